Source: an optimization exercise on an open RTL-to-GDS flow (aim: small area). Production flows keep margins and buffers that such runs may drop.
Only simulation tests tie the RTL to the original design; equivalence was not proved.
Runs are listed by start time; runs that overlapped did not see each other's results, and the first one shown may already differ from the original design.
Some runs may be left out. An edit can pass the tests and still lose a function that they never use.
Power is estimated from default activity; no workload was simulated.

--- flow/run.sh ---
#!/bin/bash
# synth_recipe.tcl (not shown) runs the flow's synth.tcl, then flattens the netlist and writes it again
# the make line also repeats each setting of config.mk as NAME=value (left out here)
make -C /OpenROAD-flow-scripts/flow DESIGN_CONFIG=/design/flow/config.mk WORK_HOME=/design/flow/orfs CLKGATE_MAP_FILE= SYNTH_SCRIPT=/design/flow/synth_recipe.tcl finish
--- flow/config.mk ---
export PLATFORM = sky130hd
export DESIGN_NAME = blinkled
export DESIGN_NICKNAME = blinkled
export VERILOG_FILES = /design/flow/design.v
export SDC_FILE = /design/flow/constraint.sdc
export NUM_CORES = 4
export LEC_CHECK = 0
export CAP_MARGIN = 20
export CORE_MARGIN = 2
export CORE_UTILIZATION = 40
export SLEW_MARGIN = 20
--- flow/constraint.sdc ---
create_clock -name core_clock -period 10.0 [get_ports {CLK}]
set_input_delay 2.0000 -clock core_clock [delete_from_list [all_inputs] [get_ports {CLK}]]
set_output_delay 2.0000 -clock core_clock [all_outputs]
set_load 0.01 [all_outputs]
--- flow/design.v ---
module blinkled
(
  input CLK,
  input RST,
  output [32-1:0] maxi_awaddr,
  output [8-1:0] maxi_awlen,
  output [3-1:0] maxi_awsize,
  output [2-1:0] maxi_awburst,
  output [1-1:0] maxi_awlock,
  output [4-1:0] maxi_awcache,
  output [3-1:0] maxi_awprot,
  output [4-1:0] maxi_awqos,
  output [2-1:0] maxi_awuser,
  output maxi_awvalid,
  input maxi_awready,
  output [32-1:0] maxi_wdata,
  output [4-1:0] maxi_wstrb,
  output maxi_wlast,
  output maxi_wvalid,
  input maxi_wready,
  input [2-1:0] maxi_bresp,
  input maxi_bvalid,
  output maxi_bready,
  output [32-1:0] maxi_araddr,
  output [8-1:0] maxi_arlen,
  output [3-1:0] maxi_arsize,
  output [2-1:0] maxi_arburst,
  output [1-1:0] maxi_arlock,
  output [4-1:0] maxi_arcache,
  output [3-1:0] maxi_arprot,
  output [4-1:0] maxi_arqos,
  output [2-1:0] maxi_aruser,
  output maxi_arvalid,
  input maxi_arready,
  input [32-1:0] maxi_rdata,
  input [2-1:0] maxi_rresp,
  input maxi_rlast,
  input maxi_rvalid,
  output maxi_rready,
  input [32-1:0] saxi_awaddr,
  input [4-1:0] saxi_awcache,
  input [3-1:0] saxi_awprot,
  input saxi_awvalid,
  output saxi_awready,
  input [32-1:0] saxi_wdata,
  input [4-1:0] saxi_wstrb,
  input saxi_wvalid,
  output saxi_wready,
  output [2-1:0] saxi_bresp,
  output saxi_bvalid,
  input saxi_bready,
  input [32-1:0] saxi_araddr,
  input [4-1:0] saxi_arcache,
  input [3-1:0] saxi_arprot,
  input saxi_arvalid,
  output saxi_arready,
  output [32-1:0] saxi_rdata,
  output [2-1:0] saxi_rresp,
  output saxi_rvalid,
  input saxi_rready
);
  assign maxi_awlen   = 8'd0;
  assign maxi_awsize  = 3'd2;
  assign maxi_awburst = 2'd1;
  assign maxi_awlock  = 1'd0;
  assign maxi_awcache = 4'd3;
  assign maxi_awprot  = 3'd0;
  assign maxi_awqos   = 4'd0;
  assign maxi_awuser  = 2'd0;
  assign maxi_wstrb   = 4'hf;
  assign maxi_wlast   = 1'b1;
  assign maxi_bready  = 1'b1;
  assign maxi_arlen   = 8'd0;
  assign maxi_arsize  = 3'd2;
  assign maxi_arburst = 2'd1;
  assign maxi_arlock  = 1'd0;
  assign maxi_arcache = 4'd3;
  assign maxi_arprot  = 3'd0;
  assign maxi_arqos   = 4'd0;
  assign maxi_aruser  = 2'd0;
  assign saxi_bresp   = 2'd0;
  assign saxi_rresp   = 2'd0;
  reg [31:0] r_n, r_a, r_b, r_c, r_s6, r_s7;
  reg        busy;
  reg        bvalid_r, rvalid_r;
  reg [2:0]  raddr;
  wire wr = saxi_awvalid & saxi_wvalid & ~bvalid_r;
  wire rd = saxi_arvalid & ~rvalid_r;
  assign saxi_awready = wr;
  assign saxi_wready  = wr;
  assign saxi_arready = ~rvalid_r;
  assign saxi_bvalid  = bvalid_r;
  assign saxi_rvalid  = rvalid_r;
  reg [31:0] rdata_mux;
  always @* begin
    case (raddr)
      3'd2: rdata_mux = r_n;
      3'd3: rdata_mux = r_a;
      3'd4: rdata_mux = r_b;
      3'd5: rdata_mux = r_c;
      3'd6: rdata_mux = r_s6;
      3'd7: rdata_mux = r_s7;
      default: rdata_mux = {31'd0, busy};
    endcase
  end
  assign saxi_rdata = rdata_mux;
  wire start = wr & (saxi_awaddr[4:2] == 3'd0) & (saxi_wdata == 32'd1);
  always @(posedge CLK) begin
    if (RST) begin
      bvalid_r <= 1'b0;
      rvalid_r <= 1'b0;
    end else begin
      if (wr) bvalid_r <= 1'b1;
      else if (saxi_bready) bvalid_r <= 1'b0;
      if (rd) rvalid_r <= 1'b1;
      else if (saxi_rready) rvalid_r <= 1'b0;
    end
    if (rd) raddr <= saxi_araddr[4:2];
    if (wr) begin
      case (saxi_awaddr[4:2])
        3'd2: r_n  <= saxi_wdata;
        3'd3: r_a  <= saxi_wdata;
        3'd4: r_b  <= saxi_wdata;
        3'd5: r_c  <= saxi_wdata;
        3'd6: r_s6 <= saxi_wdata;
        3'd7: r_s7 <= saxi_wdata;
        default: ;
      endcase
    end
  end
  wire [4:0] n5  = r_n[4:0];
  wire [3:0] nm1 = n5 - 5'd1;
  wire [8:0] nn  = n5 * n5;
  wire [7:0] nnm1 = nn - 9'd1;
  reg       ar_run, ar_sel;
  reg [3:0] ak, aj, ai;
  reg [7:0] arow, boff;
  wire [7:0]  aoff  = arow + {4'd0, ak};
  wire [7:0]  roff  = ar_sel ? boff : aoff;
  wire [31:0] rbase = ar_sel ? r_b : r_a;
  assign maxi_araddr  = rbase + {22'd0, roff, 2'b00};
  assign maxi_arvalid = ar_run;
  wire ar_hs = ar_run & maxi_arready;
  wire ak_last = (ak == nm1);
  wire aj_last = (aj == nm1);
  always @(posedge CLK) begin
    if (RST) ar_run <= 1'b0;
    else if (start) ar_run <= 1'b1;
    else if (ar_hs & ar_sel & ak_last & aj_last & (ai == nm1)) ar_run <= 1'b0;
    if (start) begin
      ar_sel <= 1'b0;
      ak <= 4'd0; aj <= 4'd0; ai <= 4'd0;
      arow <= 8'd0; boff <= 8'd0;
    end else if (ar_hs) begin
      ar_sel <= ~ar_sel;
      if (ar_sel) begin
        boff <= (ak_last & aj_last) ? 8'd0 : boff + 8'd1;
        ak <= ak_last ? 4'd0 : ak + 4'd1;
        if (ak_last) begin
          aj <= aj_last ? 4'd0 : aj + 4'd1;
          if (aj_last) begin
            arow <= arow + {3'd0, n5};
            ai <= ai + 4'd1;
          end
        end
      end
    end
  end
  localparam C_IDLE = 3'd0, C_A = 3'd1, C_B = 3'd2, C_L = 3'd3, C_W = 3'd4;
  reg [2:0]  cst;
  reg [1:0]  s;
  reg        pend3;
  reg [31:0] X, acc;
  reg [3:0]  ck;
  reg [7:0]  cidx;
  reg        aw_ok, b_pend;
  wire slice3 = ((cst == C_A) & pend3) | (cst == C_L);
  reg [7:0] ysel;
  always @* begin
    case (s)
      2'd0: ysel = maxi_rdata[7:0];
      2'd1: ysel = maxi_rdata[15:8];
      default: ysel = maxi_rdata[23:16];
    endcase
  end
  wire [7:0]  y   = slice3 ? X[7:0] : ysel;
  wire [31:0] xm  = slice3 ? {X[31:8], 8'd0} : X;
  wire [31:0] accn = acc + xm * y;
  assign maxi_rready  = (cst == C_A) | ((cst == C_B) & (s == 2'd2));
  assign maxi_wdata   = acc;
  assign maxi_wvalid  = (cst == C_W) & aw_ok;
  assign maxi_awvalid = (cst != C_IDLE) & ~aw_ok & ~b_pend;
  assign maxi_awaddr  = r_c + {22'd0, cidx, 2'b00};
  wire w_hs = maxi_wvalid & maxi_wready;
  always @(posedge CLK) begin
    if (RST) begin
      cst <= C_IDLE;
      pend3 <= 1'b0;
      aw_ok <= 1'b0;
      b_pend <= 1'b0;
      busy <= 1'b0;
    end else begin
      if (start) busy <= 1'b1;
      else if (busy & (cst == C_IDLE) & ~b_pend & ~rvalid_r) busy <= 1'b0;
      if (maxi_awvalid & maxi_awready) aw_ok <= 1'b1;
      else if (w_hs) aw_ok <= 1'b0;
      if (w_hs) b_pend <= 1'b1;
      else if (maxi_bvalid) b_pend <= 1'b0;
      case (cst)
        C_IDLE: if (start) cst <= C_A;
        C_A: begin
          pend3 <= 1'b0;
          if (maxi_rvalid) cst <= C_B;
        end
        C_B: if (maxi_rvalid & (s == 2'd2)) begin
          if (ck == nm1) cst <= C_L;
          else begin cst <= C_A; pend3 <= 1'b1; end
        end
        C_L: cst <= C_W;
        C_W: if (w_hs) cst <= (cidx == nnm1) ? C_IDLE : C_A;
        default: cst <= C_IDLE;
      endcase
    end
    if (start) begin
      acc <= 32'd0;
      ck <= 4'd0;
      cidx <= 8'd0;
      s <= 2'd0;
    end
    if (slice3 | ((cst == C_B) & maxi_rvalid)) acc <= accn;
    case (cst)
      C_A: if (maxi_rvalid) begin X <= maxi_rdata; s <= 2'd0; end
      C_B: if (maxi_rvalid) begin
        s <= s + 2'd1;
        if (s == 2'd2) begin
          X <= {X[23:0], maxi_rdata[31:24]};
          ck <= ck + 4'd1;
        end else begin
          X <= {X[23:0], 8'd0};
        end
      end
      C_W: if (w_hs) begin
        acc <= 32'd0;
        ck <= 4'd0;
        cidx <= cidx + 8'd1;
      end
      default: ;
    endcase
  end
endmodule
==> results of run 1 <==
-- sequential cells by signal (all words and copies together), names as in the netlist, 8 cells and up --
register and flops:
r_b 32, r_s7 32, r_s6 32, cidx 8, r_a 32, r_c 32
boff 8, X 32, acc 32, r_n 32, arow 8
-- report_power, final --
part	total, uW	switching, uW	internal, uW
Sequential	1500	52.9	1440
Combinational	5800	3380	2410
Clock	1530	601	934
Total	8830	4040	4790
-- per-stage QoR --
stage / utilization, % / hold WS (ns) / total power [uW] / cell area [um^2]
detailed placement: 45.10 / 0.4570 / 7266 / 25920
global route: 47.55 / 0.4864 / 9657 / 27330
global placement: 45.10 / 0.4563 / 7145 / 25920
CTS: 47.52 / 0.4684 / 8845 / 27310
finish: 47.55 / 0.4661 / 8827 / 27330
floorplan: - / 0.4370 / 5924 / 23360
-- logic make-up after synthesis --
logic type               Yosys count  share of synthesized area (%)
other                              2                        0.03247
AO/OA/AOI/OAI                    372                          10.66
AND/OR/NAND/NOR                  719                          14.72
adder cells (fa/ha/maj)          282                          21.55
multiplexers                      43                          2.061
XOR/XNOR                         144                          5.577
buffers and inverters            452                          8.563
flip-flops                       312                          36.83
-- synth_stat cells (68+ instances only) --
| library cell | n |
|---|---|
| inv_1 | 300 |
| nand3_1 | 70 |
| fa_1 | 194 |
| clkbuf_1 | 69 |
| nor2_1 | 125 |
| and2_1 | 128 |
| a21oi_1 | 68 |
| o21ai_0 | 78 |
| a22oi_1 | 95 |
| nand2_1 | 265 |
| ha_1 | 88 |
| xnor2_1 | 76 |
| edfxtp_1 | 227 |
| dfxtp_1 | 85 |
| buf_4 | 69 |
-- worst paths after layout --
kind         slack (ns)       to  depth (start not counted)          start
max                1.62  acc[28]                         21  maxi_rdata[5]
min                0.47     busy                          2           busy
max reg2reg        2.48  acc[28]                         20         cst[0]
min reg2reg        0.47     busy                          2           busy
-- worst reg2reg max path, stage by stage (launching register included) --
cell,delay [ns]
dfxtp_1,0.52
inv_2,0.13
or3_2,0.77
mux2i_2,0.95
and2_1,0.27
fa_1,0.41
fa_1,0.47
fa_1,0.54
inv_1,0.05
fa_1,0.52
inv_1,0.04
ha_1,0.37
a21o_1,0.20
a21o_1,0.20
a311oi_1,0.58
nor2_1,0.09
nor2_1,0.25
a31oi_1,0.21
o21a_1,0.24
or3_1,0.31
a32o_1,0.26
-- cell type report --
| class | instances | area (um^2) |
|---|---|---|
| antenna | 2 | 5.005 |
| multi-input combinational | 1624 | 12980 |
| sequential | 312 | 8519 |
| clock inverter | 23 | 387.9 |
| inverter | 301 | 1130 |
| fill | 5360 | 30140 |
| clock buffer | 46 | 1001 |
| tap | 765 | 957.2 |
| timing repair buffer | 241 | 2355 |
-- per-layer routing --
metal  wire [um]  vias to the layer above  share of wire [%]  global-route usage, %
met3        4402                      118                6.7                  4.006
met5          38                        -              0.058                      0
met4        2136                        6                3.3                  7.389
met1       27630                     8770                 42                  28.67
met2       31430                      597                 48                  36.29
li1            -                     8056                  -                      -
==> summary.txt, run 1 <==
Placement
  • Estimated wirelength of the detail-placed design: between 40000 and 50000 um
  • I/O Buffers: roughly 220
  • Worst slack at placement: 1.086 ns
  • Placed cells: 3243
  • Routability cong.: between 0.8 and 0.9

GRT
  • Vias in the first global route: roughly 18000
  • Largest net degree at the start of global routing: 47
  • Initial antenna violation count: 5
  • Tot GR Track Use: between 20% and 30%
  • First-pass GRT wire length: a little over 100000 um
  • Global route overflow: 0

Final layout
  • Area Growth Syn to Fin: 18.17%
  • Layout Nets: just under 3000
  • Layout cells sized above 1: 5.300%
  • Leading cell type in the layout, fill and taps excluded: inv_1
  • Non-Filler Instances: 3314
  • Commonest cells after routing, fill and taps aside: 300 x inv_1, 265 x nand2_1, 227 x edfxtp_1

Critical path
  • Critical Path RT: 10.45 ns
  • Critical Path Max Stage Delay: slightly below 0.6 ns
  • Most frequent CP cell: fa_1
  • Critical path class: in2reg
  • Worst EP arrival: between 8 and 9 ns
  • Worst Path Buf+Inv: 3
  • Critical path's slowest cell: a311oi_1
  • CP delay by family, top: compound AO/OA/AOI/OAI gates
  • Worst Path Max Fanout: 19
  • Cells along the critical path: clkdlybuf4s50_1, a22o_1, a21oi_1, a21oi_2, and2_1, fa_1, fa_1, fa_1, inv_1, fa_1, inv_1, ha_1, a21o_1, a21o_1, a311oi_1, nor2_1, nor2_1, a31oi_1, o21a_1, or3_1, a32o_1
  • Crit end category: flop
  • Crit path launch type: input port

Run
  • Max Cap Violations: 0

Floorplanning
  • Die extent in x: approximately 240 um
  • Placeable Area: about 0.057 mm^2
  • IO Count: about 360
  • Initial Util: a little over 40%
  • Die footprint: 0.05976 mm^2
  • Number of core rows: 88
  • Die Y: between 200 and 250 um

Synthesis
  • Yosys top cell area share: just under 30%
  • EDFF count, synth: 227
  • Netlist cell types: 73
  • Cell taking the most area after synthesis: edfxtp_1
  • Syn Inst Count: ~2300
  • Syn avg cell area: 9.944 um^2
  • Asr flop ratio synth: 0%
  • Ys flop type: edfxtp_1
  • Post-Syn Area: around 0.023 mm^2
  • Synth Warn #: 1
  • Largest cells by area after synthesis: edfxtp_1 29%, fa_1 17%, dfxtp_1 7.4%, inv_1 4.9%, ha_1 4.8%
  • Sequential share of the synthesized area: a little under two fifths
  • Yosys reg bits: between 300 and 400

Drt
  • DRT iter0 DRCs: ~1100
  • Routed via count: roughly 18000
  • Routed WL per cell: 19.81 um
  • Pre-antenna DRT Iters: 5
  • Detail Route Antenna Nets: 0
  • DRC: 0
  • Routed wire length: about 66000 um
  • Via/cell ratio: approximately 5.3

CTS
  • CTS resizes: 0
  • Max clock buf depth: 3
  • Clock sink count: about 310
  • CTS Hold Bufs: 0
  • H-tree depth: 2
  • Clk Latency, worst-skew pair: slightly below 0.6 ns
  • Root Driver: clkbuf_16
  • Post-CTS Repair Setup Buffers: 0
  • TritonCTS buffer count: 38
  • CTS tree: done
  • CTS clk-pin slew, worst paths: around 0.06 ns

Timing
  • TNS Setup: 0 ns
  • Setup-failing EPs final: 0
  • Worst slew pin tran: 1.072 ns
  • Clock Skew: about 0.045 ns
  • Fin crit period: 8.382 ns
  • Final WS setup: 1.618 ns
  • Fin crit share: between 80% and 90%
  • Unrepaired setup endpoints after global routing: no
  • Max Slew Vio Count: 0
  • Max-Slew Margin vs Limit: a little over a quarter
  • Final Hold Viols: 0
  • F_max: ~120 MHz

Power and ir drop
  • Pleak: 0.01125 uW
  • Peak supply drop: 0.0003768 V
  • P per Cell Area: between 300 and 400 mW/mm^2

Min path
  • HP Class: reg2reg

Outcome
  • Status: timing/DRC/antenna clean
==> inputs of run 2 (changes only) <==
--- a/flow/design.v
+++ b/flow/design.v
@@ -83,5 +83,5 @@
   reg [31:0] r_n, r_a, r_b, r_c, r_s6, r_s7;
-  reg        busy;
-  reg        bvalid_r, rvalid_r;
+  reg        bvalid_r, rvalid_r, rbusy;
   reg [2:0]  raddr;
+  wire       busy;
   wire wr = saxi_awvalid & saxi_wvalid & ~bvalid_r;
@@ -102,3 +102,3 @@
       3'd7: rdata_mux = r_s7;
-      default: rdata_mux = {31'd0, busy};
+      default: rdata_mux = {31'd0, rbusy};
     endcase
@@ -117,3 +117,6 @@
     end
-    if (rd) raddr <= saxi_araddr[4:2];
+    if (rd) begin
+      raddr <= saxi_araddr[4:2];
+      rbusy <= busy;
+    end
     if (wr) begin
@@ -132,4 +135,21 @@
   wire [3:0] nm1 = n5 - 5'd1;
-  wire [8:0] nn  = n5 * n5;
-  wire [7:0] nnm1 = nn - 9'd1;
+  function [29:0] addr_add;
+    input [29:0] base;
+    input [7:0]  off;
+    reg c;
+    reg p;
+    integer i;
+    begin
+      c = 1'b0;
+      for (i = 0; i < 8; i = i + 1) begin
+        addr_add[i] = base[i] ^ off[i] ^ c;
+        c = (base[i] & off[i]) | (c & (base[i] ^ off[i]));
+      end
+      p = 1'b1;
+      for (i = 8; i < 30; i = i + 1) begin
+        addr_add[i] = base[i] ^ (c & p);
+        p = p & base[i];
+      end
+    end
+  endfunction
   reg       ar_run, ar_sel;
@@ -137,14 +157,30 @@
   reg [7:0] arow, boff;
-  wire [7:0]  aoff  = arow + {4'd0, ak};
-  wire [7:0]  roff  = ar_sel ? boff : aoff;
-  wire [31:0] rbase = ar_sel ? r_b : r_a;
-  assign maxi_araddr  = rbase + {22'd0, roff, 2'b00};
-  assign maxi_arvalid = ar_run;
-  wire ar_hs = ar_run & maxi_arready;
+  reg       aw_v;
+  reg [1:0] wcnt;
   wire ak_last = (ak == nm1);
   wire aj_last = (aj == nm1);
+  wire ai_last = (ai == nm1);
+  wire elem_end = ar_sel & ak_last;
+  wire [7:0]  aoff  = arow + {4'd0, ak};
+  wire [7:0]  roff  = ar_sel ? boff : aoff;
+  wire [29:0] rbase = ar_sel ? r_b[31:2] : r_a[31:2];
+  assign maxi_araddr  = {addr_add(rbase, roff), 2'b00};
+  assign maxi_arvalid = ar_run & ~(elem_end & (aw_v | (wcnt == 2'd3)));
+  assign maxi_awvalid = aw_v;
+  assign maxi_awaddr  = {addr_add(r_c[31:2], arow + {4'd0, aj}), 2'b00};
+  assign busy = ar_run | (wcnt != 2'd0);
+  wire ar_hs = maxi_arvalid & maxi_arready;
+  wire job_end = elem_end & aj_last & ai_last;
   always @(posedge CLK) begin
-    if (RST) ar_run <= 1'b0;
-    else if (start) ar_run <= 1'b1;
-    else if (ar_hs & ar_sel & ak_last & aj_last & (ai == nm1)) ar_run <= 1'b0;
+    if (RST) begin
+      ar_run <= 1'b0;
+      aw_v <= 1'b0;
+      wcnt <= 2'd0;
+    end else begin
+      if (start) ar_run <= 1'b1;
+      else if (ar_hs & job_end) ar_run <= 1'b0;
+      if (start | (ar_hs & elem_end & ~job_end)) aw_v <= 1'b1;
+      else if (maxi_awready) aw_v <= 1'b0;
+      wcnt <= wcnt + {1'b0, start | (ar_hs & elem_end & ~job_end)} - {1'b0, maxi_bvalid};
+    end
     if (start) begin
@@ -168,3 +204,3 @@
   end
-  localparam C_IDLE = 3'd0, C_A = 3'd1, C_B = 3'd2, C_L = 3'd3, C_W = 3'd4;
+  localparam C_A = 3'd0, C_B = 3'd1, C_L = 3'd2, C_F = 3'd3, C_W = 3'd4;
   reg [2:0]  cst;
@@ -173,39 +209,32 @@
   reg [31:0] X, acc;
+  reg [2:0]  cr;
   reg [3:0]  ck;
-  reg [7:0]  cidx;
-  reg        aw_ok, b_pend;
   wire slice3 = ((cst == C_A) & pend3) | (cst == C_L);
-  reg [7:0] ysel;
+  wire bslice = (cst == C_B);
+  reg [8:0] ybus;
   always @* begin
     case (s)
-      2'd0: ysel = maxi_rdata[7:0];
-      2'd1: ysel = maxi_rdata[15:8];
-      default: ysel = maxi_rdata[23:16];
+      2'd0: ybus = {maxi_rdata[7:0], 1'b0};
+      2'd1: ybus = maxi_rdata[15:7];
+      default: ybus = maxi_rdata[23:15];
     endcase
   end
-  wire [7:0]  y   = slice3 ? X[7:0] : ysel;
-  wire [31:0] xm  = slice3 ? {X[31:8], 8'd0} : X;
-  wire [31:0] accn = acc + xm * y;
-  assign maxi_rready  = (cst == C_A) | ((cst == C_B) & (s == 2'd2));
-  assign maxi_wdata   = acc;
-  assign maxi_wvalid  = (cst == C_W) & aw_ok;
-  assign maxi_awvalid = (cst != C_IDLE) & ~aw_ok & ~b_pend;
-  assign maxi_awaddr  = r_c + {22'd0, cidx, 2'b00};
-  wire w_hs = maxi_wvalid & maxi_wready;
+  wire [8:0]  y  = ({9{slice3}} & X[8:0]) | ({9{bslice}} & ybus);
+  wire [31:0] xm = slice3 ? {X[31:9], 9'd0} : X;
+  wire [31:0] sum;
+  wire [2:0]  co;
+  mac_core u_mac (.x(xm), .y(y), .acc(acc), .ci(cr), .sum(sum), .co(co));
+  assign maxi_rready = (cst == C_A) | (bslice & (s == 2'd2));
+  assign maxi_wdata  = acc;
+  assign maxi_wvalid = (cst == C_W);
+  wire w_hs = (cst == C_W) & maxi_wready;
   always @(posedge CLK) begin
     if (RST) begin
-      cst <= C_IDLE;
+      cst <= C_A;
+      pend3 <= 1'b0;
+    end else if (start) begin
+      cst <= C_A;
       pend3 <= 1'b0;
-      aw_ok <= 1'b0;
-      b_pend <= 1'b0;
-      busy <= 1'b0;
     end else begin
-      if (start) busy <= 1'b1;
-      else if (busy & (cst == C_IDLE) & ~b_pend & ~rvalid_r) busy <= 1'b0;
-      if (maxi_awvalid & maxi_awready) aw_ok <= 1'b1;
-      else if (w_hs) aw_ok <= 1'b0;
-      if (w_hs) b_pend <= 1'b1;
-      else if (maxi_bvalid) b_pend <= 1'b0;
       case (cst)
-        C_IDLE: if (start) cst <= C_A;
         C_A: begin
@@ -218,14 +247,16 @@
         end
-        C_L: cst <= C_W;
-        C_W: if (w_hs) cst <= (cidx == nnm1) ? C_IDLE : C_A;
-        default: cst <= C_IDLE;
+        C_L: cst <= (co == 3'd0) ? C_W : C_F;
+        C_F: if (co == 3'd0) cst <= C_W;
+        C_W: if (maxi_wready) cst <= C_A;
+        default: cst <= C_A;
       endcase
     end
-    if (start) begin
+    if (start | w_hs) begin
       acc <= 32'd0;
+      cr <= 3'd0;
       ck <= 4'd0;
-      cidx <= 8'd0;
-      s <= 2'd0;
+    end else if (slice3 | (bslice & maxi_rvalid) | (cst == C_F)) begin
+      acc <= sum;
+      cr <= co;
     end
-    if (slice3 | ((cst == C_B) & maxi_rvalid)) acc <= accn;
     case (cst)
@@ -235,3 +266,3 @@
         if (s == 2'd2) begin
-          X <= {X[23:0], maxi_rdata[31:24]};
+          X <= {X[23:1], maxi_rdata[31:23]};
           ck <= ck + 4'd1;
@@ -241,7 +272,2 @@
       end
-      C_W: if (w_hs) begin
-        acc <= 32'd0;
-        ck <= 4'd0;
-        cidx <= cidx + 8'd1;
-      end
       default: ;
@@ -250 +276,551 @@
 endmodule
+module mac_core (
+  input  [31:0] x,
+  input  [8:0]  y,
+  input  [31:0] acc,
+  input  [2:0]  ci,
+  output [31:0] sum,
+  output [2:0]  co
+);
+  wire one1 = y[1] ^ y[0];
+  wire two2 = (y[2] & ~y[1] & ~y[0]) | (~y[2] & y[1] & y[0]);
+  wire neg3 = y[2] & ~(y[1] & y[0]);
+  wire pp4 = ((one1 & x[0]) ^ neg3);
+  wire pp5 = (((one1 & x[1]) | (two2 & x[0])) ^ neg3);
+  wire pp6 = (((one1 & x[2]) | (two2 & x[1])) ^ neg3);
+  wire pp7 = (((one1 & x[3]) | (two2 & x[2])) ^ neg3);
+  wire pp8 = (((one1 & x[4]) | (two2 & x[3])) ^ neg3);
+  wire pp9 = (((one1 & x[5]) | (two2 & x[4])) ^ neg3);
+  wire pp10 = (((one1 & x[6]) | (two2 & x[5])) ^ neg3);
+  wire pp11 = (((one1 & x[7]) | (two2 & x[6])) ^ neg3);
+  wire pp12 = (((one1 & x[8]) | (two2 & x[7])) ^ neg3);
+  wire pp13 = (((one1 & x[9]) | (two2 & x[8])) ^ neg3);
+  wire pp14 = (((one1 & x[10]) | (two2 & x[9])) ^ neg3);
+  wire pp15 = (((one1 & x[11]) | (two2 & x[10])) ^ neg3);
+  wire pp16 = (((one1 & x[12]) | (two2 & x[11])) ^ neg3);
+  wire pp17 = (((one1 & x[13]) | (two2 & x[12])) ^ neg3);
+  wire pp18 = (((one1 & x[14]) | (two2 & x[13])) ^ neg3);
+  wire pp19 = (((one1 & x[15]) | (two2 & x[14])) ^ neg3);
+  wire pp20 = (((one1 & x[16]) | (two2 & x[15])) ^ neg3);
+  wire pp21 = (((one1 & x[17]) | (two2 & x[16])) ^ neg3);
+  wire pp22 = (((one1 & x[18]) | (two2 & x[17])) ^ neg3);
+  wire pp23 = (((one1 & x[19]) | (two2 & x[18])) ^ neg3);
+  wire pp24 = (((one1 & x[20]) | (two2 & x[19])) ^ neg3);
+  wire pp25 = (((one1 & x[21]) | (two2 & x[20])) ^ neg3);
+  wire pp26 = (((one1 & x[22]) | (two2 & x[21])) ^ neg3);
+  wire pp27 = (((one1 & x[23]) | (two2 & x[22])) ^ neg3);
+  wire pp28 = (((one1 & x[24]) | (two2 & x[23])) ^ neg3);
+  wire pp29 = (((one1 & x[25]) | (two2 & x[24])) ^ neg3);
+  wire pp30 = (((one1 & x[26]) | (two2 & x[25])) ^ neg3);
+  wire pp31 = (((one1 & x[27]) | (two2 & x[26])) ^ neg3);
+  wire pp32 = (((one1 & x[28]) | (two2 & x[27])) ^ neg3);
+  wire pp33 = (((one1 & x[29]) | (two2 & x[28])) ^ neg3);
+  wire pp34 = (((one1 & x[30]) | (two2 & x[29])) ^ neg3);
+  wire pp35 = (((one1 & x[31]) | (two2 & x[30])) ^ neg3);
+  wire one36 = y[3] ^ y[2];
+  wire two37 = (y[4] & ~y[3] & ~y[2]) | (~y[4] & y[3] & y[2]);
+  wire neg38 = y[4] & ~(y[3] & y[2]);
+  wire pp39 = ((one36 & x[0]) ^ neg38);
+  wire pp40 = (((one36 & x[1]) | (two37 & x[0])) ^ neg38);
+  wire pp41 = (((one36 & x[2]) | (two37 & x[1])) ^ neg38);
+  wire pp42 = (((one36 & x[3]) | (two37 & x[2])) ^ neg38);
+  wire pp43 = (((one36 & x[4]) | (two37 & x[3])) ^ neg38);
+  wire pp44 = (((one36 & x[5]) | (two37 & x[4])) ^ neg38);
+  wire pp45 = (((one36 & x[6]) | (two37 & x[5])) ^ neg38);
+  wire pp46 = (((one36 & x[7]) | (two37 & x[6])) ^ neg38);
+  wire pp47 = (((one36 & x[8]) | (two37 & x[7])) ^ neg38);
+  wire pp48 = (((one36 & x[9]) | (two37 & x[8])) ^ neg38);
+  wire pp49 = (((one36 & x[10]) | (two37 & x[9])) ^ neg38);
+  wire pp50 = (((one36 & x[11]) | (two37 & x[10])) ^ neg38);
+  wire pp51 = (((one36 & x[12]) | (two37 & x[11])) ^ neg38);
+  wire pp52 = (((one36 & x[13]) | (two37 & x[12])) ^ neg38);
+  wire pp53 = (((one36 & x[14]) | (two37 & x[13])) ^ neg38);
+  wire pp54 = (((one36 & x[15]) | (two37 & x[14])) ^ neg38);
+  wire pp55 = (((one36 & x[16]) | (two37 & x[15])) ^ neg38);
+  wire pp56 = (((one36 & x[17]) | (two37 & x[16])) ^ neg38);
+  wire pp57 = (((one36 & x[18]) | (two37 & x[17])) ^ neg38);
+  wire pp58 = (((one36 & x[19]) | (two37 & x[18])) ^ neg38);
+  wire pp59 = (((one36 & x[20]) | (two37 & x[19])) ^ neg38);
+  wire pp60 = (((one36 & x[21]) | (two37 & x[20])) ^ neg38);
+  wire pp61 = (((one36 & x[22]) | (two37 & x[21])) ^ neg38);
+  wire pp62 = (((one36 & x[23]) | (two37 & x[22])) ^ neg38);
+  wire pp63 = (((one36 & x[24]) | (two37 & x[23])) ^ neg38);
+  wire pp64 = (((one36 & x[25]) | (two37 & x[24])) ^ neg38);
+  wire pp65 = (((one36 & x[26]) | (two37 & x[25])) ^ neg38);
+  wire pp66 = (((one36 & x[27]) | (two37 & x[26])) ^ neg38);
+  wire pp67 = (((one36 & x[28]) | (two37 & x[27])) ^ neg38);
+  wire pp68 = (((one36 & x[29]) | (two37 & x[28])) ^ neg38);
+  wire one69 = y[5] ^ y[4];
+  wire two70 = (y[6] & ~y[5] & ~y[4]) | (~y[6] & y[5] & y[4]);
+  wire neg71 = y[6] & ~(y[5] & y[4]);
+  wire pp72 = ((one69 & x[0]) ^ neg71);
+  wire pp73 = (((one69 & x[1]) | (two70 & x[0])) ^ neg71);
+  wire pp74 = (((one69 & x[2]) | (two70 & x[1])) ^ neg71);
+  wire pp75 = (((one69 & x[3]) | (two70 & x[2])) ^ neg71);
+  wire pp76 = (((one69 & x[4]) | (two70 & x[3])) ^ neg71);
+  wire pp77 = (((one69 & x[5]) | (two70 & x[4])) ^ neg71);
+  wire pp78 = (((one69 & x[6]) | (two70 & x[5])) ^ neg71);
+  wire pp79 = (((one69 & x[7]) | (two70 & x[6])) ^ neg71);
+  wire pp80 = (((one69 & x[8]) | (two70 & x[7])) ^ neg71);
+  wire pp81 = (((one69 & x[9]) | (two70 & x[8])) ^ neg71);
+  wire pp82 = (((one69 & x[10]) | (two70 & x[9])) ^ neg71);
+  wire pp83 = (((one69 & x[11]) | (two70 & x[10])) ^ neg71);
+  wire pp84 = (((one69 & x[12]) | (two70 & x[11])) ^ neg71);
+  wire pp85 = (((one69 & x[13]) | (two70 & x[12])) ^ neg71);
+  wire pp86 = (((one69 & x[14]) | (two70 & x[13])) ^ neg71);
+  wire pp87 = (((one69 & x[15]) | (two70 & x[14])) ^ neg71);
+  wire pp88 = (((one69 & x[16]) | (two70 & x[15])) ^ neg71);
+  wire pp89 = (((one69 & x[17]) | (two70 & x[16])) ^ neg71);
+  wire pp90 = (((one69 & x[18]) | (two70 & x[17])) ^ neg71);
+  wire pp91 = (((one69 & x[19]) | (two70 & x[18])) ^ neg71);
+  wire pp92 = (((one69 & x[20]) | (two70 & x[19])) ^ neg71);
+  wire pp93 = (((one69 & x[21]) | (two70 & x[20])) ^ neg71);
+  wire pp94 = (((one69 & x[22]) | (two70 & x[21])) ^ neg71);
+  wire pp95 = (((one69 & x[23]) | (two70 & x[22])) ^ neg71);
+  wire pp96 = (((one69 & x[24]) | (two70 & x[23])) ^ neg71);
+  wire pp97 = (((one69 & x[25]) | (two70 & x[24])) ^ neg71);
+  wire pp98 = (((one69 & x[26]) | (two70 & x[25])) ^ neg71);
+  wire pp99 = (((one69 & x[27]) | (two70 & x[26])) ^ neg71);
+  wire one100 = y[7] ^ y[6];
+  wire two101 = (y[8] & ~y[7] & ~y[6]) | (~y[8] & y[7] & y[6]);
+  wire neg102 = y[8] & ~(y[7] & y[6]);
+  wire pp103 = ((one100 & x[0]) ^ neg102);
+  wire pp104 = (((one100 & x[1]) | (two101 & x[0])) ^ neg102);
+  wire pp105 = (((one100 & x[2]) | (two101 & x[1])) ^ neg102);
+  wire pp106 = (((one100 & x[3]) | (two101 & x[2])) ^ neg102);
+  wire pp107 = (((one100 & x[4]) | (two101 & x[3])) ^ neg102);
+  wire pp108 = (((one100 & x[5]) | (two101 & x[4])) ^ neg102);
+  wire pp109 = (((one100 & x[6]) | (two101 & x[5])) ^ neg102);
+  wire pp110 = (((one100 & x[7]) | (two101 & x[6])) ^ neg102);
+  wire pp111 = (((one100 & x[8]) | (two101 & x[7])) ^ neg102);
+  wire pp112 = (((one100 & x[9]) | (two101 & x[8])) ^ neg102);
+  wire pp113 = (((one100 & x[10]) | (two101 & x[9])) ^ neg102);
+  wire pp114 = (((one100 & x[11]) | (two101 & x[10])) ^ neg102);
+  wire pp115 = (((one100 & x[12]) | (two101 & x[11])) ^ neg102);
+  wire pp116 = (((one100 & x[13]) | (two101 & x[12])) ^ neg102);
+  wire pp117 = (((one100 & x[14]) | (two101 & x[13])) ^ neg102);
+  wire pp118 = (((one100 & x[15]) | (two101 & x[14])) ^ neg102);
+  wire pp119 = (((one100 & x[16]) | (two101 & x[15])) ^ neg102);
+  wire pp120 = (((one100 & x[17]) | (two101 & x[16])) ^ neg102);
+  wire pp121 = (((one100 & x[18]) | (two101 & x[17])) ^ neg102);
+  wire pp122 = (((one100 & x[19]) | (two101 & x[18])) ^ neg102);
+  wire pp123 = (((one100 & x[20]) | (two101 & x[19])) ^ neg102);
+  wire pp124 = (((one100 & x[21]) | (two101 & x[20])) ^ neg102);
+  wire pp125 = (((one100 & x[22]) | (two101 & x[21])) ^ neg102);
+  wire pp126 = (((one100 & x[23]) | (two101 & x[22])) ^ neg102);
+  wire pp127 = (((one100 & x[24]) | (two101 & x[23])) ^ neg102);
+  wire pp128 = (((one100 & x[25]) | (two101 & x[24])) ^ neg102);
+  wire s129 = pp8 ^ pp41;
+  wire c130 = pp8 & pp41;
+  wire s131 = pp9 ^ pp42;
+  wire c132 = pp9 & pp42;
+  wire p133 = pp10 ^ pp43;
+  wire s134 = p133 ^ pp74;
+  wire c135 = (pp10 & pp43) | (p133 & pp74);
+  wire s136 = pp103 ^ neg102;
+  wire c137 = pp103 & neg102;
+  wire p138 = pp11 ^ pp44;
+  wire s139 = p138 ^ pp75;
+  wire c140 = (pp11 & pp44) | (p138 & pp75);
+  wire s141 = pp104 ^ acc[7];
+  wire c142 = pp104 & acc[7];
+  wire p143 = pp12 ^ pp45;
+  wire s144 = p143 ^ pp76;
+  wire c145 = (pp12 & pp45) | (p143 & pp76);
+  wire s146 = pp105 ^ acc[8];
+  wire c147 = pp105 & acc[8];
+  wire p148 = pp13 ^ pp46;
+  wire s149 = p148 ^ pp77;
+  wire c150 = (pp13 & pp46) | (p148 & pp77);
+  wire s151 = pp106 ^ acc[9];
+  wire c152 = pp106 & acc[9];
+  wire p153 = pp14 ^ pp47;
+  wire s154 = p153 ^ pp78;
+  wire c155 = (pp14 & pp47) | (p153 & pp78);
+  wire s156 = pp107 ^ acc[10];
+  wire c157 = pp107 & acc[10];
+  wire p158 = pp15 ^ pp48;
+  wire s159 = p158 ^ pp79;
+  wire c160 = (pp15 & pp48) | (p158 & pp79);
+  wire s161 = pp108 ^ acc[11];
+  wire c162 = pp108 & acc[11];
+  wire p163 = pp16 ^ pp49;
+  wire s164 = p163 ^ pp80;
+  wire c165 = (pp16 & pp49) | (p163 & pp80);
+  wire s166 = pp109 ^ acc[12];
+  wire c167 = pp109 & acc[12];
+  wire p168 = pp17 ^ pp50;
+  wire s169 = p168 ^ pp81;
+  wire c170 = (pp17 & pp50) | (p168 & pp81);
+  wire s171 = pp110 ^ acc[13];
+  wire c172 = pp110 & acc[13];
+  wire p173 = pp18 ^ pp51;
+  wire s174 = p173 ^ pp82;
+  wire c175 = (pp18 & pp51) | (p173 & pp82);
+  wire s176 = pp111 ^ acc[14];
+  wire c177 = pp111 & acc[14];
+  wire p178 = pp19 ^ pp52;
+  wire s179 = p178 ^ pp83;
+  wire c180 = (pp19 & pp52) | (p178 & pp83);
+  wire s181 = pp112 ^ acc[15];
+  wire c182 = pp112 & acc[15];
+  wire p183 = pp20 ^ pp53;
+  wire s184 = p183 ^ pp84;
+  wire c185 = (pp20 & pp53) | (p183 & pp84);
+  wire s186 = pp113 ^ acc[16];
+  wire c187 = pp113 & acc[16];
+  wire p188 = pp21 ^ pp54;
+  wire s189 = p188 ^ pp85;
+  wire c190 = (pp21 & pp54) | (p188 & pp85);
+  wire s191 = pp114 ^ acc[17];
+  wire c192 = pp114 & acc[17];
+  wire p193 = pp22 ^ pp55;
+  wire s194 = p193 ^ pp86;
+  wire c195 = (pp22 & pp55) | (p193 & pp86);
+  wire s196 = pp115 ^ acc[18];
+  wire c197 = pp115 & acc[18];
+  wire p198 = pp23 ^ pp56;
+  wire s199 = p198 ^ pp87;
+  wire c200 = (pp23 & pp56) | (p198 & pp87);
+  wire s201 = pp116 ^ acc[19];
+  wire c202 = pp116 & acc[19];
+  wire p203 = pp24 ^ pp57;
+  wire s204 = p203 ^ pp88;
+  wire c205 = (pp24 & pp57) | (p203 & pp88);
+  wire s206 = pp117 ^ acc[20];
+  wire c207 = pp117 & acc[20];
+  wire p208 = pp25 ^ pp58;
+  wire s209 = p208 ^ pp89;
+  wire c210 = (pp25 & pp58) | (p208 & pp89);
+  wire s211 = pp118 ^ acc[21];
+  wire c212 = pp118 & acc[21];
+  wire p213 = pp26 ^ pp59;
+  wire s214 = p213 ^ pp90;
+  wire c215 = (pp26 & pp59) | (p213 & pp90);
+  wire s216 = pp119 ^ acc[22];
+  wire c217 = pp119 & acc[22];
+  wire p218 = pp27 ^ pp60;
+  wire s219 = p218 ^ pp91;
+  wire c220 = (pp27 & pp60) | (p218 & pp91);
+  wire s221 = pp120 ^ acc[23];
+  wire c222 = pp120 & acc[23];
+  wire p223 = pp28 ^ pp61;
+  wire s224 = p223 ^ pp92;
+  wire c225 = (pp28 & pp61) | (p223 & pp92);
+  wire s226 = pp121 ^ acc[24];
+  wire c227 = pp121 & acc[24];
+  wire p228 = pp29 ^ pp62;
+  wire s229 = p228 ^ pp93;
+  wire c230 = (pp29 & pp62) | (p228 & pp93);
+  wire s231 = pp122 ^ acc[25];
+  wire c232 = pp122 & acc[25];
+  wire p233 = pp30 ^ pp63;
+  wire s234 = p233 ^ pp94;
+  wire c235 = (pp30 & pp63) | (p233 & pp94);
+  wire s236 = pp123 ^ acc[26];
+  wire c237 = pp123 & acc[26];
+  wire p238 = pp31 ^ pp64;
+  wire s239 = p238 ^ pp95;
+  wire c240 = (pp31 & pp64) | (p238 & pp95);
+  wire s241 = pp124 ^ acc[27];
+  wire c242 = pp124 & acc[27];
+  wire p243 = pp32 ^ pp65;
+  wire s244 = p243 ^ pp96;
+  wire c245 = (pp32 & pp65) | (p243 & pp96);
+  wire s246 = pp125 ^ acc[28];
+  wire c247 = pp125 & acc[28];
+  wire p248 = pp33 ^ pp66;
+  wire s249 = p248 ^ pp97;
+  wire c250 = (pp33 & pp66) | (p248 & pp97);
+  wire s251 = pp126 ^ acc[29];
+  wire c252 = pp126 & acc[29];
+  wire p253 = pp34 ^ pp67;
+  wire s254 = p253 ^ pp98;
+  wire c255 = (pp34 & pp67) | (p253 & pp98);
+  wire s256 = pp127 ^ acc[30];
+  wire c257 = pp127 & acc[30];
+  wire p258 = pp35 ^ pp68;
+  wire s259 = p258 ^ pp99;
+  wire c260 = (pp35 & pp68) | (p258 & pp99);
+  wire s261 = pp128 ^ acc[31];
+  wire c262 = pp128 & acc[31];
+  wire s263 = pp6 ^ pp39;
+  wire c264 = pp6 & pp39;
+  wire s265 = pp7 ^ pp40;
+  wire c266 = pp7 & pp40;
+  wire p267 = s129 ^ pp72;
+  wire s268 = p267 ^ neg71;
+  wire c269 = (s129 & pp72) | (p267 & neg71);
+  wire p270 = s131 ^ pp73;
+  wire s271 = p270 ^ acc[5];
+  wire c272 = (s131 & pp73) | (p270 & acc[5]);
+  wire p273 = s134 ^ s136;
+  wire s274 = p273 ^ acc[6];
+  wire c275 = (s134 & s136) | (p273 & acc[6]);
+  wire p276 = s139 ^ s141;
+  wire s277 = p276 ^ c135;
+  wire c278 = (s139 & s141) | (p276 & c135);
+  wire p279 = s144 ^ s146;
+  wire s280 = p279 ^ c140;
+  wire c281 = (s144 & s146) | (p279 & c140);
+  wire p282 = s149 ^ s151;
+  wire s283 = p282 ^ c145;
+  wire c284 = (s149 & s151) | (p282 & c145);
+  wire p285 = s154 ^ s156;
+  wire s286 = p285 ^ c150;
+  wire c287 = (s154 & s156) | (p285 & c150);
+  wire p288 = s159 ^ s161;
+  wire s289 = p288 ^ c155;
+  wire c290 = (s159 & s161) | (p288 & c155);
+  wire p291 = s164 ^ s166;
+  wire s292 = p291 ^ c160;
+  wire c293 = (s164 & s166) | (p291 & c160);
+  wire p294 = s169 ^ s171;
+  wire s295 = p294 ^ c165;
+  wire c296 = (s169 & s171) | (p294 & c165);
+  wire p297 = s174 ^ s176;
+  wire s298 = p297 ^ c170;
+  wire c299 = (s174 & s176) | (p297 & c170);
+  wire p300 = s179 ^ s181;
+  wire s301 = p300 ^ c175;
+  wire c302 = (s179 & s181) | (p300 & c175);
+  wire p303 = s184 ^ s186;
+  wire s304 = p303 ^ c180;
+  wire c305 = (s184 & s186) | (p303 & c180);
+  wire p306 = s189 ^ s191;
+  wire s307 = p306 ^ c185;
+  wire c308 = (s189 & s191) | (p306 & c185);
+  wire p309 = s194 ^ s196;
+  wire s310 = p309 ^ c190;
+  wire c311 = (s194 & s196) | (p309 & c190);
+  wire p312 = s199 ^ s201;
+  wire s313 = p312 ^ c195;
+  wire c314 = (s199 & s201) | (p312 & c195);
+  wire p315 = s204 ^ s206;
+  wire s316 = p315 ^ c200;
+  wire c317 = (s204 & s206) | (p315 & c200);
+  wire p318 = s209 ^ s211;
+  wire s319 = p318 ^ c205;
+  wire c320 = (s209 & s211) | (p318 & c205);
+  wire p321 = s214 ^ s216;
+  wire s322 = p321 ^ c210;
+  wire c323 = (s214 & s216) | (p321 & c210);
+  wire p324 = s219 ^ s221;
+  wire s325 = p324 ^ c215;
+  wire c326 = (s219 & s221) | (p324 & c215);
+  wire p327 = s224 ^ s226;
+  wire s328 = p327 ^ c220;
+  wire c329 = (s224 & s226) | (p327 & c220);
+  wire p330 = s229 ^ s231;
+  wire s331 = p330 ^ c225;
+  wire c332 = (s229 & s231) | (p330 & c225);
+  wire p333 = s234 ^ s236;
+  wire s334 = p333 ^ c230;
+  wire c335 = (s234 & s236) | (p333 & c230);
+  wire p336 = s239 ^ s241;
+  wire s337 = p336 ^ c235;
+  wire c338 = (s239 & s241) | (p336 & c235);
+  wire p339 = s244 ^ s246;
+  wire s340 = p339 ^ c240;
+  wire c341 = (s244 & s246) | (p339 & c240);
+  wire p342 = s249 ^ s251;
+  wire s343 = p342 ^ c245;
+  wire c344 = (s249 & s251) | (p342 & c245);
+  wire p345 = s254 ^ s256;
+  wire s346 = p345 ^ c250;
+  wire c347 = (s254 & s256) | (p345 & c250);
+  wire p348 = s259 ^ s261;
+  wire s349 = p348 ^ c255;
+  wire c350 = (s259 & s261) | (p348 & c255);
+  wire s351 = pp4 ^ neg3;
+  wire c352 = pp4 & neg3;
+  wire s353 = pp5 ^ acc[1];
+  wire c354 = pp5 & acc[1];
+  wire p355 = s263 ^ neg38;
+  wire s356 = p355 ^ acc[2];
+  wire c357 = (s263 & neg38) | (p355 & acc[2]);
+  wire p358 = s265 ^ acc[3];
+  wire s359 = p358 ^ c264;
+  wire c360 = (s265 & acc[3]) | (p358 & c264);
+  wire p361 = s268 ^ acc[4];
+  wire s362 = p361 ^ c266;
+  wire c363 = (s268 & acc[4]) | (p361 & c266);
+  wire p364 = s271 ^ c130;
+  wire s365 = p364 ^ c269;
+  wire c366 = (s271 & c130) | (p364 & c269);
+  wire p367 = s274 ^ c132;
+  wire s368 = p367 ^ c272;
+  wire c369 = (s274 & c132) | (p367 & c272);
+  wire p370 = s277 ^ c137;
+  wire s371 = p370 ^ c275;
+  wire c372 = (s277 & c137) | (p370 & c275);
+  wire p373 = s280 ^ c142;
+  wire s374 = p373 ^ c278;
+  wire c375 = (s280 & c142) | (p373 & c278);
+  wire p376 = s283 ^ c147;
+  wire s377 = p376 ^ c281;
+  wire c378 = (s283 & c147) | (p376 & c281);
+  wire p379 = s286 ^ c152;
+  wire s380 = p379 ^ c284;
+  wire c381 = (s286 & c152) | (p379 & c284);
+  wire p382 = s289 ^ c157;
+  wire s383 = p382 ^ c287;
+  wire c384 = (s289 & c157) | (p382 & c287);
+  wire p385 = s292 ^ c162;
+  wire s386 = p385 ^ c290;
+  wire c387 = (s292 & c162) | (p385 & c290);
+  wire p388 = s295 ^ c167;
+  wire s389 = p388 ^ c293;
+  wire c390 = (s295 & c167) | (p388 & c293);
+  wire p391 = s298 ^ c172;
+  wire s392 = p391 ^ c296;
+  wire c393 = (s298 & c172) | (p391 & c296);
+  wire p394 = s301 ^ c177;
+  wire s395 = p394 ^ c299;
+  wire c396 = (s301 & c177) | (p394 & c299);
+  wire p397 = s304 ^ c182;
+  wire s398 = p397 ^ c302;
+  wire c399 = (s304 & c182) | (p397 & c302);
+  wire p400 = s307 ^ c187;
+  wire s401 = p400 ^ c305;
+  wire c402 = (s307 & c187) | (p400 & c305);
+  wire p403 = s310 ^ c192;
+  wire s404 = p403 ^ c308;
+  wire c405 = (s310 & c192) | (p403 & c308);
+  wire p406 = s313 ^ c197;
+  wire s407 = p406 ^ c311;
+  wire c408 = (s313 & c197) | (p406 & c311);
+  wire p409 = s316 ^ c202;
+  wire s410 = p409 ^ c314;
+  wire c411 = (s316 & c202) | (p409 & c314);
+  wire p412 = s319 ^ c207;
+  wire s413 = p412 ^ c317;
+  wire c414 = (s319 & c207) | (p412 & c317);
+  wire p415 = s322 ^ c212;
+  wire s416 = p415 ^ c320;
+  wire c417 = (s322 & c212) | (p415 & c320);
+  wire p418 = s325 ^ c217;
+  wire s419 = p418 ^ c323;
+  wire c420 = (s325 & c217) | (p418 & c323);
+  wire p421 = s328 ^ c222;
+  wire s422 = p421 ^ c326;
+  wire c423 = (s328 & c222) | (p421 & c326);
+  wire p424 = s331 ^ c227;
+  wire s425 = p424 ^ c329;
+  wire c426 = (s331 & c227) | (p424 & c329);
+  wire p427 = s334 ^ c232;
+  wire s428 = p427 ^ c332;
+  wire c429 = (s334 & c232) | (p427 & c332);
+  wire p430 = s337 ^ c237;
+  wire s431 = p430 ^ c335;
+  wire c432 = (s337 & c237) | (p430 & c335);
+  wire p433 = s340 ^ c242;
+  wire s434 = p433 ^ c338;
+  wire c435 = (s340 & c242) | (p433 & c338);
+  wire p436 = s343 ^ c247;
+  wire s437 = p436 ^ c341;
+  wire c438 = (s343 & c247) | (p436 & c341);
+  wire p439 = s346 ^ c252;
+  wire s440 = p439 ^ c344;
+  wire c441 = (s346 & c252) | (p439 & c344);
+  wire p442 = s349 ^ c257;
+  wire s443 = p442 ^ c347;
+  wire c444 = (s349 & c257) | (p442 & c347);
+  wire s445 = s351 ^ acc[0];
+  wire c446 = s351 & acc[0];
+  wire p447 = s353 ^ c352;
+  wire s448 = p447 ^ c446;
+  wire c449 = (s353 & c352) | (p447 & c446);
+  wire p450 = s356 ^ c354;
+  wire s451 = p450 ^ c449;
+  wire c452 = (s356 & c354) | (p450 & c449);
+  wire p453 = s359 ^ c357;
+  wire s454 = p453 ^ c452;
+  wire c455 = (s359 & c357) | (p453 & c452);
+  wire p456 = s362 ^ c360;
+  wire s457 = p456 ^ c455;
+  wire c458 = (s362 & c360) | (p456 & c455);
+  wire p459 = s365 ^ c363;
+  wire s460 = p459 ^ c458;
+  wire c461 = (s365 & c363) | (p459 & c458);
+  wire p462 = s368 ^ c366;
+  wire s463 = p462 ^ c461;
+  wire c464 = (s368 & c366) | (p462 & c461);
+  wire p465 = s371 ^ c369;
+  wire s466 = p465 ^ c464;
+  wire c467 = (s371 & c369) | (p465 & c464);
+  wire p468 = s374 ^ c372;
+  wire s469 = p468 ^ ci[0];
+  wire c470 = (s374 & c372) | (p468 & ci[0]);
+  wire p471 = s377 ^ c375;
+  wire s472 = p471 ^ c470;
+  wire c473 = (s377 & c375) | (p471 & c470);
+  wire p474 = s380 ^ c378;
+  wire s475 = p474 ^ c473;
+  wire c476 = (s380 & c378) | (p474 & c473);
+  wire p477 = s383 ^ c381;
+  wire s478 = p477 ^ c476;
+  wire c479 = (s383 & c381) | (p477 & c476);
+  wire p480 = s386 ^ c384;
+  wire s481 = p480 ^ c479;
+  wire c482 = (s386 & c384) | (p480 & c479);
+  wire p483 = s389 ^ c387;
+  wire s484 = p483 ^ c482;
+  wire c485 = (s389 & c387) | (p483 & c482);
+  wire p486 = s392 ^ c390;
+  wire s487 = p486 ^ c485;
+  wire c488 = (s392 & c390) | (p486 & c485);
+  wire p489 = s395 ^ c393;
+  wire s490 = p489 ^ c488;
+  wire c491 = (s395 & c393) | (p489 & c488);
+  wire p492 = s398 ^ c396;
+  wire s493 = p492 ^ ci[1];
+  wire c494 = (s398 & c396) | (p492 & ci[1]);
+  wire p495 = s401 ^ c399;
+  wire s496 = p495 ^ c494;
+  wire c497 = (s401 & c399) | (p495 & c494);
+  wire p498 = s404 ^ c402;
+  wire s499 = p498 ^ c497;
+  wire c500 = (s404 & c402) | (p498 & c497);
+  wire p501 = s407 ^ c405;
+  wire s502 = p501 ^ c500;
+  wire c503 = (s407 & c405) | (p501 & c500);
+  wire p504 = s410 ^ c408;
+  wire s505 = p504 ^ c503;
+  wire c506 = (s410 & c408) | (p504 & c503);
+  wire p507 = s413 ^ c411;
+  wire s508 = p507 ^ c506;
+  wire c509 = (s413 & c411) | (p507 & c506);
+  wire p510 = s416 ^ c414;
+  wire s511 = p510 ^ c509;
+  wire c512 = (s416 & c414) | (p510 & c509);
+  wire p513 = s419 ^ c417;
+  wire s514 = p513 ^ c512;
+  wire c515 = (s419 & c417) | (p513 & c512);
+  wire p516 = s422 ^ c420;
+  wire s517 = p516 ^ ci[2];
+  wire c518 = (s422 & c420) | (p516 & ci[2]);
+  wire p519 = s425 ^ c423;
+  wire s520 = p519 ^ c518;
+  wire c521 = (s425 & c423) | (p519 & c518);
+  wire p522 = s428 ^ c426;
+  wire s523 = p522 ^ c521;
+  wire c524 = (s428 & c426) | (p522 & c521);
+  wire p525 = s431 ^ c429;
+  wire s526 = p525 ^ c524;
+  wire c527 = (s431 & c429) | (p525 & c524);
+  wire p528 = s434 ^ c432;
+  wire s529 = p528 ^ c527;
+  wire c530 = (s434 & c432) | (p528 & c527);
+  wire p531 = s437 ^ c435;
+  wire s532 = p531 ^ c530;
+  wire c533 = (s437 & c435) | (p531 & c530);
+  wire p534 = s440 ^ c438;
+  wire s535 = p534 ^ c533;
+  wire c536 = (s440 & c438) | (p534 & c533);
+  wire p537 = s443 ^ c441;
+  wire s538 = p537 ^ c536;
+  wire c539 = (s443 & c441) | (p537 & c536);
+  assign sum = {s538, s535, s532, s529, s526, s523, s520, s517, s514, s511, s508, s505, s502, s499, s496, s493, s490, s487, s484, s481, s478, s475, s472, s469, s466, s463, s460, s457, s454, s451, s448, s445};
+  assign co = {c515, c491, c467};
+endmodule
==> summary.txt, run 2 <==
Outcome
  • Status: timing/DRC/antenna clean

Synthesis
  • EDFF count, synth: 230 (+1.3%)
  • Synth Warn #: 1 (unchanged)
  • Syn Inst Count: 1934 (-17%)
  • Largest cells by area after synthesis: edfxtp_1 33%, fa_1 12%, dfxtp_1 7.5%, a22oi_1 7.3%, xnor2_1 4.8%
  • Netlist cell types: 78 (+6.8%)
  • Syn avg cell area: 10.74 um^2 (+8.0%)
  • Yosys top cell area share: 33.26% (+3.8 points)
  • Sequential share of the synthesized area: 40.78% (+4.0 points)
  • Cell taking the most area after synthesis: edfxtp_1
  • Post-Syn Area: 0.02076 mm^2 (-10%)
  • Ys flop type: edfxtp_1
  • Synth cell count leaders: 230 x edfxtp_1, 203 x a22oi_1, 176 x nand2_1, 154 x inv_1, 127 x fa_1
  • Asr flop ratio synth: 0% (unchanged)
  • Yosys reg bits: 308 (-1.3%)
  • Most common cell in the synthesized netlist: edfxtp_1

CTS
  • TritonCTS buffer count: 37 (-2.6%)
  • Post-CTS Repair Setup Buffers: 0 (unchanged)
  • CTS tree: done
  • Max clock buf depth: 3 (unchanged)
  • Clk Latency, worst-skew pair: 0.57 ns (-0.02 ns)
  • CTS Hold Bufs: 0 (unchanged)
  • CTS clk-pin slew, worst paths: 0.06 ns (about the same)
  • H-tree depth: 2 (unchanged)
  • CTS resizes: 0 (unchanged)
  • Root Driver: clkbuf_16
  • Clock sink count: 308 (-1.3%)

Drt
  • Routed via count: 15130 (-14%)
  • Pre-antenna DRT Iters: 6 (+1)
  • DRT iter0 DRCs: 1379 (+25%)
  • DRC: 0 (unchanged)
  • Routed wire length: 58080 um (-12%)
  • Via/cell ratio: 5.343 (+0.91%)
  • Detail Route Antenna Nets: 0 (unchanged)
  • Routed WL per cell: 20.52 um (+3.6%)

Placement
  • Estimated wirelength of the detail-placed design: 41510 um (-15%)
  • I/O Buffers: 214 (-1.8%)
  • Routability cong.: 0.8778 (+1.9%)

GRT
  • First-pass GRT wire length: 88330 um (-13%)
  • Vias in the first global route: 15030 (-15%)
  • Global route overflow: 0 (unchanged)
  • Initial antenna violation count: 13 (+8)
  • Tot GR Track Use: 21.45% (-0.38 points)
  • Largest net degree at the start of global routing: 48 (+2.1%)

Final layout
  • Layout Nets: 2473 (-17%)
  • Layout cells sized above 1: 8.617% (+3.3 points)
  • Post-route core utilization: 48.24% (+0.68 points)
  • Area Growth Syn to Fin: 19.18%
  • Leading cell type in the layout, fill and taps excluded: edfxtp_1
  • Commonest cells after routing, fill and taps aside: 230 x edfxtp_1, 214 x clkdlybuf4s50_1, 203 x a22oi_1

Critical path
  • Worst Path Max Fanout: 9 (-10)
  • R2R Path Start: cst[0]
  • Worst EP arrival: 10.03 ns (+1.20 ns)
  • Critical Path RT: 10.49 ns (+0.04 ns)
  • Crit path from: maxi_rdata[17]
  • Crit path launch type: input port
  • Crit end category: flop
  • R2R Setup Slk: 1.40 ns (-1.08 ns)
  • Critical path class: in2reg
  • R2R Path End: acc[31]
  • R2r worst-path depth: 27 (+35%)
  • Worst setup path endpoint: acc[31]

Floorplanning
  • Placeable Area: 0.05130 mm^2 (-11%)
  • IO Count: 364 (unchanged)
  • Number of core rows: 83 (-5.7%)
  • Die Y: 231.8 um (-5.2%)
  • Initial Util: 40.47% (+0.23 points)
  • Die extent in x: 231.8 um (-5.2%)
  • Die footprint: 0.05375 mm^2 (-10%)

Timing
  • Worst slew pin tran: 1.021 ns (-0.05077 ns)
  • Max-Slew Margin vs Limit: 31.68% (+4.5 points)
  • Final Hold Viols: 0 (unchanged)
  • F_max: 104.8 MHz (-12%)
  • Setup-failing EPs final: 0 (unchanged)
  • Unrepaired setup endpoints after global routing: no
  • Clock Skew: 0.03241 ns (-0.01266 ns)
  • Hold Slack: 0.4733 ns (+0.007206 ns)
  • Fin crit share: 95.44% (+12 points)
  • Max Slew Vio Count: 0 (unchanged)
  • Fin crit period: 9.544 ns (+1.162 ns)

Run
  • Max Cap Violations: 0 (unchanged)

Power and ir drop
  • Pleak: 0.009551 uW (-15%)
  • P per Cell Area: 253.7 mW/mm^2 (-21%)
  • Peak supply drop: 0.0001825 V (-52%)
  • PnR Total Power: 6277 uW (-29%)

Min path
  • HP Class: reg2reg
[run 2: where the power goes]
part,total [uW],switching (uW),internal [uW]
clock,1370,572,795
sequential,1630,131,1490
combinational,3280,1740,1550
total,6280,2440,3840
[run 2: metrics by stage]
stage / TNS, ns / instance area (um^2) / setup WS, ns / instances
after detailed placement: -0.07925 / 23490 / -0.05557 / 2760
after CTS: 0 / 24720 / 0.5174 / 2826
final: 0 / 24750 / 0.4560 / 2831
after global routing: 0 / 24740 / 0.1358 / 2829
after floorplan: 0 / 21010 / 0.7712 / 2000
after global placement: 0 / 23490 / 0.02177 / 2760
[run 2: worst min path at each step]
stage	cells after the start	end	slack, ns	from
6_report	2	acc[4]	0.47	acc[4]
5_1_grt	2	acc[11]	0.49	acc[11]
4_1_cts	2	acc[4]	0.48	acc[4]
3_5_place_dp	2	acc[4]	0.47	acc[4]
3_3_place_gp	2	acc[0]	0.47	acc[0]
2_1_floorplan	2	ck[3]	0.48	ck[3]
[run 2: cells by family after synthesis]
logic type / share of synthesized area [%]
compound gates: 12.20
xor+xnor: 9.780
other cells: 0.03617
buf+inv: 8.014
mux: 2.320
fa+ha+maj: 16.04
simple gates: 10.82
flops: 40.78
[run 2: worst max-delay path, stage by stage]
cell and delay, ns:
clkdlybuf4s50_1 0.53, nor3b_1 0.36, o21ai_1 0.24, a211o_1 0.43
mux2i_4 0.36, buf_4 0.25, a22oi_1 0.09, xnor2_1 0.23
fa_1 0.48, fa_1 0.49, inv_1 0.05, fa_1 0.40
inv_1 0.07, fa_1 0.15, inv_1 0.04, fa_1 0.37
fa_1 0.39, fa_1 0.43, fa_1 0.41, fa_1 0.39
fa_1 0.39, xnor2_1 0.15, xnor2_1 0.22, xnor2_1 0.16
xnor2_1 0.16, xnor3_1 0.37, xnor3_1 0.20, a211oi_2 0.21
[run 2: final cells by class]
type,instances,area (um^2)
clock inverters,22,272.8
inverters,156,585.6
clock buffers,44,952.2
multi-input cells,1342,10970
repair buffers,275,2638
flip-flops and latches,308,8469
fillers,4708,26560
well taps,680,850.8
diodes,4,10.01
[run 2: per-layer routing]
| layer | GRT usage [%] | wire, um |
|---|---|---|
| met5 | 0 | 88 |
| met2 | 33.48 | 26390 |
| met1 | 29.07 | 25260 |
| met3 | 5.464 | 4728 |
| met4 | 7.091 | 1615 |
==> inputs of run 3 (changes only) <==
==> flow/flow/run.sh (new file) <==
#!/bin/bash
# Standard ORFS layout, with smaller port buffers and a clock tree of small
# buffers without dummy loads. Each tool's output goes to a log of its own.
set -euo pipefail
bash standard.sh \
  'BUFFER_PORTS_ARGS=-buffer_cell sky130_fd_sc_hd__buf_1' \
  'CTS_ARGS=-sink_clustering_enable -repair_clock_nets -dont_use_dummy_load -buf_list {sky130_fd_sc_hd__clkbuf_4 sky130_fd_sc_hd__clkbuf_8}' \
  finish > flow_make.log 2>&1
==> flow/standard.sh (new file) <==
#!/bin/bash
# synth_recipe.tcl (not shown) runs the flow's synth.tcl, then flattens the netlist and writes it again
# the make line also repeats each setting of config.mk as NAME=value (left out here)
make -C /OpenROAD-flow-scripts/flow DESIGN_CONFIG=/design/flow/config.mk WORK_HOME=/design/flow/orfs CLKGATE_MAP_FILE= SYNTH_SCRIPT=/design/flow/synth_recipe.tcl "${@:-finish}"
removed: flow/run.sh
==> summary.txt, run 3 <==
Outcome
  • Status: timing/DRC/antenna clean

GRT
  • Global route overflow: 0 (unchanged)
  • Vias in the first global route: 14790 (-1.5%)
  • Tot GR Track Use: 20.89% (-0.56 points)
  • Met3 usage: 5.378% (-0.086 points)
  • Grt met2 use: 32.62% (-0.86 points)
  • M1 GR Usage: 28.21% (-0.86 points)
  • Most used routing layer: met2
  • Largest net degree at the start of global routing: 48 (unchanged)
  • Initial antenna violation count: 11 (-2)
  • First-pass GRT wire length: 86420 um (-2.2%)

Power and ir drop
  • PnR Total Power: 5727 uW (-8.8%)
  • P per Cell Area: 250.4 mW/mm^2 (-1.3%)
  • P_sw: 2350 uW (-3.6%)
  • Peak supply drop: 0.0001620 V (-11%)
  • Pleak: 0.008733 uW (-8.6%)
  • Internal power: 3376 uW (-12%)
  • Flop pwr share: 28.4% (+2.5 points)
  • Clock share of power: 16.5% (-5.3 points)
  • Sw frac: 41.04% (+2.2 points)
  • Combinational share of power: 55.1% (+2.8 points)

CTS
  • TritonCTS buffer count: 54 (+46%)
  • H-tree depth: 2 (unchanged)
  • Root Driver: clkbuf_8
  • Clock sink count: 308 (unchanged)
  • CTS tree: done
  • Max clock buf depth: 3 (unchanged)
  • CTS clk-pin slew, worst paths: 0.05 ns (about the same)
  • CTS Hold Bufs: 0 (unchanged)
  • CTS resizes: 0 (unchanged)
  • Post-CTS Repair Setup Buffers: 0 (unchanged)
  • Clk Latency, worst-skew pair: 0.68 ns (+0.11 ns)

Placement
  • Placed instance area: 0.02209 mm^2 (-5.9%)
  • Estimated wirelength of the detail-placed design: 40410 um (-2.7%)
  • Routability cong.: 0.8958 (+2.1%)
  • I/O Buffers: 214 (unchanged)

Drt
  • Pre-antenna DRT Iters: 7 (+1)
  • DRT iter0 DRCs: 1131 (-18%)
  • Routed via count: 15080 (-0.30%)
  • Detail Route Antenna Nets: 0 (unchanged)
  • Routed wire length: 56900 um (-2.0%)
  • Routed WL per cell: 20.25 um (-1.3%)
  • DRC: 0 (unchanged)
  • Via/cell ratio: 5.367 (+0.45%)

Floorplanning
  • Number of core rows: 83 (unchanged)
  • Die extent in x: 231.8 um (unchanged)
  • Placeable Area: 0.05130 mm^2 (unchanged)
  • IO Count: 364 (unchanged)
  • Die footprint: 0.05375 mm^2 (unchanged)
  • Die Y: 231.8 um (unchanged)
  • Initial Util: 40.47% (unchanged)

Synthesis
  • Largest cells by area after synthesis: edfxtp_1 33%, fa_1 12%, dfxtp_1 7.5%, a22oi_1 7.3%, xnor2_1 4.8%
  • Asr flop ratio synth: 0% (unchanged)
  • EDFF count, synth: 230 (unchanged)
  • Synth Warn #: 1 (unchanged)
  • Cell taking the most area after synthesis: edfxtp_1
  • Sequential share of the synthesized area: 40.78% (unchanged)
  • Netlist cell types: 78 (unchanged)
  • Syn avg cell area: 10.74 um^2 (unchanged)
  • Post-Syn Area: 0.02076 mm^2 (unchanged)
  • Synth cell count leaders: 230 x edfxtp_1, 203 x a22oi_1, 176 x nand2_1, 154 x inv_1, 127 x fa_1
  • Yosys reg bits: 308 (unchanged)
  • Yosys top cell area share: 33.26% (unchanged)
  • Most common cell in the synthesized netlist: edfxtp_1
  • Ys flop type: edfxtp_1
  • Syn Inst Count: 1934 (unchanged)

Critical path
  • Critical path class: in2reg
  • Crit end category: flop
  • Critical path's slowest cell: o21ai_1
  • Worst Path Max Fanout: 17 (+8)
  • R2r worst-path depth: 26 (-3.7%)
  • Crit path launch type: input port
  • Critical Path RT: 10.52 ns (+0.03 ns)
  • R2R Setup Slk: 1.18 ns (-0.22 ns)
  • Critical Path Max Stage Delay: 0.51 ns (-0.02 ns)
  • R2R Path End: acc[31]
  • Most frequent CP cell: fa_1
  • R2R Path Start: cst[2]
  • Worst EP arrival: 9.66 ns (-0.37 ns)

Min path
  • Worst hold path startpoint: acc[1]
  • WHS Path Cells: 2 (unchanged)
  • HP Class: reg2reg
  • Hold Path Sink: acc[1]

Final layout
  • Post-route cell area: 0.02287 mm^2 (-7.6%)
  • Area Growth Syn to Fin: 10.16%
  • Commonest cells after routing, fill and taps aside: 230 x edfxtp_1, 214 x buf_1, 203 x a22oi_1
  • Fillers: 4961 (+5.4%)
  • Leading cell type in the layout, fill and taps excluded: edfxtp_1
  • Layout Nets: 2482 (+0.36%)
  • Layout cells sized above 1: 8.416% (-0.20 points)

Timing
  • F_max: 109.5 MHz (+4.5%)
  • Clock Skew: 0.1285 ns (+0.09607 ns)
  • Fin crit period: 9.135 ns (-0.4094 ns)
  • Fin crit share: 91.35% (-4.1 points)
  • TNS Setup: 0 ns (unchanged)
  • Setup-failing EPs final: 0 (unchanged)
  • Max-Slew Margin vs Limit: 33.37% (+1.7 points)
  • Final Hold Viols: 0 (unchanged)
  • Max Slew Vio Count: 0 (unchanged)
  • Worst slew pin tran: 0.9994 ns (-0.02153 ns)
  • Unrepaired setup endpoints after global routing: no

Run
  • Max Cap Violations: 0 (unchanged)
-- run 3: cell counts after synthesis --
Identical to the previous run, type by type.
-- run 3: final cells by class --
| type | instances | area [um^2] | share of cell area (%) |
|---|---|---|---|
| flip-flops and latches | 308 | 8469 | 37.03 |
| diodes | 3 | 7.507 | 0.03282 |
| multi-input cells | 1342 | 10980 | 48.02 |
| well taps | 680 | 850.8 | 3.720 |
| inverters | 156 | 585.6 | 2.560 |
| clock buffers | 54 | 743.2 | 3.249 |
| repair buffers | 267 | 1234 | 5.394 |
-- run 3: logic make-up (layout without fill, tap and decap cells) --
family	Yosys count	after routing	synth area share, %
and+or+nand+nor	467	467	10.82
DFF	308	308	40.78
xor gates and xnor gates	223	223	9.780
muxes	44	44	2.320
adders and majority gates	190	190	16.04
buffers and inverters	350	477	8.014
other	2	71	0.03617
AOI/OAI and AO/OA	350	350	12.20
-- run 3: routing by layer --
metal / wire, um / share of wire [%]
met5: 126 / 0.22
met3: 4607 / 8.1
met1: 24300 / 43
met4: 1827 / 3.2
met2: 26030 / 46
-- run 3: worst max path at each step --
| stage | startpoint | endpoint | slack [ns] | depth (start not counted) |
|---|---|---|---|---|
| 3_5_place_dp | maxi_rdata[1] | acc[31] | 0.23 | 27 |
| 2_1_floorplan | maxi_rdata[20] | acc[31] | 0.77 | 28 |
| 3_3_place_gp | maxi_rdata[1] | acc[31] | 0.26 | 27 |
| 5_1_grt | maxi_rdata[1] | acc[31] | 0.54 | 27 |
| 4_1_cts | maxi_rdata[20] | acc[31] | 0.94 | 27 |
| 6_report | maxi_rdata[1] | acc[31] | 0.87 | 28 |
-- run 3: critical path: cells and delay by family --
| family | cells | cell delay [ns] |
|---|---|---|
| buffers and inverters | 5 | 0.58 |
| AOI/OAI and AO/OA | 5 | 1.33 |
| xor gates and xnor gates | 7 | 1.62 |
| muxes | 1 | 0.27 |
| adders and majority gates | 10 | 3.84 |
-- run 3: stage by stage --
step / util [%] / hold WS (ns) / instances / setup slack [ns]
after detailed placement: 43.07 / 0.4759 / 2752 / 0.2296
final: 44.59 / 0.4788 / 2810 / 0.8655
after global placement: 43.07 / 0.4682 / 2752 / 0.2626
after floorplan: - / 0.4762 / 2000 / 0.7712
after global routing: 44.58 / 0.5051 / 2809 / 0.5444
after CTS: 44.52 / 0.4850 / 2806 / 0.9424
-- run 3: power by group through the flow --
stage / clock network [uW] / registers, uW / logic (uW)
3_3_place_gp: 0 / 1650 / 3100
3_5_place_dp: 0 / 1650 / 3170
6_report: 948 / 1630 / 3150
4_1_cts: 982 / 1620 / 3190
5_1_grt: 1030 / 1640 / 3680
2_1_floorplan: 0 / 1610 / 2470
==> inputs of run 4 (changes only) <==
--- a/flow/design.v
+++ b/flow/design.v
@@ -135,4 +135,4 @@
   wire [3:0] nm1 = n5 - 5'd1;
-  function [29:0] addr_add;
-    input [29:0] base;
+  function [13:0] addr_add;
+    input [13:0] base;
     input [7:0]  off;
@@ -148,3 +148,3 @@
       p = 1'b1;
-      for (i = 8; i < 30; i = i + 1) begin
+      for (i = 8; i < 14; i = i + 1) begin
         addr_add[i] = base[i] ^ (c & p);
@@ -165,7 +165,7 @@
   wire [7:0]  roff  = ar_sel ? boff : aoff;
-  wire [29:0] rbase = ar_sel ? r_b[31:2] : r_a[31:2];
-  assign maxi_araddr  = {addr_add(rbase, roff), 2'b00};
+  wire [13:0] rbase = ar_sel ? r_b[15:2] : r_a[15:2];
+  assign maxi_araddr  = {r_a[31:16], addr_add(rbase, roff), 2'b00};
   assign maxi_arvalid = ar_run & ~(elem_end & (aw_v | (wcnt == 2'd3)));
   assign maxi_awvalid = aw_v;
-  assign maxi_awaddr  = {addr_add(r_c[31:2], arow + {4'd0, aj}), 2'b00};
+  assign maxi_awaddr  = {r_c[31:16], addr_add(r_c[15:2], arow + {4'd0, aj}), 2'b00};
   assign busy = ar_run | (wcnt != 2'd0);
==> flow/flow/run.sh (replaced) <==
#!/bin/bash
# Standard ORFS layout, with smaller port buffers, one tie cell per constant,
# and a clock tree of small buffers without dummy loads. Each tool's output
# goes to a log of its own.
set -euo pipefail
bash standard.sh \
  'BUFFER_PORTS_ARGS=-buffer_cell sky130_fd_sc_hd__buf_1' \
  'SKIP_REPAIR_TIE_FANOUT=1' \
  'CTS_ARGS=-sink_clustering_enable -repair_clock_nets -dont_use_dummy_load -sink_clustering_size 12 -sink_clustering_max_diameter 50 -buf_list {sky130_fd_sc_hd__clkbuf_8}' \
  finish > flow_make.log 2>&1
--- a/flow/config.mk
+++ b/flow/config.mk
@@ -7,5 +7,5 @@
 export LEC_CHECK = 0
-export CAP_MARGIN = 20
+export CAP_MARGIN = 5
 export CORE_MARGIN = 2
 export CORE_UTILIZATION = 40
-export SLEW_MARGIN = 20
+export SLEW_MARGIN = 5
==> summary.txt, run 4 <==
Critical path
  • Worst EP arrival: 9.69 ns (+0.03 ns)
  • Worst Path Max Fanout: 14 (-3)
  • Critical Path RT: 10.47 ns (-0.05 ns)
  • R2R Setup Slk: 1.18 ns (about the same)
  • R2R Path Start: cst[2]
  • Critical path class: in2reg
  • R2r worst-path depth: 24 (-7.7%)
  • Crit path from: maxi_rdata[20]
  • R2R Path End: cst[1]
  • Crit path launch type: input port
  • Worst setup path endpoint: acc[31]
  • Crit end category: flop

Min path
  • HP Class: reg2reg
  • Worst hold path startpoint: acc[4]

CTS
  • H-tree depth: 2 (unchanged)
  • CTS resizes: 0 (unchanged)
  • CTS tree: done
  • Max clock buf depth: 3 (unchanged)
  • CTS clk-pin slew, worst paths: 0.04 ns (about the same)
  • Clk Latency, worst-skew pair: 0.66 ns (-0.02 ns)
  • Post-CTS Repair Setup Buffers: 0 (unchanged)
  • Root Driver: clkbuf_8
  • Clock sink count: 308 (unchanged)
  • CTS Hold Bufs: 0 (unchanged)
  • TritonCTS buffer count: 42 (-22%)

Timing
  • Unrepaired setup endpoints after global routing: no
  • Worst slew pin tran: 1.229 ns (+0.2300 ns)
  • Max Slew Vio Count: 0 (unchanged)
  • Clock Skew: 0.1160 ns (-0.01245 ns)
  • Fin crit period: 9.224 ns (+0.08907 ns)
  • Final Hold Viols: 0 (unchanged)
  • F_max: 108.4 MHz (-0.97%)
  • Final WS setup: 0.7764 ns (-0.08907 ns)
  • Fin crit share: 92.24% (+0.89 points)
  • Setup-failing EPs final: 0 (unchanged)
  • TNS Setup: 0 ns (unchanged)
  • Max-Slew Margin vs Limit: 17.84% (-16 points)

Synthesis
  • EDFF count, synth: 230 (unchanged)
  • Largest cells by area after synthesis: edfxtp_1 34%, fa_1 13%, dfxtp_1 7.8%, a22oi_1 7.5%, xnor2_1 4.0%
  • Post-Syn Area: 0.02013 mm^2 (-3.0%)
  • Synth cell count leaders: 230 x edfxtp_1, 202 x a22oi_1, 156 x nand2_1, 152 x inv_1, 127 x fa_1
  • Yosys top cell area share: 34.30% (+1.0 points)
  • Ys flop type: edfxtp_1
  • Cell taking the most area after synthesis: edfxtp_1
  • Netlist cell types: 71 (-9.0%)
  • Sequential share of the synthesized area: 42.06% (+1.3 points)
  • Syn avg cell area: 10.93 um^2 (+1.8%)
  • Asr flop ratio synth: 0% (unchanged)
  • Synth Warn #: 1 (unchanged)
  • Syn Inst Count: 1842 (-4.8%)
  • Yosys reg bits: 308 (unchanged)
  • Most common cell in the synthesized netlist: edfxtp_1

Drt
  • Via/cell ratio: 5.323 (-0.81%)
  • Routed via count: 13830 (-8.3%)
  • Routed WL per cell: 19.68 um (-2.8%)
  • Routed wire length: 51110 um (-10%)
  • DRC: 0 (unchanged)
  • Detail Route Antenna Nets: 0 (unchanged)
  • DRT iter0 DRCs: 950 (-16%)
  • Pre-antenna DRT Iters: 6 (-1)

Power and ir drop
  • P per Cell Area: 290.5 mW/mm^2 (+16%)
  • Peak supply drop: 0.0002102 V (+30%)
  • Pleak: 0.008143 uW (-6.8%)

Final layout
  • Post-route cell area: 0.02154 mm^2 (-5.8%)
  • Multi-input logic area: 0.009907 mm^2 (-9.8%)
  • Post-route core utilization: 43.11% (-1.5 points)
  • Register Area: 0.008468 mm^2 (about the same)
  • Area Growth Syn to Fin: 6.992%
  • Layout cells sized above 1: 8.264% (-0.15 points)
  • Leading cell type in the layout, fill and taps excluded: edfxtp_1
  • Layout Nets: 2279 (-8.2%)
  • Commonest cells after routing, fill and taps aside: 230 x edfxtp_1, 214 x buf_1, 202 x a22oi_1
  • Fillers: 4820 (-2.8%)
  • Non-Filler Instances: 2597 (-7.6%)

GRT
  • Largest net degree at the start of global routing: 55 (+15%)
  • Vias in the first global route: 13860 (-6.3%)
  • Tot GR Track Use: 19.51% (-1.4 points)
  • Initial antenna violation count: 7 (-4)
  • Global route overflow: 0 (unchanged)
  • First-pass GRT wire length: 79850 um (-7.6%)

Placement
  • Placed instance area: 0.02096 mm^2 (-5.1%)
  • I/O Buffers: 214 (unchanged)
  • Estimated wirelength of the detail-placed design: 36710 um (-9.1%)
  • Worst slack at placement: 0.1962 ns (-0.03343 ns)
  • Placed cells: 2554 (-7.2%)
  • Routability cong.: 0.8599 (-4.0%)

Floorplanning
  • Die footprint: 0.05214 mm^2 (-3.0%)
  • Placeable Area: 0.04997 mm^2 (-2.6%)
  • IO Count: 364 (unchanged)
  • Number of core rows: 82 (-1.2%)
  • Die Y: 228.4 um (-1.5%)
  • Die extent in x: 228.4 um (-1.5%)
  • Initial Util: 40.29% (-0.18 points)

Run
  • Max Cap Violations: 0 (unchanged)

Outcome
  • Status: timing/DRC/antenna clean
[run 4: cell types whose count changed after synthesis, sizes merged, moves of 5 or more]
| cell | delta |
|---|---|
| xnor2 | -20 |
| nand3 | -13 |
| nor3 | -5 |
| clkbuf | -6 |
| mux2i | -11 |
| nand4 | -5 |
| buf | +31 |
| and3 | -8 |
| nand2 | -20 |
| xor2 | -16 |
| nor2 | -8 |
| nand3b | -5 |
[run 4: layout make-up]
| cell class | count | area share (%) |
|---|---|---|
| clock buffers | 42 | 2.684 |
| inverters | 154 | 2.684 |
| repair buffers | 259 | 5.414 |
| flip-flops and latches | 308 | 39.31 |
| diodes | 1 | 0.01162 |
| well taps | 672 | 3.903 |
| multi-input cells | 1161 | 45.99 |
[run 4: worst min-delay path by stage]
stage / endpoint / slack, ns / cells past startpoint
after floorplan: ck[3] / 0.48 / 2
after global placement: acc[4] / 0.47 / 2
after detailed placement: acc[4] / 0.47 / 2
after CTS: acc[4] / 0.48 / 2
after global routing: acc[0] / 0.50 / 2
final: acc[4] / 0.48 / 2
[run 4: layer usage]
layer,share of wire (%),GRT usage (%),up-vias,wire length (um)
li1,-,-,6431,-
met1,44,27.09,6799,22390
met2,45,30.28,493,23050
met3,8.4,4.865,90,4298
met4,2.5,5.617,12,1285
met5,0.17,0,-,85
[run 4: worst max-delay path, stage by stage]
cell	delay, ns
buf_1	0.09
or3b_2	0.46
a21oi_2	0.30
or2_2	0.22
ha_1	0.46
a22oi_1	0.30
xor2_1	0.20
fa_1	0.48
fa_1	0.55
inv_1	0.05
fa_1	0.46
inv_1	0.08
fa_1	0.16
inv_1	0.05
fa_1	0.37
fa_1	0.38
fa_1	0.39
fa_1	0.38
fa_1	0.38
fa_1	0.38
xnor2_1	0.15
xnor2_1	0.28
xnor2_1	0.17
xnor2_1	0.16
xnor3_1	0.34
xnor3_1	0.20
a211oi_2	0.22
[run 4: logic make-up (layout without fill, tap and decap cells)]
| group | Yosys count | count (layout) | share of synthesized area [%] |
|---|---|---|---|
| simple gates | 407 | 407 | 9.676 |
| buf+inv | 373 | 455 | 9.266 |
| compound gates | 344 | 344 | 12.22 |
| flops | 308 | 308 | 42.06 |
| fa+ha+maj | 190 | 190 | 16.54 |
| xor+xnor | 186 | 186 | 8.440 |
| mux | 32 | 32 | 1.752 |
| other cells | 2 | 3 | 0.03730 |
[run 4: through the flow]
stage / total power (uW) / hold slack [ns]
finish: 6257 / 0.4775
global route: 7041 / 0.5023
CTS: 6368 / 0.4795
detailed placement: 5543 / 0.4749
global placement: 5467 / 0.4692
floorplan: 4669 / 0.4755
[run 4: report_power, final]
group	leakage [uW]	total, uW	internal [uW]	switching [uW]
Combinational	0.00509	3810	1720	2080
Sequential	0.00275	1640	1500	135
Clock	0.000302	813	370	443
==> inputs of run 5 (changes only) <==
--- a/flow/flow/run.sh
+++ b/flow/flow/run.sh
@@ -8,3 +8,3 @@
   'SKIP_REPAIR_TIE_FANOUT=1' \
-  'CTS_ARGS=-sink_clustering_enable -repair_clock_nets -dont_use_dummy_load -sink_clustering_size 12 -sink_clustering_max_diameter 50 -buf_list {sky130_fd_sc_hd__clkbuf_8}' \
+  'CTS_ARGS=-sink_clustering_enable -repair_clock_nets -dont_use_dummy_load -sink_clustering_size 20 -sink_clustering_max_diameter 60 -buf_list {sky130_fd_sc_hd__clkbuf_8}' \
   finish > flow_make.log 2>&1
--- a/flow/config.mk
+++ b/flow/config.mk
@@ -7,5 +7,5 @@
 export LEC_CHECK = 0
-export CAP_MARGIN = 5
+export CAP_MARGIN = 20
 export CORE_MARGIN = 2
 export CORE_UTILIZATION = 40
-export SLEW_MARGIN = 5
+export SLEW_MARGIN = 20
==> summary.txt, run 5 <==
Synthesis
  • Asr flop ratio synth: 0% (unchanged)
  • Syn avg cell area: 10.93 um^2 (unchanged)
  • Yosys top cell area share: 34.30% (unchanged)
  • Synth Warn #: 1 (unchanged)
  • Sequential share of the synthesized area: 42.06% (unchanged)
  • Yosys reg bits: 308 (unchanged)
  • Syn Inst Count: 1842 (unchanged)
  • Netlist cell types: 71 (unchanged)
  • Cell taking the most area after synthesis: edfxtp_1
  • Most common cell in the synthesized netlist: edfxtp_1
  • Synth cell count leaders: 230 x edfxtp_1, 202 x a22oi_1, 156 x nand2_1, 152 x inv_1, 127 x fa_1
  • Post-Syn Area: 0.02013 mm^2 (unchanged)
  • Largest cells by area after synthesis: edfxtp_1 34%, fa_1 13%, dfxtp_1 7.8%, a22oi_1 7.5%, xnor2_1 4.0%
  • Ys flop type: edfxtp_1
  • EDFF count, synth: 230 (unchanged)

Timing
  • Max-Slew Margin vs Limit: 29.40% (+12 points)
  • Fin crit share: 92.88% (+0.65 points)
  • Fin crit period: 9.288 ns (+0.06488 ns)
  • Unrepaired setup endpoints after global routing: no
  • TNS Setup: 0 ns (unchanged)
  • F_max: 107.7 MHz (-0.70%)
  • Clock Skew: 0.1228 ns (+0.006775 ns)
  • Max Slew Vio Count: 0 (unchanged)
  • Worst slew pin tran: 1.059 ns (-0.1705 ns)
  • Final Hold Viols: 0 (unchanged)
  • Setup-failing EPs final: 0 (unchanged)

Drt
  • Pre-antenna DRT Iters: 5 (-1)
  • DRC: 0 (unchanged)
  • Routed WL per cell: 19.74 um (+0.30%)
  • Via/cell ratio: 5.325 (about the same)
  • DRT iter0 DRCs: 938 (-1.3%)
  • Detail Route Antenna Nets: 0 (unchanged)
  • Routed wire length: 51160 um (+0.11%)
  • Routed via count: 13800 (-0.17%)

Placement
  • Estimated wirelength of the detail-placed design: 36780 um (+0.20%)
  • Routability cong.: 0.8599 (unchanged)
  • I/O Buffers: 214 (unchanged)

Floorplanning
  • Initial Util: 40.29% (unchanged)
  • Die Y: 228.4 um (unchanged)
  • Number of core rows: 82 (unchanged)
  • Die footprint: 0.05214 mm^2 (unchanged)
  • Placeable Area: 0.04997 mm^2 (unchanged)
  • Die extent in x: 228.4 um (unchanged)
  • IO Count: 364 (unchanged)

Min path
  • Hold Path Sink: acc[4]
  • HP Class: reg2reg
  • WHS Path Cells: 2 (unchanged)
  • Worst hold path startpoint: acc[4]

CTS
  • Clock sink count: 308 (unchanged)
  • TritonCTS buffer count: 34 (-19%)
  • CTS Hold Bufs: 0 (unchanged)
  • CTS resizes: 0 (unchanged)
  • H-tree depth: 2 (unchanged)
  • Post-CTS Repair Setup Buffers: 0 (unchanged)
  • CTS clk-pin slew, worst paths: 0.04 ns (about the same)
  • Root Driver: clkbuf_8
  • CTS tree: done
  • Clk Latency, worst-skew pair: 0.64 ns (-0.02 ns)
  • Max clock buf depth: 3 (unchanged)

Final layout
  • Fillers: 4772 (-1.0%)
  • Area Growth Syn to Fin: 6.693%
  • Post-route core utilization: 42.99% (-0.12 points)
  • Commonest cells after routing, fill and taps aside: 230 x edfxtp_1, 214 x buf_1, 202 x a22oi_1
  • Layout Nets: 2273 (-0.26%)
  • Layout cells sized above 1: 7.977% (-0.29 points)
  • Leading cell type in the layout, fill and taps excluded: edfxtp_1

GRT
  • First-pass GRT wire length: 79580 um (-0.34%)
  • Largest net degree at the start of global routing: 55 (unchanged)
  • Vias in the first global route: 13780 (-0.61%)
  • Initial antenna violation count: 7 (unchanged)
  • Tot GR Track Use: 19.45% (-0.056 points)
  • Global route overflow: 0 (unchanged)

Power and ir drop
  • Pleak: 0.008105 uW (-0.47%)
  • PnR Total Power: 6186 uW (-1.1%)
  • Peak supply drop: 0.0002558 V (+22%)
  • P per Cell Area: 288.0 mW/mm^2 (-0.87%)

Critical path
  • R2R Path End: cst[1]
  • Critical path's slowest cell: fa_1
  • Most frequent CP cell: fa_1
  • Crit end category: flop
  • R2R Path Start: cst[2]
  • Critical Path Max Stage Delay: 0.55 ns (about the same)
  • Worst Path Max Fanout: 14 (unchanged)
  • R2r worst-path depth: 24 (unchanged)
  • Critical path class: in2reg
  • Worst EP arrival: 9.72 ns (+0.03 ns)
  • R2R Setup Slk: 1.12 ns (-0.06 ns)
  • Crit path launch type: input port
  • Critical Path RT: 10.43 ns (-0.04 ns)

Outcome
  • Status: timing/DRC/antenna clean

Run
  • Max Cap Violations: 0 (unchanged)
run 5: area by class of cell:
class	count	area [um^2]	area share, %
antenna	2	5.005	0.02330
clock buffer	34	467.9	2.178
inverter	154	578.1	2.691
multi-input combinational	1161	9907	46.12
sequential	308	8468	39.42
tap	672	840.8	3.914
timing repair buffer	261	1214	5.650
run 5: cells by family after synthesis:
kind of cell / synth area share (%)
other: 0.03730
multiplexers: 1.752
AO/OA/AOI/OAI: 12.22
buffers and inverters: 9.266
flip-flops: 42.06
adder cells (fa/ha/maj): 16.54
AND/OR/NAND/NOR: 9.676
XOR/XNOR: 8.440
run 5: through the flow:
step | hold WS [ns] | worst slack [ns] | area, um^2 | std cells
finish | 0.4820 | 0.7115 | 21480 | 2592
floorplan | 0.4755 | 0.7697 | 20130 | 1842
detailed placement | 0.4747 | 0.1901 | 20990 | 2555
CTS | 0.4819 | 0.7630 | 21460 | 2589
global route | 0.5084 | 0.3970 | 21480 | 2592
global placement | 0.4692 | 0.2747 | 20960 | 2554
run 5: report_power, final:
part | internal (uW) | total (uW) | switching (uW)
clock network | 303 | 735 | 432
registers | 1500 | 1640 | 135
logic | 1720 | 3810 | 2090
run 5: worst max-delay path by stage:
stage,startpoint,to,slack (ns)
2_1_floorplan,maxi_rdata[20],acc[31],0.77
3_3_place_gp,maxi_rdata[20],acc[31],0.27
3_5_place_dp,maxi_rdata[20],acc[31],0.19
4_1_cts,maxi_rdata[20],acc[31],0.76
5_1_grt,maxi_rdata[20],acc[31],0.40
6_report,maxi_rdata[20],acc[31],0.71
run 5: worst max-delay path, delay by kind of cell:
| kind | cells | cell delay (ns) |
|---|---|---|
| compound gates | 3 | 0.76 |
| xor+xnor | 7 | 1.53 |
| fa+ha+maj | 10 | 4.32 |
| buf+inv | 3 | 0.43 |
| simple gates | 2 | 0.68 |
run 5: layer usage:
layer | part of all wire [%] | track usage [%] | routed length (um)
met5 | 0.13 | 0 | 67
met4 | 2.3 | 5.208 | 1156
met3 | 7.0 | 4.391 | 3583
met2 | 46 | 30.58 | 23300
met1 | 45 | 27.14 | 23050
==> inputs of run 6 (changes only) <==
--- a/flow/design.v
+++ b/flow/design.v
@@ -135,4 +135,4 @@
   wire [3:0] nm1 = n5 - 5'd1;
-  function [13:0] addr_add;
-    input [13:0] base;
+  function [29:0] addr_add;
+    input [29:0] base;
     input [7:0]  off;
@@ -148,3 +148,3 @@
       p = 1'b1;
-      for (i = 8; i < 14; i = i + 1) begin
+      for (i = 8; i < 30; i = i + 1) begin
         addr_add[i] = base[i] ^ (c & p);
@@ -165,7 +165,7 @@
   wire [7:0]  roff  = ar_sel ? boff : aoff;
-  wire [13:0] rbase = ar_sel ? r_b[15:2] : r_a[15:2];
-  assign maxi_araddr  = {r_a[31:16], addr_add(rbase, roff), 2'b00};
+  wire [29:0] rbase = ar_sel ? r_b[31:2] : r_a[31:2];
+  assign maxi_araddr  = {addr_add(rbase, roff), 2'b00};
   assign maxi_arvalid = ar_run & ~(elem_end & (aw_v | (wcnt == 2'd3)));
   assign maxi_awvalid = aw_v;
-  assign maxi_awaddr  = {r_c[31:16], addr_add(r_c[15:2], arow + {4'd0, aj}), 2'b00};
+  assign maxi_awaddr  = {addr_add(r_c[31:2], arow + {4'd0, aj}), 2'b00};
   assign busy = ar_run | (wcnt != 2'd0);
==> summary.txt, run 6 <==
Synthesis
  • Main combinational cell family by area after synthesis: adder cells
  • Most common cell in the synthesized netlist: edfxtp_1
  • Post-synthesis xor/xnor area fraction: 9.780% (+1.3 points)
  • Yosys reg bits: 308 (unchanged)
  • Compound-Gate Fraction of Synth Area: 12.20% (-0.022 points)
  • Ys flop type: edfxtp_1
  • Mux share of post-synthesis cell area: 2.320% (+0.57 points)
  • Synth cell count leaders: 230 x edfxtp_1, 203 x a22oi_1, 176 x nand2_1, 154 x inv_1, 127 x fa_1
  • Netlist cell types: 78 (+9.9%)
  • Largest cells by area after synthesis: edfxtp_1 33%, fa_1 12%, dfxtp_1 7.5%, a22oi_1 7.3%, xnor2_1 4.8%
  • Yosys top cell area share: 33.26% (-1.0 points)
  • Cell taking the most area after synthesis: edfxtp_1
  • Asr flop ratio synth: 0% (unchanged)
  • Post-Synth Adder-Cell Area: 16.04% (-0.50 points)
  • Syn avg cell area: 10.74 um^2 (-1.8%)
  • Post-Syn Area: 0.02076 mm^2 (+3.1%)
  • Simple-gate share of the synthesized area: 10.82% (+1.1 points)
  • Sequential share of the synthesized area: 40.78% (-1.3 points)
  • Synth Warn #: 1 (unchanged)
  • Syn Inst Count: 1934 (+5.0%)
  • EDFF count, synth: 230 (unchanged)

Timing
  • Final Hold Viols: 0 (unchanged)
  • Max Slew Vio Count: 0 (unchanged)
  • Max-Slew Margin vs Limit: 31.10% (+1.7 points)
  • TNS Setup: 0 ns (unchanged)
  • Setup-failing EPs final: 0 (unchanged)
  • Fin crit share: 90.54% (-2.3 points)
  • Worst slew pin tran: 1.030 ns (-0.02928 ns)
  • Clock Skew: 0.1003 ns (-0.02247 ns)
  • Fin crit period: 9.054 ns (-0.2344 ns)
  • Unrepaired setup endpoints after global routing: no
  • Final WS setup: 0.9459 ns (+0.2344 ns)
  • F_max: 110.4 MHz (+2.6%)

Critical path
  • Critical path class: in2reg
  • Critical Path RT: 10.55 ns (+0.12 ns)
  • Worst EP arrival: 9.60 ns (-0.12 ns)
  • Worst Path Max Fanout: 6 (-8)
  • Crit path launch type: input port
  • Crit end category: flop

CTS
  • Max clock buf depth: 3 (unchanged)
  • Root Driver: clkbuf_8
  • CTS resizes: 0 (unchanged)
  • H-tree depth: 1 (-1)
  • CTS clk-pin slew, worst paths: 0.08 ns (+0.04 ns)
  • Post-CTS Repair Setup Buffers: 0 (unchanged)
  • TritonCTS buffer count: 31 (-8.8%)
  • CTS Hold Bufs: 0 (unchanged)
  • Clock sink count: 308 (unchanged)
  • CTS tree: done
  • Clk Latency, worst-skew pair: 0.69 ns (+0.05 ns)

Drt
  • Routed via count: 14690 (+6.5%)
  • Routed WL per cell: 20.43 um (+3.5%)
  • Pre-antenna DRT Iters: 5 (unchanged)
  • Routed wire length: 55610 um (+8.7%)
  • DRT iter0 DRCs: 1120 (+19%)
  • Via/cell ratio: 5.398 (+1.4%)
  • DRC: 0 (unchanged)
  • Detail Route Antenna Nets: 0 (unchanged)

GRT
  • Vias in the first global route: 14550 (+5.6%)
  • Initial antenna violation count: 13 (+6)
  • Tot GR Track Use: 20.56% (+1.1 points)
  • Global route overflow: 0 (unchanged)
  • Largest net degree at the start of global routing: 55 (unchanged)
  • First-pass GRT wire length: 85840 um (+7.9%)

Power and ir drop
  • Pleak: 0.008342 uW (+2.9%)
  • Peak supply drop: 0.0001592 V (-38%)
  • P per Cell Area: 243.9 mW/mm^2 (-15%)

Placement
  • I/O Buffers: 214 (unchanged)
  • Routability cong.: 0.9023 (+4.9%)
  • Worst slack at placement: 0.3080 ns (+0.1179 ns)
  • Estimated wirelength of the detail-placed design: 39980 um (+8.7%)

Min path
  • HP Class: reg2reg

Outcome
  • Status: timing/DRC/antenna clean

Floorplanning
  • Die Y: 231.8 um (+1.5%)
  • Initial Util: 40.47% (+0.18 points)
  • Die extent in x: 231.8 um (+1.5%)
  • Number of core rows: 83 (+1.2%)
  • Placeable Area: 0.05130 mm^2 (+2.7%)
  • IO Count: 364 (unchanged)
  • Die footprint: 0.05375 mm^2 (+3.1%)

Final layout
  • Area Growth Syn to Fin: 7.466%
  • Commonest cells after routing, fill and taps aside: 230 x edfxtp_1, 214 x buf_1, 203 x a22oi_1
  • Layout Nets: 2390 (+5.1%)
  • Leading cell type in the layout, fill and taps excluded: edfxtp_1
  • Layout cells sized above 1: 7.518% (-0.46 points)

Run
  • Max Cap Violations: 0 (unchanged)
-- run 6: cell types whose count changed in the layout (fill, tap and decap cells not counted), moves of 4 or more --
cell / change
and3_1: +6
buf_4: +4
diode_2: +5
mux2i_1: +9
nand2_1: +20
nand3_1: +13
nand3b_1: +5
nor2_1: +9
nor3_1: +5
or3b_2: -4
xnor2_1: +21
xor2_1: +16
-- run 6: report_power, final --
part / total (uW) / internal [uW] / switching, uW
Combinational: 3120 / 1400 / 1720
Sequential: 1620 / 1490 / 130
Clock: 698 / 272 / 426
-- run 6: path summary, 6_finish.rpt --
path | slack, ns | cells after the start | endpoint | from
worst max-delay path | 0.95 | 27 | acc[31] | maxi_rdata[1]
worst min-delay path | 0.48 | 2 | acc[1] | acc[1]
worst max register to register | 1.23 | 27 | acc[31] | cst[0]
worst min register to register | 0.48 | 2 | acc[1] | acc[1]
-- run 6: area by class of cell --
| type | count | area, um^2 |
|---|---|---|
| Timing Repair Buffer | 264 | 1224 |
| Fill cell | 4957 | 28990 |
| Clock buffer | 31 | 426.7 |
| Antenna cell | 7 | 17.52 |
| Tap cell | 680 | 850.8 |
| Sequential cell | 308 | 8469 |
| Multi-Input combinational cell | 1276 | 10740 |
| Inverter | 156 | 585.6 |
-- run 6: metrics by stage --
stage	total power, uW	hold slack (ns)	instances	util, %	area (um^2)
after CTS	5530	0.4777	2714	43.41	22270
after global routing	6061	0.5102	2717	43.47	22300
after global placement	4739	0.4685	2683	42.58	21840
final	5443	0.4784	2722	43.50	22310
after floorplan	4084	0.4762	1934	-	20760
after detailed placement	4824	0.4714	2683	42.58	21840
-- run 6: logic make-up (layout without fill, tap and decap cells) --
logic type               after synthesis  after routing
AND/OR/NAND/NOR                      467            467
buffers and inverters                350            451
adder cells (fa/ha/maj)              190            190
other                                  2              9
flip-flops                           308            308
AO/OA/AOI/OAI                        350            350
XOR/XNOR                             223            223
multiplexers                          44             44
-- run 6: per-layer routing --
| layer | wire length [um] | up-vias | global-route usage, % | part of all wire (%) |
|---|---|---|---|---|
| met2 | 24850 | 559 | 31.52 | 45 |
| li1 | - | 6851 | - | - |
| met5 | 93 | - | 0 | 0.17 |
| met1 | 23780 | 7151 | 28.12 | 43 |
| met4 | 2064 | 14 | 7.732 | 3.7 |
| met3 | 4816 | 119 | 5.010 | 8.7 |
-- run 6: critical path: stages --
cell and delay [ns]:
buf_1 0.12, a22o_1 0.22, o21ai_1 0.54, o211ai_1 0.27, mux2i_2 0.31, a22oi_1 0.16
xor2_1 0.20, fa_1 0.55, fa_1 0.55, inv_1 0.05, fa_1 0.46, inv_1 0.08
fa_1 0.16, inv_1 0.05, fa_1 0.37, fa_1 0.39, fa_1 0.39, fa_1 0.40
fa_1 0.39, fa_1 0.39, xnor2_1 0.21, xnor2_1 0.13, xnor2_1 0.26, xnor2_1 0.19
xnor3_1 0.36, xnor3_1 0.19, a211oi_2 0.21
==> inputs of run 7 (changes only) <==
--- a/flow/design.v
+++ b/flow/design.v
@@ -135,4 +135,4 @@
   wire [3:0] nm1 = n5 - 5'd1;
-  function [29:0] addr_add;
-    input [29:0] base;
+  function [13:0] addr_add;
+    input [13:0] base;
     input [7:0]  off;
@@ -148,3 +148,3 @@
       p = 1'b1;
-      for (i = 8; i < 30; i = i + 1) begin
+      for (i = 8; i < 14; i = i + 1) begin
         addr_add[i] = base[i] ^ (c & p);
@@ -165,7 +165,7 @@
   wire [7:0]  roff  = ar_sel ? boff : aoff;
-  wire [29:0] rbase = ar_sel ? r_b[31:2] : r_a[31:2];
-  assign maxi_araddr  = {addr_add(rbase, roff), 2'b00};
+  wire [13:0] rbase = ar_sel ? r_b[15:2] : r_a[15:2];
+  assign maxi_araddr  = {r_a[31:16], addr_add(rbase, roff), 2'b00};
   assign maxi_arvalid = ar_run & ~(elem_end & (aw_v | (wcnt == 2'd3)));
   assign maxi_awvalid = aw_v;
-  assign maxi_awaddr  = {addr_add(r_c[31:2], arow + {4'd0, aj}), 2'b00};
+  assign maxi_awaddr  = {r_c[31:16], addr_add(r_c[15:2], arow + {4'd0, aj}), 2'b00};
   assign busy = ar_run | (wcnt != 2'd0);
==> flow/flow/run.sh (replaced) <==
#!/bin/bash
# ORFS layout through standard.sh, with these changes:
#  - after the standard synthesis, flow/fa_polarity.py re-chooses the
#    polarity of each full-adder cell (a full adder on inverted inputs gives
#    inverted outputs) to remove inverters; registers are untouched;
#  - smaller port buffers, one tie cell per constant;
#  - a clock tree of clkbuf_8 without dummy loads.
# Each tool's output goes to a log of its own in this folder.
set -euo pipefail
ARGS=(
  'BUFFER_PORTS_ARGS=-buffer_cell sky130_fd_sc_hd__buf_1'
  'SKIP_REPAIR_TIE_FANOUT=1'
  'CTS_ARGS=-sink_clustering_enable -repair_clock_nets -dont_use_dummy_load -sink_clustering_size 20 -sink_clustering_max_diameter 60 -buf_list {sky130_fd_sc_hd__clkbuf_8}'
)
R=orfs/results/sky130hd/blinkled/base
bash standard.sh "${ARGS[@]}" synth > flow_synth.log 2>&1
cp "$R/1_2_yosys.v" flow_1_2_yosys_standard.v
python3 flow/fa_polarity.py flow_1_2_yosys_standard.v "$R/1_2_yosys.v" > flow_fa_polarity.log 2>&1
rm -f "$R/1_synth.odb" "$R/1_synth.sdc"
bash standard.sh "${ARGS[@]}" finish > flow_make.log 2>&1
==> flow/flow/fa_polarity.py (new file) <==
#!/usr/bin/env python3
"""Remove inverters around full-adder cells of a flat sky130hd netlist.

A full adder is self-dual: FA(~a, ~b, ~c) = (~sum, ~cout).  This script
chooses, for each sky130_fd_sc_hd__fa_* cell, whether to implement it on the
complemented inputs (giving complemented outputs), so that as few inverters
as possible are needed, and rewrites the netlist with one inverter per net
that needs one.  Registers and all other cells are left as they are.

usage: fa_polarity.py IN.v OUT.v
"""
import re
import sys

OUT_PINS = {"X", "Y", "Q", "Q_N", "SUM", "COUT", "HI", "LO"}

src = open(sys.argv[1]).read()
inst_re = re.compile(r"(?ms)^  (sky130_fd_sc_hd__(\w+)) (\S+) \((.*?)\n  \);\n")
pin_re = re.compile(r"\.(\w+)\(([^()]*)\)")

insts = []
for m in inst_re.finditer(src):
    pins = [(p, n.strip()) for p, n in pin_re.findall(m.group(4))]
    insts.append(dict(span=m.span(), cell=m.group(1), typ=m.group(2), name=m.group(3), pins=pins))

# output ports (bit-level names as they appear on pins)
outports = set()
for m in re.finditer(r"(?m)^  output (\[(\d+):(\d+)\] )?(\S+);", src):
    if m.group(1):
        hi, lo = int(m.group(2)), int(m.group(3))
        for b in range(min(hi, lo), max(hi, lo) + 1):
            outports.add(f"{m.group(4)}[{b}]")
    else:
        outports.add(m.group(4))

def is_inv(i):
    return re.fullmatch(r"(clk)?inv_\d+", i["typ"]) is not None

def is_fa(i):
    return re.fullmatch(r"fa_\d+", i["typ"]) is not None

# inverters we may remove: output net is not a port, input is not a constant
inv_of = {}   # output net -> input net
removable = set()
for k, i in enumerate(insts):
    if is_inv(i):
        d = dict(i["pins"])
        if d["Y"] not in outports and not d["A"].startswith(("1'", "0'")):
            inv_of[d["Y"]] = d["A"]
            removable.add(k)

def root(n):
    p = 0
    seen = 0
    while n in inv_of:
        n = inv_of[n]
        p ^= 1
        seen += 1
        if seen > 100:
            raise SystemExit("inverter loop")
    return n, p

# driver of each root net
drv = {}
for k, i in enumerate(insts):
    if k in removable:
        continue
    for p, n in i["pins"]:
        if p in OUT_PINS:
            drv[n] = k

# loads: (inst index, pin, root, parity)
loads = {}   # root -> list of (k, pin, parity)
for k, i in enumerate(insts):
    if k in removable:
        continue
    for p, n in i["pins"]:
        if p in OUT_PINS:
            continue
        r, par = root(n)
        loads.setdefault(r, []).append((k, p, par))
# output ports that are driven through removable inverters can't happen (kept)

fa_ids = [k for k, i in enumerate(insts) if is_fa(i)]
flip = {k: 0 for k in fa_ids}

def needs_inv(r):
    f = flip.get(drv.get(r, -1), 0)
    for k, p, par in loads.get(r, []):
        g = flip.get(k, 0)
        if par ^ g ^ f:
            return 1
    return 0

def roots_of(k):
    rs = set()
    for p, n in insts[k]["pins"]:
        if p in OUT_PINS:
            rs.add(n)
        else:
            rs.add(root(n)[0])
    return rs

before = sum(needs_inv(r) for r in loads)
changed = True
passes = 0
while changed and passes < 50:
    changed = False
    passes += 1
    for k in fa_ids:
        rs = roots_of(k)
        c0 = sum(needs_inv(r) for r in rs)
        flip[k] ^= 1
        c1 = sum(needs_inv(r) for r in rs)
        if c1 < c0:
            changed = True
        else:
            flip[k] ^= 1
# then a deterministic annealing pass, keeping the best assignment seen
import math
import random
rng = random.Random(1)
cur = sum(needs_inv(r) for r in loads)
best = dict(flip)
bestc = cur
STEPS = 200000
for it in range(STEPS):
    k = rng.choice(fa_ids)
    rs = roots_of(k)
    c0 = sum(needs_inv(r) for r in rs)
    flip[k] ^= 1
    d = sum(needs_inv(r) for r in rs) - c0
    T = max(0.05, 2.0 * (1 - it / STEPS))
    if d <= 0 or rng.random() < math.exp(-d / T):
        cur += d
        if cur < bestc:
            bestc = cur
            best = dict(flip)
    else:
        flip[k] ^= 1
flip.update(best)
after = sum(needs_inv(r) for r in loads)

# rewrite
def esc(n):
    return n + " " if n.startswith("\\") else n

newnet = {}
new_insts = []
for r in sorted(loads):
    if needs_inv(r):
        idx = len(newnet)
        nn = f"_fapol_n{idx}_"
        newnet[r] = nn
        new_insts.append(f"  sky130_fd_sc_hd__inv_1 _fapol_i{idx}_ (\n    .A({esc(r)}),\n    .Y({nn})\n  );\n")

def pin_net(k, p, n):
    r, par = root(n)
    f = flip.get(drv.get(r, -1), 0)
    g = flip.get(k, 0)
    return newnet[r] if (par ^ g ^ f) else r

out = []
pos = 0
for k, i in enumerate(insts):
    s, e = i["span"]
    out.append(src[pos:s])
    pos = e
    if k in removable:
        continue
    body = []
    for p, n in i["pins"]:
        body.append(f"    .{p}({esc(n if p in OUT_PINS else pin_net(k, p, n))})")
    out.append(f"  {i['cell']} {i['name']} (\n" + ",\n".join(body) + "\n  );\n")
rest = src[pos:]
decl = "".join(f"  wire {nn};\n" for nn in newnet.values())
ins = "".join(new_insts)
endm = rest.rindex("endmodule")
out.append(rest[:endm] + decl + ins + rest[endm:])
open(sys.argv[2], "w").write("".join(out))
print(f"fa cells {len(fa_ids)}, flipped {sum(flip.values())}, removable inverters {len(removable)}, "
      f"inverters before {before} (kept {len(insts) and sum(1 for i in insts if is_inv(i)) - len(removable)}), after {after}")
==> summary.txt, run 7 <==
GRT
  • Global route overflow: 0 (unchanged)
  • Initial antenna violation count: 6 (-7)
  • First-pass GRT wire length: 79320 um (-7.6%)
  • Vias in the first global route: 13620 (-6.4%)
  • Largest net degree at the start of global routing: 55 (unchanged)
  • Tot GR Track Use: 19.85% (-0.71 points)

CTS
  • TritonCTS buffer count: 30 (-3.2%)
  • Post-CTS Repair Setup Buffers: 0 (unchanged)
  • CTS clk-pin slew, worst paths: 0.05 ns (-0.03 ns)
  • CTS tree: done
  • CTS resizes: 0 (unchanged)
  • Max clock buf depth: 3 (unchanged)
  • Clk Latency, worst-skew pair: 0.68 ns (about the same)
  • CTS Hold Bufs: 0 (unchanged)
  • H-tree depth: 1 (unchanged)
  • Clock sink count: 308 (unchanged)
  • Root Driver: clkbuf_8

Critical path
  • Crit end category: flop
  • Critical Path Max Stage Delay: 0.59 ns (+0.04 ns)
  • Critical Path RT: 10.49 ns (-0.06 ns)
  • Critical path's slowest cell: fa_1
  • R2R Setup Slk: 1.00 ns (-0.23 ns)
  • Worst Path Max Fanout: 7 (+1)
  • R2R Path End: acc[31]
  • R2R Path Start: cst[0]
  • Crit path launch type: input port
  • CP delay by family, top: adder cells
  • Critical path class: in2reg
  • Worst EP arrival: 9.90 ns (+0.30 ns)
  • Worst Path Buf+Inv: 2 (-2)
  • R2r worst-path depth: 24 (-11%)
  • Most frequent CP cell: fa_1

Drt
  • Routed wire length: 51420 um (-7.5%)
  • Detail Route Antenna Nets: 0 (unchanged)
  • Routed WL per cell: 20.28 um (-0.71%)
  • Routed via count: 13660 (-7.0%)
  • Via/cell ratio: 5.389 (-0.16%)
  • DRC: 0 (unchanged)
  • Pre-antenna DRT Iters: 5 (unchanged)
  • DRT iter0 DRCs: 1157 (+3.3%)

Timing
  • Setup-failing EPs final: 0 (unchanged)
  • Max Slew Vio Count: 0 (unchanged)
  • Unrepaired setup endpoints after global routing: no
  • Fin crit period: 9.418 ns (+0.3639 ns)
  • Hold Slack: 0.4805 ns (+0.002130 ns)
  • TNS Setup: 0 ns (unchanged)
  • Worst slew pin tran: 1.099 ns (+0.06906 ns)
  • Clock Skew: 0.1330 ns (+0.03267 ns)
  • Final Hold Viols: 0 (unchanged)
  • Fin crit share: 94.18% (+3.6 points)
  • F_max: 106.2 MHz (-3.9%)
  • Max-Slew Margin vs Limit: 26.43% (-4.7 points)

Placement
  • Estimated wirelength of the detail-placed design: 37100 um (-7.2%)
  • Routability cong.: 0.8597 (-4.7%)
  • I/O Buffers: 214 (unchanged)

Final layout
  • Fillers: 4683 (-5.5%)
  • Post-route core utilization: 43.39% (-0.11 points)
  • Layout Nets: 2225 (-6.9%)
  • Leading cell type in the layout, fill and taps excluded: edfxtp_1
  • Layout cells sized above 1: 8.289% (+0.77 points)
  • Commonest cells after routing, fill and taps aside: 230 x edfxtp_1, 214 x buf_1, 202 x a22oi_1
  • Area Growth Syn to Fin: 6.726%

Power and ir drop
  • Sw frac: 42.53% (+0.76 points)
  • PnR Total Power: 6136 uW (+13%)
  • Clock share of power: 11.1% (-1.7 points)
  • Combinational share of power: 62.1% (+4.7 points)
  • Pleak: 0.008016 uW (-3.9%)
  • Flop pwr share: 26.8% (-3.0 points)
  • Peak supply drop: 0.0001812 V (+14%)
  • P_sw: 2610 uW (+15%)
  • Internal power: 3526 uW (+11%)
  • P per Cell Area: 288.3 mW/mm^2 (+18%)

Floorplanning
  • Die footprint: 0.05166 mm^2 (-3.9%)
  • Die Y: 227.3 um (-2.0%)
  • Die extent in x: 227.3 um (-2.0%)
  • Placeable Area: 0.04905 mm^2 (-4.4%)
  • IO Count: 364 (unchanged)
  • Number of core rows: 81 (-2.4%)
  • Initial Util: 40.65% (+0.18 points)

Outcome
  • Status: timing/DRC/antenna clean

Synthesis
  • Post-Syn Area: 0.01994 mm^2 (-4.0%)
  • Syn Inst Count: 1791 (-7.4%)
  • Synth Warn #: 1 (unchanged)
  • Syn avg cell area: 11.13 um^2 (+3.7%)

Min path
  • Worst hold path startpoint: acc[30]
  • Hold Path Sink: acc[30]
  • HP Class: reg2reg
  • WHS Path Cells: 2 (unchanged)

Run
  • Max Cap Violations: 0 (unchanged)
run 7: cell types whose count changed in the layout (fill, tap and decap cells not counted), moves of 9 or more:
| cell | delta |
|---|---|
| xor2_1 | -16 |
| nand3_1 | -13 |
| mux2i_1 | -10 |
| inv_1 | -51 |
| xnor2_1 | -21 |
| nor2_1 | -9 |
| nand2_1 | -20 |
run 7: cell type report:
cell class                      instances  area [um^2]  share of cell area, %
Timing Repair Buffer                  268         1266                  5.949
Antenna cell                            1        2.502                0.01176
Inverter                              103        386.6                  1.817
Clock buffer                           30        412.9                  1.940
Multi-Input combinational cell       1161         9916                  46.59
Tap cell                              664        830.8                  3.904
Sequential cell                       308         8468                  39.79
run 7: routing by layer:
metal,GRT usage [%],vias to the layer above,wire length (um)
met2,30.29,457,23330
li1,-,6336,-
met1,29.44,6791,23510
met5,0,-,63
met4,4.617,10,1047
met3,3.407,68,3467
run 7: worst min-delay path, delay by kind of cell, from the launching register on:
kind	cells	cell delay, ns
DFF	1	0.32
and+or+nand+nor	1	0.06
AOI/OAI and AO/OA	1	0.05
run 7: power groups by stage:
stage	Combinational [uW]	Clock (uW)	Sequential, uW
floorplan	3040	0	1620
global placement	3780	0	1670
detailed placement	3860	0	1670
CTS	3890	704	1640
global route	4490	747	1660
finish	3810	684	1640
run 7: how the worst max path moves through the flow:
stage          cells after the start      startpoint  slack [ns]  endpoint
2_1_floorplan                     26  maxi_rdata[20]        0.61   acc[31]
6_report                          25   maxi_rdata[1]        0.58   acc[31]
4_1_cts                           25   maxi_rdata[1]        0.60   acc[31]
3_3_place_gp                      25   maxi_rdata[1]        0.03   acc[31]
3_5_place_dp                      25   maxi_rdata[1]       -0.03   acc[31]
5_1_grt                           25   maxi_rdata[1]        0.21   acc[31]
run 7: through the flow:
| stage | cells | area [um^2] | setup WS (ns) |
|---|---|---|---|
| 2_1_floorplan | 1791 | 19940 | 0.6103 |
| 3_3_place_gp | 2503 | 20840 | 0.03010 |
| 3_5_place_dp | 2504 | 20870 | -0.02987 |
| 4_1_cts | 2534 | 21280 | 0.6044 |
| 5_1_grt | 2534 | 21280 | 0.2057 |
| 6_report | 2535 | 21280 | 0.5820 |
==> inputs of run 8 (changes only) <==
--- a/flow/flow/run.sh
+++ b/flow/flow/run.sh
@@ -6,3 +6,3 @@
 #  - smaller port buffers, one tie cell per constant;
-#  - a clock tree of clkbuf_8 without dummy loads.
+#  - a clock tree of clkbuf_4 without dummy loads.
 # Each tool's output goes to a log of its own in this folder.
@@ -12,3 +12,3 @@
   'SKIP_REPAIR_TIE_FANOUT=1'
-  'CTS_ARGS=-sink_clustering_enable -repair_clock_nets -dont_use_dummy_load -sink_clustering_size 20 -sink_clustering_max_diameter 60 -buf_list {sky130_fd_sc_hd__clkbuf_8}'
+  'CTS_ARGS=-sink_clustering_enable -repair_clock_nets -dont_use_dummy_load -sink_clustering_size 10 -sink_clustering_max_diameter 40 -buf_list {sky130_fd_sc_hd__clkbuf_4}'
 )
==> summary.txt, run 8 <==
Floorplanning
  • Initial Util: 40.65% (unchanged)
  • Die extent in x: 227.3 um (unchanged)
  • Placeable Area: 0.04905 mm^2 (unchanged)
  • Die footprint: 0.05166 mm^2 (unchanged)
  • IO Count: 364 (unchanged)
  • Number of core rows: 81 (unchanged)
  • Die Y: 227.3 um (unchanged)

Outcome
  • Status: timing/DRC/antenna clean

Drt
  • Routed wire length: 51550 um (+0.24%)
  • Pre-antenna DRT Iters: 5 (unchanged)
  • Via/cell ratio: 5.397 (+0.15%)
  • Routed WL per cell: 20.14 um (-0.74%)
  • Detail Route Antenna Nets: 0 (unchanged)
  • DRT iter0 DRCs: 1249 (+8.0%)
  • Routed via count: 13820 (+1.1%)
  • DRC: 0 (unchanged)

Final layout
  • Leading cell type in the layout, fill and taps excluded: edfxtp_1
  • Area Growth Syn to Fin: 6.651% (about the same)
  • Non-Filler Instances: 2560 (+0.99%)
  • Layout cells sized above 1: 9.355% (+1.1 points)
  • Commonest cells after routing, fill and taps aside: 230 x edfxtp_1, 214 x buf_1, 202 x a22oi_1
  • Layout Nets: 2247 (+0.99%)

CTS
  • H-tree depth: 2 (+1)
  • Max clock buf depth: 3 (unchanged)
  • Post-CTS Repair Setup Buffers: 0 (unchanged)
  • Root Driver: clkbuf_4
  • CTS tree: done
  • TritonCTS buffer count: 52 (+73%)
  • Clk Latency, worst-skew pair: 0.85 ns (+0.17 ns)
  • CTS resizes: 0 (unchanged)
  • CTS clk-pin slew, worst paths: 0.05 ns (about the same)
  • Clock sink count: 308 (unchanged)
  • CTS Hold Bufs: 0 (unchanged)

Critical path
  • Worst Path Buf+Inv: 2 (unchanged)
  • Critical path's slowest cell: fa_1
  • Critical Path RT: 10.63 ns (+0.14 ns)
  • Most frequent CP cell: fa_1
  • R2R Setup Slk: 1.07 ns (+0.07 ns)
  • R2r worst-path depth: 24 (unchanged)
  • Worst Path Max Fanout: 7 (unchanged)
  • R2R Path Start: cst[0]
  • R2R Path End: acc[31]
  • CP delay by family, top: adder cells
  • Worst EP arrival: 9.92 ns (+0.02 ns)
  • Critical Path Max Stage Delay: 0.59 ns (about the same)
  • Crit path launch type: input port
  • Crit end category: flop
  • Critical path class: in2reg

Power and ir drop
  • Peak supply drop: 0.0001790 V (-1.2%)
  • Pleak: 0.008039 uW (+0.29%)
  • PnR Total Power: 6112 uW (-0.40%)
  • P per Cell Area: 287.4 mW/mm^2 (-0.32%)

Timing
  • Fin crit share: 92.89% (-1.3 points)
  • Max Slew Vio Count: 0 (unchanged)
  • Worst slew pin tran: 1.114 ns (+0.01556 ns)
  • Max-Slew Margin vs Limit: 25.39% (-1.0 points)
  • Clock Skew: 0.1274 ns (-0.005591 ns)
  • Unrepaired setup endpoints after global routing: no
  • Fin crit period: 9.289 ns (-0.1288 ns)
  • Setup-failing EPs final: 0 (unchanged)
  • Final Hold Viols: 0 (unchanged)
  • F_max: 107.7 MHz (+1.4%)

GRT
  • M1 GR Usage: 29.32% (-0.12 points)
  • Largest net degree at the start of global routing: 55 (unchanged)
  • Initial antenna violation count: 8 (+2)
  • Grt met2 use: 30.20% (-0.089 points)
  • Most used routing layer: met2
  • First-pass GRT wire length: 79570 um (+0.31%)
  • Tot GR Track Use: 20.04% (+0.19 points)
  • Global route overflow: 0 (unchanged)
  • Vias in the first global route: 13840 (+1.6%)
  • Met3 usage: 4.143% (+0.74 points)

Min path
  • Worst hold path startpoint: acc[30]
  • HP Class: reg2reg
  • WHS Path Cells: 2 (unchanged)
  • Hold Path Sink: acc[30]

Placement
  • Estimated wirelength of the detail-placed design: 37100 um (unchanged)
  • Placed cells: 2504 (unchanged)
  • I/O Buffers: 214 (unchanged)
  • Routability cong.: 0.8597 (unchanged)

Synthesis
  • Post-Syn Area: 0.01994 mm^2 (unchanged)
  • Syn avg cell area: 11.13 um^2 (unchanged)
  • Syn Inst Count: 1791 (unchanged)
  • Synth Warn #: 1 (unchanged)

Run
  • Max Cap Violations: 0 (unchanged)
-- run 8: cell count changes in the layout (fill, tap and decap cells not counted) --
cell      previous run  this run
clkbuf_8            30         0
clkbuf_4             0        52
diode_2              1         4
-- run 8: metrics by stage --
step	utilization, %	setup TNS [ns]	hold WS (ns)	area (um^2)	worst slack, ns
2_1_floorplan	-	0	0.4755	19940	0.6103
3_3_place_gp	42.49	0	0.4699	20840	0.03010
3_5_place_dp	42.54	-0.02987	0.4693	20870	-0.02987
4_1_cts	43.34	0	0.4766	21260	0.7838
5_1_grt	43.35	0	0.4998	21270	0.3899
6_report	43.36	0	0.4816	21270	0.7108
-- run 8: worst reg2reg max path, cell delays in order (launching register included) --
cell      delay [ns]
dfxtp_1         0.71
nor3b_4         0.61
o21ai_1         0.42
a211o_1         0.43
mux2i_2         0.41
a22oi_1         0.14
xor2_1          0.20
fa_1            0.59
inv_1           0.07
fa_1            0.50
fa_1            0.51
fa_1            0.42
fa_1            0.39
fa_1            0.39
fa_1            0.39
fa_1            0.40
fa_1            0.39
fa_1            0.39
xnor2_1         0.18
xnor2_1         0.11
xnor2_1         0.24
xnor2_1         0.18
xnor3_1         0.35
xnor3_1         0.22
a211oi_2        0.22
-- run 8: layout make-up --
cell class              instances  area, um^2
flip-flops and latches        308        8468
diodes                          4       10.01
well taps                     664       830.8
clock buffers                  52       390.4
repair buffers                268        1266
inverters                     103       386.6
multi-input cells            1161        9916
fillers                      4715       27780
-- run 8: worst max-delay path by stage --
stage / startpoint / cells after the start / slack, ns / to
3_3_place_gp: maxi_rdata[1] / 25 / 0.03 / acc[31]
4_1_cts: maxi_rdata[1] / 25 / 0.78 / acc[31]
6_report: maxi_rdata[1] / 25 / 0.71 / acc[31]
3_5_place_dp: maxi_rdata[1] / 25 / -0.03 / acc[31]
5_1_grt: maxi_rdata[1] / 25 / 0.39 / acc[31]
2_1_floorplan: maxi_rdata[20] / 26 / 0.61 / acc[31]
-- run 8: per-layer routing --
metal | routed length (um) | vias up
met1 | 23570 | 6848
met4 | 1026 | 10
met3 | 3677 | 85
met2 | 23200 | 478
li1 | - | 6396
met5 | 65 | -
-- run 8: where the power goes --
group          internal, uW  switching (uW)
registers              1500             142
clock network           236             428
logic                  1760            2040
==> inputs of run 9 (changes only) <==
--- a/flow/design.v
+++ b/flow/design.v
@@ -204,6 +204,5 @@
   end
-  localparam C_A = 3'd0, C_B = 3'd1, C_L = 3'd2, C_F = 3'd3, C_W = 3'd4;
-  reg [2:0]  cst;
-  reg [1:0]  s;
-  reg        pend3;
+  localparam Q_A = 3'd0, Q_A3 = 3'd1, Q_L = 3'd2, Q_F = 3'd3,
+             Q_B0 = 3'd4, Q_B1 = 3'd5, Q_B2 = 3'd6, Q_W = 3'd7;
+  reg [2:0]  q;
   reg [31:0] X, acc;
@@ -211,7 +210,8 @@
   reg [3:0]  ck;
-  wire slice3 = ((cst == C_A) & pend3) | (cst == C_L);
-  wire bslice = (cst == C_B);
+  wire qa     = (q[2:1] == 2'b00);             
+  wire slice3 = (q == Q_A3) | (q == Q_L);
+  wire bslice = q[2] & ~(q[1] & q[0]);         
   reg [8:0] ybus;
   always @* begin
-    case (s)
+    case (q[1:0])
       2'd0: ybus = {maxi_rdata[7:0], 1'b0};
@@ -226,27 +226,19 @@
   mac_core u_mac (.x(xm), .y(y), .acc(acc), .ci(cr), .sum(sum), .co(co));
-  assign maxi_rready = (cst == C_A) | (bslice & (s == 2'd2));
+  assign maxi_rready = qa | (q == Q_B2);
   assign maxi_wdata  = acc;
-  assign maxi_wvalid = (cst == C_W);
-  wire w_hs = (cst == C_W) & maxi_wready;
+  assign maxi_wvalid = (q == Q_W);
+  wire w_hs = (q == Q_W) & maxi_wready;
   always @(posedge CLK) begin
-    if (RST) begin
-      cst <= C_A;
-      pend3 <= 1'b0;
-    end else if (start) begin
-      cst <= C_A;
-      pend3 <= 1'b0;
+    if (RST | start) begin
+      q <= Q_A;
     end else begin
-      case (cst)
-        C_A: begin
-          pend3 <= 1'b0;
-          if (maxi_rvalid) cst <= C_B;
-        end
-        C_B: if (maxi_rvalid & (s == 2'd2)) begin
-          if (ck == nm1) cst <= C_L;
-          else begin cst <= C_A; pend3 <= 1'b1; end
-        end
-        C_L: cst <= (co == 3'd0) ? C_W : C_F;
-        C_F: if (co == 3'd0) cst <= C_W;
-        C_W: if (maxi_wready) cst <= C_A;
-        default: cst <= C_A;
+      case (q)
+        Q_A, Q_A3: if (maxi_rvalid) q <= Q_B0;
+                   else q <= Q_A;
+        Q_B0: if (maxi_rvalid) q <= Q_B1;
+        Q_B1: if (maxi_rvalid) q <= Q_B2;
+        Q_B2: if (maxi_rvalid) q <= (ck == nm1) ? Q_L : Q_A3;
+        Q_L: q <= (co == 3'd0) ? Q_W : Q_F;
+        Q_F: if (co == 3'd0) q <= Q_W;
+        default: if (maxi_wready) q <= Q_A;
       endcase
@@ -257,3 +249,3 @@
       ck <= 4'd0;
-    end else if (slice3 | (bslice & maxi_rvalid) | (cst == C_F)) begin
+    end else if (slice3 | (bslice & maxi_rvalid) | (q == Q_F)) begin
       acc <= sum;
@@ -261,15 +253,11 @@
     end
-    case (cst)
-      C_A: if (maxi_rvalid) begin X <= maxi_rdata; s <= 2'd0; end
-      C_B: if (maxi_rvalid) begin
-        s <= s + 2'd1;
-        if (s == 2'd2) begin
-          X <= {X[23:1], maxi_rdata[31:23]};
-          ck <= ck + 4'd1;
-        end else begin
-          X <= {X[23:0], 8'd0};
-        end
+    if (qa & maxi_rvalid) X <= maxi_rdata;
+    else if (bslice & maxi_rvalid) begin
+      if (q == Q_B2) begin
+        X <= {X[23:1], maxi_rdata[31:23]};
+        ck <= ck + 4'd1;
+      end else begin
+        X <= {X[23:0], 8'd0};
       end
-      default: ;
-    endcase
+    end
   end
==> summary.txt, run 9 <==
Outcome
  • Status: timing/DRC/antenna clean

Critical path
  • R2R Setup Slk: 1.25 ns (+0.18 ns)
  • Critical Path RT: 10.67 ns (+0.04 ns)
  • Crit end category: flop
  • Most frequent CP cell: fa_1
  • Worst Path Max Fanout: 14 (+7)
  • R2r worst-path depth: 25 (+4.2%)
  • Critical Path Max Stage Delay: 0.55 ns (-0.04 ns)
  • Critical path class: in2reg
  • Critical path's slowest cell: fa_1
  • R2R Path End: q[2]
  • R2R Path Start: q[1]
  • Crit path launch type: input port
  • Worst EP arrival: 9.59 ns (-0.33 ns)

CTS
  • TritonCTS buffer count: 52 (unchanged)
  • H-tree depth: 2 (unchanged)
  • CTS tree: done
  • Clock sink count: 305 (-0.97%)
  • CTS Hold Bufs: 0 (unchanged)
  • CTS clk-pin slew, worst paths: 0.09 ns (+0.04 ns)
  • Root Driver: clkbuf_4
  • Clk Latency, worst-skew pair: 0.83 ns (-0.02 ns)
  • Post-CTS Repair Setup Buffers: 0 (unchanged)
  • CTS resizes: 0 (unchanged)
  • Max clock buf depth: 3 (unchanged)

Floorplanning
  • Die footprint: 0.05066 mm^2 (-1.9%)
  • Die extent in x: 225.1 um (-0.97%)
  • Placeable Area: 0.04855 mm^2 (-1.0%)
  • Die Y: 225.1 um (-0.97%)
  • Initial Util: 40.27% (-0.38 points)
  • IO Count: 364 (unchanged)
  • Number of core rows: 81 (unchanged)

Final layout
  • Area Growth Syn to Fin: 6.208%
  • Commonest cells after routing, fill and taps aside: 228 x edfxtp_1, 214 x buf_1, 193 x a22oi_1
  • Layout Nets: 2164 (-3.7%)
  • Leading cell type in the layout, fill and taps excluded: edfxtp_1
  • Post-route core utilization: 42.77% (-0.59 points)
  • Layout cells sized above 1: 8.940% (-0.41 points)

Drt
  • Via/cell ratio: 5.451 (+1.0%)
  • Detail Route Antenna Nets: 0 (unchanged)
  • Routed WL per cell: 20.81 um (+3.4%)
  • Pre-antenna DRT Iters: 5 (unchanged)
  • DRT iter0 DRCs: 907 (-27%)
  • DRC: 0 (unchanged)
  • Routed via count: 13290 (-3.9%)
  • Routed wire length: 50720 um (-1.6%)

Timing
  • Final WS setup: 1.078 ns (+0.3671 ns)
  • Fin crit share: 89.22% (-3.7 points)
  • Final Hold Viols: 0 (unchanged)
  • Max Slew Vio Count: 0 (unchanged)
  • F_max: 112.1 MHz (+4.1%)
  • Fin crit period: 8.922 ns (-0.3671 ns)
  • Setup-failing EPs final: 0 (unchanged)
  • Worst slew pin tran: 1.042 ns (-0.07234 ns)
  • Unrepaired setup endpoints after global routing: no
  • Clock Skew: 0.1368 ns (+0.009400 ns)
  • TNS Setup: 0 ns (unchanged)
  • Max-Slew Margin vs Limit: 30.28% (+4.9 points)

GRT
  • Met3 usage: 3.598% (-0.54 points)
  • Tot GR Track Use: 20.01% (-0.030 points)
  • Global route overflow: 0 (unchanged)
  • Grt met2 use: 31.85% (+1.6 points)
  • Largest net degree at the start of global routing: 55 (unchanged)
  • Vias in the first global route: 13280 (-4.1%)
  • M1 GR Usage: 27.70% (-1.6 points)
  • First-pass GRT wire length: 77510 um (-2.6%)
  • Most used routing layer: met2
  • Initial antenna violation count: 6 (-2)

Min path
  • Worst hold path startpoint: acc[18]
  • HP Class: reg2reg
  • WHS Path Cells: 2 (unchanged)
  • Hold Path Sink: acc[18]

Run
  • Max Cap Violations: 0 (unchanged)

Power and ir drop
  • P per Cell Area: 261.2 mW/mm^2 (-9.1%)
  • Peak supply drop: 0.0001755 V (-1.9%)
  • Pleak: 0.007670 uW (-4.6%)

Synthesis
  • Post-Syn Area: 0.01955 mm^2 (-2.0%)
  • Synth Warn #: 1 (unchanged)
  • Syn Inst Count: 1722 (-3.9%)
  • Syn avg cell area: 11.35 um^2 (+2.0%)

Placement
  • I/O Buffers: 214 (unchanged)
  • Estimated wirelength of the detail-placed design: 35680 um (-3.8%)
  • Routability cong.: 0.8514 (-0.97%)
  • Worst slack at placement: 0.3424 ns (+0.3722 ns)
run 9: final cells by class:
cell class | instances | area (um^2)
antenna | 3 | 7.507
clock buffer | 52 | 390.4
fill | 4644 | 27780
inverter | 100 | 375.4
multi-input combinational | 1093 | 9634
sequential | 305 | 8388
tap | 622 | 778.2
timing repair buffer | 262 | 1189
run 9: stage by stage:
stage          cell area [um^2]  hold slack (ns)  total power, uW  cells
5_1_grt                   20760           0.5030             6108   2436
4_1_cts                   20750           0.4899             5511   2434
3_5_place_dp              20360           0.4791             4831   2382
2_1_floorplan             19550           0.4794             4129   1722
6_report                  20760           0.4826             5423   2437
3_3_place_gp              20360           0.4690             4742   2382
run 9: routing by layer:
| layer | part of all wire (%) | routed length (um) |
|---|---|---|
| met1 | 45 | 22820 |
| met4 | 3.0 | 1546 |
| met5 | 0.028 | 14 |
| met3 | 5.8 | 2942 |
| met2 | 46 | 23400 |
run 9: worst max-delay path, delay by kind of cell:
| family | cells | cell delay (ns) |
|---|---|---|
| multiplexers | 1 | 0.17 |
| AND/OR/NAND/NOR | 3 | 0.55 |
| buffers and inverters | 4 | 0.62 |
| AO/OA/AOI/OAI | 5 | 1.33 |
| XOR/XNOR | 1 | 0.18 |
| adder cells (fa/ha/maj) | 11 | 4.75 |
run 9: worst max-delay path by stage:
stage          cells after the start       to           start  slack [ns]
2_1_floorplan                     27  acc[31]  maxi_rdata[17]        0.87
3_3_place_gp                      25     q[2]  maxi_rdata[17]        0.47
3_5_place_dp                      26  acc[31]  maxi_rdata[17]        0.34
4_1_cts                           26  acc[31]  maxi_rdata[17]        1.15
5_1_grt                           25     q[2]   maxi_rdata[1]        0.82
6_report                          25     q[2]   maxi_rdata[1]        1.08
run 9: where the power goes:
part	internal (uW)	switching [uW]
Sequential	1490	116
Combinational	1470	1690
Clock	235	428
==> inputs of run 10 (changes only) <==
--- a/flow/config.mk
+++ b/flow/config.mk
@@ -9,3 +9,3 @@
 export CORE_MARGIN = 2
-export CORE_UTILIZATION = 40
+export CORE_UTILIZATION = 60
 export SLEW_MARGIN = 20
==> summary.txt, run 10 <==
Floorplanning
  • Placeable Area: 0.03229 mm^2 (-33%)
  • Die extent in x: 184.5 um (-18%)
  • Number of core rows: 66 (-19%)
  • Die Y: 184.5 um (-18%)
  • Die footprint: 0.03404 mm^2 (-33%)
  • Initial Util: 60.54% (+20 points)
  • IO Count: 364 (unchanged)

Placement
  • Routability cong.: 0.8720 (+2.4%)
  • Estimated wirelength of the detail-placed design: 33840 um (-5.1%)
  • I/O Buffers: 214 (unchanged)

Drt
  • Routed wire length: 48100 um (-5.2%)
  • DRT iter0 DRCs: 886 (-2.3%)
  • DRC: 0 (unchanged)
  • Routed via count: 13230 (-0.41%)
  • Via/cell ratio: 5.883 (+7.9%)
  • Detail Route Antenna Nets: 0 (unchanged)
  • Routed WL per cell: 21.39 um (+2.8%)
  • Pre-antenna DRT Iters: 5 (unchanged)

Timing
  • Setup-failing EPs final: 0 (unchanged)
  • Unrepaired setup endpoints after global routing: no
  • F_max: 112.3 MHz (+0.23%)
  • Worst slew pin tran: 1.024 ns (-0.01777 ns)
  • Clock Skew: 0.1203 ns (-0.01653 ns)
  • Fin crit share: 89.02% (-0.20 points)
  • Fin crit period: 8.902 ns (-0.02009 ns)
  • Final Hold Viols: 0 (unchanged)
  • TNS Setup: 0 ns (unchanged)
  • Max-Slew Margin vs Limit: 31.47% (+1.2 points)
  • Max Slew Vio Count: 0 (unchanged)

Critical path
  • Critical path class: in2reg
  • Crit path launch type: input port
  • Critical path's slowest cell: mux2i_2
  • Most frequent CP cell: fa_1
  • Crit path from: maxi_rdata[5]
  • R2R Setup Slk: 1.54 ns (+0.29 ns)
  • R2R Path End: acc[31]
  • Critical path depth: 27 (+8.0%)
  • R2r worst-path depth: 28 (+12%)
  • Critical Path Max Stage Delay: 0.54 ns (about the same)
  • Crit end category: flop
  • Worst EP arrival: 9.58 ns (about the same)
  • Worst setup path endpoint: acc[31]
  • R2R Path Start: q[0]
  • Worst Path Buf+Inv: 3 (-1)
  • Critical Path RT: 10.68 ns (about the same)
  • CP delay by family, top: adder cells
  • Worst Path Max Fanout: 14 (unchanged)

CTS
  • CTS Hold Bufs: 0 (unchanged)
  • Clock sink count: 305 (unchanged)
  • CTS clk-pin slew, worst paths: 0.08 ns (about the same)
  • Clk Latency, worst-skew pair: 0.80 ns (-0.03 ns)
  • Post-CTS Repair Setup Buffers: 0 (unchanged)
  • TritonCTS buffer count: 48 (-7.7%)
  • H-tree depth: 2 (unchanged)
  • Max clock buf depth: 3 (unchanged)
  • CTS tree: done
  • Root Driver: clkbuf_4
  • CTS resizes: 0 (unchanged)

GRT
  • First-pass GRT wire length: 73830 um (-4.8%)
  • Vias in the first global route: 13230 (-0.39%)
  • Initial antenna violation count: 7 (+1)
  • Tot GR Track Use: 28.64% (+8.6 points)
  • Largest net degree at the start of global routing: 55 (unchanged)
  • Global route overflow: 0 (unchanged)

Power and ir drop
  • PnR Total Power: 5430 uW (+0.13%)
  • P per Cell Area: 264.5 mW/mm^2 (+1.3%)
  • Peak supply drop: 0.0002193 V (+25%)
  • Pleak: 0.007646 uW (-0.31%)

Final layout
  • Layout cells sized above 1: 8.592% (-0.35 points)
  • Area Growth Syn to Fin: 5.005%
  • Fillers: 2639 (-43%)
  • Leading cell type in the layout, fill and taps excluded: edfxtp_1
  • Layout Nets: 2156 (-0.37%)
  • Commonest cells after routing, fill and taps aside: 228 x edfxtp_1, 214 x buf_1, 193 x a22oi_1

Synthesis
  • Syn avg cell area: 11.35 um^2 (unchanged)
  • Post-Syn Area: 0.01955 mm^2 (unchanged)
  • Syn Inst Count: 1722 (unchanged)
  • Synth Warn #: 1 (unchanged)

Outcome
  • Status: timing/DRC/antenna clean

Run
  • Max Cap Violations: 0 (unchanged)

Min path
  • HP Class: reg2reg
==> run 10: worst min-delay path by stage <==
stage             from      end  slack (ns)  cells past startpoint
4_1_cts        acc[30]  acc[30]        0.48                      2
3_3_place_gp    acc[0]   acc[0]        0.46                      2
2_1_floorplan  boff[7]  boff[7]        0.48                      2
5_1_grt        acc[18]  acc[18]        0.50                      2
3_5_place_dp   acc[30]  acc[30]        0.47                      2
6_report       acc[30]  acc[30]        0.48                      2
==> run 10: worst min-delay path, cell delays in order, from the launching register on <==
cell	delay, ns
dfxtp_1	0.33
nand2_1	0.05
a21oi_1	0.05
==> run 10: metrics by stage <==
step	setup slack, ns	cells	area (um^2)	utilization (%)	hold slack [ns]
2_1_floorplan	0.8745	1722	19550	-	0.4794
3_3_place_gp	0.5025	2195	20080	62.18	0.4629
3_5_place_dp	0.4277	2195	20080	62.18	0.4677
4_1_cts	1.266	2243	20440	63.29	0.4790
5_1_grt	0.9199	2247	20520	63.56	0.4983
6_report	1.098	2249	20530	63.57	0.4763
==> run 10: final cells by class <==
cell class / count / area, um^2 / area share (%)
multi-input cells: 1093 / 9637 / 46.95
flip-flops and latches: 305 / 8388 / 40.86
repair buffers: 258 / 1206 / 5.876
well taps: 442 / 553.0 / 2.694
inverters: 100 / 375.4 / 1.829
clock buffers: 48 / 360.3 / 1.755
diodes: 3 / 7.507 / 0.03657
==> run 10: routing by layer <==
layer	vias up	part of all wire (%)	GRT usage (%)	wire length [um]
met5	-	0.12	0	59
met3	94	6.7	6.106	3221
met4	8	3.5	12.16	1699
met1	6541	40	35.56	19240
met2	434	50	48.57	23880
li1	6154	-	-	-
==> run 10: report_power, final <==
| group | switching [uW] | leakage, uW | internal [uW] |
|---|---|---|---|
| sequential | 105 | 0.00272 | 1480 |
| combinational | 1730 | 0.00470 | 1480 |
| clock | 415 | 0.000221 | 218 |
| total | 2250 | 0.00765 | 3180 |
==> inputs of run 11 (changes only) <==
--- a/flow/design.v
+++ b/flow/design.v
@@ -135,4 +135,4 @@
   wire [3:0] nm1 = n5 - 5'd1;
-  function [13:0] addr_add;
-    input [13:0] base;
+  function [29:0] addr_add;
+    input [29:0] base;
     input [7:0]  off;
@@ -148,3 +148,3 @@
       p = 1'b1;
-      for (i = 8; i < 14; i = i + 1) begin
+      for (i = 8; i < 30; i = i + 1) begin
         addr_add[i] = base[i] ^ (c & p);
@@ -165,7 +165,7 @@
   wire [7:0]  roff  = ar_sel ? boff : aoff;
-  wire [13:0] rbase = ar_sel ? r_b[15:2] : r_a[15:2];
-  assign maxi_araddr  = {r_a[31:16], addr_add(rbase, roff), 2'b00};
+  wire [29:0] rbase = ar_sel ? r_b[31:2] : r_a[31:2];
+  assign maxi_araddr  = {addr_add(rbase, roff), 2'b00};
   assign maxi_arvalid = ar_run & ~(elem_end & (aw_v | (wcnt == 2'd3)));
   assign maxi_awvalid = aw_v;
-  assign maxi_awaddr  = {r_c[31:16], addr_add(r_c[15:2], arow + {4'd0, aj}), 2'b00};
+  assign maxi_awaddr  = {addr_add(r_c[31:2], arow + {4'd0, aj}), 2'b00};
   assign busy = ar_run | (wcnt != 2'd0);
==> summary.txt, run 11 <==
Timing
  • F_max: 109.3 MHz (-2.7%)
  • Setup-failing EPs final: 0 (unchanged)
  • Clock Skew: 0.06700 ns (-0.05329 ns)
  • Hold Slack: 0.4768 ns (+0.0005190 ns)
  • Worst slew pin tran: 1.092 ns (+0.06764 ns)
  • Unrepaired setup endpoints after global routing: no
  • Max Slew Vio Count: 0 (unchanged)
  • Fin crit share: 91.49% (+2.5 points)
  • TNS Setup: 0 ns (unchanged)
  • Fin crit period: 9.149 ns (+0.2468 ns)
  • Max-Slew Margin vs Limit: 26.89% (-4.6 points)
  • Final Hold Viols: 0 (unchanged)

Power and ir drop
  • Sw frac: 43.08% (+1.7 points)
  • Combinational share of power: 68.0% (+9.0 points)
  • Internal power: 4022 uW (+26%)
  • Pleak: 0.007999 uW (+4.6%)
  • P per Cell Area: 327.6 mW/mm^2 (+24%)
  • PnR Total Power: 7066 uW (+30%)
  • Flop pwr share: 23.0% (-6.3 points)
  • Peak supply drop: 0.0004573 V (+110%)
  • P_sw: 3044 uW (+35%)
  • Clock share of power: 9.0% (-2.7 points)

Synthesis
  • Syn avg cell area: 11.08 um^2 (-2.4%)
  • Post-Syn Area: 0.02031 mm^2 (+3.9%)
  • Synth Warn #: 1 (unchanged)
  • Syn Inst Count: 1833 (+6.4%)

Critical path
  • R2R Setup Slk: 1.29 ns (-0.25 ns)
  • Worst Path Max Fanout: 38 (+24)
  • R2R Path Start: q[2]
  • Critical Path RT: 8.00 ns (-2.68 ns)
  • Crit path from: ar_sel
  • R2r worst-path depth: 24 (-14%)
  • Crit end category: output pin
  • Worst setup path endpoint: maxi_araddr[31]
  • Crit path launch type: flop
  • R2R Path End: acc[31]
  • Critical path class: reg2out
  • Worst EP arrival: 7.15 ns (-2.43 ns)

CTS
  • CTS Hold Bufs: 0 (unchanged)
  • Clk Latency, worst-skew pair: 0.79 ns (about the same)
  • Clock sink count: 305 (unchanged)
  • Max clock buf depth: 3 (unchanged)
  • CTS resizes: 0 (unchanged)
  • Post-CTS Repair Setup Buffers: 0 (unchanged)
  • Root Driver: clkbuf_4
  • CTS tree: done
  • CTS clk-pin slew, worst paths: 0.09 ns (about the same)
  • TritonCTS buffer count: 47 (-2.1%)
  • H-tree depth: 2 (unchanged)

GRT
  • Vias in the first global route: 14760 (+12%)
  • Initial antenna violation count: 10 (+3)
  • Global route overflow: 0 (unchanged)
  • Tot GR Track Use: 30.16% (+1.5 points)
  • First-pass GRT wire length: 81810 um (+11%)
  • Largest net degree at the start of global routing: 55 (unchanged)

Drt
  • Via/cell ratio: 6.113 (+3.9%)
  • Pre-antenna DRT Iters: 6 (+1)
  • Routed wire length: 52810 um (+9.8%)
  • DRC: 0 (unchanged)
  • Detail Route Antenna Nets: 0 (unchanged)
  • Routed WL per cell: 22.02 um (+2.9%)
  • DRT iter0 DRCs: 1010 (+14%)
  • Routed via count: 14670 (+11%)

Final layout
  • Layout cells sized above 1: 8.286% (-0.31 points)
  • Commonest cells after routing, fill and taps aside: 228 x edfxtp_1, 214 x buf_1, 200 x a22oi_1
  • Leading cell type in the layout, fill and taps excluded: edfxtp_1
  • Area Growth Syn to Fin: 6.197%
  • Post-route cell area: 0.02157 mm^2 (+5.1%)
  • Non-Filler Instances: 2399 (+6.7%)
  • Layout Nets: 2295 (+6.4%)

Floorplanning
  • Number of core rows: 67 (+1.5%)
  • Die Y: 188.0 um (+1.9%)
  • Die footprint: 0.03534 mm^2 (+3.8%)
  • Die extent in x: 188.0 um (+1.9%)
  • Placeable Area: 0.03345 mm^2 (+3.6%)
  • IO Count: 364 (unchanged)
  • Initial Util: 60.72% (+0.18 points)

Min path
  • HP Class: reg2reg
  • WHS Path Cells: 2 (unchanged)

Placement
  • I/O Buffers: 214 (unchanged)
  • Placed cells: 2341 (+6.7%)
  • Placed instance area: 0.02111 mm^2 (+5.2%)
  • Routability cong.: 0.8847 (+1.5%)
  • Estimated wirelength of the detail-placed design: 37810 um (+12%)

Outcome
  • Status: timing/DRC/antenna clean

Run
  • Max Cap Violations: 0 (unchanged)
## run 11: changes by cell type in the layout (fill, tap and decap cells not counted), sizes merged, moves of 6 or more
cell / previous run / this run
nand2: 99 / 122
nand3: 48 / 67
xor2: 88 / 105
nor2: 86 / 101
mux2i: 30 / 44
xnor2: 97 / 111
mux2: 24 / 35
a22oi: 194 / 200
inv: 100 / 94
## run 11: power groups by stage
| stage | registers [uW] | logic [uW] | clock network [uW] |
|---|---|---|---|
| 6_report | 1620 | 4810 | 635 |
| 5_1_grt | 1640 | 5680 | 703 |
| 4_1_cts | 1630 | 4910 | 656 |
| 3_5_place_dp | 1650 | 4870 | 0 |
| 3_3_place_gp | 1650 | 4800 | 0 |
| 2_1_floorplan | 1630 | 3790 | 0 |
## run 11: metal layers
layer	wire [um]	global-route usage, %	vias to the layer above
li1	-	-	6670
met1	20680	37.40	7243
met2	26040	51.09	620
met3	3906	6.494	126
met4	2152	12.93	6
met5	44	0	-
## run 11: cell type report
class	count	area, um^2
antenna	8	20.02
clock buffer	47	352.8
fill	2760	11880
inverter	94	352.8
multi-input combinational	1236	10620
sequential	305	8389
tap	448	560.5
timing repair buffer	261	1279
## run 11: through the flow
stage	utilization, %	setup slack [ns]
floorplan	-	0.2836
global placement	63.12	0.1573
detailed placement	63.12	0.1213
CTS	64.18	0.6833
global route	64.47	0.4169
finish	64.49	0.8512
## run 11: critical path, stage by stage, from the launching register on
cell      delay, ns
dfxtp_2        0.49
buf_4          0.51
mux2i_1        0.24
fa_1           0.47
fa_1           0.39
fa_1           0.38
fa_1           0.39
fa_1           0.40
fa_1           0.37
inv_1          0.07
fa_1           0.25
inv_1          0.08
a211oi_1       0.57
nand4_1        0.28
nor2_1         0.27
and4b_1        0.44
nand3_1        0.15
xor2_1         0.16
mux2i_1        0.24
buf_1          0.19
## run 11: worst min-delay path by stage
| stage | end | from | slack (ns) |
|---|---|---|---|
| 3_5_place_dp | acc[18] | acc[18] | 0.47 |
| 6_report | acc[13] | acc[13] | 0.48 |
| 2_1_floorplan | boff[1] | boff[1] | 0.46 |
| 4_1_cts | acc[18] | acc[18] | 0.48 |
| 5_1_grt | acc[11] | acc[11] | 0.50 |
| 3_3_place_gp | acc[0] | acc[0] | 0.46 |
==> inputs of run 12 (changes only) <==
--- a/flow/design.v
+++ b/flow/design.v
@@ -135,4 +135,4 @@
   wire [3:0] nm1 = n5 - 5'd1;
-  function [29:0] addr_add;
-    input [29:0] base;
+  function [13:0] addr_add;
+    input [13:0] base;
     input [7:0]  off;
@@ -148,3 +148,3 @@
       p = 1'b1;
-      for (i = 8; i < 30; i = i + 1) begin
+      for (i = 8; i < 14; i = i + 1) begin
         addr_add[i] = base[i] ^ (c & p);
@@ -165,7 +165,7 @@
   wire [7:0]  roff  = ar_sel ? boff : aoff;
-  wire [29:0] rbase = ar_sel ? r_b[31:2] : r_a[31:2];
-  assign maxi_araddr  = {addr_add(rbase, roff), 2'b00};
+  wire [13:0] rbase = ar_sel ? r_b[15:2] : r_a[15:2];
+  assign maxi_araddr  = {r_a[31:16], addr_add(rbase, roff), 2'b00};
   assign maxi_arvalid = ar_run & ~(elem_end & (aw_v | (wcnt == 2'd3)));
   assign maxi_awvalid = aw_v;
-  assign maxi_awaddr  = {addr_add(r_c[31:2], arow + {4'd0, aj}), 2'b00};
+  assign maxi_awaddr  = {r_c[31:16], addr_add(r_c[15:2], arow + {4'd0, aj}), 2'b00};
   assign busy = ar_run | (wcnt != 2'd0);
--- a/flow/config.mk
+++ b/flow/config.mk
@@ -7,5 +7,5 @@
 export LEC_CHECK = 0
-export CAP_MARGIN = 20
+export CAP_MARGIN = 0
 export CORE_MARGIN = 2
 export CORE_UTILIZATION = 60
-export SLEW_MARGIN = 20
+export SLEW_MARGIN = 0
==> summary.txt, run 12 <==
Outcome
  • Status: timing/DRC/antenna clean

Min path
  • HP Class: reg2reg

Power and ir drop
  • Internal power: 3179 uW (-21%)
  • Sw frac: 41.39% (-1.7 points)
  • Peak supply drop: 0.0002193 V (-52%)
  • Clock share of power: 11.6% (+2.6 points)
  • P per Cell Area: 265.4 mW/mm^2 (-19%)
  • PnR Total Power: 5425 uW (-23%)
  • Combinational share of power: 59.0% (-9.0 points)
  • P_sw: 2246 uW (-26%)
  • Flop pwr share: 29.3% (+6.3 points)
  • Pleak: 0.007611 uW (-4.9%)

CTS
  • Clock sink count: 305 (unchanged)
  • Post-CTS Repair Setup Buffers: 0 (unchanged)
  • CTS Hold Bufs: 0 (unchanged)
  • TritonCTS buffer count: 48 (+2.1%)
  • CTS resizes: 0 (unchanged)
  • CTS tree: done
  • Root Driver: clkbuf_4
  • Max clock buf depth: 3 (unchanged)
  • H-tree depth: 2 (unchanged)
  • Clk Latency, worst-skew pair: 0.80 ns (about the same)
  • CTS clk-pin slew, worst paths: 0.08 ns (about the same)

Drt
  • DRC: 0 (unchanged)
  • Pre-antenna DRT Iters: 6 (unchanged)
  • Routed WL per cell: 21.43 um (-2.7%)
  • Routed via count: 13250 (-9.6%)
  • DRT iter0 DRCs: 872 (-14%)
  • Detail Route Antenna Nets: 0 (unchanged)
  • Routed wire length: 48100 um (-8.9%)
  • Via/cell ratio: 5.902 (-3.5%)

GRT
  • Most used routing layer: met2
  • M1 GR Usage: 35.56% (-1.8 points)
  • Grt met2 use: 48.57% (-2.5 points)
  • Met3 usage: 6.106% (-0.39 points)
  • Global route overflow: 0 (unchanged)
  • Largest net degree at the start of global routing: 55 (unchanged)
  • First-pass GRT wire length: 73830 um (-9.8%)
  • Initial antenna violation count: 7 (-3)
  • Vias in the first global route: 13230 (-10%)
  • Tot GR Track Use: 28.64% (-1.5 points)

Floorplanning
  • Die Y: 184.5 um (-1.9%)
  • IO Count: 364 (unchanged)
  • Initial Util: 60.54% (-0.18 points)
  • Die extent in x: 184.5 um (-1.9%)
  • Die footprint: 0.03404 mm^2 (-3.7%)
  • Placeable Area: 0.03229 mm^2 (-3.5%)
  • Number of core rows: 66 (-1.5%)

Final layout
  • Layout Nets: 2153 (-6.2%)
  • Post-route core utilization: 63.31% (-1.2 points)
  • Layout cells sized above 1: 8.384% (+0.098 points)
  • Register Area: 0.008388 mm^2 (about the same)
  • Fillers: 2650 (-4.0%)
  • Commonest cells after routing, fill and taps aside: 228 x edfxtp_1, 214 x buf_1, 193 x a22oi_1
  • Leading cell type in the layout, fill and taps excluded: edfxtp_1
  • Multi-input logic area: 0.009635 mm^2 (-9.2%)
  • Area Growth Syn to Fin: 4.564%

Critical path
  • Crit end category: flop
  • Most frequent CP cell: fa_1
  • Critical Path Max Stage Delay: 0.55 ns (-0.02 ns)
  • Worst EP arrival: 9.58 ns (+2.43 ns)
  • Crit path launch type: input port
  • Worst Path Max Fanout: 14 (-63%)
  • Critical Path RT: 10.67 ns (+2.67 ns)
  • Critical path class: in2reg
  • Critical path's slowest cell: mux2i_2

Timing
  • TNS Setup: 0 ns (unchanged)
  • Worst slew pin tran: 1.196 ns (+0.1043 ns)
  • Max-Slew Margin vs Limit: 20.26% (-6.6 points)
  • Clock Skew: 0.1228 ns (+0.05580 ns)
  • Max Slew Vio Count: 0 (unchanged)
  • Fin crit share: 89.07% (-2.4 points)
  • Unrepaired setup endpoints after global routing: no
  • Fin crit period: 8.907 ns (-0.2423 ns)
  • F_max: 112.3 MHz (+2.7%)
  • Final Hold Viols: 0 (unchanged)
  • Setup-failing EPs final: 0 (unchanged)

Synthesis
  • Syn Inst Count: 1722 (-6.1%)
  • Syn avg cell area: 11.35 um^2 (+2.5%)
  • Post-Syn Area: 0.01955 mm^2 (-3.8%)
  • Synth Warn #: 1 (unchanged)

Run
  • Max Cap Violations: 0 (unchanged)

Placement
  • Estimated wirelength of the detail-placed design: 33840 um (-11%)
  • Routability cong.: 0.8720 (-1.4%)
  • I/O Buffers: 214 (unchanged)
-- run 12: power groups by stage --
stage | registers (uW) | clock network [uW] | logic [uW]
after CTS | 1590 | 657 | 3260
final | 1590 | 632 | 3200
after global placement | 1620 | 0 | 3120
after detailed placement | 1620 | 0 | 3250
after global routing | 1600 | 703 | 3750
after floorplan | 1610 | 0 | 2520
-- run 12: area by class of cell --
type / instances / share of cell area [%]
antenna: 2 / 0.02448
clock buffer: 48 / 1.763
inverter: 100 / 1.836
multi-input combinational: 1093 / 47.14
sequential: 305 / 41.04
tap: 442 / 2.706
timing repair buffer: 255 / 5.497
-- run 12: path summary, 6_finish.rpt --
path / start / to / slack, ns / cells after the start
worst max-delay path: maxi_rdata[5] / acc[31] / 1.09 / 27
worst min-delay path: acc[30] / acc[30] / 0.48 / 2
worst max register to register: q[0] / acc[31] / 1.52 / 28
worst min register to register: acc[30] / acc[30] / 0.48 / 2
-- run 12: per-layer routing --
| layer | part of all wire [%] | routed length, um |
|---|---|---|
| met5 | 0.15 | 73 |
| met4 | 3.6 | 1736 |
| met3 | 6.7 | 3235 |
| met2 | 49 | 23740 |
| met1 | 40 | 19320 |
-- run 12: through the flow --
stage	area, um^2	std cells	hold WS (ns)	worst slack, ns
after floorplan	19550	1722	0.4794	0.8745
after global placement	20080	2195	0.4629	0.5025
after detailed placement	20080	2195	0.4677	0.4277
after CTS	20440	2243	0.4790	1.266
after global routing	20440	2244	0.4983	0.9199
final	20440	2245	0.4763	1.093
-- run 12: worst max-delay path, delay by kind of cell --
| kind | cells | cell delay, ns |
|---|---|---|
| xor gates and xnor gates | 7 | 1.33 |
| adders and majority gates | 10 | 4.09 |
| buffers and inverters | 3 | 0.61 |
| AOI/OAI and AO/OA | 3 | 0.53 |
| and+or+nand+nor | 2 | 0.32 |
| muxes | 2 | 0.69 |
==> inputs of run 13 (changes only) <==
--- a/flow/flow/run.sh
+++ b/flow/flow/run.sh
@@ -12,2 +12,3 @@
   'SKIP_REPAIR_TIE_FANOUT=1'
+  'REMOVE_ABC_BUFFERS=1'
   'CTS_ARGS=-sink_clustering_enable -repair_clock_nets -dont_use_dummy_load -sink_clustering_size 10 -sink_clustering_max_diameter 40 -buf_list {sky130_fd_sc_hd__clkbuf_4}'
--- a/flow/config.mk
+++ b/flow/config.mk
@@ -10,2 +10,3 @@
 export CORE_UTILIZATION = 60
+export GPL_TIMING_DRIVEN = 0
 export SLEW_MARGIN = 0
==> summary.txt, run 13 <==
Critical path
  • Critical Path Max Stage Delay: 0.86 ns (+0.31 ns)
  • CP delay by family, top: adder cells
  • Worst Path Buf+Inv: 5 (+2)
  • Crit path launch type: flop
  • Critical Path RT: 10.71 ns (+0.04 ns)
  • Crit end category: flop
  • Most frequent CP cell: fa_1
  • Critical path's slowest cell: dfxtp_2
  • Worst Path Max Fanout: 31 (+17)
  • R2r worst-path depth: 25 (-11%)
  • Worst EP arrival: 10.18 ns (+0.60 ns)
  • R2R Path End: q[2]
  • Critical path class: reg2reg
  • R2R Setup Slk: 0.53 ns (-0.99 ns)
  • R2R Path Start: q[1]

Min path
  • Worst hold path startpoint: acc[16]
  • HP Class: reg2reg
  • WHS Path Cells: 2 (unchanged)
  • Hold Path Sink: acc[16]

CTS
  • Max clock buf depth: 3 (unchanged)
  • Root Driver: clkbuf_4
  • Clk Latency, worst-skew pair: 0.79 ns (about the same)
  • Clock sink count: 305 (unchanged)
  • CTS tree: done
  • CTS clk-pin slew, worst paths: 0.10 ns (+0.02 ns)
  • TritonCTS buffer count: 48 (unchanged)
  • H-tree depth: 2 (unchanged)

Final layout
  • Commonest cells after routing, fill and taps aside: 228 x edfxtp_1, 214 x buf_1, 193 x a22oi_1
  • Leading cell type in the layout, fill and taps excluded: edfxtp_1
  • Post-route core utilization: 64.07% (+0.76 points)
  • Area Growth Syn to Fin: 5.824%
  • Layout cells sized above 1: 8.212% (-0.17 points)
  • Non-Filler Instances: 2237 (-0.36%)
  • Layout Nets: 2142 (-0.51%)

Timing
  • Fin crit share: 94.65% (+5.6 points)
  • Max Slew Vio Count: 0 (unchanged)
  • Final Hold Viols: 0 (unchanged)
  • Fin crit period: 9.465 ns (+0.5585 ns)
  • Worst slew pin tran: 1.388 ns (+0.1915 ns)
  • Final WS setup: 0.5350 ns (-0.5585 ns)
  • Unrepaired setup endpoints after global routing: no
  • F_max: 105.7 MHz (-5.9%)
  • Clock Skew: 0.08229 ns (-0.04051 ns)
  • Setup-failing EPs final: 0 (unchanged)
  • Max-Slew Margin vs Limit: 7.499% (-13 points)

Floorplanning
  • Placeable Area: 0.03229 mm^2 (unchanged)
  • Initial Util: 60.54% (unchanged)
  • IO Count: 364 (unchanged)
  • Number of core rows: 66 (unchanged)
  • Die extent in x: 184.5 um (unchanged)
  • Die Y: 184.5 um (unchanged)
  • Die footprint: 0.03404 mm^2 (unchanged)

Placement
  • Placed cells: 2184 (-0.50%)
  • Worst slack at placement: -0.3273 ns (-0.7550 ns)
  • I/O Buffers: 214 (unchanged)
  • Routability cong.: 0.8736 (+0.18%)
  • Estimated wirelength of the detail-placed design: 33220 um (-1.8%)

Synthesis
  • Post-Syn Area: 0.01955 mm^2 (unchanged)
  • Synth Warn #: 1 (unchanged)
  • Syn avg cell area: 11.35 um^2 (unchanged)
  • Syn Inst Count: 1722 (unchanged)

Power and ir drop
  • Pleak: 0.007646 uW (+0.45%)
  • Peak supply drop: 0.0001991 V (-9.2%)
  • P per Cell Area: 262.8 mW/mm^2 (-0.98%)

Drt
  • Routed wire length: 47720 um (-0.80%)
  • DRC: 0 (unchanged)
  • DRT iter0 DRCs: 949 (+8.8%)
  • Via/cell ratio: 5.949 (+0.79%)
  • Routed via count: 13310 (+0.43%)
  • Pre-antenna DRT Iters: 5 (-1)
  • Routed WL per cell: 21.33 um (-0.44%)
  • Detail Route Antenna Nets: 0 (unchanged)

Outcome
  • Status: timing/DRC/antenna clean

Run
  • Max Cap Violations: 0 (unchanged)

GRT
  • Largest net degree at the start of global routing: 55 (unchanged)
  • First-pass GRT wire length: 74110 um (+0.38%)
  • Global route overflow: 0 (unchanged)
  • Initial antenna violation count: 4 (-3)
  • Tot GR Track Use: 28.58% (-0.059 points)
  • Vias in the first global route: 13390 (+1.2%)
==> run 13: worst max-delay path by stage <==
stage | startpoint | endpoint | slack, ns | depth (start not counted)
floorplan | maxi_rdata[20] | acc[31] | -0.13 | 24
global placement | q[1] | acc[31] | -1.93 | 26
detailed placement | maxi_rdata[17] | acc[31] | -0.33 | 27
CTS | q[2] | acc[31] | 0.23 | 26
global route | q[1] | q[2] | 0.07 | 25
finish | q[1] | q[2] | 0.53 | 25
==> run 13: area by class of cell <==
class / count / area (um^2)
multi-input cells: 1093 / 9666
flip-flops and latches: 305 / 8393
clock buffers: 48 / 360.3
fillers: 2640 / 11600
inverters: 100 / 375.4
repair buffers: 244 / 1328
diodes: 5 / 12.51
well taps: 442 / 553.0
==> run 13: per-layer routing <==
metal	up-vias	global-route usage, %	wire length, um
met2	462	47.77	23810
met4	0	9.088	1092
li1	6139	-	-
met1	6617	37.47	19620
met5	-	0	0
met3	89	5.947	3192
==> run 13: per-stage QoR <==
step                cell area (um^2)  total power [uW]  TNS (ns)  hold WS [ns]
floorplan                      18290              4086   -0.1324        0.4794
global placement               19640              4720    -14.66        0.4654
detailed placement             20310              4872   -0.6264        0.4704
CTS                            20670              5536         0        0.4783
global route                   20680              6082         0        0.5014
finish                         20690              5437         0        0.4755
==> run 13: worst register-to-register path: cells and delay by family, from the launching register on <==
| kind | cells | cell delay [ns] |
|---|---|---|
| adder cells (fa/ha/maj) | 12 | 5.09 |
| buffers and inverters | 5 | 1.26 |
| AO/OA/AOI/OAI | 3 | 1.02 |
| flip-flops | 1 | 0.86 |
| XOR/XNOR | 2 | 0.72 |
| AND/OR/NAND/NOR | 3 | 0.51 |
==> run 13: what timing repair did <==
item / CTS / global route
buffers inserted: 0 / 0
endpoints found under the setup margin: 2 / 2
gates resized for setup: 1 / 2
pin swaps: 0 / 0
hold buffers: 0 / 0
==> run 13: where the power goes <==
group / total [uW] / internal [uW] / leakage, uW / switching (uW)
Combinational: 3200 / 1490 / 0.00470 / 1710
Sequential: 1590 / 1490 / 0.00273 / 109
Clock: 642 / 218 / 0.000221 / 424
==> inputs of run 14 (changes only) <==
--- a/flow/design.v
+++ b/flow/design.v
@@ -135,4 +135,4 @@
   wire [3:0] nm1 = n5 - 5'd1;
-  function [13:0] addr_add;
-    input [13:0] base;
+  function [29:0] addr_add;
+    input [29:0] base;
     input [7:0]  off;
@@ -148,3 +148,3 @@
       p = 1'b1;
-      for (i = 8; i < 14; i = i + 1) begin
+      for (i = 8; i < 30; i = i + 1) begin
         addr_add[i] = base[i] ^ (c & p);
@@ -163,9 +163,10 @@
   wire elem_end = ar_sel & ak_last;
-  wire [7:0]  aoff  = arow + {4'd0, ak};
-  wire [7:0]  roff  = ar_sel ? boff : aoff;
-  wire [13:0] rbase = ar_sel ? r_b[15:2] : r_a[15:2];
-  assign maxi_araddr  = {r_a[31:16], addr_add(rbase, roff), 2'b00};
-  assign maxi_arvalid = ar_run & ~(elem_end & (aw_v | (wcnt == 2'd3)));
+  wire [7:0]  rowoff = arow + {4'd0, aw_v ? aj : ak};
+  wire [7:0]  off    = (ar_sel & ~aw_v) ? boff : rowoff;
+  wire [29:0] base   = aw_v ? r_c[31:2] : ar_sel ? r_b[31:2] : r_a[31:2];
+  wire [29:0] addr   = addr_add(base, off);
+  assign maxi_araddr  = {addr, 2'b00};
+  assign maxi_awaddr  = {addr, 2'b00};
+  assign maxi_arvalid = ar_run & ~aw_v & ~(elem_end & (wcnt == 2'd3));
   assign maxi_awvalid = aw_v;
-  assign maxi_awaddr  = {r_c[31:16], addr_add(r_c[15:2], arow + {4'd0, aj}), 2'b00};
   assign busy = ar_run | (wcnt != 2'd0);
--- a/flow/flow/run.sh
+++ b/flow/flow/run.sh
@@ -12,3 +12,2 @@
   'SKIP_REPAIR_TIE_FANOUT=1'
-  'REMOVE_ABC_BUFFERS=1'
   'CTS_ARGS=-sink_clustering_enable -repair_clock_nets -dont_use_dummy_load -sink_clustering_size 10 -sink_clustering_max_diameter 40 -buf_list {sky130_fd_sc_hd__clkbuf_4}'
--- a/flow/config.mk
+++ b/flow/config.mk
@@ -10,3 +10,2 @@
 export CORE_UTILIZATION = 60
-export GPL_TIMING_DRIVEN = 0
 export SLEW_MARGIN = 0
==> summary.txt, run 14 <==
Outcome
  • Status: timing/DRC/antenna clean

Timing
  • F_max: 103.2 MHz (-2.3%)
  • Worst slew pin tran: 1.119 ns (-0.2686 ns)
  • Final Hold Viols: 0 (unchanged)
  • Setup-failing EPs final: 0 (unchanged)
  • Clock Skew: 0.07430 ns (-0.007990 ns)
  • Fin crit share: 96.87% (+2.2 points)
  • Unrepaired setup endpoints after global routing: no
  • TNS Setup: 0 ns (unchanged)
  • Fin crit period: 9.687 ns (+0.2219 ns)
  • Max-Slew Margin vs Limit: 25.24% (+18 points)
  • Max Slew Vio Count: 0 (unchanged)

Floorplanning
  • Die Y: 185.6 um (+0.61%)
  • Die extent in x: 185.6 um (+0.61%)
  • Die footprint: 0.03446 mm^2 (+1.2%)
  • IO Count: 364 (unchanged)
  • Placeable Area: 0.03254 mm^2 (+0.77%)
  • Initial Util: 60.84% (+0.29 points)
  • Number of core rows: 66 (unchanged)

GRT
  • M1 GR Usage: 36.09% (-1.4 points)
  • First-pass GRT wire length: 75430 um (+1.8%)
  • Largest net degree at the start of global routing: 55 (unchanged)
  • Met3 usage: 5.185% (-0.76 points)
  • Initial antenna violation count: 1 (-3)
  • Global route overflow: 0 (unchanged)
  • Vias in the first global route: 13610 (+1.6%)
  • Most used routing layer: met2
  • Grt met2 use: 50.94% (+3.2 points)
  • Tot GR Track Use: 29.03% (+0.45 points)

Placement
  • Routability cong.: 0.8945 (+2.4%)
  • Estimated wirelength of the detail-placed design: 34700 um (+4.5%)
  • I/O Buffers: 214 (unchanged)

CTS
  • Clock sink count: 305 (unchanged)
  • CTS tree: done
  • CTS Hold Bufs: 0 (unchanged)
  • Max clock buf depth: 3 (unchanged)
  • H-tree depth: 2 (unchanged)
  • TritonCTS buffer count: 46 (-4.2%)
  • Root Driver: clkbuf_4
  • Clk Latency, worst-skew pair: 0.76 ns (-0.03 ns)
  • CTS clk-pin slew, worst paths: 0.09 ns (about the same)

Power and ir drop
  • Peak supply drop: 0.0002360 V (+19%)
  • Pleak: 0.007955 uW (+4.0%)
  • PnR Total Power: 5393 uW (-0.80%)
  • P per Cell Area: 259.0 mW/mm^2 (-1.5%)

Final layout
  • Area Growth Syn to Fin: 5.221%
  • Leading cell type in the layout, fill and taps excluded: edfxtp_1
  • Commonest cells after routing, fill and taps aside: 228 x edfxtp_1, 214 x buf_1, 195 x a22oi_1
  • Layout cells sized above 1: 9.373% (+1.2 points)
  • Fillers: 2657 (+0.64%)
  • Layout Nets: 2205 (+2.9%)
  • Post-route core utilization: 64.01% (about the same)

Critical path
  • Crit path launch type: flop
  • Crit end category: output pin
  • Worst EP arrival: 7.69 ns (-2.49 ns)
  • Critical Path RT: 8.00 ns (-2.71 ns)
  • R2R Setup Slk: 1.28 ns (+0.75 ns)
  • Critical path class: reg2out
  • R2r worst-path depth: 27 (+8.0%)
  • Worst Path Max Fanout: 7 (-77%)

Synthesis
  • Syn avg cell area: 11.15 um^2 (-1.8%)
  • Syn Inst Count: 1776 (+3.1%)
  • Post-Syn Area: 0.01979 mm^2 (+1.3%)
  • Synth Warn #: 1 (unchanged)

Drt
  • Routed via count: 13880 (+4.3%)
  • Via/cell ratio: 6.008 (+1.0%)
  • Routed WL per cell: 21.49 um (+0.72%)
  • DRT iter0 DRCs: 1091 (+15%)
  • Detail Route Antenna Nets: 0 (unchanged)
  • DRC: 0 (unchanged)
  • Routed wire length: 49630 um (+4.0%)
  • Pre-antenna DRT Iters: 6 (+1)

Min path
  • WHS Path Cells: 2 (unchanged)
  • HP Class: reg2reg

Run
  • Max Cap Violations: 0 (unchanged)
## run 14: stage by stage
step / hold WS, ns / std cells / setup slack, ns / instance area (um^2)
floorplan: 0.4739 / 1776 / 0.5202 / 19790
global route: 0.5126 / 2310 / 0.03770 / 20830
finish: 0.4759 / 2310 / 0.3130 / 20830
global placement: 0.4655 / 2262 / 0.3621 / 20470
CTS: 0.4781 / 2308 / 0.003181 / 20810
detailed placement: 0.4685 / 2262 / 0.2796 / 20470
## run 14: power by group
| group | internal (uW) | total, uW | switching [uW] |
|---|---|---|---|
| logic | 1480 | 3180 | 1690 |
| clock network | 210 | 618 | 409 |
| registers | 1490 | 1600 | 113 |
| total | 3180 | 5390 | 2210 |
## run 14: layout make-up
type	instances	area (um^2)	area share [%]
inverter	89	334.1	1.604
antenna	1	2.502	0.01201
multi-input combinational	1160	9960	47.82
sequential	305	8391	40.29
timing repair buffer	267	1242	5.965
clock buffer	46	345.3	1.658
tap	442	553.0	2.655
## run 14: layer usage
metal / wire length [um] / share of wire (%)
met5: 0 / 0
met4: 1564 / 3.2
met1: 19630 / 40
met3: 3322 / 6.7
met2: 25120 / 51
## run 14: path summary, 6_finish.rpt
check | start | endpoint
worst max-delay path | aw_v | maxi_awaddr[31]
worst min-delay path | acc[25] | acc[25]
worst max register to register | q[0] | acc[31]
worst min register to register | acc[25] | acc[25]
## run 14: repair_timing
item,CTS,global route
endpoints found under the setup margin,0,4
buffers inserted,0,1
gates resized for setup,0,1
## run 14: worst max-delay path, cell delays in order (launching register included)
cell      delay, ns
dfxtp_2        0.41
mux2_2         0.36
ha_1           0.21
fa_1           0.50
mux2i_1        0.12
fa_1           0.44
fa_1           0.39
fa_1           0.39
fa_1           0.39
fa_1           0.39
fa_1           0.39
fa_1           0.48
a211o_1        0.33
nor4_4         0.45
nand3b_4       0.19
or4_4          0.59
nor4_4         0.14
buf_4          0.18
a211o_1        0.12
and4_1         0.27
buf_1          0.17
==> inputs of run 15 (changes only) <==
--- a/flow/design.v
+++ b/flow/design.v
@@ -135,4 +135,4 @@
   wire [3:0] nm1 = n5 - 5'd1;
-  function [29:0] addr_add;
-    input [29:0] base;
+  function [13:0] addr_add;
+    input [13:0] base;
     input [7:0]  off;
@@ -148,3 +148,3 @@
       p = 1'b1;
-      for (i = 8; i < 30; i = i + 1) begin
+      for (i = 8; i < 14; i = i + 1) begin
         addr_add[i] = base[i] ^ (c & p);
@@ -165,6 +165,6 @@
   wire [7:0]  off    = (ar_sel & ~aw_v) ? boff : rowoff;
-  wire [29:0] base   = aw_v ? r_c[31:2] : ar_sel ? r_b[31:2] : r_a[31:2];
-  wire [29:0] addr   = addr_add(base, off);
-  assign maxi_araddr  = {addr, 2'b00};
-  assign maxi_awaddr  = {addr, 2'b00};
+  wire [13:0] base   = aw_v ? r_c[15:2] : ar_sel ? r_b[15:2] : r_a[15:2];
+  wire [13:0] addr   = addr_add(base, off);
+  assign maxi_araddr  = {r_a[31:16], addr, 2'b00};
+  assign maxi_awaddr  = {r_c[31:16], addr, 2'b00};
   assign maxi_arvalid = ar_run & ~aw_v & ~(elem_end & (wcnt == 2'd3));
==> summary.txt, run 15 <==
CTS
  • CTS clk-pin slew, worst paths: 0.09 ns (about the same)
  • TritonCTS buffer count: 47 (+2.2%)
  • Post-CTS Repair Setup Buffers: 0 (unchanged)
  • CTS tree: done
  • Root Driver: clkbuf_4
  • Clock sink count: 305 (unchanged)
  • Clk Latency, worst-skew pair: 0.77 ns (about the same)
  • CTS Hold Bufs: 0 (unchanged)
  • H-tree depth: 2 (unchanged)
  • CTS resizes: 0 (unchanged)
  • Max clock buf depth: 3 (unchanged)

Drt
  • Routed WL per cell: 21.91 um (+2.0%)
  • Detail Route Antenna Nets: 0 (unchanged)
  • Routed via count: 13180 (-5.0%)
  • Pre-antenna DRT Iters: 5 (-1)
  • Via/cell ratio: 6.005 (about the same)
  • DRC: 0 (unchanged)
  • Routed wire length: 48080 um (-3.1%)
  • DRT iter0 DRCs: 901 (-17%)

Run
  • Max Cap Violations: 0 (unchanged)

Timing
  • Fin crit period: 8.938 ns (-0.7487 ns)
  • Fin crit share: 89.38% (-7.5 points)
  • Final Hold Viols: 0 (unchanged)
  • Max Slew Vio Count: 0 (unchanged)
  • Worst slew pin tran: 1.143 ns (+0.02400 ns)
  • Max-Slew Margin vs Limit: 23.62% (-1.6 points)
  • F_max: 111.9 MHz (+8.4%)
  • TNS Setup: 0 ns (unchanged)
  • Setup-failing EPs final: 0 (unchanged)
  • Unrepaired setup endpoints after global routing: no
  • Clock Skew: 0.07349 ns (-0.0008075 ns)

GRT
  • Tot GR Track Use: 29.03% (about the same)
  • Vias in the first global route: 13140 (-3.4%)
  • Initial antenna violation count: 7 (+6)
  • First-pass GRT wire length: 74300 um (-1.5%)
  • Largest net degree at the start of global routing: 55 (unchanged)
  • Global route overflow: 0 (unchanged)

Final layout
  • Post-route cell area: 0.02014 mm^2 (-3.3%)
  • Commonest cells after routing, fill and taps aside: 228 x edfxtp_1, 214 x buf_1, 194 x a22oi_1
  • Layout Nets: 2127 (-3.5%)
  • Layout cells sized above 1: 8.888% (-0.49 points)
  • Area Growth Syn to Fin: 3.892%
  • Leading cell type in the layout, fill and taps excluded: edfxtp_1
  • Fillers: 2664 (+0.26%)
  • Non-Filler Instances: 2195 (-5.0%)

Power and ir drop
  • Peak supply drop: 0.0002000 V (-15%)
  • P per Cell Area: 271.9 mW/mm^2 (+5.0%)
  • PnR Total Power: 5477 uW (+1.6%)
  • Pleak: 0.007505 uW (-5.7%)

Critical path
  • R2R Path End: q[2]
  • Crit path launch type: input port
  • R2R Setup Slk: 1.46 ns (+0.18 ns)
  • Critical Path RT: 10.67 ns (+2.67 ns)
  • Worst Path Max Fanout: 18 (+11)
  • R2R Path Start: q[2]
  • Critical Path Max Stage Delay: 0.66 ns (+0.07 ns)
  • R2r worst-path depth: 24 (-11%)
  • Crit path from: maxi_rdata[17]
  • Crit end category: flop
  • Critical path's slowest cell: ha_1
  • Worst setup path endpoint: q[2]
  • Most frequent CP cell: fa_1
  • Worst EP arrival: 9.61 ns (+1.92 ns)
  • Critical path class: in2reg

Placement
  • Routability cong.: 0.8855 (-1.0%)
  • I/O Buffers: 214 (unchanged)
  • Placed instance area: 0.01978 mm^2 (-3.4%)
  • Placed cells: 2144 (-5.2%)
  • Estimated wirelength of the detail-placed design: 33140 um (-4.5%)

Synthesis
  • Syn Inst Count: 1721 (-3.1%)
  • Syn avg cell area: 11.26 um^2 (+1.1%)
  • Synth Warn #: 1 (unchanged)
  • Post-Syn Area: 0.01939 mm^2 (-2.1%)

Floorplanning
  • Placeable Area: 0.03172 mm^2 (-2.5%)
  • Die footprint: 0.03376 mm^2 (-2.0%)
  • Initial Util: 61.12% (+0.28 points)
  • IO Count: 364 (unchanged)
  • Number of core rows: 65 (-1.5%)
  • Die Y: 183.8 um (-1.0%)
  • Die extent in x: 183.8 um (-1.0%)

Min path
  • HP Class: reg2reg
  • Worst hold path startpoint: acc[27]

Outcome
  • Status: timing/DRC/antenna clean
run 15: final cells by class:
type / instances / area [um^2] / share of cell area, %
well taps: 402 / 503.0 / 2.497
repair buffers: 259 / 1154 / 5.728
flip-flops and latches: 305 / 8388 / 41.65
multi-input cells: 1088 / 9395 / 46.65
clock buffers: 47 / 352.8 / 1.752
diodes: 4 / 10.01 / 0.04970
inverters: 90 / 337.8 / 1.677
run 15: critical path, delay by kind of cell:
family                     cells  cell delay, ns
AOI/OAI and AO/OA              4            0.68
xor gates and xnor gates       1            0.10
adders and majority gates     12            5.33
buffers and inverters          4            0.85
muxes                          1            0.16
and+or+nand+nor                3            0.47
run 15: how the worst min path moves through the flow:
stage,endpoint,slack [ns],cells after the start
after global routing,acc[27],0.49,2
after detailed placement,acc[27],0.47,2
after CTS,acc[27],0.48,2
after global placement,acc[1],0.46,2
after floorplan,boff[7],0.47,2
final,acc[27],0.47,2
run 15: report_power, final:
| part | switching [uW] | internal, uW | total, uW | leakage [uW] |
|---|---|---|---|---|
| Clock | 422 | 214 | 636 | 0.000216 |
| Combinational | 1750 | 1490 | 3240 | 0.00456 |
| Sequential | 114 | 1490 | 1600 | 0.00272 |
| Total | 2280 | 3190 | 5480 | 0.00750 |
run 15: per-stage QoR:
stage | hold WS (ns) | worst slack (ns) | utilization [%]
floorplan | 0.4739 | 0.7668 | -
global placement | 0.4615 | 0.4241 | 62.36
detailed placement | 0.4710 | 0.3509 | 62.36
CTS | 0.4758 | 1.168 | 63.47
global route | 0.4864 | 0.6742 | 63.48
finish | 0.4716 | 1.062 | 63.50
run 15: layer usage:
metal,up-vias,part of all wire [%],global-route usage (%)
li1,6106,-,-
met1,6507,41,37.22
met2,468,49,48.48
met3,94,6.5,5.408
met4,6,3.5,12.51
met5,-,0.096,0
==> inputs of run 16 (changes only) <==
--- a/flow/flow/run.sh
+++ b/flow/flow/run.sh
@@ -6,3 +6,3 @@
 #  - smaller port buffers, one tie cell per constant;
-#  - a clock tree of clkbuf_4 without dummy loads.
+#  - a clock tree of clkbuf_2 without dummy loads.
 # Each tool's output goes to a log of its own in this folder.
@@ -12,3 +12,3 @@
   'SKIP_REPAIR_TIE_FANOUT=1'
-  'CTS_ARGS=-sink_clustering_enable -repair_clock_nets -dont_use_dummy_load -sink_clustering_size 10 -sink_clustering_max_diameter 40 -buf_list {sky130_fd_sc_hd__clkbuf_4}'
+  'CTS_ARGS=-sink_clustering_enable -repair_clock_nets -dont_use_dummy_load -sink_clustering_size 6 -sink_clustering_max_diameter 30 -buf_list {sky130_fd_sc_hd__clkbuf_2}'
 )
==> summary.txt, run 16 <==
Critical path
  • R2r worst-path depth: 25 (+4.2%)
  • Worst setup path endpoint: acc[31]
  • Critical Path RT: 10.80 ns (+0.13 ns)
  • R2R Setup Slk: 1.46 ns (about the same)
  • Crit path from: maxi_rdata[17]
  • R2R Path End: acc[31]
  • Worst EP arrival: 9.62 ns (about the same)
  • Worst Path Max Fanout: 13 (-5)
  • Crit path launch type: input port
  • Critical path class: in2reg
  • Crit end category: flop
  • R2R Path Start: q[2]

CTS
  • Max clock buf depth: 3 (unchanged)
  • CTS Hold Bufs: 0 (unchanged)
  • Root Driver: clkbuf_2
  • Clock sink count: 305 (unchanged)
  • CTS tree: done
  • H-tree depth: 3 (+1)
  • CTS clk-pin slew, worst paths: 0.05 ns (-0.04 ns)
  • TritonCTS buffer count: 78 (+66%)
  • Post-CTS Repair Setup Buffers: 0 (unchanged)
  • CTS resizes: 0 (unchanged)
  • Clk Latency, worst-skew pair: 0.91 ns (+0.14 ns)

Drt
  • Routed wire length: 48170 um (+0.19%)
  • Detail Route Antenna Nets: 0 (unchanged)
  • Routed WL per cell: 21.66 um (-1.1%)
  • DRT iter0 DRCs: 908 (+0.78%)
  • Via/cell ratio: 6.000 (about the same)
  • DRC: 0 (unchanged)
  • Pre-antenna DRT Iters: 5 (unchanged)
  • Routed via count: 13340 (+1.2%)

Power and ir drop
  • Peak supply drop: 0.0001988 V (-0.61%)
  • Pleak: 0.007613 uW (+1.4%)
  • P per Cell Area: 272.1 mW/mm^2 (about the same)

Floorplanning
  • Die Y: 183.8 um (unchanged)
  • Placeable Area: 0.03172 mm^2 (unchanged)
  • Die extent in x: 183.8 um (unchanged)
  • Die footprint: 0.03376 mm^2 (unchanged)
  • Number of core rows: 65 (unchanged)
  • IO Count: 364 (unchanged)
  • Initial Util: 61.12% (unchanged)

GRT
  • Vias in the first global route: 13350 (+1.6%)
  • Global route overflow: 0 (unchanged)
  • Largest net degree at the start of global routing: 55 (unchanged)
  • Initial antenna violation count: 6 (-1)
  • Tot GR Track Use: 29.24% (+0.21 points)
  • First-pass GRT wire length: 74660 um (+0.48%)

Placement
  • Routability cong.: 0.8855 (unchanged)
  • Estimated wirelength of the detail-placed design: 33140 um (unchanged)
  • I/O Buffers: 214 (unchanged)
  • Worst slack at placement: 0.3509 ns (unchanged)

Synthesis
  • Post-Syn Area: 0.01939 mm^2 (unchanged)
  • Syn avg cell area: 11.26 um^2 (unchanged)
  • Syn Inst Count: 1721 (unchanged)
  • Synth Warn #: 1 (unchanged)

Timing
  • Worst slew pin tran: 1.132 ns (-0.01088 ns)
  • Max-Slew Margin vs Limit: 24.35% (+0.73 points)
  • Fin crit period: 8.817 ns (-0.1216 ns)
  • Max Slew Vio Count: 0 (unchanged)
  • Final Hold Viols: 0 (unchanged)
  • F_max: 113.4 MHz (+1.4%)
  • Final WS setup: 1.183 ns (+0.1216 ns)
  • Unrepaired setup endpoints after global routing: no
  • Clock Skew: 0.1116 ns (+0.03807 ns)
  • Setup-failing EPs final: 0 (unchanged)
  • Fin crit share: 88.17% (-1.2 points)
  • TNS Setup: 0 ns (unchanged)

Final layout
  • Commonest cells after routing, fill and taps aside: 228 x edfxtp_1, 214 x buf_1, 194 x a22oi_1
  • Multi-input logic area: 0.009395 mm^2 (unchanged)
  • Fillers: 2678 (+0.53%)
  • Layout cells sized above 1: 10.44% (+1.6 points)
  • Register Area: 0.008388 mm^2 (unchanged)
  • Leading cell type in the layout, fill and taps excluded: edfxtp_1
  • Area Growth Syn to Fin: 4.060%
  • Layout Nets: 2158 (+1.5%)

Run
  • Max Cap Violations: 0 (unchanged)

Min path
  • HP Class: reg2reg

Outcome
  • Status: timing/DRC/antenna clean
-- run 16: final cells by class --
| type | instances | area share (%) |
|---|---|---|
| diodes | 2 | 0.02481 |
| well taps | 402 | 2.493 |
| inverters | 90 | 1.675 |
| repair buffers | 259 | 5.719 |
| clock buffers | 78 | 1.935 |
| flip-flops and latches | 305 | 41.58 |
| multi-input cells | 1088 | 46.57 |
-- run 16: how the worst min path moves through the flow --
| stage | start | depth (start not counted) | endpoint |
|---|---|---|---|
| after floorplan | boff[7] | 2 | boff[7] |
| after global placement | acc[1] | 2 | acc[1] |
| after detailed placement | acc[27] | 2 | acc[27] |
| after CTS | acc[27] | 2 | acc[27] |
| after global routing | acc[27] | 2 | acc[27] |
| final | acc[27] | 2 | acc[27] |
-- run 16: worst max-delay path, stage by stage --
cell	delay (ns)
buf_1	0.12
mux2i_1	0.16
o21ai_1	0.09
a22oi_2	0.28
inv_1	0.18
ha_1	0.66
a22oi_1	0.19
xnor2_1	0.20
fa_1	0.53
inv_1	0.05
fa_1	0.50
fa_1	0.51
fa_1	0.43
fa_1	0.41
fa_1	0.41
fa_1	0.41
fa_1	0.39
fa_1	0.40
fa_1	0.41
xnor2_1	0.23
xnor2_1	0.16
xnor2_1	0.16
xnor2_1	0.10
xnor2_1	0.23
xnor3_1	0.25
a21oi_1	0.15
-- run 16: metal layers --
metal  global-route usage, %  vias to the layer above  wire length (um)
li1                        -                     6179                 -
met1                   36.90                     6544             19650
met2                   48.33                      496             23500
met3                   6.319                      118              3112
met4                   13.70                        6              1874
met5                       0                        -                40
-- run 16: report_power, final --
part	switching (uW)	internal, uW	leakage (uW)
sequential	113	1490	0.00272
clock	447	201	0.000324
combinational	1750	1490	0.00456
-- run 16: through the flow --
step | instance area (um^2) | util, % | hold slack (ns) | total power [uW] | instances
2_1_floorplan | 19390 | - | 0.4739 | 4132 | 1721
3_3_place_gp | 19780 | 62.36 | 0.4615 | 4813 | 2144
3_5_place_dp | 19780 | 62.36 | 0.4710 | 4905 | 2144
4_1_cts | 20170 | 63.59 | 0.4770 | 5573 | 2222
5_1_grt | 20170 | 63.59 | 0.4882 | 6140 | 2223
6_report | 20170 | 63.60 | 0.4727 | 5490 | 2224
==> inputs of run 17 (changes only) <==
--- a/flow/flow/run.sh
+++ b/flow/flow/run.sh
@@ -6,3 +6,3 @@
 #  - smaller port buffers, one tie cell per constant;
-#  - a clock tree of clkbuf_2 without dummy loads.
+#  - a clock tree of clkbuf_4 without dummy loads.
 # Each tool's output goes to a log of its own in this folder.
@@ -12,3 +12,3 @@
   'SKIP_REPAIR_TIE_FANOUT=1'
-  'CTS_ARGS=-sink_clustering_enable -repair_clock_nets -dont_use_dummy_load -sink_clustering_size 6 -sink_clustering_max_diameter 30 -buf_list {sky130_fd_sc_hd__clkbuf_2}'
+  'CTS_ARGS=-sink_clustering_enable -repair_clock_nets -dont_use_dummy_load -sink_clustering_size 10 -sink_clustering_max_diameter 40 -buf_list {sky130_fd_sc_hd__clkbuf_4}'
 )
--- a/flow/config.mk
+++ b/flow/config.mk
@@ -9,3 +9,3 @@
 export CORE_MARGIN = 2
-export CORE_UTILIZATION = 60
+export CORE_UTILIZATION = 75
 export SLEW_MARGIN = 0
==> summary.txt, run 17 <==
Timing
  • Max Slew Vio Count: 0 (unchanged)
  • Worst slew pin tran: 1.181 ns (+0.04916 ns)
  • Setup-failing EPs final: 0 (unchanged)
  • Unrepaired setup endpoints after global routing: no
  • Fin crit share: 94.16% (+6.0 points)
  • Final Hold Viols: 0 (unchanged)
  • Max-Slew Margin vs Limit: 21.06% (-3.3 points)
  • Fin crit period: 9.416 ns (+0.5992 ns)
  • Hold Slack: 0.4784 ns (+0.005734 ns)
  • TNS Setup: 0 ns (unchanged)
  • F_max: 106.2 MHz (-6.4%)
  • Clock Skew: 0.05879 ns (-0.05278 ns)

Synthesis
  • Syn avg cell area: 11.26 um^2 (unchanged)
  • Synth Warn #: 1 (unchanged)
  • Post-Syn Area: 0.01939 mm^2 (unchanged)
  • Syn Inst Count: 1721 (unchanged)

Drt
  • DRC: 0 (unchanged)
  • Pre-antenna DRT Iters: 6 (+1)
  • Top routing layer used: met4
  • Met3 routed WL: 3909 um (+26%)
  • Detail Route Antenna Nets: 0 (unchanged)
  • DRT iter0 DRCs: 1012 (+11%)
  • Via/cell ratio: 6.384 (+6.4%)
  • Routed wire length: 46310 um (-3.9%)
  • Routed WL per cell: 21.93 um (+1.2%)
  • Metal1 wirelength: 17180 um (-13%)
  • Routed wl met2: 23430 um (-0.31%)
  • Routed via count: 13480 (+1.0%)

Min path
  • HP Class: reg2reg

Placement
  • Placed cells: 2067 (-3.6%)
  • Estimated wirelength of the detail-placed design: 32450 um (-2.1%)
  • Placed instance area: 0.01971 mm^2 (-0.32%)
  • I/O Buffers: 214 (unchanged)
  • Routability cong.: 0.9249 (+4.4%)

Floorplanning
  • IO Count: 364 (unchanged)
  • Die Y: 164.8 um (-10%)
  • Die footprint: 0.02715 mm^2 (-20%)
  • Initial Util: 76.76% (+16 points)
  • Die extent in x: 164.8 um (-10%)
  • Placeable Area: 0.02525 mm^2 (-20%)
  • Number of core rows: 58 (-11%)

Critical path
  • Critical Path Max Stage Delay: 0.52 ns (-0.14 ns)
  • Crit path launch type: input port
  • Critical path class: in2reg
  • Worst Path Max Fanout: 9 (-4)
  • Most frequent CP cell: fa_1
  • R2R Setup Slk: 1.08 ns (-0.38 ns)
  • Critical Path RT: 10.56 ns (-0.24 ns)
  • Critical path's slowest cell: a21oi_2
  • Worst EP arrival: 9.97 ns (+0.35 ns)
  • Crit end category: flop

CTS
  • TritonCTS buffer count: 43 (-45%)
  • CTS clk-pin slew, worst paths: 0.06 ns (about the same)
  • CTS Hold Bufs: 0 (unchanged)
  • Post-CTS Repair Setup Buffers: 0 (unchanged)
  • Clock sink count: 305 (unchanged)
  • Clk Latency, worst-skew pair: 0.68 ns (-0.23 ns)
  • Root Driver: clkbuf_4
  • CTS resizes: 0 (unchanged)
  • Max clock buf depth: 3 (unchanged)
  • H-tree depth: 2 (-1)
  • CTS tree: done

Run
  • Max Cap Violations: 0 (unchanged)

Final layout
  • Layout Nets: 2118 (-1.9%)
  • Layout cells sized above 1: 8.483% (-2.0 points)
  • Multi-input logic area: 0.009397 mm^2 (about the same)
  • Leading cell type in the layout, fill and taps excluded: edfxtp_1
  • Area Growth Syn to Fin: 3.382%
  • Fillers: 1635 (-39%)
  • Commonest cells after routing, fill and taps aside: 228 x edfxtp_1, 214 x buf_1, 194 x a22oi_1
  • Non-Filler Instances: 2112 (-5.0%)
  • Register Area: 0.008388 mm^2 (unchanged)
  • Post-route cell area: 0.02004 mm^2 (-0.65%)

GRT
  • Largest net degree at the start of global routing: 55 (unchanged)
  • Vias in the first global route: 13620 (+2.1%)
  • First-pass GRT wire length: 70930 um (-5.0%)
  • Tot GR Track Use: 34.36% (+5.1 points)
  • Initial antenna violation count: 1 (-5)
  • Global route overflow: 0 (unchanged)

Power and ir drop
  • P per Cell Area: 272.5 mW/mm^2 (+0.13%)
  • Peak supply drop: 0.0003996 V (+100%)
  • Pleak: 0.007481 uW (-1.7%)
  • PnR Total Power: 5462 uW (-0.52%)

Outcome
  • Status: timing/DRC/antenna clean
==> run 17: path summary, 6_finish.rpt <==
check | startpoint | to | depth (start not counted)
setup reg to reg | q[1] | acc[31] | 27
setup / recovery | maxi_rdata[17] | acc[31] | 27
hold / removal | acc[27] | acc[27] | 2
hold reg to reg | acc[27] | acc[27] | 2
==> run 17: metal layers <==
metal	global-route usage (%)	vias up
met3	6.856	122
met1	42.03	6641
met4	16.25	0
met5	0	-
li1	-	6087
met2	58.90	632
==> run 17: report_power, final <==
group          switching [uW]  leakage [uW]  total, uW  internal [uW]
combinational            1770       0.00456       3280           1510
sequential                110       0.00272       1590           1480
clock                     394      0.000198        591            197
total                    2270       0.00748       5460           3190
==> run 17: worst max-delay path, delay by kind of cell <==
family          cells  cell delay (ns)
fa+ha+maj          11             4.56
mux                 1             0.16
compound gates      4             1.05
xor+xnor            7             1.41
buf+inv             4             0.78
==> run 17: final cells by class <==
type,count,area share [%]
Clock buffer,43,1.611
Antenna cell,2,0.02497
Inverter,90,1.686
Timing Repair Buffer,254,5.881
Multi-Input combinational cell,1088,46.88
Tap cell,330,2.060
Sequential cell,305,41.85
==> run 17: stage by stage <==
step | setup slack [ns] | utilization [%]
after floorplan | 0.7668 | -
after global placement | 0.1823 | 78.06
after global routing | 0.2856 | 79.35
after detailed placement | 0.007243 | 78.06
final | 0.5842 | 79.36
after CTS | 0.6549 | 79.34
==> inputs of run 18 (changes only) <==
--- a/flow/design.v
+++ b/flow/design.v
@@ -135,4 +135,4 @@
   wire [3:0] nm1 = n5 - 5'd1;
-  function [13:0] addr_add;
-    input [13:0] base;
+  function [29:0] addr_add;
+    input [29:0] base;
     input [7:0]  off;
@@ -148,3 +148,3 @@
       p = 1'b1;
-      for (i = 8; i < 14; i = i + 1) begin
+      for (i = 8; i < 30; i = i + 1) begin
         addr_add[i] = base[i] ^ (c & p);
@@ -165,6 +165,6 @@
   wire [7:0]  off    = (ar_sel & ~aw_v) ? boff : rowoff;
-  wire [13:0] base   = aw_v ? r_c[15:2] : ar_sel ? r_b[15:2] : r_a[15:2];
-  wire [13:0] addr   = addr_add(base, off);
-  assign maxi_araddr  = {r_a[31:16], addr, 2'b00};
-  assign maxi_awaddr  = {r_c[31:16], addr, 2'b00};
+  wire [29:0] base   = aw_v ? r_c[31:2] : ar_sel ? r_b[31:2] : r_a[31:2];
+  wire [29:0] addr   = addr_add(base, off);
+  assign maxi_araddr  = {addr, 2'b00};
+  assign maxi_awaddr  = {addr, 2'b00};
   assign maxi_arvalid = ar_run & ~aw_v & ~(elem_end & (wcnt == 2'd3));
@@ -205,4 +205,4 @@
   end
-  localparam Q_A = 3'd0, Q_A3 = 3'd1, Q_L = 3'd2, Q_F = 3'd3,
-             Q_B0 = 3'd4, Q_B1 = 3'd5, Q_B2 = 3'd6, Q_W = 3'd7;
+  localparam Q_A = 3'd0, Q_A3 = 3'd1, Q_L = 3'd2, Q_W = 3'd3,
+             Q_B0 = 3'd4, Q_B1 = 3'd5, Q_B2 = 3'd6;
   reg [2:0]  q;
@@ -229,4 +229,4 @@
   assign maxi_wdata  = acc;
-  assign maxi_wvalid = (q == Q_W);
-  wire w_hs = (q == Q_W) & maxi_wready;
+  assign maxi_wvalid = (q == Q_W) & (cr == 3'd0);
+  wire w_hs = maxi_wvalid & maxi_wready;
   always @(posedge CLK) begin
@@ -241,5 +241,5 @@
         Q_B2: if (maxi_rvalid) q <= (ck == nm1) ? Q_L : Q_A3;
-        Q_L: q <= (co == 3'd0) ? Q_W : Q_F;
-        Q_F: if (co == 3'd0) q <= Q_W;
-        default: if (maxi_wready) q <= Q_A;
+        Q_L: q <= Q_W;
+        Q_W: if (w_hs) q <= Q_A;
+        default: q <= Q_A;
       endcase
@@ -250,3 +250,3 @@
       ck <= 4'd0;
-    end else if (slice3 | (bslice & maxi_rvalid) | (q == Q_F)) begin
+    end else if (~(bslice & ~maxi_rvalid)) begin
       acc <= sum;
@@ -254,3 +254,3 @@
     end
-    if (qa & maxi_rvalid) X <= maxi_rdata;
+    if (qa) X <= maxi_rdata;
     else if (bslice & maxi_rvalid) begin
--- a/flow/config.mk
+++ b/flow/config.mk
@@ -9,3 +9,3 @@
 export CORE_MARGIN = 2
-export CORE_UTILIZATION = 75
+export CORE_UTILIZATION = 60
 export SLEW_MARGIN = 0
==> summary.txt, run 18 <==
Timing
  • F_max: 104.3 MHz (-1.8%)
  • Max Slew Vio Count: 0 (unchanged)
  • Clock Skew: 0.06831 ns (+0.009520 ns)
  • Fin crit share: 95.85% (+1.7 points)
  • Unrepaired setup endpoints after global routing: no
  • Worst slew pin tran: 1.043 ns (-0.1382 ns)
  • TNS Setup: 0 ns (unchanged)
  • Max-Slew Margin vs Limit: 30.31% (+9.2 points)
  • Setup-failing EPs final: 0 (unchanged)
  • Final Hold Viols: 0 (unchanged)
  • Fin crit period: 9.585 ns (+0.1696 ns)

Drt
  • Routed via count: 13890 (+3.0%)
  • Metal1 wirelength: 19720 um (+15%)
  • DRT iter0 DRCs: 1121 (+11%)
  • DRC: 0 (unchanged)
  • Top routing layer used: met5
  • Routed wl met2: 24840 um (+6.0%)
  • Detail Route Antenna Nets: 0 (unchanged)
  • Via/cell ratio: 6.026 (-5.6%)
  • Routed WL per cell: 21.72 um (-0.94%)
  • Routed wire length: 50070 um (+8.1%)
  • Pre-antenna DRT Iters: 6 (unchanged)
  • Met3 routed WL: 3719 um (-4.9%)

Final layout
  • Leading cell type in the layout, fill and taps excluded: edfxtp_1
  • Layout cells sized above 1: 9.414% (+0.93 points)
  • Area Growth Syn to Fin: 4.815%
  • Layout Nets: 2197 (+3.7%)
  • Commonest cells after routing, fill and taps aside: 228 x edfxtp_1, 214 x buf_1, 195 x a22oi_1
  • Post-route core utilization: 63.79% (-16 points)

GRT
  • Largest net degree at the start of global routing: 55 (unchanged)
  • Global route overflow: 0 (unchanged)
  • First-pass GRT wire length: 76870 um (+8.4%)
  • Initial antenna violation count: 5 (+4)
  • Vias in the first global route: 13810 (+1.4%)
  • Tot GR Track Use: 29.43% (-4.9 points)

CTS
  • CTS clk-pin slew, worst paths: 0.10 ns (+0.04 ns)
  • Root Driver: clkbuf_4
  • CTS tree: done
  • Clk Latency, worst-skew pair: 0.81 ns (+0.13 ns)
  • Clock sink count: 305 (unchanged)
  • Max clock buf depth: 3 (unchanged)
  • CTS Hold Bufs: 0 (unchanged)
  • H-tree depth: 2 (unchanged)
  • TritonCTS buffer count: 49 (+14%)

Floorplanning
  • Die Y: 185.7 um (+13%)
  • Number of core rows: 66 (+14%)
  • Placeable Area: 0.03254 mm^2 (+29%)
  • IO Count: 364 (unchanged)
  • Die extent in x: 185.7 um (+13%)
  • Die footprint: 0.03447 mm^2 (+27%)
  • Initial Util: 60.86% (-16 points)

Min path
  • WHS Path Cells: 2 (unchanged)
  • HP Class: reg2reg
  • Hold Path Sink: acc[19]
  • Worst hold path startpoint: acc[19]

Critical path
  • R2R Path Start: q[1]
  • Cells along the critical path: mux2_2, ha_1, fa_1, mux2i_1, fa_1, fa_1, fa_1, fa_1, fa_1, fa_1, fa_1, inv_1, o211ai_2, nor4_4, or4b_4, or3_4, nand2b_4, nor4_4, xnor2_1, buf_1
  • Most frequent CP cell: fa_1
  • Critical Path RT: 8.00 ns (-2.56 ns)
  • Crit path launch type: flop
  • R2R Setup Slk: 1.36 ns (+0.28 ns)
  • Critical Path Max Stage Delay: 0.55 ns (+0.03 ns)
  • Worst EP arrival: 7.59 ns (-2.38 ns)
  • Crit end category: output pin
  • Worst Path Max Fanout: 4 (-5)
  • R2r worst-path depth: 24 (-11%)
  • Critical path class: reg2out
  • R2R Path End: acc[15]
  • Critical path's slowest cell: or4b_4

Placement
  • Routability cong.: 0.8540 (-7.7%)
  • Estimated wirelength of the detail-placed design: 34000 um (+4.8%)
  • I/O Buffers: 214 (unchanged)

Run
  • Max Cap Violations: 0 (unchanged)

Power and ir drop
  • Pleak: 0.007849 uW (+4.9%)
  • Peak supply drop: 0.0002891 V (-28%)
  • P per Cell Area: 296.2 mW/mm^2 (+8.7%)

Synthesis
  • Syn avg cell area: 11.16 um^2 (-0.97%)
  • Synth Warn #: 1 (unchanged)
  • Post-Syn Area: 0.01980 mm^2 (+2.1%)
  • Syn Inst Count: 1775 (+3.1%)

Outcome
  • Status: timing/DRC/antenna clean
## run 18: worst max-delay path: cells and delay by family, from the launching register on
| kind | cells | cell delay (ns) |
|---|---|---|
| XOR/XNOR | 1 | 0.17 |
| AND/OR/NAND/NOR | 5 | 1.67 |
| AO/OA/AOI/OAI | 1 | 0.15 |
| buffers and inverters | 2 | 0.32 |
| multiplexers | 2 | 0.45 |
| flip-flops | 1 | 0.41 |
| adder cells (fa/ha/maj) | 9 | 3.62 |
## run 18: worst max path at each step
stage | startpoint | endpoint | slack (ns) | cells after the start
6_report | aw_v | maxi_awaddr[24] | 0.41 | 20
5_1_grt | aw_v | maxi_awaddr[24] | 0.08 | 20
4_1_cts | aw_v | maxi_araddr[29] | 0.05 | 20
3_5_place_dp | maxi_rdata[5] | acc[31] | 0.47 | 25
3_3_place_gp | maxi_rdata[21] | acc[31] | 0.55 | 25
2_1_floorplan | maxi_rdata[17] | acc[31] | 0.76 | 26
## run 18: final cells by class
cell class / instances / area [um^2]
fillers: 2724 / 11780
multi-input cells: 1160 / 9963
flip-flops and latches: 305 / 8389
repair buffers: 253 / 1125
well taps: 442 / 553.0
clock buffers: 49 / 367.9
inverters: 92 / 345.3
diodes: 4 / 10.01
## run 18: power by group
| group | switching [uW] | total (uW) | internal (uW) |
|---|---|---|---|
| Sequential | 128 | 1680 | 1550 |
| Combinational | 1970 | 3820 | 1850 |
| Clock | 426 | 649 | 223 |
## run 18: routing by layer
layer	GRT usage [%]	vias up
li1	-	6364
met1	36.70	6890
met2	50.15	515
met3	6.359	118
met4	11.56	2
met5	0	-
## run 18: metrics by stage
step / power, uW / std cells / setup slack [ns] / hold slack, ns / area, um^2
6_report: 6148 / 2305 / 0.4146 / 0.4738 / 20750
5_1_grt: 6932 / 2304 / 0.08086 / 0.4958 / 20750
4_1_cts: 6237 / 2301 / 0.05295 / 0.4757 / 20720
3_5_place_dp: 5576 / 2252 / 0.4704 / 0.4675 / 20360
3_3_place_gp: 5446 / 2252 / 0.5459 / 0.4618 / 20360
2_1_floorplan: 4807 / 1775 / 0.7614 / 0.4733 / 19800
## run 18: repair_timing
item                                    4_1_cts  5_1_grt
buffers inserted                              0        0
endpoints found under the setup margin        0       10
resized for setup                             0        3
==> inputs of run 19 (changes only) <==
--- a/flow/design.v
+++ b/flow/design.v
@@ -135,4 +135,4 @@
   wire [3:0] nm1 = n5 - 5'd1;
-  function [29:0] addr_add;
-    input [29:0] base;
+  function [13:0] addr_add;
+    input [13:0] base;
     input [7:0]  off;
@@ -148,3 +148,3 @@
       p = 1'b1;
-      for (i = 8; i < 30; i = i + 1) begin
+      for (i = 8; i < 14; i = i + 1) begin
         addr_add[i] = base[i] ^ (c & p);
@@ -165,6 +165,6 @@
   wire [7:0]  off    = (ar_sel & ~aw_v) ? boff : rowoff;
-  wire [29:0] base   = aw_v ? r_c[31:2] : ar_sel ? r_b[31:2] : r_a[31:2];
-  wire [29:0] addr   = addr_add(base, off);
-  assign maxi_araddr  = {addr, 2'b00};
-  assign maxi_awaddr  = {addr, 2'b00};
+  wire [13:0] base   = aw_v ? r_c[15:2] : ar_sel ? r_b[15:2] : r_a[15:2];
+  wire [13:0] addr   = addr_add(base, off);
+  assign maxi_araddr  = {r_a[31:16], addr, 2'b00};
+  assign maxi_awaddr  = {r_c[31:16], addr, 2'b00};
   assign maxi_arvalid = ar_run & ~aw_v & ~(elem_end & (wcnt == 2'd3));
==> summary.txt, run 19 <==
Critical path
  • Crit path launch type: flop
  • Worst EP arrival: 6.85 ns (-0.74 ns)
  • Critical path depth: 17 (-15%)
  • Most frequent CP cell: fa_1
  • Critical Path RT: 8.00 ns (about the same)
  • R2r worst-path depth: 23 (-4.2%)
  • R2R Path Start: q[0]
  • Worst Path Buf+Inv: 2 (unchanged)
  • R2R Path End: acc[15]
  • Critical path's slowest cell: nor4_1
  • Crit end category: output pin
  • R2R Setup Slk: 1.52 ns (+0.16 ns)
  • Critical path class: reg2out
  • Critical Path Max Stage Delay: 0.53 ns (-0.02 ns)
  • Crit path from: aw_v
  • CP delay by family, top: adder cells
  • Worst Path Max Fanout: 38 (+34)
  • Worst setup path endpoint: maxi_araddr[15]
  • Cells along the critical path: buf_4, mux2_2, ha_1, fa_1, mux2i_1, fa_1, fa_1, fa_1, fa_1, fa_1, fa_1, fa_1, nor4_1, nor2b_1, nand2b_1, xnor2_1, buf_1

Drt
  • Routed WL per cell: 21.45 um (-1.3%)
  • DRC: 0 (unchanged)
  • Routed via count: 13030 (-6.2%)
  • Detail Route Antenna Nets: 0 (unchanged)
  • Routed wire length: 46600 um (-6.9%)
  • Via/cell ratio: 5.996 (-0.49%)
  • DRT iter0 DRCs: 821 (-27%)
  • Pre-antenna DRT Iters: 6 (unchanged)

Timing
  • Setup-failing EPs final: 0 (unchanged)
  • Unrepaired setup endpoints after global routing: no
  • Fin crit share: 88.52% (-7.3 points)
  • TNS Setup: 0 ns (unchanged)
  • Final Hold Viols: 0 (unchanged)
  • Max Slew Vio Count: 0 (unchanged)
  • Hold Slack: 0.4760 ns (+0.002227 ns)
  • Final WS setup: 1.148 ns (+0.7337 ns)
  • Fin crit period: 8.852 ns (-0.7337 ns)
  • Worst slew pin tran: 1.192 ns (+0.1494 ns)
  • F_max: 113.0 MHz (+8.3%)
  • Clock Skew: 0.1004 ns (+0.03208 ns)
  • Max-Slew Margin vs Limit: 20.32% (-10 points)

Final layout
  • Register Area: 0.008388 mm^2 (about the same)
  • Layout cells sized above 1: 8.376% (-1.0 points)
  • Commonest cells after routing, fill and taps aside: 228 x edfxtp_1, 214 x buf_1, 195 x a22oi_1
  • Area Growth Syn to Fin: 3.658%
  • Leading cell type in the layout, fill and taps excluded: edfxtp_1
  • Multi-input logic area: 0.009270 mm^2 (-7.0%)
  • Fillers: 2585 (-5.1%)
  • Post-route cell area: 0.01993 mm^2 (-4.0%)
  • Layout Nets: 2105 (-4.2%)

CTS
  • CTS resizes: 0 (unchanged)
  • CTS Hold Bufs: 0 (unchanged)
  • Clk Latency, worst-skew pair: 0.80 ns (about the same)
  • Post-CTS Repair Setup Buffers: 0 (unchanged)
  • TritonCTS buffer count: 47 (-4.1%)
  • Root Driver: clkbuf_4
  • H-tree depth: 2 (unchanged)
  • Max clock buf depth: 3 (unchanged)
  • Clock sink count: 305 (unchanged)
  • CTS tree: done
  • CTS clk-pin slew, worst paths: 0.07 ns (-0.03 ns)

Floorplanning
  • Die extent in x: 183 um (-1.4%)
  • Number of core rows: 65 (-1.5%)
  • IO Count: 364 (unchanged)
  • Die Y: 183 um (-1.4%)
  • Initial Util: 60.92% (+0.068 points)
  • Placeable Area: 0.03156 mm^2 (-3.0%)
  • Die footprint: 0.03349 mm^2 (-2.8%)

GRT
  • Vias in the first global route: 12920 (-6.5%)
  • First-pass GRT wire length: 71980 um (-6.4%)
  • Tot GR Track Use: 28.10% (-1.3 points)
  • Global route overflow: 0 (unchanged)
  • Initial antenna violation count: 7 (+2)
  • Largest net degree at the start of global routing: 55 (unchanged)

Synthesis
  • Syn avg cell area: 11.30 um^2 (+1.3%)
  • Post-Syn Area: 0.01922 mm^2 (-2.9%)
  • Syn Inst Count: 1702 (-4.1%)
  • Synth Warn #: 1 (unchanged)

Run
  • Max Cap Violations: 0 (unchanged)

Power and ir drop
  • Pleak: 0.007418 uW (-5.5%)
  • P per Cell Area: 304.5 mW/mm^2 (+2.8%)
  • Peak supply drop: 0.0002381 V (-18%)

Placement
  • Estimated wirelength of the detail-placed design: 32750 um (-3.7%)
  • Placed instance area: 0.01957 mm^2 (-3.9%)
  • Worst slack at placement: 0.5554 ns (+0.08497 ns)
  • I/O Buffers: 214 (unchanged)
  • Routability cong.: 0.8912 (+4.4%)

Min path
  • HP Class: reg2reg

Outcome
  • Status: timing/DRC/antenna clean
run 19: cell types whose count changed in the layout (fill, tap and decap cells not counted), moves of 4 or more:
| cell | before | now |
|---|---|---|
| mux2i_1 | 39 | 25 |
| mux2_2 | 47 | 34 |
| xnor2_1 | 102 | 89 |
| nor2_1 | 103 | 93 |
| a21oi_1 | 64 | 57 |
| nand2_1 | 105 | 100 |
| xor2_1 | 87 | 82 |
| inv_1 | 92 | 88 |
| nor3_1 | 11 | 7 |
run 19: cell type report:
| type | instances | area share (%) |
|---|---|---|
| timing repair buffer | 250 | 5.387 |
| tap | 402 | 2.524 |
| inverter | 88 | 1.658 |
| antenna | 4 | 0.05023 |
| sequential | 305 | 42.09 |
| clock buffer | 47 | 1.771 |
| multi-input combinational | 1077 | 46.52 |
run 19: power by group:
group	internal, uW	switching (uW)	total, uW
Combinational	1810	1960	3770
Sequential	1550	133	1680
Clock	214	404	618
run 19: metrics by stage:
stage	total power, uW	instances	utilization (%)
after CTS	6163	2169	63.12
after global routing	6846	2171	63.14
after detailed placement	5522	2122	62.00
final	6068	2173	63.15
after global placement	5426	2122	62.00
after floorplan	4743	1702	-
run 19: per-layer routing:
metal / vias up / routed length (um) / global-route usage (%)
met3: 99 / 3038 / 5.064
met1: 6421 / 19620 / 37.23
met5: - / 32 / 0
met4: 6 / 1740 / 11.78
met2: 458 / 22170 / 45.95
li1: 6045 / - / -
run 19: how the worst min path moves through the flow:
stage / from / to / depth (start not counted)
after floorplan: ck[2] / ck[2] / 2
after global placement: acc[0] / acc[0] / 2
after detailed placement: acc[21] / acc[21] / 2
after CTS: acc[21] / acc[21] / 2
after global routing: acc[29] / acc[29] / 2
final: acc[21] / acc[21] / 2
run 19: worst min-delay path, delay by kind of cell, from the launching register on:
family             cells  cell delay (ns)
AOI/OAI and AO/OA      1             0.05
DFF                    1             0.32
and+or+nand+nor        1             0.06

## static timing again, ports no longer ideal
In the flow no input, the clock included, has a driving cell. The finished layouts below were timed again as built, in two steps. Step 1 assumes that a clkbuf_16 drives the clock port and a buf_2 every other input. Step 2 times the ports against the registers' clock, not the clock port: input delays grow and output delays shrink by t, the midpoint of the rising clock arrivals with the driver on. a / b / c = ideal ports / drivers / drivers and shift; a / b = the first two.
run | t, ns | setup slack, ns | hold slack, ns | clock arrival spread, ns | cell pins on the clock port's net
run 1 | 0.630 | 1.618 / 1.654 / 1.024 | 0.466 / 0.466 / 0.466 | 0.053 / 0.052 | 1
run 2 | 0.617 | 0.456 / 0.486 / -0.130 | 0.473 / 0.473 / 0.473 | 0.050 / 0.049 | 1
run 3 | 0.670 | 0.865 / 0.858 / 0.188 | 0.479 / 0.479 / 0.479 | 0.129 / 0.128 | 1
run 4 | 0.658 | 0.776 / 0.808 / 0.150 | 0.478 / 0.478 / 0.478 | 0.124 / 0.124 | 1
run 5 | 0.641 | 0.712 / 0.743 / 0.102 | 0.482 / 0.482 / 0.482 | 0.141 / 0.141 | 1
run 6 | 0.696 | 0.946 / 0.917 / 0.221 | 0.478 / 0.478 / 0.478 | 0.106 / 0.106 | 1
run 7 | 0.683 | 0.582 / 0.616 / -0.068 | 0.481 / 0.481 / 0.481 | 0.155 / 0.155 | 1
run 8 | 0.814 | 0.711 / 0.742 / -0.072 | 0.482 / 0.482 / 0.482 | 0.174 / 0.174 | 1
run 9 | 0.817 | 1.078 / 1.109 / 0.292 | 0.483 / 0.483 / 0.483 | 0.140 / 0.140 | 1
run 10 | 0.793 | 1.098 / 1.121 / 0.328 | 0.476 / 0.476 / 0.476 | 0.127 / 0.126 | 1
run 11 | 0.815 | 0.851 / 0.799 / 0.108 | 0.477 / 0.477 / 0.477 | 0.084 / 0.083 | 1
run 12 | 0.787 | 1.093 / 1.116 / 0.329 | 0.476 / 0.476 / 0.476 | 0.129 / 0.129 | 1
run 13 | 0.800 | 0.535 / 0.535 / -0.225 | 0.476 / 0.476 / 0.476 | 0.093 / 0.094 | 1
run 14 | 0.796 | 0.313 / 0.263 / 0.225 | 0.476 / 0.476 / 0.476 | 0.123 / 0.123 | 1
run 15 | 0.800 | 1.062 / 1.090 / 0.290 | 0.472 / 0.472 / 0.472 | 0.113 / 0.112 | 1
run 16 | 0.915 | 1.183 / 1.207 / 0.292 | 0.473 / 0.473 / 0.473 | 0.136 / 0.136 | 1
run 17 | 0.709 | 0.584 / 0.612 / -0.096 | 0.478 / 0.478 / 0.478 | 0.080 / 0.081 | 1
run 18 | 0.814 | 0.415 / 0.364 / 0.443 | 0.474 / 0.474 / 0.474 | 0.099 / 0.099 | 1
run 19 | 0.796 | 1.148 / 1.096 / 0.553 | 0.476 / 0.476 / 0.476 | 0.104 / 0.103 | 1
Met with ideal ports but missed after step 2: setup timing in 5 of these runs. For run 16, which loses most, drivers alone change the setup slack by +0.024 ns; drivers and shift together by -0.891 ns.
